Background: an optimization exercise with open tools, aiming at small area. Do not read the settings as production practice.
RTL that was checked went through simulation tests only; none was proved equivalent to the original.
Order is by start time. A run may have started before the one above it ended, and the first run may already hold edits.
Some runs may be left out. An edit can pass the tests and still lose a function that they never use.
For runs 11, 14 and 17, only the layout was checked, not whether the RTL still works.
The clock cells of runs 7 to 18 come from the design's own scripts or RTL, not from TritonCTS.
The flow treats the clock pin as an ideal source. Dropping or thinning the clock tree relies on that and would not hold on a real chip.

==> config.mk <==
export PLATFORM = sky130hd
export DESIGN_NAME = dianti_top
export DESIGN_NICKNAME = dianti_top
export VERILOG_FILES = /design/flow/design.v
export SDC_FILE = /design/flow/constraint.sdc
export NUM_CORES = 4
export LEC_CHECK = 0
export CAP_MARGIN = 20
export CORE_MARGIN = 2
export CORE_UTILIZATION = 40
export SLEW_MARGIN = 20
==> constraint.sdc <==
create_clock -name core_clock -period 6.0 [get_ports {clk}]
set_input_delay 1.2000 -clock core_clock [delete_from_list [all_inputs] [get_ports {clk}]]
set_output_delay 1.2000 -clock core_clock [all_outputs]
set_load 0.01 [all_outputs]
==> design.v <==
module dianti(
	input 		clk,
	input 		rst_n,
	input 		kin1, 
	input 		kin2, 
	input 		kin3, 
	input 		kin4, 
	input 		kin1_up, 
	input 		kin2_up, 
	input 		kin2_down, 
	input 		kin3_up, 
	input 		kin3_down, 
	input 		kin4_down, 
	output reg  led_up, 
	output reg  led_down, 
	output reg  led_open, 
	output reg	led_close, 
	output reg  led1_up, 
	output reg	led1_down,
	output reg  led2_up, 
	output reg  led2_down, 
	output reg  led3_up, 
	output reg  led3_down, 
	output reg	led4_up,
	output reg  led4_down, 
	output	reg [7:0] curr_st,
	output	reg	[7:0] fl_num
	);
	reg k1_up_buf ;
	reg k1_buf ;
	reg k2_up_buf ;
	reg k2_down_buf ;
	reg k2_buf ;
	reg k3_up_buf ;
	reg k3_down_buf ;
	reg k3_buf ;
	reg k4_down_buf ;
	reg k4_buf ;
	reg[31:0] wait_open_close_cnt;
	reg[31:0] wait_close_cnt;
	reg[31:0] wait_up_cnt;
	reg[31:0] wait_down_cnt;
	reg[1:0]dir_flag;
	reg		led_open_close;
	parameter stop=0;
	parameter up=1;
	parameter down=2;
	parameter wait_open_close_time=32'd1900; 
	parameter wait_up_time=190; 
	parameter wait_down_time=190; 
	parameter
	        F1            =8'd0,  
	        F1_OPEN_UP    =8'd1,   
	        F1_READY_UP   =8'd2,  
	        F1_UP         =8'd3,  
	        F2            =8'd4,  
	        F2_OPEN_UP    =8'd5,  
	        F2_READY_UP   =8'd6,  
	        F2_OPEN_DOWN  =8'd7,    
	        F2_READY_DOWN =8'd8,  
	        F2_UP         =8'd9,  
	        F2_DOWN       =8'd10,  
	        F3            =8'd11,  
	        F3_OPEN_UP    =8'd12,   
	        F3_READY_UP   =8'd13,  
	        F3_OPEN_DOWN  =8'd14,    
	        F3_READY_DOWN =8'd15,  
	        F3_UP         =8'd16,  
	        F3_DOWN       =8'd17,  
	        F4            =8'd18,  
	        F4_OPEN_DOWN  =8'd19,   
	        F4_READY_DOWN =8'd20,   
	        F4_DOWN       =8'd21;
	assign	k1=~kin1;
	assign	k2=~kin2;
	assign	k3=~kin3;
	assign	k4=~kin4;
	assign	k1_up=~kin1_up;
	assign	k2_up=~kin2_up;
	assign	k2_down=~kin2_down;
	assign	k3_up=~kin3_up;
	assign	k3_down=~kin3_down;
	assign	k4_down=~kin4_down;
	always@(posedge clk or negedge rst_n)
		begin
			if(!rst_n)begin
				led_open<=0;
				led_close<=0;
			end else if(curr_st==F1_OPEN_UP||curr_st==F2_OPEN_UP||curr_st==F3_OPEN_UP||
						curr_st==F2_OPEN_DOWN||curr_st==F3_OPEN_DOWN||curr_st==F4_OPEN_DOWN)
				begin
					if(wait_open_close_cnt<=wait_open_close_time[31:1])
						begin
							led_open<=1;
							led_close<=0;
						end
					else
						begin
							led_open<=0;
							led_close<=1;
						end
				end
			else
				;
		end
	always@(posedge clk or negedge rst_n)
		begin
			if(!rst_n)
				k1_up_buf<=1;
			else if (k1_up==0)
			   k1_up_buf<=0;
			else if (curr_st==F1_READY_UP)
			   k1_up_buf<=1; 
			else
			  ;
		end
	always@(posedge clk or negedge rst_n)
		begin
			if(!rst_n)
				begin
					led1_up			<=0;
					led1_down		<=0;
					led2_up     <=0;
					led2_down   <=0;
					led3_up     <=0;
					led3_down   <=0;
					led4_up			<=0;
					led4_down   <=0;
				end
			else 
				begin
					led1_up			<=led_up;
					led1_down		<=led_down;
					led2_up     <=led_up;
					led2_down   <=led_down;
					led3_up     <=led_up;
					led3_down   <=led_down;
					led4_up			<=led_up;
					led4_down   <=led_down;
				end
		end
	always@(posedge clk or negedge rst_n)
		begin
			if(!rst_n)
				k2_up_buf<=1;
			else if (k2_up==0)
			   k2_up_buf<=0;
			else if (curr_st==F2_READY_UP)
			   k2_up_buf<=1; 
			else
			  ;
		end
	always@(posedge clk or negedge rst_n)
		begin
			if(!rst_n)
				k2_down_buf<=1;
			else if (k2_down==0)
			   k2_down_buf<=0;
			else if (curr_st==F2_READY_DOWN)
			   k2_down_buf<=1; 
			else
			  ;
		end
	always@(posedge clk or negedge rst_n)
		begin
			if(!rst_n)
				k3_up_buf<=1;
			else if (k3_up==0)
			   k3_up_buf<=0;
			else if (curr_st==F3_READY_UP)
			   k3_up_buf<=1; 
			else
			  ;
		end
	always@(posedge clk or negedge rst_n)
		begin
			if(!rst_n)
				k3_down_buf<=1;
			else if (k3_down==0)
			   k3_down_buf<=0;
			else if (curr_st==F3_READY_DOWN)
			   k3_down_buf<=1; 
			else
			  ;
		end
	always@(posedge clk or negedge rst_n)
		begin
			if(!rst_n)
				k4_down_buf<=1;
			else if (k4_down==0)
			   k4_down_buf<=0;
			else if (curr_st==F4_READY_DOWN)
			   k4_down_buf<=1; 
			else
			  ;
		end
	always@(posedge clk or negedge rst_n)
		begin
			if(!rst_n)
				k1_buf<=1;
			else if (k1==0)
			   k1_buf<=0;
			else if (curr_st==F1_OPEN_UP)
			   k1_buf<=1; 
			else
			  ;
		end
	always@(posedge clk or negedge rst_n)
		begin
			if(!rst_n)
				k2_buf<=1;
			else if (k2==0)
			   k2_buf<=0;
			else if (curr_st==F2_OPEN_UP|curr_st==F2_OPEN_DOWN)
			   k2_buf<=1; 
			else
			  ;
		end
	always@(posedge clk or negedge rst_n)
		begin
			if(!rst_n)
				k3_buf<=1;
			else if (k3==0)
			   k3_buf<=0;
			else if (curr_st==F3_OPEN_UP|curr_st==F3_OPEN_DOWN)
			   k3_buf<=1; 
			else
			  ;
		end
	always@(posedge clk or negedge rst_n)
		begin
			if(!rst_n)
				k4_buf<=1;
			else if (k4==0)
			   k4_buf<=0;
			else if (curr_st==F4_OPEN_DOWN)
			   k4_buf<=1; 
			else
			  ;
		end
	always@(posedge clk or negedge rst_n)
		begin
			if(!rst_n)
				begin
					curr_st<=F1;
					fl_num<=1;
					led_open_close<=0;
					led_up<=0;
					led_down<=0;
					dir_flag<=stop;
				end
			else
				begin
					case(curr_st)
						F1:
							begin
								led_up<=0;
								led_down<=0;
								led_open_close<=0;
								fl_num<=1;
								if(!k1_up_buf|!k1_buf)
									curr_st<=F1_OPEN_UP;
								else if(!k2_up_buf|!k3_up_buf|!k2_down_buf|!k3_down_buf|!k4_down_buf)
									curr_st<=F1_UP;
								else if(!k2_buf|!k3_buf|!k4_buf)
									curr_st<=F1_UP;
								else
									;
							end
						F1_OPEN_UP:
							begin
								led_up<=0;
								led_down<=0;
								led_open_close<=1;
								if(wait_open_close_cnt==wait_open_close_time)
									curr_st<=F1_READY_UP;
								else
									;
							end
						F1_READY_UP:
							begin
								led_up<=0;
								led_down<=0;
								led_open_close<=0;
								if(!k2_buf|!k3_buf|!k4_buf)
									begin
										curr_st<=F1_UP;
									end
								else if(!k2_up_buf|!k3_up_buf|
												!k2_down_buf|!k3_down_buf|!k4_down_buf)
									begin
										curr_st<=F1_UP;
									end
								else if(!k1_up_buf|!k1_buf)
									curr_st<=F1_OPEN_UP;
								else
									;
							end
						F1_UP:
							begin
								led_open_close<=0;
								led_up<=1;
								led_down<=0;
								dir_flag<=up;
								if(wait_up_cnt==wait_up_time)
									curr_st<=F2;
								else
									;
							end
						F2:
							begin
								led_open_close<=0;
								led_up<=0;
								led_down<=0;
								fl_num<=2;
								if(dir_flag==up)
									begin
										if(!k2_up_buf|!k2_buf)
											curr_st<=F2_OPEN_UP;
										else if(!k3_up_buf|!k3_down_buf|!k4_down_buf)
											curr_st<=F2_UP;
										else if(!k3_buf|!k4_buf)
											curr_st<=F2_UP;
										else if(!k2_down_buf&(k3_up_buf|k3_down_buf|k4_down_buf))
											curr_st<=F2_OPEN_DOWN;
										else if(!k1_up_buf)
											curr_st<=F2_DOWN;
										else if(!k1_buf)
											curr_st<=F2_DOWN;
										else
											;
									end
								else if(dir_flag==down)
									begin
										if(!k2_down_buf|!k2_buf)
											curr_st<=F2_OPEN_DOWN;
										else if(!k1_up_buf)
											curr_st<=F2_DOWN;
										else if(!k1_buf)
											curr_st<=F2_DOWN;
										else if(!k2_up_buf)
											curr_st<=F2_OPEN_UP;
										else if(!k3_up_buf|!k3_down_buf|!k4_down_buf)
											curr_st<=F2_UP;
										else if(!k3_buf|!k4_buf)
											curr_st<=F2_UP;
										else 
											;
									end
								else
									;
							end
					F2_OPEN_UP:
						begin
							led_up<=0;
							led_down<=0;
							led_open_close<=1;
							if(wait_open_close_cnt==wait_open_close_time)
								curr_st<=F2_READY_UP;
							else
								;
						end	
					F2_READY_UP:
						begin
							led_open_close<=0;
							led_up<=0;
							led_down<=0;
							dir_flag<=up;
							if(!k3_up_buf|!k3_down_buf|!k4_down_buf)
								curr_st<=F2_UP;
							else if(!k3_buf|!k4_buf)
								curr_st<=F2_UP;
							else if(!k1_up_buf)
								curr_st<=F2_DOWN;
							else if(!k1_buf)
								curr_st<=F2_DOWN;
							else if(!k2_up_buf|!k2_buf)
									curr_st<=F2_OPEN_UP;
							else
									;
						end
					F2_OPEN_DOWN:
						begin
							led_open_close<=1;
							led_up<=0;
							led_down<=0;
							if(wait_open_close_cnt==wait_open_close_time)
								curr_st<=F2_READY_DOWN;
							else
								;
						end
					F2_READY_DOWN:
						begin
							led_open_close<=0;
							led_up<=0;
							led_down<=0;
							dir_flag<=down;
							if(!k1_up_buf)
								curr_st<=F2_DOWN;
							else if(!k1_buf)
								curr_st<=F2_DOWN;
							else if(!k3_up_buf|!k3_down_buf|!k4_down_buf)
								curr_st<=F2_UP;
							else if(!k3_buf|!k4_buf)
								curr_st<=F2_UP;
							else if(!k2_down_buf|!k2_buf)
								curr_st<=F2_OPEN_DOWN;
								else
									;
						end
					F2_UP:
						begin
							led_open_close<=0;
							led_up<=1;
							led_down<=0;
							dir_flag<=up;
							if(wait_up_cnt==wait_up_time)
								curr_st<=F3;
							else
								;
						end
					F2_DOWN:
						begin
							led_open_close<=0;
							led_up<=0;
							led_down<=1;
							dir_flag<=down;
							if(wait_down_cnt==wait_down_time)
								curr_st<=F1;
							else
								;
						end
					F3:
						begin
								led_open_close<=0;
								led_up<=0;
								led_down<=0;
								fl_num<=3;
								if(dir_flag==down)
									begin
										if(!k3_down_buf|!k3_buf)
											curr_st<=F3_OPEN_DOWN;
										else if(!k1_up_buf|!k2_up_buf|!k2_down_buf)
											curr_st<=F3_DOWN;
										else if(!k2_buf|!k1_buf)
											curr_st<=F3_DOWN;
										else if(!k3_up_buf)
											curr_st<=F3_OPEN_UP;
										else if(!k4_down_buf)
											curr_st<=F3_UP;
										else if(!k4_buf)
											curr_st<=F3_UP;
										else 
											;
									end
								else if(dir_flag==up)
									begin
										if(!k3_up_buf|!k3_buf)
											curr_st<=F3_OPEN_UP;
										else if(!k4_down_buf)
											curr_st<=F3_UP;
										else if(!k4_buf)
											curr_st<=F3_UP;
										else if(!k3_down_buf)
											curr_st<=F3_OPEN_DOWN;
										else if(!k1_up_buf|!k2_up_buf|!k2_down_buf)
											curr_st<=F3_DOWN;
										else if(!k2_buf|!k1_buf)
											curr_st<=F3_DOWN;
										else
											;
									end
								else
									;
						end	
					F3_OPEN_UP:
						begin
							led_up<=0;
							led_down<=0;
							led_open_close<=1;
							if(wait_open_close_cnt==wait_open_close_time)
								curr_st<=F3_READY_UP;
							else
								;
						end
					F3_READY_UP:
						begin
							led_open_close<=0;
							led_up<=0;
							led_down<=0;
							dir_flag<=up;
							if(!k4_down_buf)
								curr_st<=F3_UP;
							else if(!k4_buf)
								curr_st<=F3_UP;
							else if(!k3_down_buf)
								curr_st<=F3_OPEN_DOWN;
							else if(!k1_up_buf|!k2_up_buf|!k2_down_buf)
								curr_st<=F3_DOWN;
							else if(!k2_buf|!k1_buf)
								curr_st<=F3_DOWN;
							else if(!k3_up_buf|!k3_buf)
								curr_st<=F3_OPEN_UP;
							else
								;
						end
					F3_OPEN_DOWN:
						begin
							led_open_close<=1;
							led_up<=0;
							led_down<=0;
							if(wait_open_close_cnt==wait_open_close_time)
								curr_st<=F3_READY_DOWN;
							else
								;
						end
					F3_READY_DOWN:
						begin
							led_open_close<=0;
							led_up<=0;
							led_down<=0;
							dir_flag<=down;
							if(!k1_up_buf|!k2_up_buf|!k2_down_buf)
								curr_st<=F3_DOWN;
							else if(!k2_buf|!k1_buf)
								curr_st<=F3_DOWN;
							else if(!k4_down_buf)
								curr_st<=F3_UP;
							else if(!k4_buf)
								curr_st<=F3_UP;
							else if(!k3_down_buf|!k3_buf)
								curr_st<=F3_OPEN_DOWN;
							else
								;
						end
					F3_UP:
						begin
							led_open_close<=0;
							led_up<=1;
							led_down<=0;
							dir_flag<=up;
							if(wait_up_cnt==wait_up_time)
								curr_st<=F4;
							else
								;
						end
					F3_DOWN:
						begin
							led_open_close<=0;
							led_down<=1;
							led_up<=0;
							dir_flag<=down;
							if(wait_down_cnt==wait_down_time)
								curr_st<=F2;
							else
								;
						end
					F4:
						begin
							led_open_close<=0;
							led_up<=0;
							led_down<=0;
							fl_num<=4;
							if(!k4_down_buf|!k4_buf)
								curr_st<=F4_OPEN_DOWN;
							else if(!k1_up_buf|!k2_up_buf|!k2_down_buf|!k3_up_buf|!k3_down_buf)
								curr_st<=F4_DOWN;
							else if(!k3_buf|!k2_buf|!k1_buf)
								curr_st<=F4_DOWN;
							else
								;
						end
					F4_OPEN_DOWN:
						begin
							led_up<=0;
							led_down<=0;
							led_open_close<=1;
							if(wait_open_close_cnt==wait_open_close_time)
								curr_st<=F4_READY_DOWN;
							else
								;
						end
					F4_READY_DOWN:
						begin
							led_open_close<=0;
							led_up<=0;
							led_down<=0;
							if(!k1_buf|!k2_buf|!k3_buf)
								begin
									curr_st<=F4_DOWN;
									dir_flag<=down;
								end
							else if(!k1_up_buf|!k2_up_buf|!k2_down_buf|!k3_up_buf|!k3_down_buf)
								begin
									curr_st<=F4_DOWN;
									dir_flag<=down;
								end
							else if(!k4_down_buf|!k4_buf)
								curr_st<=F4_OPEN_DOWN;
							else
								;
						end
					F4_DOWN:
						begin
							led_open_close<=0;
							led_down<=1;
							led_up<=0;
							dir_flag<=down;
							if(wait_down_cnt==wait_down_time)
								begin
									curr_st<=F3;
									dir_flag<=down;
								end
							else
								;
						end
					default:;
					endcase
				end
		end
		always@(posedge clk or negedge rst_n)
			begin
				if(!rst_n)
					wait_open_close_cnt<=0;
				else if(curr_st==F1_OPEN_UP|curr_st==F2_OPEN_UP|curr_st==F2_OPEN_DOWN|curr_st==F3_OPEN_UP|curr_st==F3_OPEN_DOWN|curr_st==F4_OPEN_DOWN)
					wait_open_close_cnt<=wait_open_close_cnt+1;
				else
					wait_open_close_cnt<=0;
			end
		always@(posedge clk or negedge rst_n)
			begin
				if(!rst_n)
					wait_up_cnt<=0;
				else if(curr_st==F1_UP|curr_st==F2_UP|curr_st==F3_UP)
					wait_up_cnt<=wait_up_cnt+1;
				else
					wait_up_cnt<=0;
			end
		always@(posedge clk or negedge rst_n)
			begin
				if(!rst_n)
					wait_down_cnt<=0;
				else if(curr_st==F2_DOWN|curr_st==F3_DOWN|curr_st==F4_DOWN)
					wait_down_cnt<=wait_down_cnt+1;
				else
					wait_down_cnt<=0;
			end
endmodule
module segMsg(
input clk190hz,
input rst,
input [15:0] dataBus,
output reg [3:0] pos,
output reg[7:0]seg
    );
    reg[1:0]posC;
    reg[3:0]dataP;
    always@(posedge clk190hz or posedge rst)begin
      if(rst)begin
        pos<=4'b0000;
        dataP<=4'd0;
        posC<=2'd0;
      end else begin
        case(posC)
        0:begin
            pos<=4'b0001;
            dataP<=dataBus[3:0];
          end
        1:begin
            pos<=4'b0010;
            dataP<=dataBus[7:4];
          end
        2:begin
            pos<=4'b0100;
            dataP<=dataBus[11:8];
          end
        3:begin
            pos<=4'b1000;
            dataP<=dataBus[15:12];
          end
        endcase
        posC<=posC+1;
      end
end
always@(dataP)
    case(dataP)
        0:seg=8'b0011_1111;
        1:seg=8'b0000_0110;
        2:seg=8'b0101_1011;
        3:seg=8'b0100_1111;
        4:seg=8'b0110_0110;
        5:seg=8'b0110_1101;
        6:seg=8'b0111_1101;
        7:seg=8'b0000_0111;
        8:seg=8'b0111_1111;
        9:seg=8'b0110_1111;
        10:seg=8'b0011_1110; 
        11:seg=8'b0101_1110; 
        12:seg=8'b0100_0000; 
        13:seg=8'b0111_0011; 
        14:seg=8'b0011_1001; 
        default:seg=8'b0000_1000;
     endcase
endmodule
module dianti_top(
	input 		clk,
	input 		rst,
	input 		kin1			,
	input 		kin2			,
	input 		kin3			,
	input 		kin4			,
	input 		kin1_up			,
	input 		kin2_up			,
	input 		kin2_down		,
	input 		kin3_up			,
	input 		kin3_down		,
	input 		kin4_down		,
	output	reg	[7:0]	led		,
	output  [3:0] 	pos			,
	output 	[7:0]	seg
	);
	reg	kin1_ff1,kin1_ff2;
	reg	kin2_ff1,kin2_ff2;
	reg	kin3_ff1,kin3_ff2;
	reg	kin4_ff1,kin4_ff2;
	reg	kin1_up_ff1,kin1_up_ff2;
	reg	kin2_up_ff1,kin2_up_ff2;
	reg	kin2_down_ff1,kin2_down_ff2;
	reg	kin3_up_ff1,kin3_up_ff2;
	reg	kin3_down_ff1,kin3_down_ff2;
	reg	kin4_down_ff1,kin4_down_ff2;
	wire	clk190hz;
	wire	[15:0]	dataBus;
	wire	[7:0]	curr_st	;
	wire	[7:0]	fl_num	;
	reg		[3:0]	run_state;
	reg		[3:0]	door_state;
	wire			led_close_1;
	wire			led_open_1;
	wire			led_up_1;
	wire			led_down_1;
	wire			kin1_1			;
	wire			kin2_1		    ;
	wire			kin3_1		    ;
	wire			kin4_1		    ;
	wire			kin1_up_1	    ;
	wire			kin2_up_1	    ;
	wire			kin2_down_1	    ;
	wire			kin3_up_1	    ;
	wire			kin3_down_1	    ;
	wire			kin4_down_1	    ;
	assign	clk190hz=clk;
	always@(posedge clk190hz or posedge rst)begin
		if(rst)begin
			kin1_ff1<=0;		kin1_ff2<=0;
			kin2_ff1<=0;		kin2_ff2<=0;
			kin3_ff1<=0;		kin3_ff2<=0;
			kin4_ff1<=0;		kin4_ff2<=0;
			kin1_up_ff1<=0;		kin1_up_ff2<=0;
			kin2_up_ff1<=0;		kin2_up_ff2<=0;
			kin2_down_ff1<=0;	kin2_down_ff2<=0;
			kin3_up_ff1<=0;		kin3_up_ff2<=0;
			kin3_down_ff1<=0;	kin3_down_ff2<=0;
			kin4_down_ff1<=0;	kin4_down_ff2<=0;
		end else begin
			kin1_ff1<=kin1;			kin1_ff2<=kin1_ff1;
			kin2_ff1<=kin2;			kin2_ff2<=kin2_ff1;
			kin3_ff1<=kin3;			kin3_ff2<=kin3_ff1;
			kin4_ff1<=kin4;			kin4_ff2<=kin4_ff1;
			kin1_up_ff1<=kin1_up;		kin1_up_ff2<=kin1_up_ff1;
			kin2_up_ff1<=kin2_up;		kin2_up_ff2<=kin2_up_ff1;
			kin2_down_ff1<=kin2_down;	kin2_down_ff2<=kin2_down_ff1;
			kin3_up_ff1<=kin3_up;		kin3_up_ff2<=kin3_up_ff1;
			kin3_down_ff1<=kin3_down;	kin3_down_ff2<=kin3_down_ff1;
			kin4_down_ff1<=kin4_down;	kin4_down_ff2<=kin4_down_ff1;
		end
	end
	assign	kin1_1		=(kin1_ff2!=kin1_ff1)?1:0;
	assign	kin2_1		=(kin2_ff2!=kin2_ff1)?1:0;
	assign	kin3_1		=(kin3_ff2!=kin3_ff1)?1:0;
	assign	kin4_1		=(kin4_ff2!=kin4_ff1)?1:0;
	assign	kin1_up_1	=(kin1_up_ff2!=kin1_up_ff1)?1:0;
	assign	kin2_up_1	=(kin2_up_ff2!=kin2_up_ff1)?1:0;
	assign	kin2_down_1	=(kin2_down_ff2!=kin2_down_ff1)?1:0;
	assign	kin3_up_1	=(kin3_up_ff2!=kin3_up_ff1)?1:0;
	assign	kin3_down_1	=kin3_down_ff2;
	assign	kin4_down_1	=kin4_down_ff2;
	assign	dataBus={fl_num[3:0],run_state,curr_st[3:0],door_state};
	reg	[3:0]	led_st;
	parameter	IDLE	=4'd0;
	parameter	LED_F1  =4'd1;
	parameter	LED_F2  =4'd2;
	parameter	LED_F3  =4'd3;
	parameter	LED_F4  =4'd4;
	always@(posedge clk190hz or posedge rst)begin
		if(rst)
			run_state<=0;
		else if(led_up_1)
			run_state<=10;
		else if(led_down_1)
			run_state<=11;
		else
			run_state<=12;
	end
	always@(posedge clk190hz or posedge rst)begin
		if(rst)
			door_state<=0;
		else if(led_open_1)
			door_state<=13;
		else if(led_close_1)
			door_state<=14;
		else
			;
	end
	always@(posedge clk190hz or posedge rst)begin
		if(rst)
			led_st<=IDLE;
		else
		case(led_st)
			IDLE:begin
				if(kin2_1||kin2_up_1||kin2_down_1)
					led_st<=LED_F2;
				if(kin3_1||kin3_up_1||kin3_down_1)
					led_st<=LED_F3;
				if(kin1_1||kin1_up_1)
					led_st<=LED_F1;
				if(kin4_1||kin4_down_1)
					led_st<=LED_F4;
			end
			LED_F1:begin
				if(fl_num==1)
					led_st<=IDLE;
				else
					;
			end
			LED_F2:begin
				if(fl_num==2)
					led_st<=IDLE;
				else
					;
			end
			LED_F3:begin
				if(fl_num==3)
					led_st<=IDLE;
				else
					;
			end
			LED_F4:begin
				if(fl_num==4)
					led_st<=IDLE;
				else
					;
			end
			default:;
		endcase
	end
	always@(posedge clk190hz or posedge rst)begin
		if(rst)
			led<=8'h00;
		else if(led_st==IDLE)
			led<=8'h00;
		else
			led<=8'hff;
	end
dianti Udianti_1(
	.clk		(clk190hz),
	.rst_n		(~rst),
	.kin1		(kin1_1		),
	.kin2		(kin2_1		),
	.kin3		(kin3_1		),
	.kin4		(kin4_1		),
	.kin1_up	(kin1_up_1	),
	.kin2_up	(kin2_up_1	),
	.kin2_down	(kin2_down_1),
	.kin3_up	(kin3_up_1	),
	.kin3_down	(kin3_down_1),
	.kin4_down	(kin4_down_1),
	.led_up		(led_up_1	),
	.led_down	(led_down_1	),
	.led_open	(led_open_1	),
	.led_close	(led_close_1),
	.led1_up	(),
	.led1_down	(),
	.led2_up	(),
	.led2_down	(),
	.led3_up	(),
	.led3_down	(),
	.led4_up	(),
	.led4_down	(),
	.curr_st	(curr_st	),
	.fl_num		(fl_num		)
	);
	segMsg UsegMsg(
	.clk190hz		(clk190hz),
	.rst			(rst),
	.dataBus		(dataBus),
	.pos			(pos),
	.seg            (seg)
    );
endmodule
==> run.sh <==
#!/bin/bash
# synth_recipe.tcl (not shown) runs the flow's synth.tcl, then flattens the netlist and writes it again
# the make line also repeats each setting of config.mk as NAME=value (left out here)
make -C /OpenROAD-flow-scripts/flow DESIGN_CONFIG=/design/flow/config.mk WORK_HOME=/design/flow/orfs CLKGATE_MAP_FILE= SYNTH_SCRIPT=/design/flow/synth_recipe.tcl finish
==> flow_metrics.tcl, run 1 <==
set metrics [dict create \
    antenna_found_initial 0 \
    synth_edf_count 0 \
    drt_iter0_drc 463 \
    initial_core_util 0.408 \
    hp-class "flop to flop" \
    firstDrtPassIters 5 \
    synth_area_per_cell_sq_um 9.30 \
    die_area_sq_mm 0.0227 \
    relSlewSlack 0.275 \
    dp.cells 1191 \
    finalHoldViolations 0 \
    grt_pass1_vias 6354 \
    slew_viol_final 0 \
    cts_sinks 161 \
    min_period_ns 3.46 \
    gp_congestion 0.949 \
    gr-total-overflow 0 \
    drive_gt1_frac 0.0738 \
    grt_use_total 0.174 \
    cts.hold.buffers_added 0 \
    rr_worst_depth 7 \
    drc 0 \
    rr_endpoint "Udianti_1.curr_st[3]" \
    yosysSeqAreaShare 0.470 \
    setup_tns_ns 0 \
    post-place-ws_ns 2.90 \
    cts.htree.levels 4 \
    synth_top_area_cell "dfrtp_1" \
    post-cts-setup-buffer-count 0 \
    cts_tree "done" \
    setup_ws_ns 2.54 \
    end_kind "output pin" \
    yosysUniqueCellTypes 73 \
    port_buffers 30 \
    r2r_start "Udianti_1.curr_st[0]" \
    grt_first_pass_wirelength_um 31600 \
    wl_per_cell_um 15.4 \
    area.growth.synth_to_final_pct 12.7 \
    n_antenna_cell 0 \
    setup.worst_path.start_class "flop" \
    antenna_left 0 \
    reg2reg_setup_slack_ns 2.82 \
    most-common-layout-cells "dfrtp_1 (150), nor2_1 (125), nand2_1 (57)" \
    rsz0062_at_grt "no" \
    ys_warn_count 13 \
    worstPathRequired_ns 4.80 \
    grt_max_degree 85 \
    crit_fanout 6 \
    viasPerCell 5.46 \
    vias 6678 \
    clk_pin_slew_ns 0.07 \
    worst_slew_pin_slew_ns 1.09 \
    synth_flop_cell "dfrtp_1" \
    crit_arrival_ns 2.26 \
    root_buffer "clkbuf_16" \
    synth_seq_cells 161 \
    min_period_over_period 0.576 \
    synth-async-reset-ratio 1.00 \
    synth_top_area_frac 0.436 \
    synth_area_leaders "dfrtp_1 (44%), nor2_1 (5.5%), xnor2_1 (4.5%)" \
    syn-cell-area_sq_mm 0.00860 \
    setup_violations 0 \
    rows 53 \
    hold_depth 0 \
    cts_buffer_depth 2 \
    syn_inst 925 \
    die_w_um 151 \
    worstSetupPathType "flop to output pin" \
    dieHeight_um 151 \
    cts.repair.resized 0 \
    routed_wl_um 18800 \
    core_area_sq_mm 0.0211 \
    outcome "no timing/DRC/antenna violations" \
    hold_end "kin4_down_ff2" \
    cap_violations 0 \
    max_freq_mhz 289 \
    io_pins 32 \
    skew_ns 0.0112 \
    fin_nets 968 \
    hpwlAfterDp_um 12700 \
    synthesis.nets 958 \
    stdcell_count 1223 \
    cts_buffers 17 \
    min_from "kin4_down_ff1" \
    worstSkewPairLatency_ns 0.44 \
    final_common_cell "dfrtp_1" \
]
-- Yosys cell counts (all sizes together), types with 2 or more instances --
cell	instances
a21o	4
or3b	5
dfrtp	150
nand2b	9
a222oi	3
nand4	29
clkbuf	26
o311ai	2
nor3b	2
xnor2	44
nand3b	2
inv	38
a211oi	3
nand2	57
ha	21
nor2	125
mux2i	4
mux2	5
nand3	56
nor4	24
dfstp	11
or3	16
o2111ai	3
nor3	31
nor4b	4
and2	7
a22oi	9
nand4b	2
buf	19
a221oi	2
o21ai	38
a21oi	46
and4	9
a21boi	2
nor2b	25
or2	5
o221ai	4
and3	7
a32oi	4
o211ai	5
a31oi	3
xor2	40
conb	2
o21a	4
o22ai	5
-- cells by family after synthesis --
kind of cell               share of synthesized area
adders and majority gates                     0.0305
buffers and inverters                         0.0413
muxes                                         0.0112
xor gates and xnor gates                      0.0855
and+or+nand+nor                                0.249
other                                       0.000873
DFF                                            0.470
AOI/OAI and AO/OA                              0.112
-- area by class of cell --
class	count	area [sq um]
clock buffers	21	460
clock inverters	11	130
multi-input cells	681	4210
repair buffers	36	358
well taps	275	344
inverters	38	148
flip-flops and latches	161	4040
fillers	2041	11400
-- worst max-delay path by stage --
stage,endpoint,start,cells after the start
after floorplan,Udianti_1.curr_st[0],rst,1
after global placement,Udianti_1.curr_st[3],Udianti_1.curr_st[0],7
after detailed placement,Udianti_1.curr_st[3],Udianti_1.curr_st[0],7
after CTS,seg[3],UsegMsg.dataP[1],5
after global routing,seg[3],UsegMsg.dataP[1],5
final,seg[3],UsegMsg.dataP[1],5
-- state kept, by name, summed over array words and instances (netlist names), 4 cells and up --
register / cells
Udianti_1.curr_st: 5
Udianti_1.wait_down_cnt: 32
run_state: 4
Udianti_1.wait_open_close_cnt: 32
UsegMsg.pos: 4
Udianti_1.wait_up_cnt: 32
UsegMsg.dataP: 4
-- metal layers --
layer / up-vias / track usage / part of all wire
met5: - / 0 / 0
li1: 3255 / - / -
met4: 0 / 0.0565 / 0.018
met1: 3238 / 0.238 / 0.47
met2: 159 / 0.273 / 0.46
met3: 26 / 0.0418 / 0.047
-- metrics by stage --
stage	hold slack, ns	instance area (sq um)	utilization
after global placement	0.334	9100	0.432
after global routing	0.363	9690	0.460
after floorplan	0.331	8600	-
after detailed placement	0.341	9100	0.432
final	0.350	9690	0.460
after CTS	0.357	9690	0.460
-- critical path: stages, from the launching register on --
cell and delay (ns):
dfrtp_1 0.43, inv_1 0.13, ha_1 0.37, o21ai_0 0.11, a22oi_1 0.22, clkdlybuf4s50_1 0.56
Power of run 1 is not shown: the default activity estimate is doubtful for this run.
==> run 2, diff against run 1 <==
==> design.v (replaced) <==
module dianti_top(
	input		clk,
	input		rst,
	input		kin1,
	input		kin2,
	input		kin3,
	input		kin4,
	input		kin1_up,
	input		kin2_up,
	input		kin2_down,
	input		kin3_up,
	input		kin3_down,
	input		kin4_down,
	output	[7:0]	led,
	output	reg [3:0]	pos,
	output	reg [7:0]	seg
	);
	wire [9:0] kin = {kin4_down,kin3_down,kin3_up,kin2_down,kin2_up,kin1_up,kin4,kin3,kin2,kin1};
	reg [9:0] s1, s2;
	always @(posedge clk or posedge rst)
		if (rst) s1 <= 10'd0; else s1 <= kin;
	always @(posedge clk) s2 <= s1;
	wire p1 = s1[0]^s2[0], p2 = s1[1]^s2[1], p3 = s1[2]^s2[2], p4 = s1[3]^s2[3];
	wire p1u = s1[4]^s2[4], p2u = s1[5]^s2[5], p2d = s1[6]^s2[6], p3u = s1[7]^s2[7];
	wire p3d = s2[8], p4d = s2[9];
	reg [4:0] st;
	localparam F1=0, F1_OPEN_UP=1, F1_READY_UP=2, F1_UP=3, F2=4, F2_OPEN_UP=5, F2_READY_UP=6,
		F2_OPEN_DOWN=7, F2_READY_DOWN=8, F2_UP=9, F2_DOWN=10, F3=11, F3_OPEN_UP=12, F3_READY_UP=13,
		F3_OPEN_DOWN=14, F3_READY_DOWN=15, F3_UP=16, F3_DOWN=17, F4=18, F4_OPEN_DOWN=19,
		F4_READY_DOWN=20, F4_DOWN=21;
	wire isOpen = st==F1_OPEN_UP || st==F2_OPEN_UP || st==F2_OPEN_DOWN || st==F3_OPEN_UP || st==F3_OPEN_DOWN || st==F4_OPEN_DOWN;
	wire isUp   = st==F1_UP || st==F2_UP || st==F3_UP;
	wire isDown = st==F2_DOWN || st==F3_DOWN || st==F4_DOWN;
	reg r1, r1u, r2, r2u, r2d, r3, r3u, r3d, r4, r4d;
	always @(posedge clk or posedge rst)
		if (rst) {r1, r1u, r2, r2u, r2d, r3, r3u, r3d, r4, r4d} <= 10'd0;
		else begin
			r1  <= p1  | (r1  & ~(st==F1_OPEN_UP));
			r1u <= p1u | (r1u & ~(st==F1_READY_UP));
			r2  <= p2  | (r2  & ~(st==F2_OPEN_UP || st==F2_OPEN_DOWN));
			r2u <= p2u | (r2u & ~(st==F2_READY_UP));
			r2d <= p2d | (r2d & ~(st==F2_READY_DOWN));
			r3  <= p3  | (r3  & ~(st==F3_OPEN_UP || st==F3_OPEN_DOWN));
			r3u <= p3u | (r3u & ~(st==F3_READY_UP));
			r3d <= p3d | (r3d & ~(st==F3_READY_DOWN));
			r4  <= p4  | (r4  & ~(st==F4_OPEN_DOWN));
			r4d <= p4d | (r4d & ~(st==F4_READY_DOWN));
		end
	wire q1 = r1 | r1u;
	wire q2 = r2 | r2u | r2d;
	wire q3 = r3 | r3u | r3d;
	wire q4 = r4 | r4d;
	reg [10:0] cnt;
	wire counting = isOpen | isUp | isDown;
	always @(posedge clk) cnt <= counting ? cnt + 11'd1 : 11'd73;
	wire openDone = &{cnt[10:7], cnt[5:4], cnt[2], cnt[0]};    
	wire moveDone = cnt[8] & cnt[2] & cnt[1] & cnt[0];           
	reg dir;	 
	always @(posedge clk) if (isUp) dir <= 1'b1; else if (isDown) dir <= 1'b0;
	always @(posedge clk or posedge rst)
		if (rst) st <= F1;
		else case (st)
			F1: if (q1) st <= F1_OPEN_UP; else if (q2 | q3 | q4) st <= F1_UP;
			F1_OPEN_UP: if (openDone) st <= F1_READY_UP;
			F1_READY_UP: if (q2 | q3 | q4) st <= F1_UP; else if (q1) st <= F1_OPEN_UP;
			F1_UP: if (moveDone) st <= F2;
			F2: if (dir) begin
					if (r2u | r2) st <= F2_OPEN_UP;
					else if (q3 | q4) st <= F2_UP;
					else if (r2d) st <= F2_OPEN_DOWN;
					else if (q1) st <= F2_DOWN;
				end else begin
					if (r2d | r2) st <= F2_OPEN_DOWN;
					else if (q1) st <= F2_DOWN;
					else if (r2u) st <= F2_OPEN_UP;
					else if (q3 | q4) st <= F2_UP;
				end
			F2_OPEN_UP: if (openDone) st <= F2_READY_UP;
			F2_READY_UP: if (q3 | q4) st <= F2_UP; else if (q1) st <= F2_DOWN; else if (r2u | r2) st <= F2_OPEN_UP;
			F2_OPEN_DOWN: if (openDone) st <= F2_READY_DOWN;
			F2_READY_DOWN: if (q1) st <= F2_DOWN; else if (q3 | q4) st <= F2_UP; else if (r2d | r2) st <= F2_OPEN_DOWN;
			F2_UP: if (moveDone) st <= F3;
			F2_DOWN: if (moveDone) st <= F1;
			F3: if (!dir) begin
					if (r3d | r3) st <= F3_OPEN_DOWN;
					else if (q1 | q2) st <= F3_DOWN;
					else if (r3u) st <= F3_OPEN_UP;
					else if (q4) st <= F3_UP;
				end else begin
					if (r3u | r3) st <= F3_OPEN_UP;
					else if (q4) st <= F3_UP;
					else if (r3d) st <= F3_OPEN_DOWN;
					else if (q1 | q2) st <= F3_DOWN;
				end
			F3_OPEN_UP: if (openDone) st <= F3_READY_UP;
			F3_READY_UP: if (q4) st <= F3_UP; else if (r3d) st <= F3_OPEN_DOWN; else if (q1 | q2) st <= F3_DOWN; else if (r3u | r3) st <= F3_OPEN_UP;
			F3_OPEN_DOWN: if (openDone) st <= F3_READY_DOWN;
			F3_READY_DOWN: if (q1 | q2) st <= F3_DOWN; else if (q4) st <= F3_UP; else if (r3d | r3) st <= F3_OPEN_DOWN;
			F3_UP: if (moveDone) st <= F4;
			F3_DOWN: if (moveDone) st <= F2;
			F4: if (q4) st <= F4_OPEN_DOWN; else if (q1 | q2 | q3) st <= F4_DOWN;
			F4_OPEN_DOWN: if (openDone) st <= F4_READY_DOWN;
			F4_READY_DOWN: if (q1 | q2 | q3) st <= F4_DOWN; else if (q4) st <= F4_OPEN_DOWN;
			F4_DOWN: if (moveDone) st <= F3;
			default: ;
		endcase
	reg [1:0] fl;
	always @(posedge clk or posedge rst)
		if (rst) fl <= 2'd0;
		else if (st==F1) fl <= 2'd0;
		else if (st==F2) fl <= 2'd1;
		else if (st==F3) fl <= 2'd2;
		else if (st==F4) fl <= 2'd3;
	reg lo, seen, dlo, dseen;
	always @(posedge clk) lo <= isOpen & ~cnt[10];
	always @(posedge clk or posedge rst)
		if (rst) seen <= 1'b0; else seen <= seen | isOpen;
	always @(posedge clk) begin dlo <= lo; dseen <= seen; end
	reg lu, ld;
	always @(posedge clk) begin lu <= isUp; ld <= isDown; end
	reg [1:0] rs;
	always @(posedge clk or posedge rst)
		if (rst) rs <= 2'd0; else rs <= lu ? 2'd1 : ld ? 2'd2 : 2'd3;
	reg la, ledr;
	reg [1:0] lf;
	always @(posedge clk or posedge rst)
		if (rst) la <= 1'b0;
		else if (!la) la <= p1 | p1u | p2 | p2u | p2d | p3 | p3u | p3d | p4 | p4d;
		else if (lf == fl) la <= 1'b0;
	always @(posedge clk)
		if (!la) lf <= (p4 | p4d) ? 2'd3 : (p1 | p1u) ? 2'd0 : (p3 | p3u | p3d) ? 2'd2 : 2'd1;
	always @(posedge clk or posedge rst)
		if (rst) ledr <= 1'b0; else ledr <= la;
	assign led = {8{ledr}};
	wire [3:0] dn = {dseen, dseen, dseen & ~dlo, dseen & dlo};
	wire [3:0] rn = {rs != 2'd0, rs == 2'd3, rs == 2'd1 || rs == 2'd2, rs == 2'd2};
	wire [3:0] fn = {1'b0, fl == 2'd3, fl[0] ^ fl[1], ~fl[0]} ;
	reg [3:0] dataP;
	always @(posedge clk or posedge rst)
		if (rst) begin pos <= 4'd0; dataP <= 4'd0; end
		else begin
			pos <= {pos[2:0], pos[3] | ~|pos};
			dataP <= (pos[3] | ~|pos) ? dn : pos[0] ? st[3:0] : pos[1] ? rn : fn;
		end
	always @(*)
		case (dataP)
			0: seg = 8'b0011_1111;
			1: seg = 8'b0000_0110;
			2: seg = 8'b0101_1011;
			3: seg = 8'b0100_1111;
			4: seg = 8'b0110_0110;
			5: seg = 8'b0110_1101;
			6: seg = 8'b0111_1101;
			7: seg = 8'b0000_0111;
			8: seg = 8'b0111_1111;
			9: seg = 8'b0110_1111;
			10: seg = 8'b0011_1110;
			11: seg = 8'b0101_1110;
			12: seg = 8'b0100_0000;
			13: seg = 8'b0111_0011;
			14: seg = 8'b0011_1001;
			default: seg = 8'b0000_1000;
		endcase
endmodule
==> run 2 against run 1 <==
Compared with the run above:
- cell count fell by 57%
- largest cell class unchanged
- critical path depth rose by 1
- routed wire length fell by 57%
==> flow_metrics.tcl, run 2 <==
set metrics [dict create \
    outcome "no timing/DRC/antenna violations" \
    die_w_um 99.5 \
    die_area_sq_mm 0.00989 \
    skew_ns 0.0113 \
    slew_viol_final 0 \
    synth_flop_cell "dfrtp_1" \
    drc 0 \
    rows 34 \
    n_antenna_cell 0 \
    rsz0062_at_grt "no" \
    gp_congestion 0.947 \
    end_kind "output pin" \
    drt_iter0_drc 422 \
    antenna_found_initial 0 \
    core_area_sq_mm 0.00876 \
    relSlewSlack 0.398 \
    yosysUniqueCellTypes 66 \
    clk_pin_slew_ns 0.07 \
    worstPathRequired_ns 4.80 \
    viasPerCell 5.76 \
    crit_fanout 6 \
    largest_reg_flops 11 \
    setup_tns_ns 0 \
    syn-cell-area_sq_mm 0.00364 \
    max_freq_mhz 298 \
    cts_buffer_depth 2 \
    routed_wl_um 8120 \
    dieHeight_um 99.5 \
    cts.htree.levels 3 \
    drive_gt1_frac 0.0745 \
    yosysSeqAreaShare 0.439 \
    synthesis.nets 423 \
    post-place-ws_ns 3.01 \
    top_register "cnt" \
    wl_per_cell_um 15.5 \
    top_regs "cnt: 11 flops, s1: 10 flops, s2: 10 flops" \
    synth_area_leaders "dfrtp_1 (27%), dfxtp_1 (15%), o21ai_0 (4.1%)" \
    worstSkewPairLatency_ns 0.34 \
    post-cts-setup-buffer-count 0 \
    vias 3019 \
    firstDrtPassIters 6 \
    setup_violations 0 \
    initial_core_util 0.416 \
    final_common_cell "dfrtp_1" \
    cts_sinks 69 \
    hpwlAfterDp_um 5720 \
    cts_tree "done" \
    synth_top_area_frac 0.275 \
    grt_max_degree 41 \
    min_period_ns 3.35 \
    cts.hold.buffers_added 0 \
    ys_warn_count 1 \
    synth_edf_count 2 \
    grt_pass1_vias 2802 \
    slowest_stage "clkdlybuf4s50_1" \
    setup_ws_ns 2.65 \
    grt_first_pass_wirelength_um 13700 \
    hp-class "flop to flop" \
    synth_top_area_cell "dfrtp_1" \
    synth_area_per_cell_sq_um 9.09 \
    synth_seq_cells 69 \
    gr-total-overflow 0 \
    io_pins 32 \
    fin_nets 433 \
    worst_slew_pin_slew_ns 0.903 \
    antenna_left 0 \
    area.growth.synth_to_final_pct 12.2 \
    most-common-layout-cells "dfrtp_1 (40), nor2_1 (34), o21ai_0 (30), clkdlybuf4s50_1 (30), dfxtp_1 (27)" \
    finalHoldViolations 0 \
    cts.repair.resized 0 \
    crit_arrival_ns 2.15 \
    root_buffer "clkbuf_8" \
    worstSetupPathType "flop to output pin" \
    path_cells "inv_1, ha_1, nand2b_1, o21ai_0, a21oi_1, clkdlybuf4s50_1" \
    cap_violations 0 \
    grt_use_total 0.174 \
    synth-async-reset-ratio 0.580 \
    slowest_delay_ns 0.55 \
    worst-path-buf-inv 2 \
    min_period_over_period 0.559 \
    syn_inst 401 \
    port_buffers 30 \
    path_delay_family "buffers and inverters" \
    yosysMostFrequentCell "dfrtp_1" \
    cts_buffers 9 \
    setup.worst_path.start_class "flop" \
    yosys-top-cells-count "dfrtp_1 (40), nor2_1 (34), o21ai_0 (30), dfxtp_1 (27)" \
]
[run 2: cell count changes after synthesis, sizes merged, moves of 14 or more]
cell,previous run,this run
dfrtp,150,40
nor2,125,34
nand3,56,16
xnor2,44,8
nand2,57,23
xor2,40,12
dfxtp,0,27
nand4,29,5
a21oi,46,23
nor3,31,10
inv,38,18
nor4,24,4
nor2b,25,6
or3,16,2
[run 2: cell type report]
| type | instances | area [sq um] |
|---|---|---|
| fill | 856 | 4670 |
| multi-input combinational | 281 | 1800 |
| timing repair buffer | 32 | 315 |
| clock inverter | 4 | 23.8 |
| clock buffer | 12 | 145 |
| inverter | 18 | 67.6 |
| tap | 108 | 135 |
| sequential | 69 | 1600 |
[run 2: cells by family (layout without fill, tap and decap cells)]
group	Yosys count	after routing	synth area share
compound gates	103	103	0.185
xor+xnor	20	20	0.0481
fa+ha+maj	10	10	0.0343
buf+inv	51	66	0.0663
flops	69	69	0.439
mux	10	10	0.0306
other cells	1	1	0.00103
simple gates	137	137	0.196
[run 2: metrics by stage]
step	instances	area, sq um	hold slack, ns	util
floorplan	401	3640	0.310	-
global placement	508	3920	0.313	0.447
detailed placement	508	3920	0.316	0.447
CTS	524	4090	0.332	0.467
global route	524	4090	0.356	0.467
finish	524	4090	0.329	0.467
[run 2: path summary, 6_finish.rpt]
path | cells after the start | endpoint | slack [ns] | start
max in group asynchronous | 3 | ledr | 4.32 | rst
max | 6 | seg[0] | 2.65 | dataP[1]
min | 0 | dlo | 0.33 | lo
min in group asynchronous | 3 | st[0] | 1.29 | rst
max reg2reg | 6 | st[2] | 3.23 | st[1]
min reg2reg | 0 | dlo | 0.33 | lo
[run 2: worst reg2reg max path: stages, from the launching register on]
cell	delay [ns]
dfrtp_1	0.94
xnor2_1	0.20
mux2i_1	0.09
a2111oi_0	0.46
o311a_1	0.25
o2111a_1	0.38
mux2_4	0.33
[run 2: routing by layer]
layer / GRT usage / vias up / part of all wire
li1: - / 1435 / -
met5: 0 / - / 0
met3: 0.0401 / 30 / 0.068
met2: 0.274 / 136 / 0.47
met1: 0.228 / 1418 / 0.44
met4: 0.0843 / 0 / 0.031
Power of run 2 is not shown: the default activity estimate is doubtful for this run.
==> run 3, diff against run 2 <==
==> design.v (replaced) <==
module dianti_top(
	input		clk,
	input		rst,
	input		kin1,
	input		kin2,
	input		kin3,
	input		kin4,
	input		kin1_up,
	input		kin2_up,
	input		kin2_down,
	input		kin3_up,
	input		kin3_down,
	input		kin4_down,
	output	[7:0]	led,
	output	reg [3:0]	pos,
	output	[7:0]	seg
	);
	wire [9:0] kin = {kin4_down,kin3_down,kin3_up,kin2_down,kin2_up,kin1_up,kin4,kin3,kin2,kin1};
	reg [9:0] s1, s2;
	always @(posedge clk or posedge rst)
		if (rst) s1 <= 10'd0; else s1 <= kin;
	always @(posedge clk) s2 <= s1;	 
	wire p1 = s1[0]^s2[0], p2 = s1[1]^s2[1], p3 = s1[2]^s2[2], p4 = s1[3]^s2[3];
	wire p1u = s1[4]^s2[4], p2u = s1[5]^s2[5], p2d = s1[6]^s2[6], p3u = s1[7]^s2[7];
	wire p3d = s2[8], p4d = s2[9];
	localparam FL = 2'd0, OP = 2'd3, RD = 2'd1, MV = 2'd2;
	reg [1:0] f, k;
	reg d;
	reg r1, r1u, r2, r2u, r2d, r3, r3u, r3d, r4, r4d;
	wire [3:0] fo = 4'b1 << f;
	wire io = k == OP;
	wire kfl = k == FL;
	wire krd = k == RD;
	wire kmv = k == MV;
	always @(posedge clk or posedge rst)
		if (rst) {r1, r1u, r2, r2u, r2d, r3, r3u, r3d, r4, r4d} <= 10'd0;
		else begin
			r1  <= p1  | (r1  & ~(fo[0] & io));
			r1u <= p1u | (r1u & ~(fo[0] & krd));
			r2  <= p2  | (r2  & ~(fo[1] & io));
			r2u <= p2u | (r2u & ~(fo[1] & krd & d));
			r2d <= p2d | (r2d & ~(fo[1] & krd & ~d));
			r3  <= p3  | (r3  & ~(fo[2] & io));
			r3u <= p3u | (r3u & ~(fo[2] & krd & d));
			r3d <= p3d | (r3d & ~(fo[2] & krd & ~d));
			r4  <= p4  | (r4  & ~(fo[3] & io));
			r4d <= p4d | (r4d & ~(fo[3] & krd));
		end
	wire q1 = r1 | r1u, q2 = r2 | r2u | r2d, q3 = r3 | r3u | r3d, q4 = r4 | r4d;
	wire rf  = fo[0]&r1 | fo[1]&r2 | fo[2]&r3 | fo[3]&r4;
	wire rfu = fo[0]&r1u | fo[1]&r2u | fo[2]&r3u;
	wire rfd = fo[1]&r2d | fo[2]&r3d | fo[3]&r4d;
	wire ab = fo[0]&(q2|q3|q4) | fo[1]&(q3|q4) | fo[2]&q4;
	wire be = fo[1]&q1 | fo[2]&(q1|q2) | fo[3]&(q1|q2|q3);
	wire cu = rf | rfu, cd = rf | rfd;
	wire dop = fo[0] | (~fo[3] & d);
	reg [10:0] cnt;
	always @(posedge clk) cnt <= (io | kmv) ? cnt + 11'd1 : 11'd71;
	wire openDone = &{cnt[10:7], cnt[5:4], cnt[1:0]};	 
	wire moveDone = cnt[8] & cnt[2] & cnt[0];		 
	wire fc = cnt[8];					 
	wire doorOpen = io & ~cnt[10] & (|{cnt[9:7], cnt[5:4]} | (cnt[3] & |cnt[2:0]));
	always @(posedge clk or posedge rst)
		if (rst) begin f <= 2'd0; k <= FL; d <= 1'b0; end
		else case (k)
			FL: if (rf) begin k <= OP; d <= dop; end
				else if (d) begin
					if (rfu) begin k <= OP; d <= 1'b1; end else if (ab) begin k <= MV; d <= 1'b1; end
					else if (rfd) begin k <= OP; d <= 1'b0; end else if (be) begin k <= MV; d <= 1'b0; end
				end else begin
					if (rfd) begin k <= OP; d <= 1'b0; end else if (be) begin k <= MV; d <= 1'b0; end
					else if (rfu) begin k <= OP; d <= 1'b1; end else if (ab) begin k <= MV; d <= 1'b1; end
				end
			OP: if (openDone) k <= RD;
			RD: if (d) begin
					if (ab) k <= MV; else if (fo[2] & rfd) begin k <= OP; d <= 1'b0; end
					else if (be) begin k <= MV; d <= 1'b0; end else if (cu) k <= OP;
				end else begin
					if (be) k <= MV; else if (ab) begin k <= MV; d <= 1'b1; end else if (cd) k <= OP;
				end
			MV: if (moveDone) begin k <= FL; f <= d ? f + 2'd1 : f - 2'd1; end
		endcase
	reg [3:0] nib;
	always @(*)
		case (f)
			2'd0: nib = kfl ? 4'd0 : io ? 4'd1 : krd ? 4'd2 : 4'd3;
			2'd1: nib = kfl ? 4'd4 : io ? (d ? 4'd5 : 4'd7) : krd ? (d ? 4'd6 : 4'd8) : (d ? 4'd9 : 4'd10);
			2'd2: nib = kfl ? 4'd11 : io ? (d ? 4'd12 : 4'd14) : krd ? (d ? 4'd13 : 4'd15) : (d ? 4'd0 : 4'd1);
			default: nib = kfl ? 4'd2 : io ? 4'd3 : krd ? 4'd4 : 4'd5;
		endcase
	wire [1:0] fl = (kfl & fc) ? (d ? f - 2'd1 : f + 2'd1) : f;
	reg la, ledr;
	reg [1:0] lf;
	always @(posedge clk or posedge rst)
		if (rst) la <= 1'b0;
		else if (!la) la <= p1 | p1u | p2 | p2u | p2d | p3 | p3u | p3d | p4 | p4d;
		else if (lf == fl) la <= 1'b0;
	always @(posedge clk)
		if (!la) lf <= (p4 | p4d) ? 2'd3 : (p1 | p1u) ? 2'd0 : (p3 | p3u | p3d) ? 2'd2 : 2'd1;
	always @(posedge clk or posedge rst)
		if (rst) ledr <= 1'b0; else ledr <= la;
	assign led = {8{ledr}};
	wire sel0 = pos[3] | ~|pos[2:0];
	reg mu, md;
	always @(posedge clk) if (sel0) begin mu <= kmv & d; md <= kmv & ~d; end
	reg seen;
	always @(posedge clk or posedge rst)
		if (rst) seen <= 1'b0; else if (pos[1]) seen <= seen | io;
	wire [3:0] dn = {seen, seen, seen & ~doorOpen, doorOpen};
	wire [3:0] rn = {1'b1, ~mu & ~md, mu | md, md};
	wire [3:0] fn = {1'b0, fl == 2'd3, fl[0] ^ fl[1], ~fl[0]};
	reg [3:0] dataP;
	always @(posedge clk or posedge rst)
		if (rst) begin pos <= 4'd0; dataP <= 4'd0; end
		else begin
			pos <= {pos[2:0], sel0};
			dataP <= sel0 ? dn : pos[0] ? nib : pos[1] ? rn : fn;
		end
	reg [6:0] sg;
	always @(*)
		case (dataP)
			4'd0: sg = 7'b011_1111;
			4'd1: sg = 7'b000_0110;
			4'd2: sg = 7'b101_1011;
			4'd3: sg = 7'b100_1111;
			4'd4: sg = 7'b110_0110;
			4'd5: sg = 7'b110_1101;
			4'd6: sg = 7'b111_1101;
			4'd7: sg = 7'b000_0111;
			4'd8: sg = 7'b111_1111;
			4'd9: sg = 7'b110_1111;
			4'd10: sg = 7'b011_1110;
			4'd11: sg = 7'b101_1110;
			4'd12: sg = 7'b100_0000;
			4'd13: sg = 7'b111_0011;
			4'd14: sg = 7'b011_1001;
			default: sg = 7'b000_1000;
		endcase
	assign seg = {1'b0, sg};
endmodule
==> run 3 against run 2 <==
Compared with the run above:
- non-clock buffer count down 1
- sequential cell count shrank 8
- area after synthesis decreased by 13%
- clock skew down 0.0051 ns
- still clean on timing, DRC and antenna
- critical endpoint unchanged
- routed wire length fell by 28%
- critical path depth unchanged
- cell count is 14% lower
- global-route usage fell by 2.6 points
- die area down 13%
==> flow_metrics.tcl, run 3 <==
set metrics [dict create \
    outcome "no timing/DRC/antenna violations" \
    setup.worst_path.start_class "flop" \
    grt_use_total 0.148 \
    nFillCells 724 \
    skew_ns 0.00617 \
    drc 0 \
    antenna_left 0 \
    worst_slew_pin_slew_ns 0.650 \
    post-cts-setup-buffer-count 0 \
    n_antenna_cell 0 \
    vias 2292 \
    synth_edf_count 4 \
    cts.hold.buffers_added 0 \
    wl_per_cell_um 13.0 \
    worstSetupPathType "flop to output pin" \
    cts_tree "done" \
    largest_reg_flops 11 \
    routed_wl_um 5870 \
    top_regs "cnt: 11 flops, s1: 10 flops, s2: 10 flops" \
    finalHoldViolations 0 \
    io_pins 32 \
    ys_warn_count 1 \
    gp_congestion 0.762 \
    grt_max_degree 37 \
    slew_viol_final 0 \
    cts.repair.resized 0 \
    synth_area_per_cell_sq_um 9.69 \
    syn_inst 327 \
    crit_fanout 8 \
    setup_tns_ns 0 \
    syn-cell-area_sq_mm 0.00317 \
    port_buffers 30 \
    yosysSeqAreaShare 0.455 \
    firstDrtPassIters 4 \
    rsz0062_at_grt "no" \
    final_common_cell "dfrtp_1" \
    synth_top_area_cell "dfrtp_1" \
    end_kind "output pin" \
    relSlewSlack 0.567 \
    worstSkewPairLatency_ns 0.35 \
    grt_pass1_vias 2126 \
    drive_gt1_frac 0.0855 \
    min_period_over_period 0.561 \
    antenna_found_initial 0 \
    top_register "cnt" \
    synth_area_leaders "dfrtp_1 (28%), dfxtp_1 (13%), ha_1 (8.7%)" \
    most-common-layout-cells "dfrtp_1 (36), clkdlybuf4s50_1 (30), nand2_1 (29)" \
    synth_seq_cells 61 \
    die_area_sq_mm 0.00865 \
    initial_core_util 0.412 \
    fin_nets 380 \
    cts_sinks 61 \
    yosys-top-cells-count "dfrtp_1 (36), nand2_1 (29), nor2_1 (27), ha_1 (22), dfxtp_1 (21)" \
    crit_arrival_ns 2.16 \
    synth_top_area_frac 0.284 \
    hpwlAfterDp_um 4170 \
    final_design_area_no_fill_sq_mm 0.00368 \
    hp-class "flop to flop" \
    area.growth.synth_to_final_pct 16.1 \
    min_period_ns 3.36 \
    synthesis.nets 361 \
    die_w_um 93.0 \
    synth_flop_cell "dfrtp_1" \
    cts.htree.levels 3 \
    cts_buffers 9 \
    core_area_sq_mm 0.00769 \
    synth-async-reset-ratio 0.590 \
    viasPerCell 5.06 \
    cap_violations 0 \
    gr-total-overflow 0 \
    clk_pin_slew_ns 0.07 \
    yosysUniqueCellTypes 55 \
    drt_iter0_drc 83 \
    max_freq_mhz 297 \
    worstPathRequired_ns 4.80 \
    root_buffer "clkbuf_8" \
    dieHeight_um 93.0 \
    grt_first_pass_wirelength_um 9850 \
    place_area_sq_mm 0.00348 \
    cts_buffer_depth 2 \
    yosysMostFrequentCell "dfrtp_1" \
    rows 32 \
    setup_violations 0 \
]
[run 3: final timing paths]
kind / startpoint / to / slack (ns) / depth (start not counted)
worst max-delay path: dataP[1] / seg[0] / 2.64 / 6
worst min-delay path: s1[8] / s2[8] / 0.35 / 0
worst max register to register: k[0] / dataP[1] / 3.65 / 9
worst min register to register: s1[8] / s2[8] / 0.35 / 0
max in group asynchronous: rst / r3d / 4.43 / 3
min in group asynchronous: rst / pos[1] / 1.25 / 3
[run 3: stage by stage]
stage	utilization	std cells	hold WS (ns)	setup slack [ns]
finish	0.479	453	0.346	2.64
global route	0.479	453	0.354	2.47
CTS	0.479	453	0.348	2.62
detailed placement	0.453	437	0.329	3.01
global placement	0.453	437	0.327	3.06
floorplan	-	327	0.324	3.60
[run 3: area by class of cell]
cell class | instances | area (sq um) | area share
well taps | 102 | 128 | 0.0347
flip-flops and latches | 61 | 1440 | 0.392
clock buffers | 9 | 124 | 0.0337
inverters | 18 | 67.6 | 0.0184
multi-input cells | 225 | 1540 | 0.418
clock inverters | 7 | 73.8 | 0.0201
repair buffers | 31 | 308 | 0.0836
[run 3: critical path, stage by stage, from the launching register on]
cell	delay (ns)
dfrtp_1	0.47
inv_1	0.13
ha_1	0.34
nand2_1	0.08
o211ai_1	0.11
o31a_1	0.17
clkdlybuf4s50_1	0.53
[run 3: logic make-up after synthesis]
| group | share of synthesized area |
|---|---|
| fa+ha+maj | 0.0869 |
| mux | 0.0387 |
| buf+inv | 0.0596 |
| flops | 0.455 |
| xor+xnor | 0.0580 |
| compound gates | 0.147 |
| other cells | 0.00118 |
| simple gates | 0.154 |
[run 3: per-layer routing]
| metal | global-route usage | vias up | routed length, um |
|---|---|---|---|
| met5 | 0 | - | 0 |
| met4 | 0.0760 | 0 | 91 |
| met3 | 0.0411 | 8 | 167 |
| met2 | 0.245 | 32 | 2950 |
| met1 | 0.176 | 1096 | 2660 |
| li1 | - | 1156 | - |
Power of run 3 is not shown: the default activity estimate is doubtful for this run.
==> run 4, diff against run 3 <==
--- a/design.v
+++ b/design.v
@@ -55,11 +55,15 @@
 	wire cu = rf | rfu, cd = rf | rfd;
 	wire dop = fo[0] | (~fo[3] & d);
 	reg [10:0] cnt;
-	always @(posedge clk) cnt <= (io | kmv) ? cnt + 11'd1 : 11'd71;
-	wire openDone = &{cnt[10:7], cnt[5:4], cnt[1:0]};	 
-	wire moveDone = cnt[8] & cnt[2] & cnt[0];		 
-	wire fc = cnt[8];					 
-	wire doorOpen = io & ~cnt[10] & (|{cnt[9:7], cnt[5:4]} | (cnt[3] & |cnt[2:0]));
+	always @(posedge clk) cnt <= (io | kmv) ? {cnt[9:0], cnt[10] ^ cnt[1]} : 11'd174;
+	wire openDone = &{cnt[10], ~cnt[9], cnt[8], ~cnt[7], ~cnt[5], ~cnt[4], cnt[3], ~cnt[1], cnt[0]};	 
+	wire moveDone = &{cnt[9], cnt[7], cnt[3], cnt[2], cnt[0]};					 
+	wire k1 = &{~cnt[10], ~cnt[9], ~cnt[7], cnt[6], cnt[4], cnt[2], ~cnt[1], cnt[0]};		 
+	wire k952 = &{~cnt[8], cnt[7], cnt[6], cnt[5], cnt[3], ~cnt[2], ~cnt[1], cnt[0]};		 
+	wire fc = cnt[10];	 
+	reg g;
+	always @(posedge clk) g <= ~io | k952 | (g & ~k1);
+	wire doorOpen = ~g;
 	always @(posedge clk or posedge rst)
 		if (rst) begin f <= 2'd0; k <= FL; d <= 1'b0; end
 		else case (k)
--- a/config.mk
+++ b/config.mk
@@ -8,4 +8,7 @@
 export CAP_MARGIN = 20
 export CORE_MARGIN = 2
 export CORE_UTILIZATION = 40
+export CTS_BUF_LIST = sky130_fd_sc_hd__clkbuf_8
+export CTS_CLUSTER_DIAMETER = 200
+export CTS_CLUSTER_SIZE = 64
 export SLEW_MARGIN = 20
==> run 4 against run 3 <==
Compared with the run above:
- via count decreased by 3.0%
- core utilization increased by 0.88 points
- worst hold slack got worse by 0.011 ns
- worst setup slack improved by 0.016 ns
- non-clock buffer count unchanged
- sequential share of layout area increased by 1.7 points
- cell area decreased by 2.9%
- cell count decreased by 5.1%
- routed wire length decreased by 1.5%
- global-route usage increased by 0.38 points
- highest routed layer unchanged
==> flow_metrics.tcl, run 4 <==
set metrics [dict create \
    setup_violations 0 \
    finalHoldViolations 0 \
    synth_area_leaders "dfrtp_1 (29%), dfxtp_1 (14%), ha_1 (7.8%)" \
    min_period_ns 3.35 \
    cts_sinks 62 \
    dieHeight_um 91.5 \
    viasPerCell 5.17 \
    firstDrtPassIters 5 \
    rows 31 \
    cts_buffers 9 \
    hold_depth 0 \
    top_register "cnt" \
    n_antenna_cell 0 \
    clk_pin_slew_ns 0.08 \
    r2r_start "f[0]" \
    rr_worst_depth 8 \
    crit_path_start "dataP[0]" \
    synth_flop_cell "dfrtp_1" \
    io_pins 32 \
    root_buffer "clkbuf_8" \
    wl_per_cell_um 13.4 \
    cts.htree.levels 3 \
    max_freq_mhz 299 \
    yosysSeqAreaShare 0.477 \
    gp_congestion 0.815 \
    synthXorXnorAreaFrac 0.0400 \
    vias 2223 \
    area.growth.synth_to_final_pct 16.6 \
    crit_arrival_ns 2.15 \
    final_common_cell "dfrtp_1" \
    top_regs "cnt: 11 flops, s1: 10 flops, s2: 10 flops" \
    post-cts-setup-buffer-count 0 \
    core_area_sq_mm 0.00733 \
    synth-compound-area-share 0.171 \
    port_buffers 30 \
    worstSetupPathType "flop to output pin" \
    syn-cell-area_sq_mm 0.00307 \
    grt_pass1_vias 2114 \
    fin_util 0.488 \
    relSlewSlack 0.589 \
    gr-total-overflow 0 \
    grt_use_total 0.152 \
    rr_endpoint "k[1]" \
    drc 0 \
    setup_tns_ns 0 \
    cts_tree "done" \
    hpwlAfterDp_um 4080 \
    routed_wl_um 5780 \
    crit_fanout 4 \
    hold_end "s2[8]" \
    rsz0062_at_grt "no" \
    largest_reg_flops 11 \
    drive_gt1_frac 0.0997 \
    path_delay_family "buffers and inverters" \
    synth-simple-area-share 0.140 \
    slew_viol_final 0 \
    slowest_delay_ns 0.54 \
    worst-path-buf-inv 2 \
    synth-async-reset-ratio 0.581 \
    path_cells "inv_1, ha_1, nand2b_1, o21ai_0, a21oi_1, clkdlybuf4s50_1" \
    cts.repair.resized 0 \
    place_area_sq_mm 0.00337 \
    slowest_stage "clkdlybuf4s50_1" \
    drt_iter0_drc 157 \
    min_from "s1[8]" \
    synth_area_per_cell_sq_um 9.95 \
    grt_first_pass_wirelength_um 10200 \
    worstSkewPairLatency_ns 0.34 \
    worst_slew_pin_slew_ns 0.617 \
    fin_nets 357 \
    synth_fa_ha_area_frac 0.0776 \
    antenna_left 0 \
    cap_violations 0 \
    die_area_sq_mm 0.00838 \
    initial_core_util 0.418 \
    synth_top_family_by_area "compound AO/OA/AOI/OAI gates" \
    syn_inst 308 \
    most-common-layout-cells "dfrtp_1 (36), nand2_1 (30), clkdlybuf4s50_1 (30)" \
    synthesis.nets 339 \
    cts_buffer_depth 2 \
    synth_seq_cells 62 \
    hp-class "flop to flop" \
    synth_edf_count 4 \
    synth_top_area_cell "dfrtp_1" \
    yosysMostFrequentCell "dfrtp_1" \
    cts.hold.buffers_added 0 \
    worstPathRequired_ns 4.80 \
    end_kind "output pin" \
    antenna_found_initial 0 \
    skew_ns 0.0107 \
    outcome "no timing/DRC/antenna violations" \
    synthMuxAreaShare 0.0339 \
    final_design_area_no_fill_sq_mm 0.00357 \
    setup.worst_path.start_class "flop" \
    ys_warn_count 1 \
    grt_max_degree 37 \
    reg2reg_setup_slack_ns 3.42 \
    synth_top_area_frac 0.294 \
    min_period_over_period 0.558 \
    yosysUniqueCellTypes 57 \
    yosys-top-cells-count "dfrtp_1 (36), nand2_1 (30), o21ai_0 (23), dfxtp_1 (22), nor2_1 (21)" \
    die_w_um 91.5 \
]
## run 4: cell types whose count changed after synthesis, moves of 4 or more
| cell | before | now |
|---|---|---|
| nand3_1 | 10 | 6 |
| nor2_1 | 27 | 21 |
| o21ai_0 | 19 | 23 |
| or2_2 | 3 | 7 |
| xnor2_1 | 12 | 8 |
## run 4: cells by family (layout without fill, tap and decap cells)
group / Yosys count / in the layout
simple gates: 89 / 89
compound gates: 74 / 74
fa+ha+maj: 19 / 19
flops: 62 / 62
buf+inv: 39 / 62
xor+xnor: 14 / 14
mux: 10 / 10
other cells: 1 / 1
## run 4: routing by layer
metal,GRT usage,up-vias,part of all wire
met3,0.0490,8,0.054
met4,0.0391,0,0.0081
li1,-,1095,-
met1,0.203,1058,0.49
met5,0,-,0
met2,0.238,62,0.45
## run 4: worst max path at each step
stage	cells after the start	slack, ns	endpoint
2_1_floorplan	4	3.58	seg[5]
3_3_place_gp	6	3.05	seg[0]
3_5_place_dp	6	3.01	seg[0]
4_1_cts	6	2.64	seg[0]
5_1_grt	6	2.45	seg[0]
6_report	6	2.65	seg[0]
## run 4: final cells by class
class / instances / area, sq um
clock buffer: 10 / 138
clock inverter: 6 / 67.6
multi-input combinational: 207 / 1420
timing repair buffer: 31 / 308
fill: 669 / 3760
inverter: 15 / 56.3
sequential: 62 / 1460
tap: 99 / 124
## run 4: per-stage QoR
stage	instances	hold WS, ns	setup WS [ns]
3_5_place_dp	414	0.329	3.01
4_1_cts	430	0.341	2.64
3_3_place_gp	414	0.326	3.05
6_report	430	0.335	2.65
5_1_grt	430	0.354	2.45
2_1_floorplan	308	0.324	3.58
Power of run 4 is not shown: the default activity estimate is doubtful for this run.
==> run 5, diff against run 4 <==
--- a/config.mk
+++ b/config.mk
@@ -8,7 +8,7 @@
 export CAP_MARGIN = 20
 export CORE_MARGIN = 2
 export CORE_UTILIZATION = 40
-export CTS_BUF_LIST = sky130_fd_sc_hd__clkbuf_8
-export CTS_CLUSTER_DIAMETER = 200
-export CTS_CLUSTER_SIZE = 64
+export CTS_BUF_LIST = sky130_fd_sc_hd__clkbuf_16
+export CTS_CLUSTER_DIAMETER = 500
+export CTS_CLUSTER_SIZE = 100
 export SLEW_MARGIN = 20
==> run 5 against run 4 <==
Compared with the run above:
- largest cell class unchanged
- clock-buffer cell count is the same
- first-iteration DRC count increased by 13%
- sequential cell count stayed put
- worst setup slack improved by 0.0067 ns
- cell area increased by 2.4%
- worst hold slack better by 0.0011 ns
- sequential share of layout area is 0.96 points lower
- routed wire length increased by 2.1%
- critical endpoint unchanged
==> flow_metrics.tcl, run 5 <==
set metrics [dict create \
    worst_slew_pin_slew_ns 0.630 \
    yosysMostFrequentCell "dfrtp_1" \
    cts_buffer_depth 2 \
    n_antenna_cell 0 \
    hold_end "s2[8]" \
    cts_buffers 9 \
    dp.cells 414 \
    gr-total-overflow 0 \
    synth_area_leaders "dfrtp_1 (29%), dfxtp_1 (14%), ha_1 (7.8%)" \
    gp_congestion 0.815 \
    nFillCells 657 \
    cap_violations 0 \
    initial_core_util 0.418 \
    stdcell_count 430 \
    drive_gt1_frac 0.0967 \
    synth_area_per_cell_sq_um 9.95 \
    setup_tns_ns 0 \
    routed_wl_um 5910 \
    die_w_um 91.5 \
    outcome "no timing/DRC/antenna violations" \
    cts_tree "done" \
    antenna_found_initial 0 \
    top_register "cnt" \
    hp-class "flop to flop" \
    setup_ws_ns 2.66 \
    worstPathRequired_ns 4.80 \
    viasPerCell 5.18 \
    core_area_sq_mm 0.00733 \
    drt_iter0_drc 178 \
    synth_edf_count 4 \
    syn_inst 308 \
    hold_depth 0 \
    synth_top_area_frac 0.294 \
    syn-cell-area_sq_mm 0.00307 \
    vias 2228 \
    clk_pin_slew_ns 0.06 \
    synth_top_area_cell "dfrtp_1" \
    grt_max_degree 37 \
    synth_flop_cell "dfrtp_1" \
    final_common_cell "dfrtp_1" \
    min_from "s1[8]" \
    ys_warn_count 1 \
    setup.worst_path.start_class "flop" \
    yosysSeqAreaShare 0.477 \
    yosysUniqueCellTypes 57 \
    rr_endpoint "k[1]" \
    cts.repair.resized 0 \
    rr_worst_depth 8 \
    most-common-layout-cells "dfrtp_1 (36), nand2_1 (30), clkdlybuf4s50_1 (30)" \
    post-cts-setup-buffer-count 0 \
    end_kind "output pin" \
    setup_violations 0 \
    largest_reg_flops 11 \
    worstSkewPairLatency_ns 0.33 \
    relSlewSlack 0.580 \
    grt_pass1_vias 2123 \
    wl_per_cell_um 13.7 \
    drc 0 \
    r2r_start "f[0]" \
    top_regs "cnt: 11 flops, s1: 10 flops, s2: 10 flops" \
    cts.hold.buffers_added 0 \
    post-place-ws_ns 3.01 \
    synth_seq_cells 62 \
    place_area_sq_mm 0.00337 \
    min_period_ns 3.34 \
    reg2reg_setup_slack_ns 3.41 \
    io_pins 32 \
    die_area_sq_mm 0.00838 \
    finalHoldViolations 0 \
    rows 31 \
    firstDrtPassIters 4 \
    root_buffer "clkbuf_16" \
    antenna_left 0 \
    crit_arrival_ns 2.14 \
    max_freq_mhz 299 \
    cts.htree.levels 3 \
    slew_viol_final 0 \
    skew_ns 0.00843 \
    fin_nets 357 \
    dieHeight_um 91.5 \
    port_buffers 30 \
    grt_use_total 0.156 \
    synthesis.nets 339 \
    crit_fanout 4 \
    synth-async-reset-ratio 0.581 \
    final_design_area_no_fill_sq_mm 0.00366 \
    min_period_over_period 0.557 \
    hpwlAfterDp_um 4080 \
    worstSetupPathType "flop to output pin" \
    grt_first_pass_wirelength_um 10300 \
    cts_sinks 62 \
    rsz0062_at_grt "no" \
    area.growth.synth_to_final_pct 19.4 \
    yosys-top-cells-count "dfrtp_1 (36), nand2_1 (30), o21ai_0 (23), dfxtp_1 (22), nor2_1 (21)" \
]
==> run 5: critical path, stage by stage, from the launching register on <==
cell and delay [ns]:
dfrtp_1 0.40, inv_1 0.11, ha_1 0.36, nand2b_1 0.14
o21ai_0 0.09, a21oi_1 0.16, clkdlybuf4s50_1 0.54
==> run 5: logic make-up after synthesis <==
kind of cell | count (synthesis) | synth area share
mux | 10 | 0.0339
flops | 62 | 0.477
simple gates | 89 | 0.140
fa+ha+maj | 19 | 0.0776
buf+inv | 39 | 0.0600
xor+xnor | 14 | 0.0400
other cells | 1 | 0.00122
compound gates | 74 | 0.171
==> run 5: stage by stage <==
step | utilization | hold WS (ns)
2_1_floorplan | - | 0.324
3_3_place_gp | 0.460 | 0.326
3_5_place_dp | 0.460 | 0.329
4_1_cts | 0.499 | 0.341
5_1_grt | 0.499 | 0.356
6_report | 0.499 | 0.336
==> run 5: area by class of cell <==
| class | instances | area (sq um) | area share |
|---|---|---|---|
| Multi-Input combinational cell | 207 | 1420 | 0.388 |
| Clock buffer | 10 | 250 | 0.0684 |
| Tap cell | 99 | 124 | 0.0338 |
| Sequential cell | 62 | 1460 | 0.399 |
| Timing Repair Buffer | 31 | 308 | 0.0841 |
| Inverter | 15 | 56.3 | 0.0154 |
| Clock inverter | 6 | 41.3 | 0.0113 |
==> run 5: worst max-delay path by stage <==
| stage | from | endpoint | slack [ns] |
|---|---|---|---|
| floorplan | dataP[1] | seg[5] | 3.58 |
| detailed placement | dataP[0] | seg[0] | 3.01 |
| finish | dataP[0] | seg[0] | 2.66 |
| CTS | dataP[0] | seg[0] | 2.65 |
| global placement | dataP[1] | seg[0] | 3.05 |
| global route | dataP[0] | seg[0] | 2.46 |
==> run 5: per-layer routing <==
layer / share of wire / GRT usage / up-vias
met2: 0.45 / 0.232 / 58
met5: 0 / 0 / -
met3: 0.056 / 0.0548 / 8
met4: 0.011 / 0.0581 / 0
li1: - / - / 1094
met1: 0.49 / 0.208 / 1068
Power of run 5 is not shown: the default activity estimate is doubtful for this run.
==> run 6, diff against run 5 <==
==> flow/run.sh (new file) <==
#!/bin/bash
# Layout flow: the standard synthesis, then the combinational logic re-mapped
# for area by ABC (registers untouched), small port buffers, and a single-buffer
# clock tree. Every tool's output goes to a log_*.txt file in this folder.
set -euo pipefail
W=$PWD
R=$W/orfs/results/$FLOW_PLATFORM/dianti_top/base
LIB=$FLOW_HOME/platforms/sky130hd/lib/sky130_fd_sc_hd__tt_025C_1v80.lib
DONT_USE="-dont_use sky130_fd_sc_hd__lpflow_bleeder_1 -dont_use sky130_fd_sc_hd__lpflow_clkbufkapwr_1 -dont_use sky130_fd_sc_hd__lpflow_clkbufkapwr_16 -dont_use sky130_fd_sc_hd__lpflow_clkbufkapwr_2 -dont_use sky130_fd_sc_hd__lpflow_clkbufkapwr_4 -dont_use sky130_fd_sc_hd__lpflow_clkbufkapwr_8 -dont_use sky130_fd_sc_hd__lpflow_clkinvkapwr_1 -dont_use sky130_fd_sc_hd__lpflow_clkinvkapwr_16 -dont_use sky130_fd_sc_hd__lpflow_clkinvkapwr_2 -dont_use sky130_fd_sc_hd__lpflow_clkinvkapwr_4 -dont_use sky130_fd_sc_hd__lpflow_clkinvkapwr_8 -dont_use sky130_fd_sc_hd__lpflow_decapkapwr_12 -dont_use sky130_fd_sc_hd__lpflow_decapkapwr_3 -dont_use sky130_fd_sc_hd__lpflow_decapkapwr_4 -dont_use sky130_fd_sc_hd__lpflow_decapkapwr_6 -dont_use sky130_fd_sc_hd__lpflow_decapkapwr_8 -dont_use sky130_fd_sc_hd__lpflow_inputiso0n_1 -dont_use sky130_fd_sc_hd__lpflow_inputiso0p_1 -dont_use sky130_fd_sc_hd__lpflow_inputiso1n_1 -dont_use sky130_fd_sc_hd__lpflow_inputiso1p_1 -dont_use sky130_fd_sc_hd__lpflow_inputisolatch_1 -dont_use sky130_fd_sc_hd__lpflow_isobufsrc_1 -dont_use sky130_fd_sc_hd__lpflow_isobufsrc_16 -dont_use sky130_fd_sc_hd__lpflow_isobufsrc_2 -dont_use sky130_fd_sc_hd__lpflow_isobufsrc_4 -dont_use sky130_fd_sc_hd__lpflow_isobufsrc_8 -dont_use sky130_fd_sc_hd__lpflow_isobufsrckapwr_16 -dont_use sky130_fd_sc_hd__lpflow_lsbuf_lh_hl_isowell_tap_1 -dont_use sky130_fd_sc_hd__lpflow_lsbuf_lh_hl_isowell_tap_2 -dont_use sky130_fd_sc_hd__lpflow_lsbuf_lh_hl_isowell_tap_4 -dont_use sky130_fd_sc_hd__lpflow_lsbuf_lh_isowell_4 -dont_use sky130_fd_sc_hd__lpflow_lsbuf_lh_isowell_tap_1 -dont_use sky130_fd_sc_hd__lpflow_lsbuf_lh_isowell_tap_2 -dont_use sky130_fd_sc_hd__lpflow_lsbuf_lh_isowell_tap_4 -dont_use sky130_fd_sc_hd__probe_p_8 -dont_use sky130_fd_sc_hd__probec_p_8 "

cat >> config.mk <<'EOC'
export BUFFER_PORTS_ARGS = -buffer_cell sky130_fd_sc_hd__buf_1
EOC
[ -f flow/extra.mk ] && cat flow/extra.mk >> config.mk

bash standard.sh synth > log_synth.txt 2>&1
cp $R/1_2_yosys.v std_netlist.v

# re-map the combinational logic with several ABC scripts, keep the smallest
python3 flow/gen_cellmap.py $LIB std_netlist.v cellmap.v > log_cellmap.txt 2>&1
best=""; best_area=""
for s in flow/abc_*.script; do
  n=$(basename $s .script)
  cat > reopt_$n.ys <<EOY
read_liberty -lib $LIB
read_verilog std_netlist.v
hierarchy -top $FLOW_TOP
techmap -map cellmap.v
techmap
opt -fast
abc -script $W/$s -liberty $LIB $DONT_USE -D 6000
opt_clean -purge
hilomap -singleton -hicell sky130_fd_sc_hd__conb_1 HI -locell sky130_fd_sc_hd__conb_1 LO
splitnets
opt_clean -purge
insbuf -buf sky130_fd_sc_hd__buf_4 A X
tee -o stat_$n.txt stat -liberty $LIB
write_verilog -noattr -nohex -nodec net_$n.v
EOY
  if ! timeout 600 yosys -s reopt_$n.ys > log_reopt_$n.txt 2>&1; then continue; fi
  a=$(grep "Chip area" stat_$n.txt | awk '{print $NF}')
  if [ -z "$best" ] || python3 -c "import sys; sys.exit(0 if $a < $best_area else 1)"; then best=$n; best_area=$a; fi
done
echo "best netlist: $best $best_area" > log_choice.txt
if [ -n "$best" ]; then
  cp net_$best.v $R/1_2_yosys.v
  rm -f $R/1_synth.odb
  bash standard.sh synth > log_synth_odb.txt 2>&1
fi

bash standard.sh finish > log_layout.txt 2>&1
==> flow/abc_s3.script (new file) <==
strash
dch
amap
==> flow/abc_s4.script (new file) <==
&get -n
&st
&syn2
&dch
&nf -a
&st
&syn2
&dch
&nf -a
&st
&dch
&nf -a
&put
==> flow/abc_s9.script (new file) <==
&get -n
&st
&deepsyn -T 20
&dch
&nf -a
&put
==> flow/gen_cellmap.py (new file) <==
# Generate Verilog behavioural models (for yosys techmap) of the combinational cells
# of the sky130hd liberty that a netlist uses.
import re, sys
lib, netlist, out = sys.argv[1], sys.argv[2], sys.argv[3]
used = set(re.findall(r'^\s*(sky130_fd_sc_hd__\w+)\s', open(netlist).read(), re.M))
txt = open(lib).read()
mods = []
for m in re.finditer(r'\n\s*cell\s*\(\s*"?(sky130_fd_sc_hd__\w+)"?\s*\)\s*\{', txt):
    name = m.group(1)
    if name not in used: continue
    # cell body: find matching brace
    i = m.end(); depth = 1
    while depth:
        c = txt[i]
        if c == '{': depth += 1
        elif c == '}': depth -= 1
        i += 1
    body = txt[m.end():i]
    if re.search(r'\b(ff|latch|statetable)\s*\(', body): continue
    pins = []
    for pm in re.finditer(r'\bpin\s*\(\s*"?(\w+)"?\s*\)\s*\{', body):
        j = pm.end(); d = 1
        while d:
            c = body[j]
            if c == '{': d += 1
            elif c == '}': d -= 1
            j += 1
        pb = body[pm.end():j]
        dirm = re.search(r'direction\s*:\s*"?(\w+)"?', pb)
        fm = re.search(r'function\s*:\s*"([^"]*)"', pb)
        pins.append((pm.group(1), dirm.group(1) if dirm else None, fm.group(1) if fm else None))
    ins = [p for p, d, f in pins if d == 'input']
    outs = [(p, f) for p, d, f in pins if d == 'output']
    if not outs or any(f is None for p, f in outs):
        print("skip", name, file=sys.stderr); continue
    def conv(f):
        f = f.replace('!', '~').replace('*', '&').replace('+', '|')
        f = re.sub(r'(\w)\s+(?=[\w(~])', r'\1 & ', f)
        f = re.sub(r'\)\s+(?=[\w(~])', ') & ', f)
        return f
    ports = ins + [p for p, f in outs]
    s = "module %s(%s);\n" % (name, ", ".join(ports))
    for p in ins: s += "  input %s;\n" % p
    for p, f in outs: s += "  output %s;\n  assign %s = %s;\n" % (p, p, conv(f))
    s += "endmodule\n"
    mods.append(s)
open(out, 'w').write("(* techmap_celltype = \"\" *)\n".join([]) + "".join(mods))
==> standard.sh (new file) <==
#!/bin/bash
# synth_recipe.tcl (not shown) runs the flow's synth.tcl, then flattens the netlist and writes it again
# the make line also repeats each setting of config.mk as NAME=value (left out here)
make -C /OpenROAD-flow-scripts/flow DESIGN_CONFIG=/design/flow/config.mk WORK_HOME=/design/flow/orfs CLKGATE_MAP_FILE= SYNTH_SCRIPT=/design/flow/synth_recipe.tcl "${@:-finish}"
--- a/config.mk
+++ b/config.mk
@@ -8,7 +8,5 @@
 export CAP_MARGIN = 20
 export CORE_MARGIN = 2
 export CORE_UTILIZATION = 40
-export CTS_BUF_LIST = sky130_fd_sc_hd__clkbuf_16
-export CTS_CLUSTER_DIAMETER = 500
-export CTS_CLUSTER_SIZE = 100
 export SLEW_MARGIN = 20
+export BUFFER_PORTS_ARGS = -buffer_cell sky130_fd_sc_hd__buf_1
removed: run.sh
==> run 6 against run 5 <==
Compared with the run above:
- still clean on timing, DRC and antenna
- clock skew grew 0.0036 ns
- area after synthesis shrank 14%
- core utilization shrank 3.5 points
- fmax grew 15%
- clock-buffer cell count grew 1
- sequential share of layout area grew 9.4 points
- synthesized cell count shrank 16%
- critical path depth shrank 1
- via count shrank 12%
- worst hold slack gained 0.0080 ns
- global-route usage shrank 0.16 points
- critical path type unchanged
- largest cell class unchanged
- highest routed layer unchanged
==> flow_metrics.tcl, run 6 <==
set metrics [dict create \
    finalHoldViolations 0 \
    nFillCells 635 \
    dieHeight_um 85.4 \
    reg2reg_setup_slack_ns 3.10 \
    crit_arrival_ns 1.71 \
    drive_gt1_frac 0.0539 \
    wl_met2_um 2510 \
    vias 1970 \
    post-cts-setup-buffer-count 0 \
    final_common_cell "dfrtp_1" \
    relSlewSlack 0.317 \
    most-common-layout-cells "dfrtp_1 (36), buf_1 (30), nand2_1 (29)" \
    grt_pass1_vias 1807 \
    final_design_area_no_fill_sq_mm 0.00297 \
    cts.htree.levels 3 \
    worst_slew_pin_slew_ns 1.01 \
    n_antenna_cell 0 \
    io_pins 32 \
    initial_core_util 0.415 \
    core_area_sq_mm 0.00639 \
    syn-cell-area_sq_mm 0.00265 \
    rsz0062_at_grt "no" \
    cts.repair.resized 0 \
    slew_viol_final 0 \
    grt_first_pass_wirelength_um 8820 \
    port_buffers 30 \
    grt_max_degree 37 \
    skew_ns 0.0120 \
    cts_buffers 9 \
    wl_met3_um 262 \
    highest_layer "met4" \
    drt_iter0_drc 149 \
    drc 0 \
    firstDrtPassIters 4 \
    cts_sinks 62 \
    setup.worst_path.start_class "flop" \
    place_area_sq_mm 0.00279 \
    rr_endpoint "k[0]" \
    viasPerCell 5.27 \
    r2r_start "f[0]" \
    wl_per_cell_um 13.7 \
    rows 29 \
    fin_nets 304 \
    worstSetupPathType "flop to output pin" \
    max_freq_mhz 344 \
    synth_area_per_cell_sq_um 10.2 \
    fin_hold_ws_ns 0.344 \
    end_kind "output pin" \
    synthesis.nets 272 \
    antenna_left 0 \
    root_buffer "clkbuf_8" \
    min_period_over_period 0.485 \
    outcome "no timing/DRC/antenna violations" \
    die_w_um 85.4 \
    cts_buffer_depth 2 \
    min_from "s1[9]" \
    routed_wl_um 5130 \
    setup_violations 0 \
    cap_violations 0 \
    hp-class "flop to flop" \
    rr_worst_depth 7 \
    cts.hold.buffers_added 0 \
    ys_warn_count 1 \
    syn_inst 260 \
    met1_length_um 2300 \
    clk_pin_slew_ns 0.07 \
    min_period_ns 2.91 \
    hold_depth 0 \
    gp_congestion 0.880 \
    hold_end "s2[9]" \
    antenna_found_initial 0 \
    top_register "cnt" \
    die_area_sq_mm 0.00729 \
    area.growth.synth_to_final_pct 12.0 \
    largest_reg_flops 11 \
    crit_fanout 8 \
    gr-total-overflow 0 \
    worstPathRequired_ns 4.80 \
    grt_use_total 0.154 \
    cts_tree "done" \
    top_regs "cnt: 11 flops, s1: 10 flops, s2: 10 flops" \
    hpwlAfterDp_um 3640 \
    worstSkewPairLatency_ns 0.34 \
    setup_tns_ns 0 \
]
[run 6: per-layer routing]
layer  global-route usage  vias up
li1                     -      977
met1                0.198      926
met2                0.245       60
met3               0.0447        7
met4               0.0606        0
met5                    0        -
[run 6: per-stage QoR]
| step | cells | setup WS [ns] | util |
|---|---|---|---|
| finish | 374 | 3.09 | 0.464 |
| global route | 374 | 2.88 | 0.464 |
| CTS | 374 | 3.08 | 0.464 |
| detailed placement | 358 | 3.18 | 0.437 |
| global placement | 358 | 3.26 | 0.437 |
| floorplan | 260 | 3.46 | - |
[run 6: how the worst max path moves through the flow]
stage / start / endpoint / slack [ns] / cells after the start
2_1_floorplan: f[0] / k[0] / 3.46 / 7
3_3_place_gp: f[0] / k[0] / 3.26 / 7
3_5_place_dp: f[0] / k[0] / 3.18 / 7
4_1_cts: dataP[3] / seg[5] / 3.08 / 5
5_1_grt: f[0] / k[0] / 2.88 / 7
6_report: dataP[3] / seg[5] / 3.09 / 5
[run 6: critical path, stage by stage (launching register included)]
cell,delay (ns)
dfrtp_1,0.45
nand2b_1,0.16
mux2i_1,0.24
clkinv_1,0.11
o32a_1,0.29
buf_1,0.13
[run 6: layout make-up]
| type | instances | area, sq um | share of cell area |
|---|---|---|---|
| repair buffers | 31 | 120 | 0.0405 |
| well taps | 77 | 96.3 | 0.0325 |
| flip-flops and latches | 62 | 1460 | 0.493 |
| inverters | 10 | 37.5 | 0.0127 |
| clock inverters | 5 | 33.8 | 0.0114 |
| multi-input cells | 178 | 1070 | 0.362 |
| clock buffers | 11 | 141 | 0.0477 |
Power of run 6 is not shown: the default activity estimate is doubtful for this run.
==> run 7, diff against run 6 <==
--- a/flow/run.sh
+++ b/flow/run.sh
@@ -48,4 +48,7 @@
   bash standard.sh synth > log_synth_odb.txt 2>&1
 fi
 
+bash standard.sh place > log_place.txt 2>&1
+# clock tree: four clkbuf_8 fed by the clock port, each driving a quarter of the registers
+bash standard.sh run RUN_SCRIPT=$W/flow/cts.tcl RUN_LOG_NAME_STEM=4_1_cts_my > log_cts.txt 2>&1
 bash standard.sh finish > log_layout.txt 2>&1
==> flow/cts.tcl (new file) <==
proc my_split_clock { clkname bufmaster nx ny } {
  set block [ord::get_db_block]
  set db [ord::get_db]
  set clknet [$block findNet $clkname]
  set master [$db findMaster $bufmaster]
  set sinks {}
  foreach it [$clknet getITerms] {
    set i [$it getInst]
    set loc [$i getLocation]
    lappend sinks [list $it [lindex $loc 0] [lindex $loc 1]]
  }
  set sinks [lsort -integer -index 1 $sinks]
  set n [llength $sinks]
  set groups {}
  for {set a 0} {$a < $nx} {incr a} {
    set lo [expr {$a * $n / $nx}]; set hi [expr {($a + 1) * $n / $nx - 1}]
    set col [lsort -integer -index 2 [lrange $sinks $lo $hi]]
    set m [llength $col]
    for {set b 0} {$b < $ny} {incr b} {
      set lo2 [expr {$b * $m / $ny}]; set hi2 [expr {($b + 1) * $m / $ny - 1}]
      lappend groups [lrange $col $lo2 $hi2]
    }
  }
  set k 0
  foreach g $groups {
    set inst [odb::dbInst_create $block $master clkbuf_leaf_$k]
    set net [odb::dbNet_create $block clk_leaf_$k]
    $net setSigType CLOCK
    set sx 0; set sy 0
    foreach s $g {
      set it [lindex $s 0]
      $it disconnect
      $it connect $net
      set sx [expr {$sx + [lindex $s 1]}]; set sy [expr {$sy + [lindex $s 2]}]
    }
    [$inst findITerm A] connect $clknet
    [$inst findITerm X] connect $net
    $inst setLocation [expr {$sx / [llength $g]}] [expr {$sy / [llength $g]}]
    $inst setPlacementStatus PLACED
    incr k
  }
}

utl::set_metrics_stage "cts__{}"
source $::env(SCRIPTS_DIR)/load.tcl
erase_non_stage_variables cts
load_design 3_place.odb 3_place.sdc

my_split_clock clk sky130_fd_sc_hd__clkbuf_8 2 2
set_propagated_clock [all_clocks]

estimate_parasitics -placement
set_placement_padding -global \
  -left $::env(CELL_PAD_IN_SITES_DETAIL_PLACEMENT) \
  -right $::env(CELL_PAD_IN_SITES_DETAIL_PLACEMENT)
detailed_placement
estimate_parasitics -placement
repair_timing_helper
detailed_placement
check_placement -verbose
report_clock_skew
report_worst_slack -min
report_worst_slack -max
report_metrics 4 "cts final"
orfs_write_db $::env(RESULTS_DIR)/4_1_cts.odb
orfs_write_sdc $::env(RESULTS_DIR)/4_cts.sdc
==> run 7 against run 6 <==
Compared with the run above:
- still clean on timing, DRC and antenna
- cell count shrank 3.2%
- worst setup slack lost 0.00075 ns
- register-to-register slack is essentially flat
- sequential cell count is the same
- clock skew shrank 0.0034 ns
- global-route usage shrank 1.7 points
- area after synthesis is the same
- critical path depth grew 2
- fmax is essentially flat
- sequential share of layout area grew 2.1 points
- synthesized cell count is the same
- routed wire length shrank 3.4%
- largest cell class unchanged
==> flow_metrics.tcl, run 7 <==
set metrics [dict create \
    relSlewSlack 0.327 \
    nFillCells 628 \
    hp-class "flop to flop" \
    fin_util 0.446 \
    drt_iter0_drc 102 \
    wl_per_cell_um 13.7 \
    gp_congestion 0.880 \
    fin_nets 299 \
    clk_pin_slew_ns 0.10 \
    synthesis.nets 272 \
    most-common-layout-cells "dfrtp_1 (36), buf_1 (30), nand2_1 (29)" \
    finalHoldViolations 0 \
    setup_violations 0 \
    routed_wl_um 4960 \
    die_area_sq_mm 0.00729 \
    max_freq_mhz 343 \
    grt_first_pass_wirelength_um 8470 \
    min_period_ns 2.91 \
    min_period_over_period 0.485 \
    grt_max_degree 37 \
    firstDrtPassIters 4 \
    cap_violations 0 \
    port_buffers 30 \
    fin_hold_ws_ns 0.347 \
    crit_arrival_ns 2.95 \
    vias 1937 \
    core_area_sq_mm 0.00639 \
    syn-cell-area_sq_mm 0.00265 \
    outcome "no timing/DRC/antenna violations" \
    setup_tns_ns 0 \
    drc 0 \
    path_cells "nor2b_1, a221o_1, a2111o_1, a2111oi_0, o21ai_0, a21boi_0, o22ai_1" \
    synth_area_per_cell_sq_um 10.2 \
    dieHeight_um 85.4 \
    area.growth.synth_to_final_pct 7.42 \
    antenna_found_initial 0 \
    rows 29 \
    antenna_left 0 \
    seqCellArea_sq_mm 0.00146 \
    syn_inst 260 \
    skew_ns 0.00861 \
    setup.worst_path.start_class "flop" \
    rsz0062_at_grt "no" \
    worstSkewPairLatency_ns 0.15 \
    gr-total-overflow 0 \
    initial_core_util 0.415 \
    hpwlAfterDp_um 3640 \
    drive_gt1_frac 0.0175 \
    viasPerCell 5.35 \
    end_kind "flop" \
    ys_warn_count 1 \
    final_common_cell "dfrtp_1" \
    crit_fanout 18 \
    worstPathRequired_ns 6.04 \
    top_regs "cnt: 11 flops, s1: 10 flops, s2: 10 flops" \
    largest_reg_flops 11 \
    multiInputGateArea_sq_mm 0.00107 \
    slowest_stage "a2111oi_0" \
    grt_use_total 0.137 \
    worst_slew_pin_slew_ns 0.995 \
    io_pins 32 \
    grt_pass1_vias 1756 \
    slowest_delay_ns 0.63 \
    worstSetupPathType "flop to flop" \
    slew_viol_final 0 \
    die_w_um 85.4 \
    n_antenna_cell 0 \
    top_register "cnt" \
]
run 7: stage by stage:
| step | instances | worst slack, ns | instance area, sq um |
|---|---|---|---|
| after floorplan | 260 | 3.46 | 2650 |
| after global placement | 358 | 3.26 | 2790 |
| after detailed placement | 358 | 3.18 | 2790 |
| after global routing | 362 | 2.88 | 2850 |
| final | 362 | 3.09 | 2850 |
run 7: final timing paths:
path / startpoint / to / slack (ns) / depth (start not counted)
min in group asynchronous: rst / pos[3] / 1.10 / 3
setup reg to reg: f[0] / k[0] / 3.09 / 7
setup / recovery: f[0] / k[0] / 3.09 / 7
max in group asynchronous: rst / r4 / 4.57 / 3
hold / removal: s1[9] / s2[9] / 0.35 / 0
hold reg to reg: s1[9] / s2[9] / 0.35 / 0
run 7: per-layer routing:
metal | vias up | global-route usage | share of wire
li1 | 959 | - | -
met1 | 915 | 0.191 | 0.45
met2 | 54 | 0.237 | 0.49
met3 | 9 | 0.00778 | 0.039
met4 | 0 | 0.0332 | 0.019
met5 | - | 0 | 0
run 7: worst max-delay path, delay by kind of cell, from the launching register on:
family	cells	cell delay [ns]
AOI/OAI and AO/OA	6	1.93
DFF	1	0.57
and+or+nand+nor	1	0.29
run 7: cell type report:
cell class / instances / area share
inverters: 10 / 0.0132
repair buffers: 31 / 0.0422
flip-flops and latches: 62 / 0.514
plain buffers: 4 / 0.0193
well taps: 77 / 0.0339
multi-input cells: 178 / 0.378
Power of run 7 is not shown: the default activity estimate is doubtful for this run.
==> run 8, diff against run 7 <==
--- a/design.v
+++ b/design.v
@@ -64,33 +64,67 @@
 	reg g;
 	always @(posedge clk) g <= ~io | k952 | (g & ~k1);
 	wire doorOpen = ~g;
+	reg [1:0] kn, fn_; reg dn_;
+	always @(*) begin
+		kn = k; dn_ = d; fn_ = f;
+		case (k)
+			FL: if (rf) begin kn = OP; dn_ = dop; end
+				else if (d) begin
+					if (rfu) begin kn = OP; dn_ = 1'b1; end else if (ab) begin kn = MV; dn_ = 1'b1; end
+					else if (rfd) begin kn = OP; dn_ = 1'b0; end else if (be) begin kn = MV; dn_ = 1'b0; end
+				end else begin
+					if (rfd) begin kn = OP; dn_ = 1'b0; end else if (be) begin kn = MV; dn_ = 1'b0; end
+					else if (rfu) begin kn = OP; dn_ = 1'b1; end else if (ab) begin kn = MV; dn_ = 1'b1; end
+				end
+			OP: if (openDone) kn = RD;
+			RD: if (d) begin
+					if (ab) kn = MV; else if (fo[2] & rfd) begin kn = OP; dn_ = 1'b0; end
+					else if (be) begin kn = MV; dn_ = 1'b0; end else if (cu) kn = OP;
+				end else begin
+					if (be) kn = MV; else if (ab) begin kn = MV; dn_ = 1'b1; end else if (cd) kn = OP;
+				end
+			MV: if (moveDone) begin kn = FL; fn_ = d ? f + 2'd1 : f - 2'd1; end
+		endcase
+	end
 	always @(posedge clk or posedge rst)
-		if (rst) begin f <= 2'd0; k <= FL; d <= 1'b0; end
-		else case (k)
-			FL: if (rf) begin k <= OP; d <= dop; end
-				else if (d) begin
-					if (rfu) begin k <= OP; d <= 1'b1; end else if (ab) begin k <= MV; d <= 1'b1; end
-					else if (rfd) begin k <= OP; d <= 1'b0; end else if (be) begin k <= MV; d <= 1'b0; end
-				end else begin
-					if (rfd) begin k <= OP; d <= 1'b0; end else if (be) begin k <= MV; d <= 1'b0; end
-					else if (rfu) begin k <= OP; d <= 1'b1; end else if (ab) begin k <= MV; d <= 1'b1; end
-				end
-			OP: if (openDone) k <= RD;
-			RD: if (d) begin
-					if (ab) k <= MV; else if (fo[2] & rfd) begin k <= OP; d <= 1'b0; end
-					else if (be) begin k <= MV; d <= 1'b0; end else if (cu) k <= OP;
-				end else begin
-					if (be) k <= MV; else if (ab) begin k <= MV; d <= 1'b1; end else if (cd) k <= OP;
-				end
-			MV: if (moveDone) begin k <= FL; f <= d ? f + 2'd1 : f - 2'd1; end
-		endcase
+		if (rst) begin f <= 2'd0; k <= FL; end
+		else begin f <= fn_; k <= kn; end
+	always @(posedge clk) d <= dn_;
 	reg [3:0] nib;
 	always @(*)
-		case (f)
-			2'd0: nib = kfl ? 4'd0 : io ? 4'd1 : krd ? 4'd2 : 4'd3;
-			2'd1: nib = kfl ? 4'd4 : io ? (d ? 4'd5 : 4'd7) : krd ? (d ? 4'd6 : 4'd8) : (d ? 4'd9 : 4'd10);
-			2'd2: nib = kfl ? 4'd11 : io ? (d ? 4'd12 : 4'd14) : krd ? (d ? 4'd13 : 4'd15) : (d ? 4'd0 : 4'd1);
-			default: nib = kfl ? 4'd2 : io ? 4'd3 : krd ? 4'd4 : 4'd5;
+		case ({f, k, d})
+			5'd0: nib = 4'd1;
+			5'd1: nib = 4'd1;
+			5'd2: nib = 4'd12;
+			5'd3: nib = 4'd12;
+			5'd4: nib = 4'd2;
+			5'd5: nib = 4'd2;
+			5'd6: nib = 4'd11;
+			5'd7: nib = 4'd11;
+			5'd8: nib = 4'd0;
+			5'd9: nib = 4'd0;
+			5'd10: nib = 4'd4;
+			5'd11: nib = 4'd14;
+			5'd12: nib = 4'd10;
+			5'd13: nib = 4'd6;
+			5'd14: nib = 4'd3;
+			5'd15: nib = 4'd15;
+			5'd16: nib = 4'd9;
+			5'd17: nib = 4'd9;
+			5'd18: nib = 4'd5;
+			5'd19: nib = 4'd13;
+			5'd20: nib = 4'd11;
+			5'd21: nib = 4'd1;
+			5'd22: nib = 4'd7;
+			5'd23: nib = 4'd8;
+			5'd24: nib = 4'd12;
+			5'd25: nib = 4'd12;
+			5'd26: nib = 4'd0;
+			5'd27: nib = 4'd0;
+			5'd28: nib = 4'd15;
+			5'd29: nib = 4'd15;
+			5'd30: nib = 4'd2;
+			5'd31: nib = 4'd2;
 		endcase
 	wire [1:0] fl = (kfl & fc) ? (d ? f - 2'd1 : f + 2'd1) : f;
 	reg la, ledr;
@@ -110,12 +144,14 @@
 	reg seen;
 	always @(posedge clk or posedge rst)
 		if (rst) seen <= 1'b0; else if (pos[1]) seen <= seen | io;
-	wire [3:0] dn = {seen, seen, seen & ~doorOpen, doorOpen};
-	wire [3:0] rn = {1'b1, ~mu & ~md, mu | md, md};
-	wire [3:0] fn = {1'b0, fl == 2'd3, fl[0] ^ fl[1], ~fl[0]};
+	wire [3:0] dn = ~seen ? 4'd1 : doorOpen ? 4'd13 : 4'd7;
+	wire [3:0] rn = mu ? 4'd10 : md ? 4'd9 : 4'd8;
+	reg [3:0] fn;
+	always @(*)
+		case (fl) 2'd0: fn = 4'd11; 2'd1: fn = 4'd12; 2'd2: fn = 4'd2; default: fn = 4'd0; endcase
 	reg [3:0] dataP;
 	always @(posedge clk or posedge rst)
-		if (rst) begin pos <= 4'd0; dataP <= 4'd0; end
+		if (rst) begin pos <= 4'd0; dataP <= 4'd1; end
 		else begin
 			pos <= {pos[2:0], sel0};
 			dataP <= sel0 ? dn : pos[0] ? nib : pos[1] ? rn : fn;
@@ -123,22 +159,22 @@
 	reg [6:0] sg;
 	always @(*)
 		case (dataP)
-			4'd0: sg = 7'b011_1111;
-			4'd1: sg = 7'b000_0110;
-			4'd2: sg = 7'b101_1011;
-			4'd3: sg = 7'b100_1111;
-			4'd4: sg = 7'b110_0110;
-			4'd5: sg = 7'b110_1101;
-			4'd6: sg = 7'b111_1101;
-			4'd7: sg = 7'b000_0111;
-			4'd8: sg = 7'b111_1111;
-			4'd9: sg = 7'b110_1111;
-			4'd10: sg = 7'b011_1110;
-			4'd11: sg = 7'b101_1110;
-			4'd12: sg = 7'b100_0000;
-			4'd13: sg = 7'b111_0011;
-			4'd14: sg = 7'b011_1001;
-			default: sg = 7'b000_1000;
+			4'd0: sg = 7'b1100110;
+			4'd1: sg = 7'b0111111;
+			4'd2: sg = 7'b1001111;
+			4'd3: sg = 7'b0000111;
+			4'd4: sg = 7'b1111111;
+			4'd5: sg = 7'b0001000;
+			4'd6: sg = 7'b1101111;
+			4'd7: sg = 7'b0111001;
+			4'd8: sg = 7'b1000000;
+			4'd9: sg = 7'b1011110;
+			4'd10: sg = 7'b0111110;
+			4'd11: sg = 7'b0000110;
+			4'd12: sg = 7'b1011011;
+			4'd13: sg = 7'b1110011;
+			4'd14: sg = 7'b1111101;
+			4'd15: sg = 7'b1101101;
 		endcase
 	assign seg = {1'b0, sg};
 endmodule
==> run 8 against run 7 <==
Compared with the run above:
- still clean
- core utilization is 0.60 points lower
- clock skew increased by 0.0015 ns
- area after synthesis down 3.5%
- register-to-register slack improved by 0.54 ns
- cell count decreased by 4.7%
- cell area shrank 3.0%
- critical path depth fell by 3
- die area down 3.4%
- synthesized cell count down 6.9%
- routed wire length down 5.6%
- highest routed layer unchanged
==> flow_metrics.tcl, run 8 <==
set metrics [dict create \
    initial_core_util 0.407 \
    worstPathRequired_ns 4.80 \
    rows 29 \
    wl_met2_um 2270 \
    cap_violations 0 \
    io_pins 32 \
    max_freq_mhz 384 \
    syn_inst 242 \
    min_period_over_period 0.434 \
    slew_viol_final 0 \
    wl_met3_um 141 \
    clk_pin_slew_ns 0.09 \
    drive_gt1_frac 0.0224 \
    routed_wl_um 4680 \
    drt_iter0_drc 85 \
    port_buffers 30 \
    crit_arrival_ns 1.40 \
    hp-class "flop to flop" \
    synthesis.nets 254 \
    grt_first_pass_wirelength_um 8270 \
    core_area_sq_mm 0.00628 \
    gp_congestion 0.857 \
    grt_pass1_vias 1731 \
    skew_ns 0.0101 \
    top_register "cnt" \
    grt_use_total 0.138 \
    highest_layer "met4" \
    hpwlAfterDp_um 3390 \
    ys_warn_count 1 \
    syn-cell-area_sq_mm 0.00255 \
    setup_violations 0 \
    largest_reg_flops 11 \
    antenna_found_initial 0 \
    grt_max_degree 36 \
    min_period_ns 2.60 \
    reg2reg_setup_slack_ns 3.63 \
    fin_nets 282 \
    viasPerCell 5.28 \
    area.growth.synth_to_final_pct 7.98 \
    worst_slew_pin_slew_ns 0.650 \
    min_from "s1[9]" \
    gr-total-overflow 0 \
    crit_fanout 4 \
    setup_tns_ns 0 \
    worstSetupPathType "flop to output pin" \
    top_regs "cnt: 11 flops, s1: 10 flops, s2: 10 flops" \
    end_kind "output pin" \
    hold_depth 0 \
    setup.worst_path.start_class "flop" \
    die_w_um 83.9 \
    outcome "no timing/DRC/antenna violations" \
    r2r_start "f[0]" \
    drc 0 \
    finalHoldViolations 0 \
    die_area_sq_mm 0.00704 \
    rr_worst_depth 6 \
    n_antenna_cell 0 \
    final_common_cell "dfrtp_1" \
    synth_area_per_cell_sq_um 10.6 \
    most-common-layout-cells "dfrtp_1 (34), buf_1 (30), nand2_1 (24)" \
    hold_end "s2[9]" \
    relSlewSlack 0.567 \
    antenna_left 0 \
    dieHeight_um 83.9 \
    met1_length_um 2190 \
    rsz0062_at_grt "no" \
    rr_endpoint "d" \
    worstSkewPairLatency_ns 0.15 \
    firstDrtPassIters 6 \
    nFillCells 628 \
    vias 1823 \
    wl_per_cell_um 13.6 \
]
-- run 8: how the worst max path moves through the flow --
stage                     startpoint      to  slack (ns)
after floorplan             dataP[0]  seg[4]        3.74
after global placement      dataP[0]  seg[5]        3.63
after detailed placement    dataP[0]  seg[5]        3.58
after CTS                   dataP[0]  seg[5]        3.39
after global routing        dataP[0]  seg[4]        3.23
final                       dataP[0]  seg[5]        3.40
-- run 8: area by class of cell --
type	count	area (sq um)	share of cell area
multi-input combinational	165	997	0.361
inverter	6	22.5	0.00816
buffer	4	55.1	0.0200
timing repair buffer	31	120	0.0435
tap	77	96.3	0.0349
sequential	62	1470	0.532
-- run 8: metrics by stage --
stage / instances / hold WS (ns) / cell area [sq um] / setup slack (ns) / utilization
final: 345 / 0.353 / 2760 / 3.40 / 0.440
after global routing: 345 / 0.368 / 2760 / 3.23 / 0.440
after detailed placement: 341 / 0.337 / 2700 / 3.58 / 0.431
after global placement: 341 / 0.326 / 2700 / 3.63 / 0.431
after floorplan: 242 / 0.324 / 2550 / 3.74 / -
-- run 8: layer usage --
layer	track usage	vias up
met3	0.00890	6
met2	0.239	33
met4	0.0191	0
met1	0.196	873
met5	0	-
li1	-	911
-- run 8: critical path, cell delays in order, from the launching register on --
cell,delay [ns]
dfstp_2,0.56
nor2b_1,0.21
a21oi_1,0.14
o22a_1,0.21
buf_1,0.12
Power of run 8 is not shown: the default activity estimate is doubtful for this run.
==> run 9, diff against run 8 <==
--- a/flow/run.sh
+++ b/flow/run.sh
@@ -16,7 +16,8 @@
 bash standard.sh synth > log_synth.txt 2>&1
 cp $R/1_2_yosys.v std_netlist.v
 
-# re-map the combinational logic with several ABC scripts, keep the smallest
+# re-map the combinational logic with several ABC scripts, keep the smallest that is
+# equivalent to the standard netlist
 python3 flow/gen_cellmap.py $LIB std_netlist.v cellmap.v > log_cellmap.txt 2>&1
 best=""; best_area=""
 for s in flow/abc_*.script; do
@@ -38,6 +39,8 @@
 write_verilog -noattr -nohex -nodec net_$n.v
 EOY
   if ! timeout 600 yosys -s reopt_$n.ys > log_reopt_$n.txt 2>&1; then continue; fi
+  # keep it only if it is equivalent to the standard netlist (flip-flops paired by name)
+  if ! timeout 600 bash flow/eqcheck.sh $LIB $FLOW_TOP std_netlist.v net_$n.v log_equiv_$n.txt; then continue; fi
   a=$(grep "Chip area" stat_$n.txt | awk '{print $NF}')
   if [ -z "$best" ] || python3 -c "import sys; sys.exit(0 if $a < $best_area else 1)"; then best=$n; best_area=$a; fi
 done
==> flow/abc_ds2.script (new file) <==
&get -n
&st
&deepsyn -T 30 -S 2
&dch
&nf -a
&put
==> flow/abc_ds3.script (new file) <==
&get -n
&st
&deepsyn -T 30 -S 3
&dch
&nf -a
&put
==> flow/abc_mix1.script (new file) <==
&get -n
&st
&syn2
&dch
&nf -a
&st
&syn2
&dch
&nf -a
&st
&syn2
&dch
&nf -a
&st
&deepsyn -T 20
&dch
&nf -a
&put
==> flow/cutff.py (new file) <==
# Cut every flip-flop of a yosys-written gate netlist: each flip-flop's outputs become
# inputs of the module and its other inputs (not the clock) become outputs, named after
# the instance, so that two netlists with the same flip-flops can be compared as
# combinational logic.
import re, sys
src, dst = sys.argv[1], sys.argv[2]
txt = open(src).read()
inst_re = re.compile(r'\n(\s*)(sky130_fd_sc_hd__(?:df|edf|sdf)\w+)\s+(\\\S+\s|\S+)\s*\((.*?)\);', re.S)
newports, assigns = [], []
def clean(n):
    return re.sub(r'[^A-Za-z0-9_]', '_', n.strip().lstrip('\\'))
def repl(m):
    inst = clean(m.group(3))
    for pm in re.finditer(r'\.(\w+)\(([^()]*)\)', m.group(4)):
        pin, conn = pm.group(1), pm.group(2).strip()
        if pin in ('CLK', 'CLK_N') or conn == '': continue
        name = 'ff_%s__%s' % (inst, pin)
        if pin.startswith('Q'):
            newports.append(('input', name)); assigns.append('  assign %s = %s ;' % (conn, name))
        else:
            newports.append(('output', name)); assigns.append('  assign %s = %s ;' % (name, conn))
    return '\n'
body = inst_re.sub(repl, txt)
m = re.search(r'module\s+(\S+)\s*\((.*?)\);', body, re.S)
ports = m.group(2).rstrip()
ports = ports + (',\n' if ports.strip() else '') + ',\n'.join('  ' + n for _, n in newports)
body = body[:m.start()] + 'module %s(%s);\n' % (m.group(1), ports) + '\n'.join('  %s %s;' % (d, n) for d, n in newports) + '\n' + body[m.end():]
body = body.replace('endmodule', '\n'.join(assigns) + '\nendmodule', 1)
open(dst, 'w').write(body)
==> flow/eqcheck.sh (new file) <==
#!/bin/bash
# usage: eqcheck.sh lib top std.v new.v [log] -> exit 0 when equivalent with flip-flops paired by name
set -e
LIB=$1; TOP=$2
D=$(mktemp -d eqXXXX)
python3 $(dirname $0)/cutff.py $3 $D/a.v
python3 $(dirname $0)/cutff.py $4 $D/b.v
cat > $D/eq.ys <<EOY
read_liberty -ignore_miss_func $LIB
read_verilog $D/a.v
rename $TOP gold
read_verilog $D/b.v
rename $TOP gate
select -assert-none gate/t:\$* gold/t:\$*
flatten gold gate
hierarchy -check
miter -equiv -flatten -make_assert gold gate miter
hierarchy -top miter
sat -verify -prove-asserts -show-ports miter
EOY
yosys -s $D/eq.ys > ${5:-$D/eq.log} 2>&1
==> run 9 against run 8 <==
Compared with the run above:
- via count grew 0.93%
- global-route usage shrank 0.76 points
- highest routed layer unchanged
- critical endpoint is now seg[4]
- clock skew shrank 0.0018 ns
- sequential share of layout area is essentially flat
- fmax shrank 4.7%
==> flow_metrics.tcl, run 9 <==
set metrics [dict create \
    fin_nets 290 \
    syn_inst 250 \
    port_buffers 30 \
    nFillCells 609 \
    synth_area_per_cell_sq_um 10.2 \
    most-common-layout-cells "nand2_1 (34), dfrtp_1 (34), buf_1 (30)" \
    synthesis.nets 262 \
    firstDrtPassIters 4 \
    crit_arrival_ns 1.53 \
    area.growth.synth_to_final_pct 7.99 \
    drt_iter0_drc 86 \
    slowest_delay_ns 0.42 \
    end_kind "output pin" \
    worstSetupPathType "flop to output pin" \
    die_w_um 83.9 \
    hpwlAfterDp_um 3330 \
    dieHeight_um 83.9 \
    rr_worst_depth 6 \
    slowest_stage "dfrtp_1" \
    setup_violations 0 \
    antenna_left 0 \
    core_area_sq_mm 0.00628 \
    grt_first_pass_wirelength_um 7910 \
    max_freq_mhz 366 \
    worstPathRequired_ns 4.80 \
    drc 0 \
    fin_util 0.439 \
    outcome "no timing/DRC/antenna violations" \
    grt_max_degree 36 \
    vias 1840 \
    drive_gt1_frac 0.0254 \
    finalHoldViolations 0 \
    path_cells "clkinv_1, o21ai_0, nand2_1, a21oi_1, buf_1" \
    gp_congestion 0.877 \
    hold_depth 0 \
    min_period_over_period 0.455 \
    die_area_sq_mm 0.00704 \
    viasPerCell 5.21 \
    syn-cell-area_sq_mm 0.00255 \
    initial_core_util 0.407 \
    ys_warn_count 1 \
    worst_slew_pin_slew_ns 0.642 \
    setup_tns_ns 0 \
    crit_fanout 5 \
    rows 29 \
    routed_wl_um 4630 \
    min_period_ns 2.73 \
    n_antenna_cell 0 \
    slew_viol_final 0 \
    antenna_found_initial 0 \
    top_regs "cnt: 11 flops, s1: 10 flops, s2: 10 flops" \
    rsz0062_at_grt "no" \
    hp-class "flop to flop" \
    io_pins 32 \
    relSlewSlack 0.572 \
    clk_pin_slew_ns 0.09 \
    largest_reg_flops 11 \
    grt_use_total 0.130 \
    skew_ns 0.00825 \
    wl_per_cell_um 13.1 \
    grt_pass1_vias 1714 \
    cap_violations 0 \
    gr-total-overflow 0 \
    worstSkewPairLatency_ns 0.15 \
    top_register "cnt" \
    dp.cells 349 \
    stdcell_count 353 \
    setup.worst_path.start_class "flop" \
]
run 9: path summary, 6_finish.rpt:
| kind | start | to | slack [ns] |
|---|---|---|---|
| worst max-delay path | dataP[3] | seg[4] | 3.27 |
| worst min-delay path | s1[9] | s2[9] | 0.35 |
| worst max register to register | f[1] | d | 3.86 |
| worst min register to register | s1[9] | s2[9] | 0.35 |
| max in group asynchronous | rst | dataP[0] | 4.57 |
| min in group asynchronous | rst | pos[3] | 1.10 |
run 9: area by class of cell:
type                       count  area (sq um)  share of cell area
sequential                    62          1470               0.532
buffer                         4          55.1              0.0200
multi-input combinational    171           988               0.358
timing repair buffer          31           120              0.0436
inverter                       8          30.0              0.0109
tap                           77          96.3              0.0349
run 9: through the flow:
stage	hold slack, ns	area (sq um)	setup WS [ns]
floorplan	0.324	2550	3.66
global placement	0.326	2700	3.55
detailed placement	0.330	2700	3.49
global route	0.357	2760	3.03
finish	0.349	2760	3.27
run 9: worst max-delay path: cells and delay by family, from the launching register on:
| family | cells | cell delay [ns] |
|---|---|---|
| DFF | 1 | 0.42 |
| AOI/OAI and AO/OA | 2 | 0.55 |
| and+or+nand+nor | 1 | 0.13 |
| buffers and inverters | 2 | 0.28 |
run 9: per-layer routing:
metal,wire length [um],vias to the layer above,part of all wire,track usage
met1,2170,855,0.47,0.184
met5,0,-,0,0
met3,223,6,0.048,0.0109
li1,-,926,-,-
met4,65,0,0.014,0.0205
met2,2180,53,0.47,0.224
Power of run 9 is not shown: the default activity estimate is doubtful for this run.
==> run 10, diff against run 9 <==
--- a/flow/run.sh
+++ b/flow/run.sh
@@ -15,18 +15,26 @@
 
 bash standard.sh synth > log_synth.txt 2>&1
 cp $R/1_2_yosys.v std_netlist.v
+# a second starting point for the re-mapping: the same synthesis without half/full-adder
+# extraction (it uses half adders as plain AND gates here)
+bash standard.sh clean_synth > log_clean_synth.txt 2>&1
+if bash standard.sh synth ADDER_MAP_FILE= > log_synth_nofa.txt 2>&1; then
+  cp $R/1_2_yosys.v nofa_netlist.v
+fi
 
-# re-map the combinational logic with several ABC scripts, keep the smallest that is
-# equivalent to the standard netlist
-python3 flow/gen_cellmap.py $LIB std_netlist.v cellmap.v > log_cellmap.txt 2>&1
+# re-map the combinational logic with several ABC scripts from each starting point, keep
+# the smallest result that is equivalent to the standard netlist (flip-flops paired by name)
 best=""; best_area=""
-for s in flow/abc_*.script; do
-  n=$(basename $s .script)
-  cat > reopt_$n.ys <<EOY
+for src in std nofa; do
+  [ -f ${src}_netlist.v ] || continue
+  python3 flow/gen_cellmap.py $LIB ${src}_netlist.v cellmap_$src.v > log_cellmap_$src.txt 2>&1
+  for s in flow/abc_*.script; do
+    n=${src}_$(basename $s .script)
+    cat > reopt_$n.ys <<EOY
 read_liberty -lib $LIB
-read_verilog std_netlist.v
+read_verilog ${src}_netlist.v
 hierarchy -top $FLOW_TOP
-techmap -map cellmap.v
+techmap -map cellmap_$src.v
 techmap
 opt -fast
 abc -script $W/$s -liberty $LIB $DONT_USE -D 6000
@@ -38,18 +46,20 @@
 tee -o stat_$n.txt stat -liberty $LIB
 write_verilog -noattr -nohex -nodec net_$n.v
 EOY
-  if ! timeout 600 yosys -s reopt_$n.ys > log_reopt_$n.txt 2>&1; then continue; fi
-  # keep it only if it is equivalent to the standard netlist (flip-flops paired by name)
-  if ! timeout 600 bash flow/eqcheck.sh $LIB $FLOW_TOP std_netlist.v net_$n.v log_equiv_$n.txt; then continue; fi
-  a=$(grep "Chip area" stat_$n.txt | awk '{print $NF}')
-  if [ -z "$best" ] || python3 -c "import sys; sys.exit(0 if $a < $best_area else 1)"; then best=$n; best_area=$a; fi
+    if ! timeout 600 yosys -s reopt_$n.ys > log_reopt_$n.txt 2>&1; then continue; fi
+    if ! timeout 600 bash flow/eqcheck.sh $LIB $FLOW_TOP std_netlist.v net_$n.v log_equiv_$n.txt; then continue; fi
+    a=$(grep "Chip area" stat_$n.txt | awk '{print $NF}')
+    if [ -z "$best" ] || python3 -c "import sys; sys.exit(0 if $a < $best_area else 1)"; then best=$n; best_area=$a; fi
+  done
 done
 echo "best netlist: $best $best_area" > log_choice.txt
-if [ -n "$best" ]; then
-  cp net_$best.v $R/1_2_yosys.v
-  rm -f $R/1_synth.odb
-  bash standard.sh synth > log_synth_odb.txt 2>&1
+if [ -z "$best" ]; then
+  best=std_unchanged
+  cp std_netlist.v net_$best.v
 fi
+cp net_$best.v $R/1_2_yosys.v
+rm -f $R/1_synth.odb
+bash standard.sh synth > log_synth_odb.txt 2>&1
 
 bash standard.sh place > log_place.txt 2>&1
 # clock tree: four clkbuf_8 fed by the clock port, each driving a quarter of the registers
==> run 10 against run 9 <==
Compared with the run above:
- sequential share of layout area about the same
- via count increased by 0.38%
- cell count increased by 0.85%
- cell area about the same
- critical endpoint is now seg[3]
- highest routed layer unchanged
==> flow_metrics.tcl, run 10 <==
set metrics [dict create \
    drt_iter0_drc 73 \
    most-common-layout-cells "nand2_1 (35), dfrtp_1 (34), buf_1 (30)" \
    worstPathRequired_ns 4.80 \
    top_register "cnt" \
    drc 0 \
    dieHeight_um 83.9 \
    wl_per_cell_um 12.9 \
    top_regs "cnt: 11 flops, s1: 10 flops, s2: 10 flops" \
    crit_arrival_ns 1.78 \
    seqCellArea_sq_mm 0.00147 \
    reg2reg_setup_slack_ns 3.68 \
    largest_reg_flops 11 \
    dp.cells 352 \
    viasPerCell 5.19 \
    core_area_sq_mm 0.00628 \
    grt_pass1_vias 1674 \
    worstSetupPathType "flop to output pin" \
    clk_pin_slew_ns 0.10 \
    crit_fanout 6 \
    stdcell_count 356 \
    syn_inst 253 \
    n_antenna_cell 0 \
    final_common_cell "nand2_1" \
    hp-class "flop to flop" \
    fin_util 0.439 \
    die_area_sq_mm 0.00704 \
    fin_hold_ws_ns 0.347 \
    worst_slew_pin_slew_ns 0.511 \
    min_period_ns 2.98 \
    outcome "no timing/DRC/antenna violations" \
    nFillCells 630 \
    rows 29 \
    antenna_left 0 \
    max_freq_mhz 336 \
    antenna_found_initial 0 \
    routed_wl_um 4590 \
    setup_tns_ns 0 \
    slew_viol_final 0 \
    min_period_over_period 0.496 \
    drive_gt1_frac 0.0215 \
    grt_use_total 0.132 \
    relSlewSlack 0.659 \
    firstDrtPassIters 4 \
    finalHoldViolations 0 \
    synthesis.nets 265 \
    area.growth.synth_to_final_pct 7.99 \
    port_buffers 30 \
    cap_violations 0 \
    ys_warn_count 1 \
    slowest_stage "dfstp_2" \
    initial_core_util 0.407 \
    rsz0062_at_grt "no" \
    die_w_um 83.9 \
    path_cells "nand2_1, mux2i_1, nand2_1, o21ai_0, nand3_1, a21oi_1, a21oi_1, buf_1" \
    skew_ns 0.0119 \
    multiInputGateArea_sq_um 965 \
    setup_violations 0 \
    gp_congestion 0.882 \
    gr-total-overflow 0 \
    fin_nets 293 \
    syn-cell-area_sq_mm 0.00255 \
    slowest_delay_ns 0.58 \
    grt_max_degree 36 \
    io_pins 32 \
    synth_area_per_cell_sq_um 10.1 \
    hpwlAfterDp_um 3400 \
    vias 1847 \
    path_delay_family "flip-flops" \
    end_kind "output pin" \
    grt_first_pass_wirelength_um 7910 \
    worst-path-buf-inv 1 \
    setup.worst_path.start_class "flop" \
    worstSkewPairLatency_ns 0.15 \
]
-- run 10: through the flow --
stage	setup slack (ns)	instance area (sq um)
after floorplan	3.31	2550
after global placement	3.36	2700
after detailed placement	3.27	2700
after global routing	2.82	2760
final	3.02	2760
-- run 10: final cells by class --
type | count | share of cell area
Multi-Input combinational cell | 168 | 0.350
Inverter | 14 | 0.0191
Tap cell | 77 | 0.0350
Sequential cell | 62 | 0.532
Timing Repair Buffer | 31 | 0.0436
Buffer | 4 | 0.0200
-- run 10: routing by layer --
| layer | up-vias | track usage | part of all wire |
|---|---|---|---|
| met4 | 0 | 0.0249 | 0.019 |
| met3 | 7 | 0.00791 | 0.035 |
| li1 | 931 | - | - |
| met2 | 47 | 0.226 | 0.47 |
| met1 | 862 | 0.186 | 0.48 |
| met5 | - | 0 | 0 |
-- run 10: path summary, 6_finish.rpt --
kind,endpoint,depth (start not counted),start
min in group asynchronous,pos[3],3,rst
max in group asynchronous,dataP[0],3,rst
max reg2reg,k[1],7,f[1]
min reg2reg,s2[8],0,s1[8]
min,s2[8],0,s1[8]
max,seg[3],8,dataP[0]
Power of run 10 is not shown: the default activity estimate is doubtful for this run.
==> run 11, diff against run 10 <==
--- a/design.v
+++ b/design.v
@@ -32,7 +32,7 @@
 	wire kfl = k == FL;
 	wire krd = k == RD;
 	wire kmv = k == MV;
-	always @(posedge clk or posedge rst)
+	always @(posedge clk)
 		if (rst) {r1, r1u, r2, r2u, r2d, r3, r3u, r3d, r4, r4d} <= 10'd0;
 		else begin
 			r1  <= p1  | (r1  & ~(fo[0] & io));
@@ -86,7 +86,7 @@
 			MV: if (moveDone) begin kn = FL; fn_ = d ? f + 2'd1 : f - 2'd1; end
 		endcase
 	end
-	always @(posedge clk or posedge rst)
+	always @(posedge clk)
 		if (rst) begin f <= 2'd0; k <= FL; end
 		else begin f <= fn_; k <= kn; end
 	always @(posedge clk) d <= dn_;
@@ -129,7 +129,7 @@
 	wire [1:0] fl = (kfl & fc) ? (d ? f - 2'd1 : f + 2'd1) : f;
 	reg la, ledr;
 	reg [1:0] lf;
-	always @(posedge clk or posedge rst)
+	always @(posedge clk)
 		if (rst) la <= 1'b0;
 		else if (!la) la <= p1 | p1u | p2 | p2u | p2d | p3 | p3u | p3d | p4 | p4d;
 		else if (lf == fl) la <= 1'b0;
@@ -142,7 +142,7 @@
 	reg mu, md;
 	always @(posedge clk) if (sel0) begin mu <= kmv & d; md <= kmv & ~d; end
 	reg seen;
-	always @(posedge clk or posedge rst)
+	always @(posedge clk)
 		if (rst) seen <= 1'b0; else if (pos[1]) seen <= seen | io;
 	wire [3:0] dn = ~seen ? 4'd1 : doorOpen ? 4'd13 : 4'd7;
 	wire [3:0] rn = mu ? 4'd10 : md ? 4'd9 : 4'd8;
==> run 11 against run 10 <==
Compared with the run above:
- still clean on timing, DRC and antenna
- routed wire length rose by 8.5%
- core utilization rose by 1.4 points
- critical path depth fell by 1
- global-route usage rose by 0.48 points
- worst hold slack barely moved
- sequential share of layout area fell by 2.4 points
- cell area fell by 0.95%
==> flow_metrics.tcl, run 11 <==
set metrics [dict create \
    largest_reg_flops 11 \
    vias 1958 \
    rsz0062_at_grt "no" \
    worstSkewPairLatency_ns 0.15 \
    gp_congestion 0.885 \
    worstSetupPathType "flop to flop" \
    die_area_sq_mm 0.00697 \
    cap_violations 0 \
    io_pins 32 \
    slowest_stage "dfxtp_1" \
    finalHoldViolations 0 \
    antenna_found_initial 0 \
    min_period_over_period 0.539 \
    most-common-layout-cells "dfxtp_1 (38), buf_1 (30), nand2_1 (27)" \
    end_kind "flop" \
    wl_per_cell_um 13.9 \
    rr_endpoint "k[1]" \
    drt_iter0_drc 162 \
    hpwlAfterDp_um 3660 \
    n_antenna_cell 0 \
    ys_warn_count 1 \
    syn-cell-area_sq_mm 0.00253 \
    setup_tns_ns 0 \
    hp-class "flop to flop" \
    fin_nets 297 \
    grt_pass1_vias 1775 \
    synthesis.nets 269 \
    top_regs "cnt: 11 flops, s1: 10 flops, s2: 10 flops" \
    max_freq_mhz 309 \
    rows 28 \
    reg2reg_setup_slack_ns 2.76 \
    worstPathRequired_ns 6.05 \
    port_buffers 30 \
    clk_pin_slew_ns 0.10 \
    viasPerCell 5.47 \
    path_cells "mux4_2, a2111o_1, a21oi_1, o21ai_0, a41oi_1, mux2_1, a2111oi_0" \
    rr_worst_depth 7 \
    initial_core_util 0.420 \
    synth_area_per_cell_sq_um 9.84 \
    setup.worst_path.start_class "flop" \
    core_area_sq_mm 0.00603 \
    antenna_left 0 \
    crit_path_end "k[1]" \
    crit_path_start "f[0]" \
    grt_use_total 0.136 \
    drive_gt1_frac 0.0212 \
    final_common_cell "dfxtp_1" \
    skew_ns 0.00985 \
    setup_violations 0 \
    relSlewSlack 0.388 \
    outcome "no timing/DRC/antenna violations" \
    slew_viol_final 0 \
    die_w_um 83.5 \
    routed_wl_um 4980 \
    drc 0 \
    r2r_start "f[0]" \
    top_register "cnt" \
    worst_slew_pin_slew_ns 0.910 \
    min_period_ns 3.24 \
    gr-total-overflow 0 \
    crit_arrival_ns 3.28 \
    area.growth.synth_to_final_pct 7.97 \
    grt_max_degree 23 \
    crit_fanout 20 \
    grt_first_pass_wirelength_um 8250 \
    firstDrtPassIters 4 \
    syn_inst 257 \
    slowest_delay_ns 0.73 \
    dieHeight_um 83.5 \
]
-- run 11: area by class of cell --
cell class	instances	area, sq um
fill	587	3300
sequential	62	1390
timing repair buffer	30	113
inverter	10	37.5
buffer	4	55.1
multi-input combinational	177	1040
tap	75	93.8
-- run 11: how the worst min path moves through the flow --
| stage | slack [ns] | start | depth (start not counted) | endpoint |
|---|---|---|---|---|
| final | 0.35 | s1[9] | 0 | s2[9] |
| after global routing | 0.35 | s1[9] | 0 | s2[9] |
| after CTS | 0.35 | s1[9] | 0 | s2[9] |
| after detailed placement | 0.33 | s1[9] | 0 | s2[9] |
| after global placement | 0.33 | s1[9] | 0 | s2[9] |
| after floorplan | 0.32 | s1[8] | 0 | s2[8] |
-- run 11: critical path: cells and delay by family (launching register included) --
kind,cells,cell delay (ns)
compound gates,5,1.41
mux,2,0.97
flops,1,0.73
-- run 11: through the flow --
stage	worst slack [ns]	hold slack, ns	area, sq um	instances	utilization
after floorplan	3.13	0.324	2530	257	-
after global placement	2.93	0.326	2680	354	0.444
after detailed placement	2.80	0.330	2680	354	0.444
after global routing	2.52	0.355	2730	358	0.453
final	2.76	0.347	2730	358	0.453
-- run 11: per-layer routing --
layer	vias to the layer above	wire length, um	GRT usage
met5	-	0	0
met4	0	71	0.0205
met3	6	317	0.0148
met2	75	2330	0.234
met1	909	2260	0.191
li1	968	-	-
Power of run 11 is not shown: the default activity estimate is doubtful for this run.
==> run 12, diff against run 11 <==
--- a/design.v
+++ b/design.v
@@ -86,7 +86,7 @@
 			MV: if (moveDone) begin kn = FL; fn_ = d ? f + 2'd1 : f - 2'd1; end
 		endcase
 	end
-	always @(posedge clk)
+	always @(posedge clk or posedge rst)
 		if (rst) begin f <= 2'd0; k <= FL; end
 		else begin f <= fn_; k <= kn; end
 	always @(posedge clk) d <= dn_;
@@ -129,7 +129,7 @@
 	wire [1:0] fl = (kfl & fc) ? (d ? f - 2'd1 : f + 2'd1) : f;
 	reg la, ledr;
 	reg [1:0] lf;
-	always @(posedge clk)
+	always @(posedge clk or posedge rst)
 		if (rst) la <= 1'b0;
 		else if (!la) la <= p1 | p1u | p2 | p2u | p2d | p3 | p3u | p3d | p4 | p4d;
 		else if (lf == fl) la <= 1'b0;
@@ -142,7 +142,7 @@
 	reg mu, md;
 	always @(posedge clk) if (sel0) begin mu <= kmv & d; md <= kmv & ~d; end
 	reg seen;
-	always @(posedge clk)
+	always @(posedge clk or posedge rst)
 		if (rst) seen <= 1'b0; else if (pos[1]) seen <= seen | io;
 	wire [3:0] dn = ~seen ? 4'd1 : doorOpen ? 4'd13 : 4'd7;
 	wire [3:0] rn = mu ? 4'd10 : md ? 4'd9 : 4'd8;
==> run 12 against run 11 <==
Compared with the run above:
- critical path depth is 1 lower
- critical path type is now flop to output pin
- fmax is 23% higher
- register-to-register slack better by 1.0 ns
- still clean
- cell count is 0.84% higher
- via count is 4.3% lower
==> flow_metrics.tcl, run 12 <==
set metrics [dict create \
    outcome "no timing/DRC/antenna violations" \
    io_pins 32 \
    r2r_start "f[1]" \
    antenna_found_initial 0 \
    die_area_sq_mm 0.00699 \
    rsz0062_at_grt "no" \
    initial_core_util 0.420 \
    max_freq_mhz 379 \
    end_kind "output pin" \
    hp-class "flop to flop" \
    worstPathRequired_ns 4.80 \
    fin_nets 300 \
    n_antenna_cell 0 \
    crit_path_end "seg[4]" \
    grt_first_pass_wirelength_um 7870 \
    grt_use_total 0.129 \
    area.growth.synth_to_final_pct 7.65 \
    clk_pin_slew_ns 0.09 \
    dp.cells 357 \
    gp_congestion 0.948 \
    grt_max_degree 26 \
    worstSkewPairLatency_ns 0.15 \
    wl_per_cell_um 12.9 \
    gr-total-overflow 0 \
    final_common_cell "dfxtp_1" \
    dieHeight_um 83.6 \
    min_period_ns 2.64 \
    die_w_um 83.6 \
    rr_endpoint "k[1]" \
    place_area_sq_mm 0.00267 \
    setup_violations 0 \
    port_buffers 30 \
    core_area_sq_mm 0.00603 \
    slew_viol_final 0 \
    setup_tns_ns 0 \
    syn_inst 261 \
    largest_reg_flops 11 \
    min_period_over_period 0.440 \
    drc 0 \
    routed_wl_um 4660 \
    final_design_area_no_fill_sq_mm 0.00273 \
    crit_arrival_ns 1.44 \
    cap_violations 0 \
    drive_gt1_frac 0.0175 \
    relSlewSlack 0.407 \
    synthesis.nets 273 \
    reg2reg_setup_slack_ns 3.76 \
    fin_hold_ws_ns 0.349 \
    ys_warn_count 1 \
    most-common-layout-cells "dfxtp_1 (32), nand2_1 (30), buf_1 (30)" \
    hpwlAfterDp_um 3430 \
    worstSetupPathType "flop to output pin" \
    worst_slew_pin_slew_ns 0.884 \
    crit_path_start "dataP[0]" \
    top_register "cnt" \
    rows 28 \
    vias 1873 \
    antenna_left 0 \
    synth_area_per_cell_sq_um 9.71 \
    viasPerCell 5.19 \
    drt_iter0_drc 126 \
    rr_worst_depth 7 \
    top_regs "cnt: 11 flops, s1: 10 flops, s2: 10 flops" \
    grt_pass1_vias 1731 \
    firstDrtPassIters 6 \
    skew_ns 0.0106 \
    crit_fanout 5 \
    setup.worst_path.start_class "flop" \
    finalHoldViolations 0 \
    syn-cell-area_sq_mm 0.00253 \
    stdcell_count 361 \
]
run 12: final cells by class:
| type | count | area (sq um) |
|---|---|---|
| flip-flops and latches | 62 | 1420 |
| fillers | 611 | 3300 |
| repair buffers | 30 | 113 |
| inverters | 7 | 26.3 |
| well taps | 75 | 93.8 |
| multi-input cells | 183 | 1020 |
| plain buffers | 4 | 55.1 |
run 12: critical path, stage by stage (launching register included):
cell	delay, ns
dfstp_2	0.56
nor2b_1	0.17
nand2_1	0.09
nor2_1	0.13
or2_0	0.15
a31oi_1	0.05
buf_1	0.14
run 12: metrics by stage:
step | setup slack, ns | util
6_report | 3.36 | 0.453
5_1_grt | 3.25 | 0.453
3_5_place_dp | 3.55 | 0.444
3_3_place_gp | 3.60 | 0.444
2_1_floorplan | 3.73 | -
run 12: worst min-delay path by stage:
stage | start | to | slack, ns | cells after the start
4_1_cts | s1[9] | s2[9] | 0.35 | 0
5_1_grt | s1[9] | s2[9] | 0.36 | 0
2_1_floorplan | s1[8] | s2[8] | 0.32 | 0
6_report | s1[9] | s2[9] | 0.35 | 0
3_3_place_gp | s1[9] | s2[9] | 0.33 | 0
3_5_place_dp | s1[9] | s2[9] | 0.33 | 0
run 12: layer usage:
layer / part of all wire / GRT usage
met2: 0.45 / 0.224
met5: 0 / 0
met4: 0.016 / 0.0176
met3: 0.050 / 0.0129
met1: 0.48 / 0.180
Power of run 12 is not shown: the default activity estimate is doubtful for this run.
==> run 13, diff against run 12 <==
--- a/design.v
+++ b/design.v
@@ -12,7 +12,7 @@
 	input		kin3_down,
 	input		kin4_down,
 	output	[7:0]	led,
-	output	reg [3:0]	pos,
+	output	[3:0]	pos,
 	output	[7:0]	seg
 	);
 	wire [9:0] kin = {kin4_down,kin3_down,kin3_up,kin2_down,kin2_up,kin1_up,kin4,kin3,kin2,kin1};
@@ -86,7 +86,7 @@
 			MV: if (moveDone) begin kn = FL; fn_ = d ? f + 2'd1 : f - 2'd1; end
 		endcase
 	end
-	always @(posedge clk or posedge rst)
+	always @(posedge clk)
 		if (rst) begin f <= 2'd0; k <= FL; end
 		else begin f <= fn_; k <= kn; end
 	always @(posedge clk) d <= dn_;
@@ -129,7 +129,7 @@
 	wire [1:0] fl = (kfl & fc) ? (d ? f - 2'd1 : f + 2'd1) : f;
 	reg la, ledr;
 	reg [1:0] lf;
-	always @(posedge clk or posedge rst)
+	always @(posedge clk)
 		if (rst) la <= 1'b0;
 		else if (!la) la <= p1 | p1u | p2 | p2u | p2d | p3 | p3u | p3d | p4 | p4d;
 		else if (lf == fl) la <= 1'b0;
@@ -138,12 +138,17 @@
 	always @(posedge clk or posedge rst)
 		if (rst) ledr <= 1'b0; else ledr <= la;
 	assign led = {8{ledr}};
-	wire sel0 = pos[3] | ~|pos[2:0];
+	reg [1:0] j; reg run;
+	always @(posedge clk or posedge rst)
+		if (rst) begin j <= 2'b00; run <= 1'b0; end
+		else begin j <= {j[0], ~j[1]}; run <= 1'b1; end
+	wire sel0 = j == 2'b00, sel1 = j == 2'b01, sel2 = j == 2'b11, sel3 = j == 2'b10;
+	assign pos = {sel0 & run, sel3, sel2, sel1};
 	reg mu, md;
 	always @(posedge clk) if (sel0) begin mu <= kmv & d; md <= kmv & ~d; end
 	reg seen;
-	always @(posedge clk or posedge rst)
-		if (rst) seen <= 1'b0; else if (pos[1]) seen <= seen | io;
+	always @(posedge clk)
+		if (rst) seen <= 1'b0; else if (sel2) seen <= seen | io;
 	wire [3:0] dn = ~seen ? 4'd1 : doorOpen ? 4'd13 : 4'd7;
 	wire [3:0] rn = mu ? 4'd10 : md ? 4'd9 : 4'd8;
 	reg [3:0] fn;
@@ -151,11 +156,8 @@
 		case (fl) 2'd0: fn = 4'd11; 2'd1: fn = 4'd12; 2'd2: fn = 4'd2; default: fn = 4'd0; endcase
 	reg [3:0] dataP;
 	always @(posedge clk or posedge rst)
-		if (rst) begin pos <= 4'd0; dataP <= 4'd1; end
-		else begin
-			pos <= {pos[2:0], sel0};
-			dataP <= sel0 ? dn : pos[0] ? nib : pos[1] ? rn : fn;
-		end
+		if (rst) dataP <= 4'd1;
+		else dataP <= sel0 ? dn : sel1 ? nib : sel2 ? rn : fn;
 	reg [6:0] sg;
 	always @(*)
 		case (dataP)
--- a/flow/run.sh
+++ b/flow/run.sh
@@ -48,7 +48,8 @@
 EOY
     if ! timeout 600 yosys -s reopt_$n.ys > log_reopt_$n.txt 2>&1; then continue; fi
     if ! timeout 600 bash flow/eqcheck.sh $LIB $FLOW_TOP std_netlist.v net_$n.v log_equiv_$n.txt; then continue; fi
-    a=$(grep "Chip area" stat_$n.txt | awk '{print $NF}')
+    # buf_4 cells only join nets for the netlist writer; the floorplan removes them
+    a=$(python3 -c "import re; t=open('stat_$n.txt').read(); a=float(re.search(r'Chip area[^:]*:\s*([0-9.]+)', t).group(1)); m=re.search(r'(\d+)\s+[0-9.]+\s+sky130_fd_sc_hd__buf_4\b', t); print(a - (int(m.group(1)) * 7.5072 if m else 0))")
     if [ -z "$best" ] || python3 -c "import sys; sys.exit(0 if $a < $best_area else 1)"; then best=$n; best_area=$a; fi
   done
 done
==> run 13 against run 12 <==
Compared with the run above:
- sequential cell count shrank 1
- first-iteration DRC count decreased by 24%
- area after synthesis down 0.40%
- critical path type is now flop to flop
- critical endpoint is now k[1]
==> flow_metrics.tcl, run 13 <==
set metrics [dict create \
    fin_util 0.449 \
    min_period_ns 2.81 \
    hp-class "flop to flop" \
    synthesis.nets 280 \
    min_period_over_period 0.468 \
    vias 1892 \
    drive_gt1_frac 0.0172 \
    grt_first_pass_wirelength_um 8220 \
    drt_iter0_drc 96 \
    dp.cells 362 \
    rows 28 \
    dieHeight_um 83.4 \
    routed_wl_um 4700 \
    most-common-layout-cells "dfxtp_1 (38), nor2_1 (35), buf_1 (30)" \
    rr_endpoint "k[1]" \
    crit_fanout 17 \
    synth_area_per_cell_sq_um 9.42 \
    gp_congestion 0.860 \
    drc 0 \
    port_buffers 30 \
    largest_reg_flops 11 \
    core_area_sq_mm 0.00603 \
    reg2reg_setup_slack_ns 3.19 \
    gr-total-overflow 0 \
    viasPerCell 5.17 \
    crit_path_end "k[1]" \
    top_regs "cnt: 11 flops, s1: 10 flops, s2: 10 flops" \
    grt_pass1_vias 1776 \
    end_kind "flop" \
    crit_path_start "f[1]" \
    n_antenna_cell 0 \
    slowest_stage "dfxtp_1" \
    hold_depth 0 \
    antenna_found_initial 0 \
    firstDrtPassIters 4 \
    setup.worst_path.start_class "flop" \
    wl_per_cell_um 12.8 \
    slowest_delay_ns 0.66 \
    grt_use_total 0.135 \
    stdcell_count 366 \
    syn-cell-area_sq_mm 0.00252 \
    io_pins 32 \
    setup_tns_ns 0 \
    rr_worst_depth 7 \
    relSlewSlack 0.428 \
    ys_warn_count 1 \
    worstSkewPairLatency_ns 0.15 \
    clk_pin_slew_ns 0.09 \
    syn_inst 268 \
    final_common_cell "dfxtp_1" \
    hpwlAfterDp_um 3420 \
    slew_viol_final 0 \
    worst_slew_pin_slew_ns 0.857 \
    fin_nets 305 \
    skew_ns 0.00889 \
    initial_core_util 0.419 \
    worstSetupPathType "flop to flop" \
    rsz0062_at_grt "no" \
    finalHoldViolations 0 \
    die_area_sq_mm 0.00696 \
    cap_violations 0 \
    r2r_start "f[1]" \
    setup_violations 0 \
    path_cells "nor2_1, a22o_1, a211oi_1, o21ai_0, a32oi_1, mux2_1, a2111oi_0" \
    antenna_left 0 \
    area.growth.synth_to_final_pct 7.09 \
    max_freq_mhz 356 \
    crit_arrival_ns 2.82 \
    outcome "no timing/DRC/antenna violations" \
    worstPathRequired_ns 6.02 \
    grt_max_degree 28 \
    fin_hold_ws_ns 0.348 \
    die_w_um 83.4 \
    top_register "cnt" \
]
-- run 13: layout make-up --
type	count	area, sq um
Buffer	4	55.1
Fill cell	605	3320
Tap cell	75	93.8
Timing Repair Buffer	30	113
Inverter	11	41.3
Sequential cell	61	1360
Multi-Input combinational cell	185	1040
-- run 13: how the worst min path moves through the flow --
stage,start,to
after floorplan,s1[8],s2[8]
after global placement,s1[9],s2[9]
after detailed placement,s1[9],s2[9]
after CTS,s1[9],s2[9]
after global routing,s1[8],s2[8]
final,s1[9],s2[9]
-- run 13: metal layers --
layer	track usage	share of wire	wire length, um
met5	0	0	0
met4	0.0279	0.026	123
met3	0.0109	0.035	164
met2	0.220	0.45	2100
met1	0.198	0.49	2310
-- run 13: critical path, delay by kind of cell (launching register included) --
| kind | cells | cell delay, ns |
|---|---|---|
| AO/OA/AOI/OAI | 5 | 1.49 |
| AND/OR/NAND/NOR | 1 | 0.14 |
| flip-flops | 1 | 0.66 |
| multiplexers | 1 | 0.38 |
-- run 13: stage by stage --
step / worst slack [ns] / instance area, sq um
after floorplan: 3.65 / 2520
after global placement: 3.02 / 2650
after detailed placement: 2.96 / 2650
after global routing: 2.82 / 2700
final: 3.19 / 2700
Power of run 13 is not shown: the default activity estimate is doubtful for this run.
==> run 14, diff against run 13 <==
--- a/design.v
+++ b/design.v
@@ -95,16 +95,16 @@
 		case ({f, k, d})
 			5'd0: nib = 4'd1;
 			5'd1: nib = 4'd1;
-			5'd2: nib = 4'd12;
-			5'd3: nib = 4'd12;
+			5'd2: nib = 4'd8;
+			5'd3: nib = 4'd8;
 			5'd4: nib = 4'd2;
 			5'd5: nib = 4'd2;
 			5'd6: nib = 4'd11;
 			5'd7: nib = 4'd11;
-			5'd8: nib = 4'd0;
-			5'd9: nib = 4'd0;
-			5'd10: nib = 4'd4;
-			5'd11: nib = 4'd14;
+			5'd8: nib = 4'd4;
+			5'd9: nib = 4'd4;
+			5'd10: nib = 4'd0;
+			5'd11: nib = 4'd13;
 			5'd12: nib = 4'd10;
 			5'd13: nib = 4'd6;
 			5'd14: nib = 4'd3;
@@ -112,15 +112,15 @@
 			5'd16: nib = 4'd9;
 			5'd17: nib = 4'd9;
 			5'd18: nib = 4'd5;
-			5'd19: nib = 4'd13;
+			5'd19: nib = 4'd14;
 			5'd20: nib = 4'd11;
 			5'd21: nib = 4'd1;
 			5'd22: nib = 4'd7;
-			5'd23: nib = 4'd8;
-			5'd24: nib = 4'd12;
-			5'd25: nib = 4'd12;
-			5'd26: nib = 4'd0;
-			5'd27: nib = 4'd0;
+			5'd23: nib = 4'd12;
+			5'd24: nib = 4'd8;
+			5'd25: nib = 4'd8;
+			5'd26: nib = 4'd4;
+			5'd27: nib = 4'd4;
 			5'd28: nib = 4'd15;
 			5'd29: nib = 4'd15;
 			5'd30: nib = 4'd2;
@@ -149,11 +149,11 @@
 	reg seen;
 	always @(posedge clk)
 		if (rst) seen <= 1'b0; else if (sel2) seen <= seen | io;
-	wire [3:0] dn = ~seen ? 4'd1 : doorOpen ? 4'd13 : 4'd7;
-	wire [3:0] rn = mu ? 4'd10 : md ? 4'd9 : 4'd8;
+	wire [3:0] dn = ~seen ? 4'd1 : doorOpen ? 4'd14 : 4'd7;
+	wire [3:0] rn = mu ? 4'd10 : md ? 4'd9 : 4'd12;
 	reg [3:0] fn;
 	always @(*)
-		case (fl) 2'd0: fn = 4'd11; 2'd1: fn = 4'd12; 2'd2: fn = 4'd2; default: fn = 4'd0; endcase
+		case (fl) 2'd0: fn = 4'd11; 2'd1: fn = 4'd8; 2'd2: fn = 4'd2; default: fn = 4'd4; endcase
 	reg [3:0] dataP;
 	always @(posedge clk or posedge rst)
 		if (rst) dataP <= 4'd1;
@@ -161,21 +161,21 @@
 	reg [6:0] sg;
 	always @(*)
 		case (dataP)
-			4'd0: sg = 7'b1100110;
+			4'd0: sg = 7'b1111111;
 			4'd1: sg = 7'b0111111;
 			4'd2: sg = 7'b1001111;
 			4'd3: sg = 7'b0000111;
-			4'd4: sg = 7'b1111111;
+			4'd4: sg = 7'b1100110;
 			4'd5: sg = 7'b0001000;
 			4'd6: sg = 7'b1101111;
 			4'd7: sg = 7'b0111001;
-			4'd8: sg = 7'b1000000;
+			4'd8: sg = 7'b1011011;
 			4'd9: sg = 7'b1011110;
 			4'd10: sg = 7'b0111110;
 			4'd11: sg = 7'b0000110;
-			4'd12: sg = 7'b1011011;
-			4'd13: sg = 7'b1110011;
-			4'd14: sg = 7'b1111101;
+			4'd12: sg = 7'b1000000;
+			4'd13: sg = 7'b1111101;
+			4'd14: sg = 7'b1110011;
 			4'd15: sg = 7'b1101101;
 		endcase
 	assign seg = {1'b0, sg};
==> run 14 against run 13 <==
Compared with the run above:
- critical path depth down 3
- cell area is essentially flat
- worst hold slack got worse by 0.00050 ns
- via count decreased by 0.48%
- register-to-register slack better by 0.48 ns
- sequential share of layout area barely moved
- first-iteration DRC count shrank 29%
- worst setup slack improved by 0.015 ns
- cell count shrank 1.6%
- die area hardly changed
- area after synthesis about the same
- largest cell class unchanged
==> flow_metrics.tcl, run 14 <==
set metrics [dict create \
    outcome "no timing/DRC/antenna violations" \
    worstSetupPathType "primary input to flop" \
    grt_first_pass_wirelength_um 8310 \
    hp-class "flop to flop" \
    end_kind "flop" \
    path_cells "buf_1, clkinv_1, o21ai_0, a21oi_1" \
    drt_iter0_drc 68 \
    slowest_stage "clkinv_1" \
    viasPerCell 5.23 \
    gp_congestion 0.839 \
    setup.worst_path.start_class "primary input" \
    crit_fanout 21 \
    max_freq_mhz 358 \
    hpwlAfterDp_um 3520 \
    area.growth.synth_to_final_pct 7.09 \
    io_pins 32 \
    fin_nets 299 \
    rsz0062_at_grt "no" \
    rr_endpoint "k[1]" \
    min_period_ns 2.79 \
    port_buffers 30 \
    worstSkewPairLatency_ns 0.15 \
    r2r_start "f[1]" \
    wl_per_cell_um 13.5 \
    grt_use_total 0.137 \
    hold_depth 0 \
    cap_violations 0 \
    setup_violations 0 \
    skew_ns 0.0111 \
    largest_reg_flops 11 \
    ys_warn_count 1 \
    drive_gt1_frac 0.0211 \
    setup_tns_ns 0 \
    grt_max_degree 22 \
    drc 0 \
    reg2reg_setup_slack_ns 3.67 \
    syn_inst 262 \
    worst-path-buf-inv 2 \
    antenna_left 0 \
    hold_end "s2[9]" \
    stdcell_count 360 \
    crit_arrival_ns 2.80 \
    most-common-layout-cells "dfxtp_1 (38), nor2_1 (31), buf_1 (30)" \
    n_antenna_cell 0 \
    core_area_sq_mm 0.00603 \
    clk_pin_slew_ns 0.10 \
    synthesis.nets 274 \
    grt_pass1_vias 1782 \
    slew_viol_final 0 \
    die_area_sq_mm 0.00696 \
    top_register "cnt" \
    worst_slew_pin_slew_ns 0.767 \
    die_w_um 83.5 \
    vias 1883 \
    gr-total-overflow 0 \
    worstPathRequired_ns 6.01 \
    top_regs "cnt: 11 flops, s1: 10 flops, s2: 10 flops" \
    antenna_found_initial 0 \
    routed_wl_um 4880 \
    slowest_delay_ns 0.79 \
    finalHoldViolations 0 \
    dieHeight_um 83.5 \
    initial_core_util 0.419 \
    syn-cell-area_sq_mm 0.00252 \
    rows 28 \
    synth_area_per_cell_sq_um 9.64 \
    firstDrtPassIters 4 \
    dp.cells 356 \
    min_from "s1[9]" \
    rr_worst_depth 6 \
    min_period_over_period 0.465 \
    final_common_cell "dfxtp_1" \
    path_delay_family "buffers and inverters" \
    relSlewSlack 0.487 \
]
## run 14: worst max path at each step
stage                        start  endpoint  cells after the start
after floorplan           dataP[0]    seg[3]                      4
after global placement         rst      f[1]                      4
after detailed placement       rst      f[1]                      4
after CTS                      rst      f[1]                      4
after global routing           rst      f[1]                      4
final                          rst      f[1]                      4
## run 14: stage by stage
stage | hold WS (ns) | util | area [sq um] | setup WS [ns]
2_1_floorplan | 0.324 | - | 2520 | 3.68
6_report | 0.348 | 0.449 | 2700 | 3.21
3_3_place_gp | 0.327 | 0.440 | 2650 | 3.01
3_5_place_dp | 0.331 | 0.440 | 2650 | 2.94
5_1_grt | 0.354 | 0.449 | 2700 | 2.84
## run 14: cell type report
cell class                      count  area, sq um
Tap cell                           75         93.8
Fill cell                         602         3320
Sequential cell                    61         1360
Timing Repair Buffer               30          113
Multi-Input combinational cell    181         1050
Inverter                            9         33.8
Buffer                              4         55.1
## run 14: layer usage
layer  vias up  track usage  share of wire
met2        51        0.240           0.47
met3        10      0.00890          0.037
met4         0       0.0279          0.025
met1       861        0.189           0.47
li1        961            -              -
met5         -            0              0
Power of run 14 is not shown: the default activity estimate is doubtful for this run.
==> run 15, diff against run 14 <==
--- a/design.v
+++ b/design.v
@@ -95,16 +95,16 @@
 		case ({f, k, d})
 			5'd0: nib = 4'd1;
 			5'd1: nib = 4'd1;
-			5'd2: nib = 4'd8;
-			5'd3: nib = 4'd8;
+			5'd2: nib = 4'd12;
+			5'd3: nib = 4'd12;
 			5'd4: nib = 4'd2;
 			5'd5: nib = 4'd2;
 			5'd6: nib = 4'd11;
 			5'd7: nib = 4'd11;
-			5'd8: nib = 4'd4;
-			5'd9: nib = 4'd4;
-			5'd10: nib = 4'd0;
-			5'd11: nib = 4'd13;
+			5'd8: nib = 4'd0;
+			5'd9: nib = 4'd0;
+			5'd10: nib = 4'd4;
+			5'd11: nib = 4'd14;
 			5'd12: nib = 4'd10;
 			5'd13: nib = 4'd6;
 			5'd14: nib = 4'd3;
@@ -112,15 +112,15 @@
 			5'd16: nib = 4'd9;
 			5'd17: nib = 4'd9;
 			5'd18: nib = 4'd5;
-			5'd19: nib = 4'd14;
+			5'd19: nib = 4'd13;
 			5'd20: nib = 4'd11;
 			5'd21: nib = 4'd1;
 			5'd22: nib = 4'd7;
-			5'd23: nib = 4'd12;
-			5'd24: nib = 4'd8;
-			5'd25: nib = 4'd8;
-			5'd26: nib = 4'd4;
-			5'd27: nib = 4'd4;
+			5'd23: nib = 4'd8;
+			5'd24: nib = 4'd12;
+			5'd25: nib = 4'd12;
+			5'd26: nib = 4'd0;
+			5'd27: nib = 4'd0;
 			5'd28: nib = 4'd15;
 			5'd29: nib = 4'd15;
 			5'd30: nib = 4'd2;
@@ -149,11 +149,11 @@
 	reg seen;
 	always @(posedge clk)
 		if (rst) seen <= 1'b0; else if (sel2) seen <= seen | io;
-	wire [3:0] dn = ~seen ? 4'd1 : doorOpen ? 4'd14 : 4'd7;
-	wire [3:0] rn = mu ? 4'd10 : md ? 4'd9 : 4'd12;
+	wire [3:0] dn = ~seen ? 4'd1 : doorOpen ? 4'd13 : 4'd7;
+	wire [3:0] rn = mu ? 4'd10 : md ? 4'd9 : 4'd8;
 	reg [3:0] fn;
 	always @(*)
-		case (fl) 2'd0: fn = 4'd11; 2'd1: fn = 4'd8; 2'd2: fn = 4'd2; default: fn = 4'd4; endcase
+		case (fl) 2'd0: fn = 4'd11; 2'd1: fn = 4'd12; 2'd2: fn = 4'd2; default: fn = 4'd0; endcase
 	reg [3:0] dataP;
 	always @(posedge clk or posedge rst)
 		if (rst) dataP <= 4'd1;
@@ -161,21 +161,21 @@
 	reg [6:0] sg;
 	always @(*)
 		case (dataP)
-			4'd0: sg = 7'b1111111;
+			4'd0: sg = 7'b1100110;
 			4'd1: sg = 7'b0111111;
 			4'd2: sg = 7'b1001111;
 			4'd3: sg = 7'b0000111;
-			4'd4: sg = 7'b1100110;
+			4'd4: sg = 7'b1111111;
 			4'd5: sg = 7'b0001000;
 			4'd6: sg = 7'b1101111;
 			4'd7: sg = 7'b0111001;
-			4'd8: sg = 7'b1011011;
+			4'd8: sg = 7'b1000000;
 			4'd9: sg = 7'b1011110;
 			4'd10: sg = 7'b0111110;
 			4'd11: sg = 7'b0000110;
-			4'd12: sg = 7'b1000000;
-			4'd13: sg = 7'b1111101;
-			4'd14: sg = 7'b1110011;
+			4'd12: sg = 7'b1011011;
+			4'd13: sg = 7'b1110011;
+			4'd14: sg = 7'b1111101;
 			4'd15: sg = 7'b1101101;
 		endcase
 	assign seg = {1'b0, sg};
--- a/flow/run.sh
+++ b/flow/run.sh
@@ -1,7 +1,7 @@
 #!/bin/bash
 # Layout flow: the standard synthesis, then the combinational logic re-mapped
-# for area by ABC (registers untouched), small port buffers, and a single-buffer
-# clock tree. Every tool's output goes to a log_*.txt file in this folder.
+# for area by ABC (registers untouched), small port buffers, and a clock tree of
+# four buffers fed by the clock port. Every tool's output goes to a log_*.txt file in this folder.
 set -euo pipefail
 W=$PWD
 R=$W/orfs/results/$FLOW_PLATFORM/dianti_top/base
@@ -21,16 +21,19 @@
 if bash standard.sh synth ADDER_MAP_FILE= > log_synth_nofa.txt 2>&1; then
   cp $R/1_2_yosys.v nofa_netlist.v
 fi
+# a third: the same with ORFS's area-oriented ABC script
+bash standard.sh clean_synth > log_clean_synth2.txt 2>&1
+if bash standard.sh synth ADDER_MAP_FILE= ABC_AREA=1 > log_synth_area.txt 2>&1; then
+  cp $R/1_2_yosys.v area_netlist.v
+fi
 
-# re-map the combinational logic with several ABC scripts from each starting point, keep
-# the smallest result that is equivalent to the standard netlist (flip-flops paired by name)
-best=""; best_area=""
-for src in std nofa; do
-  [ -f ${src}_netlist.v ] || continue
-  python3 flow/gen_cellmap.py $LIB ${src}_netlist.v cellmap_$src.v > log_cellmap_$src.txt 2>&1
-  for s in flow/abc_*.script; do
-    n=${src}_$(basename $s .script)
-    cat > reopt_$n.ys <<EOY
+# re-map the combinational logic with several ABC scripts from each starting point (four
+# at a time), keep the smallest result that is equivalent to the standard netlist
+# (flip-flops paired by name)
+reopt_one() {
+  local src=$1 s=$2
+  local n=${src}_$(basename $s .script)
+  cat > reopt_$n.ys <<EOY
 read_liberty -lib $LIB
 read_verilog ${src}_netlist.v
 hierarchy -top $FLOW_TOP
@@ -46,12 +49,27 @@
 tee -o stat_$n.txt stat -liberty $LIB
 write_verilog -noattr -nohex -nodec net_$n.v
 EOY
-    if ! timeout 600 yosys -s reopt_$n.ys > log_reopt_$n.txt 2>&1; then continue; fi
-    if ! timeout 600 bash flow/eqcheck.sh $LIB $FLOW_TOP std_netlist.v net_$n.v log_equiv_$n.txt; then continue; fi
-    # buf_4 cells only join nets for the netlist writer; the floorplan removes them
-    a=$(python3 -c "import re; t=open('stat_$n.txt').read(); a=float(re.search(r'Chip area[^:]*:\s*([0-9.]+)', t).group(1)); m=re.search(r'(\d+)\s+[0-9.]+\s+sky130_fd_sc_hd__buf_4\b', t); print(a - (int(m.group(1)) * 7.5072 if m else 0))")
-    if [ -z "$best" ] || python3 -c "import sys; sys.exit(0 if $a < $best_area else 1)"; then best=$n; best_area=$a; fi
+  timeout 900 yosys -s reopt_$n.ys > log_reopt_$n.txt 2>&1 || return 0
+  timeout 900 bash flow/eqcheck.sh $LIB $FLOW_TOP std_netlist.v net_$n.v log_equiv_$n.txt || return 0
+  touch ok_$n
+}
+for src in std nofa area; do
+  [ -f ${src}_netlist.v ] || continue
+  python3 flow/gen_cellmap.py $LIB ${src}_netlist.v cellmap_$src.v > log_cellmap_$src.txt 2>&1
+  for s in flow/abc_*.script; do
+    while [ $(jobs -r | wc -l) -ge ${NUM_CORES:-4} ]; do sleep 1; done
+    reopt_one $src $s &
   done
+done
+wait
+best=""; best_area=""
+for f in ok_*; do
+  [ -e "$f" ] || continue
+  n=${f#ok_}
+  # buf_4 cells only join nets for the netlist writer; the floorplan removes them
+  a=$(python3 -c "import re; t=open('stat_$n.txt').read(); a=float(re.search(r'Chip area[^:]*:\s*([0-9.]+)', t).group(1)); m=re.search(r'(\d+)\s+[0-9.]+\s+sky130_fd_sc_hd__buf_4\b', t); print(a - (int(m.group(1)) * 7.5072 if m else 0))")
+  echo "$n $a" >> log_candidates.txt
+  if [ -z "$best" ] || python3 -c "import sys; sys.exit(0 if $a < $best_area else 1)"; then best=$n; best_area=$a; fi
 done
 echo "best netlist: $best $best_area" > log_choice.txt
 if [ -z "$best" ]; then
==> flow/abc_ds1.script (new file) <==
&get -n
&st
&deepsyn -T 30 -S 1
&dch
&nf -a
&put
==> flow/abc_ds4.script (new file) <==
&get -n
&st
&deepsyn -T 30 -S 11
&dch
&nf -a
&put
==> run 15 against run 14 <==
Compared with the run above:
- sequential cell count is the same
- largest cell class unchanged
- global-route usage decreased by 0.10 points
- routed wire length down 0.39%
- first-iteration DRC count grew 53%
- die area down 0.19%
- worst hold slack improved by 0.0022 ns
- core utilization up 0.18 points
- still clean
==> flow_metrics.tcl, run 15 <==
set metrics [dict create \
    outcome "no timing/DRC/antenna violations" \
    cap_violations 0 \
    vias 1890 \
    min_period_over_period 0.487 \
    most-common-layout-cells "dfxtp_1 (38), nor2_1 (34), buf_1 (30)" \
    die_w_um 83.4 \
    synth_area_per_cell_sq_um 9.40 \
    worst-path-buf-inv 1 \
    nFillCells 603 \
    routed_wl_um 4860 \
    dp.cells 362 \
    path_delay_family "simple AND/OR/NAND/NOR gates" \
    rows 28 \
    viasPerCell 5.16 \
    area.growth.synth_to_final_pct 7.10 \
    setup_tns_ns 0 \
    io_pins 32 \
    firstDrtPassIters 4 \
    slowest_delay_ns 0.58 \
    drc 0 \
    skew_ns 0.00800 \
    syn_inst 268 \
    reg2reg_setup_slack_ns 3.55 \
    crit_path_start "dataP[0]" \
    rsz0062_at_grt "no" \
    grt_max_degree 21 \
    seqCellArea_sq_mm 0.00136 \
    die_area_sq_mm 0.00695 \
    wl_per_cell_um 13.3 \
    multiInputGateArea_sq_mm 0.00103 \
    relSlewSlack 0.499 \
    hpwlAfterDp_um 3510 \
    grt_first_pass_wirelength_um 8240 \
    stdcell_count 366 \
    port_buffers 30 \
    slowest_stage "dfstp_2" \
    max_freq_mhz 342 \
    grt_use_total 0.136 \
    fin_nets 305 \
    antenna_found_initial 0 \
    largest_reg_flops 11 \
    end_kind "output pin" \
    min_period_ns 2.92 \
    drt_iter0_drc 104 \
    gr-total-overflow 0 \
    slew_viol_final 0 \
    worstPathRequired_ns 4.80 \
    setup_violations 0 \
    worst_slew_pin_slew_ns 0.751 \
    syn-cell-area_sq_mm 0.00252 \
    dieHeight_um 83.4 \
    fin_hold_ws_ns 0.350 \
    drive_gt1_frac 0.0172 \
    core_area_sq_mm 0.00599 \
    crit_path_end "seg[3]" \
    n_antenna_cell 0 \
    synthesis.nets 280 \
    grt_pass1_vias 1784 \
    final_common_cell "dfxtp_1" \
    r2r_start "f[0]" \
    rr_endpoint "k[1]" \
    worstSkewPairLatency_ns 0.15 \
    setup.worst_path.start_class "flop" \
    hp-class "flop to flop" \
    cp_num_cells 8 \
    top_regs "cnt: 11 flops, s1: 10 flops, s2: 10 flops" \
    crit_arrival_ns 1.72 \
    path_cells "nand2_1, nor2_1, nor2_1, nor2_1, a21oi_1, nor2b_1, o21ai_0, buf_1" \
    finalHoldViolations 0 \
    worstSetupPathType "flop to output pin" \
    rr_worst_depth 7 \
    crit_fanout 5 \
    crit_top_cell "nor2_1" \
    top_register "cnt" \
    initial_core_util 0.421 \
    antenna_left 0 \
    gp_congestion 0.839 \
    clk_pin_slew_ns 0.09 \
    ys_warn_count 1 \
]
## run 15: changes by cell type in the layout (fill, tap and decap cells not counted), sizes merged, moves of 3 or more
cell    before  now
xnor2        1    5
o21ai       16   13
nor2        31   34
nor2b        3    7
nand2       18   23
nand2b      11    8
## run 15: worst min-delay path by stage
stage	endpoint	slack, ns	startpoint	cells past startpoint
finish	s2[8]	0.35	s1[8]	0
global route	s2[8]	0.36	s1[8]	0
CTS	s2[8]	0.35	s1[8]	0
detailed placement	s2[8]	0.33	s1[8]	0
global placement	s2[8]	0.33	s1[8]	0
floorplan	s2[8]	0.32	s1[8]	0
## run 15: through the flow
step                      utilization  setup slack, ns  cell area [sq um]
after floorplan                     -             3.36               2520
after global placement          0.441             2.94               2640
after detailed placement        0.441             2.87               2640
after global routing            0.451             2.77               2700
final                           0.451             3.08               2700
## run 15: routing by layer
layer  wire length, um  global-route usage  vias to the layer above
met5                 0                   0                        -
met4                93              0.0283                        0
met3               224              0.0159                        6
met2              2180               0.222                       47
met1              2360               0.195                      874
li1                  -                   -                      963
## run 15: cell type report
class | count | area share
sequential | 61 | 0.505
multi-input combinational | 185 | 0.383
timing repair buffer | 30 | 0.0417
tap | 75 | 0.0348
buffer | 4 | 0.0204
inverter | 11 | 0.0153
Power of run 15 is not shown: the default activity estimate is doubtful for this run.
==> run 16, diff against run 15 <==
--- a/flow/cts.tcl
+++ b/flow/cts.tcl
@@ -46,7 +46,10 @@
 erase_non_stage_variables cts
 load_design 3_place.odb 3_place.sdc
 
-my_split_clock clk sky130_fd_sc_hd__clkbuf_8 2 2
+set nx 2; set ny 2
+if { [info exists ::env(FLOW_CLK_SPLIT)] } { lassign $::env(FLOW_CLK_SPLIT) nx ny }
+puts "clock split: $nx x $ny"
+my_split_clock clk sky130_fd_sc_hd__clkbuf_8 $nx $ny
 set_propagated_clock [all_clocks]
 
 estimate_parasitics -placement
==> run 16 against run 15 <==
Compared with the run above:
- still clean on timing, DRC and antenna
- die area is the same
- via count did not move
- worst setup slack is the same
- sequential share of layout area unchanged
- clock skew did not move
==> flow_metrics.tcl, run 16 <==
set metrics [dict create \
    grt_pass1_vias 1784 \
    grt_use_total 0.136 \
    synthesis.nets 280 \
    crit_fanout 5 \
    worst-path-buf-inv 1 \
    gp_congestion 0.839 \
    slew_viol_final 0 \
    fin_nets 305 \
    worstSetupPathType "flop to output pin" \
    skew_ns 0.00800 \
    slowest_stage "dfstp_2" \
    grt_first_pass_wirelength_um 8240 \
    crit_arrival_ns 1.72 \
    relSlewSlack 0.499 \
    area.growth.synth_to_final_pct 7.10 \
    finalHoldViolations 0 \
    hp-class "flop to flop" \
    wl_per_cell_um 13.3 \
    crit_top_cell "nor2_1" \
    viasPerCell 5.16 \
    syn_inst 268 \
    setup_tns_ns 0 \
    r2r_start "f[0]" \
    drt_iter0_drc 104 \
    core_area_sq_mm 0.00599 \
    antenna_found_initial 0 \
    grt_max_degree 21 \
    hpwlAfterDp_um 3510 \
    min_period_over_period 0.487 \
    max_freq_mhz 342 \
    path_cells "nand2_1, nor2_1, nor2_1, nor2_1, a21oi_1, nor2b_1, o21ai_0, buf_1" \
    min_period_ns 2.92 \
    port_buffers 30 \
    initial_core_util 0.421 \
    rr_endpoint "k[1]" \
    worstSkewPairLatency_ns 0.15 \
    reg2reg_setup_slack_ns 3.55 \
    clk_pin_slew_ns 0.09 \
    setup_violations 0 \
    synth_area_per_cell_sq_um 9.40 \
    rr_worst_depth 7 \
    syn-cell-area_sq_mm 0.00252 \
    slowest_delay_ns 0.58 \
    die_area_sq_mm 0.00695 \
    most-common-layout-cells "dfxtp_1 (38), nor2_1 (34), buf_1 (30)" \
    worstPathRequired_ns 4.80 \
    setup.worst_path.start_class "flop" \
    top_register "cnt" \
    n_antenna_cell 0 \
    gr-total-overflow 0 \
    outcome "no timing/DRC/antenna violations" \
    rows 28 \
    hold_depth 0 \
    drc 0 \
    drive_gt1_frac 0.0172 \
    antenna_left 0 \
    dieHeight_um 83.4 \
    path_delay_family "simple AND/OR/NAND/NOR gates" \
    top_regs "cnt: 11 flops, s1: 10 flops, s2: 10 flops" \
    largest_reg_flops 11 \
    end_kind "output pin" \
    vias 1890 \
    ys_warn_count 1 \
    cap_violations 0 \
    hold_end "s2[8]" \
    die_w_um 83.4 \
    routed_wl_um 4860 \
    min_from "s1[8]" \
    rsz0062_at_grt "no" \
    final_common_cell "dfxtp_1" \
    worst_slew_pin_slew_ns 0.751 \
    io_pins 32 \
    firstDrtPassIters 4 \
]
## run 16: worst max path at each step
stage	start	endpoint	slack (ns)	cells after the start
6_report	dataP[0]	seg[3]	3.08	8
5_1_grt	rst	f[0]	2.77	4
3_3_place_gp	rst	f[0]	2.94	4
3_5_place_dp	rst	f[0]	2.87	4
4_1_cts	rst	f[0]	3.04	4
2_1_floorplan	dataP[0]	seg[3]	3.36	7
## run 16: routing by layer
layer	routed length, um	share of wire	track usage
met1	2360	0.49	0.195
met2	2180	0.45	0.222
met3	224	0.046	0.0159
met4	93	0.019	0.0283
met5	0	0	0
## run 16: through the flow
stage	instances	utilization	worst slack, ns	cell area (sq um)	hold WS (ns)
floorplan	268	-	3.36	2520	0.324
global placement	362	0.441	2.94	2640	0.326
detailed placement	362	0.441	2.87	2640	0.332
global route	366	0.451	2.77	2700	0.355
finish	366	0.451	3.08	2700	0.350
## run 16: layout make-up
cell class / count / area (sq um)
Fill cell: 603 / 3290
Sequential cell: 61 / 1360
Multi-Input combinational cell: 185 / 1030
Timing Repair Buffer: 30 / 113
Tap cell: 75 / 93.8
Buffer: 4 / 55.1
Inverter: 11 / 41.3
Power of run 16 is not shown: the default activity estimate is doubtful for this run.
==> run 17, diff against run 16 <==
--- a/design.v
+++ b/design.v
@@ -86,7 +86,7 @@
 			MV: if (moveDone) begin kn = FL; fn_ = d ? f + 2'd1 : f - 2'd1; end
 		endcase
 	end
-	always @(posedge clk)
+	always @(posedge clk or posedge rst)
 		if (rst) begin f <= 2'd0; k <= FL; end
 		else begin f <= fn_; k <= kn; end
 	always @(posedge clk) d <= dn_;
@@ -129,7 +129,7 @@
 	wire [1:0] fl = (kfl & fc) ? (d ? f - 2'd1 : f + 2'd1) : f;
 	reg la, ledr;
 	reg [1:0] lf;
-	always @(posedge clk)
+	always @(posedge clk or posedge rst)
 		if (rst) la <= 1'b0;
 		else if (!la) la <= p1 | p1u | p2 | p2u | p2d | p3 | p3u | p3d | p4 | p4d;
 		else if (lf == fl) la <= 1'b0;
@@ -147,7 +147,7 @@
 	reg mu, md;
 	always @(posedge clk) if (sel0) begin mu <= kmv & d; md <= kmv & ~d; end
 	reg seen;
-	always @(posedge clk)
+	always @(posedge clk or posedge rst)
 		if (rst) seen <= 1'b0; else if (sel2) seen <= seen | io;
 	wire [3:0] dn = ~seen ? 4'd1 : doorOpen ? 4'd13 : 4'd7;
 	wire [3:0] rn = mu ? 4'd10 : md ? 4'd9 : 4'd8;
==> run 17 against run 16 <==
Compared with the run above:
- fmax rose by 15%
- core utilization barely moved
- routed wire length rose by 0.35%
- worst setup slack improved by 0.38 ns
- synthesized cell count fell by 3.4%
- critical path type is now flop to flop
- critical path depth fell by 1
- area after synthesis rose by 0.55%
- sequential share of layout area rose by 0.85 points
- register-to-register slack got worse by 0.096 ns
==> flow_metrics.tcl, run 17 <==
set metrics [dict create \
    die_area_sq_mm 0.00699 \
    final_common_cell "dfxtp_1" \
    finalHoldViolations 0 \
    cap_violations 0 \
    hpwlAfterDp_um 3620 \
    grt_use_total 0.138 \
    rsz0062_at_grt "no" \
    use_met1 0.191 \
    hp-class "flop to flop" \
    syn-cell-area_sq_mm 0.00253 \
    firstDrtPassIters 4 \
    ys_warn_count 1 \
    r2r_start "k[1]" \
    routed_wl_um 4880 \
    crit_arrival_ns 2.59 \
    multiInputGateArea_sq_mm 0.00101 \
    syn_inst 259 \
    drt_iter0_drc 141 \
    met2_usage 0.241 \
    setup.worst_path.start_class "flop" \
    clk_pin_slew_ns 0.09 \
    gr-total-overflow 0 \
    worstSkewPairLatency_ns 0.15 \
    nFillCells 569 \
    port_buffers 30 \
    most-common-layout-cells "dfxtp_1 (32), buf_1 (30), nand2_1 (27)" \
    crit_path_start "k[1]" \
    end_kind "flop" \
    viasPerCell 5.25 \
    setup_violations 0 \
    skew_ns 0.0107 \
    synth_area_per_cell_sq_um 9.78 \
    slew_viol_final 0 \
    core_area_sq_mm 0.00603 \
    gp_congestion 0.932 \
    grt.busiest_layer "met2" \
    min_period_ns 2.55 \
    dieHeight_um 83.6 \
    max_freq_mhz 393 \
    worstPathRequired_ns 6.04 \
    grt_first_pass_wirelength_um 8380 \
    min_from "s1[9]" \
    drc 0 \
    initial_core_util 0.420 \
    grt_util_met3 0.00890 \
    area.growth.synth_to_final_pct 7.06 \
    antenna_left 0 \
    drive_gt1_frac 0.0177 \
    min_period_over_period 0.424 \
    largest_reg_flops 11 \
    grt_pass1_vias 1811 \
    fin_nets 296 \
    worstSetupPathType "flop to flop" \
    rows 28 \
    wl_per_cell_um 13.7 \
    n_antenna_cell 0 \
    antenna_found_initial 0 \
    top_register "cnt" \
    worst_slew_pin_slew_ns 0.881 \
    crit_fanout 26 \
    seqCellArea_sq_mm 0.00139 \
    outcome "no timing/DRC/antenna violations" \
    io_pins 32 \
    top_regs "cnt: 11 flops, s1: 10 flops, s2: 10 flops" \
    relSlewSlack 0.409 \
    die_w_um 83.6 \
    vias 1876 \
    grt_max_degree 27 \
    synthesis.nets 271 \
    setup_tns_ns 0 \
]
run 17: worst max-delay path: stages (launching register included):
cell and delay, ns:
dfrtp_1 0.85, clkinv_1 0.32, nand2_1 0.25, nand2_1 0.11, o21ai_0 0.22, a32o_1 0.21
mux2i_1 0.11, o41a_1 0.37
run 17: routing by layer:
metal	vias to the layer above	share of wire
met4	0	0.016
li1	949	-
met5	-	0
met3	8	0.050
met2	59	0.46
met1	860	0.47
run 17: layout make-up:
class / count / share of cell area
Multi-Input combinational cell: 175 / 0.374
Inverter: 12 / 0.0166
Timing Repair Buffer: 30 / 0.0415
Sequential cell: 61 / 0.513
Buffer: 4 / 0.0203
Tap cell: 75 / 0.0346
run 17: worst paths after layout:
path,end,slack (ns),depth (start not counted)
worst max-delay path,k[1],3.45,7
min in group asynchronous,f[1],1.32,2
worst max register to register,k[1],3.45,7
worst min-delay path,s2[9],0.35,0
worst min register to register,s2[9],0.35,0
max in group asynchronous,la,4.26,2
run 17: metrics by stage:
stage | cells | worst slack, ns | hold WS (ns) | util | area [sq um]
after global placement | 353 | 3.57 | 0.326 | 0.441 | 2660
after floorplan | 259 | 3.79 | 0.324 | - | 2530
final | 357 | 3.45 | 0.349 | 0.450 | 2710
after detailed placement | 353 | 3.50 | 0.331 | 0.441 | 2660
after global routing | 357 | 3.30 | 0.355 | 0.450 | 2710
Power of run 17 is not shown: the default activity estimate is doubtful for this run.
==> run 18, diff against run 17 <==
--- a/design.v
+++ b/design.v
@@ -86,7 +86,7 @@
 			MV: if (moveDone) begin kn = FL; fn_ = d ? f + 2'd1 : f - 2'd1; end
 		endcase
 	end
-	always @(posedge clk or posedge rst)
+	always @(posedge clk)
 		if (rst) begin f <= 2'd0; k <= FL; end
 		else begin f <= fn_; k <= kn; end
 	always @(posedge clk) d <= dn_;
@@ -129,7 +129,7 @@
 	wire [1:0] fl = (kfl & fc) ? (d ? f - 2'd1 : f + 2'd1) : f;
 	reg la, ledr;
 	reg [1:0] lf;
-	always @(posedge clk or posedge rst)
+	always @(posedge clk)
 		if (rst) la <= 1'b0;
 		else if (!la) la <= p1 | p1u | p2 | p2u | p2d | p3 | p3u | p3d | p4 | p4d;
 		else if (lf == fl) la <= 1'b0;
@@ -147,7 +147,7 @@
 	reg mu, md;
 	always @(posedge clk) if (sel0) begin mu <= kmv & d; md <= kmv & ~d; end
 	reg seen;
-	always @(posedge clk or posedge rst)
+	always @(posedge clk)
 		if (rst) seen <= 1'b0; else if (sel2) seen <= seen | io;
 	wire [3:0] dn = ~seen ? 4'd1 : doorOpen ? 4'd13 : 4'd7;
 	wire [3:0] rn = mu ? 4'd10 : md ? 4'd9 : 4'd8;
==> flow/abc_ds5.script (new file) <==
&get -n
&st
&deepsyn -T 30 -S 65
&dch
&nf -a
&put
==> flow/abc_ds6.script (new file) <==
&get -n
&st
&deepsyn -T 30 -S 78
&dch
&nf -a
&put
==> flow/abc_ds7.script (new file) <==
&get -n
&st
&deepsyn -T 30 -S 91
&dch
&nf -a
&put
==> flow/abc_ds8.script (new file) <==
&get -n
&st
&deepsyn -T 30 -S 104
&dch
&nf -a
&put
==> flow/abc_mix2.script (new file) <==
&get -n
&st
&syn2
&dch
&nf -a
&st
&syn2
&dch
&nf -a
&st
&deepsyn -T 30 -S 99
&dch -f
&nf -a
&put
==> run 18 against run 17 <==
Compared with the run above:
- critical path depth decreased by 2
- sequential share of layout area is 0.94 points lower
- core utilization rose by 0.12 points
- clock skew fell by 0.0011 ns
- worst hold slack got worse by 0.0028 ns
- die area is 0.61% lower
- global-route usage fell by 0.090 points
- fmax is 4.0% lower
- worst setup slack lost 0.11 ns
- synthesized cell count increased by 0.77%
- sequential cell count did not move
- via count increased by 1.6%
- critical endpoint is now seg[5]
- highest routed layer unchanged
==> flow_metrics.tcl, run 18 <==
set metrics [dict create \
    min_from "s1[8]" \
    setup.worst_path.start_class "flop" \
    n_antenna_cell 0 \
    setup_ws_ns 3.35 \
    finalHoldViolations 0 \
    rsz0062_at_grt "no" \
    rr_endpoint "k[0]" \
    r2r_start "f[0]" \
    top_register "cnt" \
    antenna_found_initial 0 \
    hpwlAfterDp_um 3640 \
    cap_violations 0 \
    final_design_area_no_fill_sq_mm 0.00270 \
    place_area_sq_mm 0.00265 \
    synthesis.nets 273 \
    skew_ns 0.00959 \
    rows 28 \
    clk_pin_slew_ns 0.10 \
    hold_end "s2[8]" \
    dieHeight_um 83.3 \
    min_period_over_period 0.442 \
    hp-class "flop to flop" \
    drt_iter0_drc 110 \
    outcome "no timing/DRC/antenna violations" \
    initial_core_util 0.420 \
    crit_arrival_ns 1.45 \
    io_pins 32 \
    post-place-ws_ns 3.15 \
    hold_depth 0 \
    nFillCells 589 \
    most-common-layout-cells "dfxtp_1 (38), nor2_1 (32), buf_1 (30)" \
    setup_violations 0 \
    reg2reg_setup_slack_ns 3.55 \
    worst_slew_pin_slew_ns 0.613 \
    drc 0 \
    slew_viol_final 0 \
    setup_tns_ns 0 \
    gp_congestion 0.915 \
    gr-total-overflow 0 \
    routed_wl_um 4810 \
    antenna_left 0 \
    fin_nets 299 \
    top_regs "cnt: 11 flops, s1: 10 flops, s2: 10 flops" \
    drive_gt1_frac 0.0211 \
    multiInputGateArea_sq_mm 0.00104 \
    syn-cell-area_sq_mm 0.00252 \
    grt_pass1_vias 1707 \
    end_kind "output pin" \
    worstSkewPairLatency_ns 0.15 \
    area.growth.synth_to_final_pct 7.41 \
    die_area_sq_mm 0.00694 \
    viasPerCell 5.29 \
    worstPathRequired_ns 4.80 \
    firstDrtPassIters 4 \
    crit_fanout 5 \
    die_w_um 83.3 \
    seqCellArea_sq_mm 0.00136 \
    ys_warn_count 1 \
    wl_per_cell_um 13.4 \
    grt_first_pass_wirelength_um 8260 \
    grt_use_total 0.137 \
    worstSetupPathType "flop to output pin" \
    core_area_sq_mm 0.00599 \
    min_period_ns 2.65 \
    grt_max_degree 18 \
    syn_inst 261 \
    final_common_cell "dfxtp_1" \
    relSlewSlack 0.591 \
    vias 1906 \
    synth_area_per_cell_sq_um 9.65 \
    rr_worst_depth 7 \
    largest_reg_flops 11 \
    max_freq_mhz 377 \
    port_buffers 30 \
]
[run 18: cell types whose count changed in the layout (fill, tap and decap cells not counted), moves of 3 or more]
cell / delta
dfxtp_1: +6
clkinv_1: -4
nand2_1: -11
nor2b_1: +7
nor2_1: +8
a21oi_1: +4
nand3_1: +3
dfrtp_1: -6
nor3_1: -3
nand4_1: -4
and2_0: +3
[run 18: layout make-up]
type                            count  share of cell area
Sequential cell                    61               0.504
Multi-Input combinational cell    181               0.385
Timing Repair Buffer               31              0.0444
Tap cell                           75              0.0347
Buffer                              4              0.0204
Inverter                            8              0.0111
[run 18: worst max path at each step]
stage / start / end
2_1_floorplan: dataP[0] / seg[4]
3_3_place_gp: rst / la
3_5_place_dp: rst / la
4_1_cts: rst / la
5_1_grt: rst / la
6_report: dataP[0] / seg[5]
[run 18: stage by stage]
| stage | utilization | std cells | hold slack, ns |
|---|---|---|---|
| after global routing | 0.451 | 360 | 0.358 |
| after detailed placement | 0.442 | 356 | 0.327 |
| after floorplan | - | 261 | 0.324 |
| after global placement | 0.442 | 356 | 0.327 |
| final | 0.451 | 360 | 0.346 |
[run 18: worst max-delay path, cell delays in order (launching register included)]
cell and delay [ns]:
dfstp_2 0.57, and2_0 0.14, nor2b_1 0.16, nor2_1 0.09
o32a_1 0.19, buf_1 0.13
[run 18: layer usage]
| layer | part of all wire | wire [um] | global-route usage |
|---|---|---|---|
| met5 | 0 | 0 | 0 |
| met4 | 0.017 | 81 | 0.0328 |
| met3 | 0.040 | 191 | 0.00994 |
| met2 | 0.47 | 2260 | 0.231 |
| met1 | 0.47 | 2280 | 0.193 |
Power of run 18 is not shown: the default activity estimate is doubtful for this run.

## what the ideal ports hide
In the flow no input, the clock included, has a driving cell. The finished layouts below were timed again as built, in two steps.
Step 1 sets driving cells, clkbuf_16 on the clock port and buf_2 on the other inputs (assumed; they add their load-dependent delay and slew).
Step 2 adds t to the input delays and takes it off the output delays; t is the mean of the earliest and latest rising clock arrival at the registers after step 1. Input paths then give back, and output paths get back, about the clock's delay inside the block.
a / b / c = ideal ports / drivers / drivers and shift; a / b = the first two.
| run | t (ns) | setup WS [ns] | worst register clock-pin slew, ns | worst data-port slew with drivers (ns) |
|---|---|---|---|---|
| run 1 | 0.475 | 2.542 / 2.497 / 2.824 | 0.07 / 0.07 | 0.04 |
| run 2 | 0.371 | 2.649 / 2.614 / 2.985 | 0.08 / 0.08 | 0.03 |
| run 3 | 0.370 | 2.636 / 2.609 / 2.979 | 0.07 / 0.07 | 0.03 |
| run 4 | 0.362 | 2.652 / 2.624 / 2.986 | 0.08 / 0.08 | 0.04 |
| run 5 | 0.361 | 2.659 / 2.627 / 2.988 | 0.06 / 0.06 | 0.04 |
| run 6 | 0.360 | 3.089 / 3.063 / 3.103 | 0.07 / 0.07 | 0.03 |
| run 7 | 0.205 | 3.088 / 3.088 / 3.088 | 0.10 / 0.10 | 0.03 |
| run 8 | 0.202 | 3.396 / 3.341 / 3.543 | 0.09 / 0.09 | 0.03 |
| run 9 | 0.201 | 3.268 / 3.214 / 3.415 | 0.09 / 0.09 | 0.03 |
| run 10 | 0.203 | 3.022 / 2.966 / 3.169 | 0.10 / 0.10 | 0.03 |
| run 11 | 0.207 | 2.765 / 2.765 / 2.765 | 0.10 / 0.10 | 0.03 |
| run 12 | 0.205 | 3.361 / 3.305 / 3.510 | 0.10 / 0.10 | 0.03 |
| run 13 | 0.204 | 3.195 / 3.195 / 3.043 | 0.09 / 0.09 | 0.03 |
| run 14 | 0.204 | 3.210 / 3.238 / 3.034 | 0.10 / 0.10 | 0.03 |
| run 15 | 0.204 | 3.079 / 3.021 / 2.923 | 0.09 / 0.09 | 0.03 |
| run 16 | 0.204 | 3.079 / 3.021 / 2.923 | 0.09 / 0.09 | 0.03 |
| run 17 | 0.203 | 3.454 / 3.415 / 3.454 | 0.09 / 0.09 | 0.03 |
| run 18 | 0.204 | 3.347 / 3.292 / 3.234 | 0.10 / 0.10 | 0.03 |
After both steps setup and hold are still met in every run listed. The setup slack of run 14, which loses most, moves by +0.028 ns with the drivers and by -0.176 ns with both steps.
